From an optimization exercise on the open Yosys and OpenROAD flow, aimed at a short achievable clock period and few clock cycles; shortcuts taken in it are not production practice.
The RTL was checked by simulation tests, not by an equivalence proof against the original design.
Order is by start time. A run may have started before the one above it ended, and the first run may already hold edits.
Not every run is shown, and edits may drop behaviour that the tests do not exercise.
Power figures rest on the tool's default switching activity, not on a simulated workload.

File: flow/config.mk
export PLATFORM = sky130hd
export DESIGN_NAME = cpu
export DESIGN_NICKNAME = cpu
export VERILOG_FILES = /design/flow/design.v
export SDC_FILE = /design/flow/constraint.sdc
export NUM_CORES = 4
export LEC_CHECK = 0
export CAP_MARGIN = 20
export CORE_MARGIN = 2
export CORE_UTILIZATION = 40
export SLEW_MARGIN = 20
File: flow/constraint.sdc
create_clock -name core_clock -period 7.0 [get_ports {clk}]
set_input_delay 1.4000 -clock core_clock [delete_from_list [all_inputs] [get_ports {clk}]]
set_output_delay 1.4000 -clock core_clock [all_outputs]
set_load 0.01 [all_outputs]
File: flow/design.v
module ALU(
    input [7:0] reg_data_A,      
    input [7:0] reg_data_B,
    input [3:0] ALU_Sel,
    output reg [3:0] NZVC,   
    output reg [7:0] Result
);
    reg [8:0] temp;   
	localparam ADD = 4'd0, SUB = 4'd1,
			LAND= 4'd2, LOR = 4'd3,
			BAND= 4'd4, BOR = 4'd5, XOR = 4'd6,
			INC = 4'd7, DEC = 4'd8;
	always @* begin
        {Result, temp, NZVC} = {8'b0, 9'b0, 4'b0};
        case(ALU_Sel)
            ADD: temp = {1'b0, reg_data_A} + {1'b0, reg_data_B};                         
            SUB: temp = {1'b0, reg_data_A} - {1'b0, reg_data_B};            				  
            LAND: Result = reg_data_A != 0 && reg_data_B != 0 ? 8'h01 : 8'h00;           
            LOR: Result = reg_data_A != 0 || reg_data_B != 0 ? 8'h01 : 8'h00;             
            BAND: Result = reg_data_A & reg_data_B;            									 
            BOR: Result = reg_data_A | reg_data_B;                                        
            XOR: Result = reg_data_A ^ reg_data_B;                                        
            INC: temp = {1'b0, reg_data_A} + 9'b1;                                        
            DEC: temp = {1'b0, reg_data_A} - 9'b1;                                       
        endcase
		if (ALU_Sel==ADD || ALU_Sel==SUB || ALU_Sel==INC || ALU_Sel==DEC)
				Result = temp[7:0];
		NZVC[3] = Result[7];                  
        NZVC[2] = ~|Result;                   
        if (ALU_Sel==ADD || ALU_Sel==INC) begin
            NZVC[1] = (reg_data_A[7]^Result[7]) & ~(reg_data_A[7]^reg_data_B[7]);  
            NZVC[0] = temp[8];                                                     
        end
        else if (ALU_Sel==SUB || ALU_Sel==DEC) begin
            NZVC[1] = (reg_data_A[7]^Result[7]) &  (reg_data_A[7]^reg_data_B[7]);  
            NZVC[0] = temp[8];                                                     
        end
    end
endmodule
module register_file(
    input clk,
    input reset,
    input [3:0] read_addr_A,
    input [3:0] read_addr_B,
    input [3:0] write_addr,
    input [7:0] write_data,
    input write_enable,
    output [7:0] read_data_A,
    output [7:0] read_data_B
);
    reg [7:0] registers [0:15];
    integer i;
    always @(posedge clk) begin
        if (!reset) begin
            for (i = 0; i < 16; i = i + 1) begin
                registers[i] <= 8'h00;
            end
        end else if (write_enable) begin
            registers[write_addr] <= write_data;
        end
    end
    assign read_data_A = registers[read_addr_A];
    assign read_data_B = registers[read_addr_B];   
endmodule
module data_path (
    input  logic        clk,
    input  logic        reset,
    input  logic        IR_Load,
    input  logic        MAR_Load,
    input  logic        PC_Load,
    input  logic        PC_Inc,
    input  logic        CCR_Load,
    input  logic [1:0]  Bus1_Sel,
    input  logic [2:0]  Bus2_Sel,
    input  logic        addr_sel,         
	 input  logic [3:0]  ALU_Sel,
    input  logic [7:0]  from_memory,
    input  logic [7:0]  alu_result,
    input  logic [7:0]  reg_data_A,
    input  logic [7:0]  reg_data_B,
    input  logic [3:0]  NZVC,
    input  logic [7:0]  immediate_value, 
    input  logic [7:0]  address_value, 
    output logic [7:0]  address,
    output logic [7:0]  to_memory,
    output logic [7:0]  bus2_data,        
    output logic [3:0]  CCR_Result,
    output logic [7:0]  IR                
);
    logic [7:0] PC, MAR, IR_reg;
    logic [3:0] CCR;
	 logic [7:0] BUS1;
	 logic [7:0] BUS2;
    assign BUS1 = (Bus1_Sel == 2'd0) ? PC         :
                       (Bus1_Sel == 2'd1) ? reg_data_A :
                                           reg_data_B;
    assign BUS2 = (Bus2_Sel == 3'd0) ? alu_result     :
                       (Bus2_Sel == 3'd1) ? BUS1           :
                       (Bus2_Sel == 3'd2) ? from_memory    :
                       (Bus2_Sel == 3'd3) ? immediate_value:  
                       (Bus2_Sel == 3'd4) ? address_value  : 8'h00;
    assign bus2_data = BUS2;  
    always_ff @(posedge clk or negedge reset) begin
        if (!reset) begin
            PC      <= 8'h00;
            MAR     <= 8'h00;
            IR_reg  <= 8'h00;
            CCR     <= 4'h0;
        end
        else begin
            if (IR_Load) IR_reg <= BUS2;
            if (MAR_Load) MAR   <= BUS2;
            if (PC_Load)        PC <= BUS2;
            else if (PC_Inc)    PC <= PC + 1;
            if (CCR_Load)       CCR <= NZVC;
        end
    end
    assign IR       = IR_reg;
    assign address  = (addr_sel) ? MAR : PC;   
    assign to_memory= BUS1;
    assign CCR_Result = CCR;
endmodule
module control_unit (
    input logic clk,
    input logic reset,
    input logic [7:0] IR,
    input logic [7:0] from_memory,
    input logic [3:0] CCR_Result,
    output logic IR_Load,
    output logic MAR_Load,
    output logic PC_Load,
    output logic PC_Inc,
    output logic [3:0] reg_read_addr_A,
    output logic [3:0] reg_read_addr_B,
    output logic [3:0] reg_write_addr,
    output logic reg_write_enable,
    output logic [3:0] ALU_Sel,
    output logic CCR_Load,
    output logic [2:0] Bus2_Sel,
    output logic [1:0] Bus1_Sel,
    output logic ALU_B_Sel,
    output logic write,
    output logic [7:0] immediate_out,
    output logic [7:0] address_out,
    output logic addr_sel
);
    typedef enum logic [2:0] {
        FETCH, DECODE, EXECUTE, LOADSTORE, DATA, BRANCH
    } state_t;
    state_t state, next;
    logic [3:0] cycle_count;
    logic [7:0] reg_operand_1, reg_operand_2;
    logic LoadStoreOP, DataOP, BranchOP;
    always_ff @(posedge clk) begin
        if (state==FETCH && cycle_count==3) reg_operand_1 <= from_memory;  
        if (state==FETCH && cycle_count==5) reg_operand_2 <= from_memory;  
    end
    assign immediate_out = (IR[7:4]==4'h2) ? reg_operand_1 : reg_operand_2;
    assign address_out   = reg_operand_2;
    always_ff @(posedge clk or negedge reset) begin
        if (!reset) begin
            state <= FETCH;
            cycle_count <= 4'd0;
        end else if (state != next) begin
				 state <= next;
				 cycle_count <= 4'd0;
			end else
				 cycle_count <= cycle_count + 4'd1;
	 end
    always_comb begin
        next = state;
        unique case (state)
            FETCH: if (cycle_count==4'd5)
                        next = DECODE;
            DECODE: next = EXECUTE;
            EXECUTE: case(IR[7:4])
                          4'h8 : next = LOADSTORE;
                          4'h9 : next = DATA;
                          4'hA : next = LOADSTORE;
                          4'h2 : next = BRANCH;
                          default : next = FETCH;
                       endcase
            LOADSTORE: if ( (IR==8'h80) || cycle_count==3'd2)
							next = FETCH;
            DATA:      if (cycle_count==3'd0)
                            next = FETCH;
            BRANCH:    if (cycle_count==3'd1)
                            next = FETCH;
            default:   next = FETCH;
        endcase
    end
    typedef logic [24:0] ctrl_t;   
	 ctrl_t ctrl;
    function automatic ctrl_t CTL (
        input logic         a_sel, b_sel, wr, ccr_load, reg_we,
        input logic [3:0]   alu, reg_wa,
        input logic [1:0]   b1,
        input logic [2:0]   b2,
        input logic         pc_inc, pc_load, mar_load, ir_load
    );
        CTL = {a_sel, b_sel, wr, ccr_load, reg_we,
                alu, reg_wa, b1, b2, pc_inc, pc_load,
                mar_load, ir_load};
    endfunction
    localparam ctrl_t
        C_NOP  = CTL(1'b0,1'b0,1'b0,1'b0,1'b0, 4'd0,4'd0, 2'd0,3'd0, 1'b0,1'b0,1'b0,1'b0),
        CF0    = CTL(1'b0,1'b0,1'b0,1'b0,1'b0, 4'd0,4'd0, 2'd0,3'b001, 1'b0,1'b0,1'b1,1'b0),
        CF1    = CTL(1'b0,1'b0,1'b0,1'b0,1'b0, 4'd0,4'd0, 2'd0,3'b010, 1'b1,1'b0,1'b0,1'b1),
        CF2    = CF0,
        CF3    = CTL(1'b0,1'b0,1'b0,1'b0,1'b0, 4'd0,4'd0, 2'd0,3'b010, 1'b1,1'b0,1'b0,1'b0),
        CF4    = CF0,
        CF5    = CF3;
    function automatic ctrl_t INC_and_DEC (input logic inc, input logic [3:0] r);
        INC_and_DEC = CTL(1'b1, 1'b0,           
                   1'b1, 1'b1, 1'b1,         
                   inc ? 4'd7 : 4'd8,   
                   r,
                   2'd1, 3'd0,      
                   1'b0,1'b0,1'b0,1'b0);
    endfunction
    function automatic ctrl_t decode(
        input state_t       state,
        input logic [2:0]   cycle_count,
        input logic [7:0]   ir
    );
        ctrl_t c;
        logic [3:0] alu;
        logic pc_load;
        c = C_NOP;
         unique case (state)
            FETCH: case (cycle_count)
                    4'd0: c = CF0;
                    4'd1: c = CF1;
                    4'd2: c = CF2;
                    4'd3: c = CF3;
                    4'd4: c = CF4;
                    4'd5: c = CF5;
                endcase
            LOADSTORE: begin
                if ((ir==8'h80) && (cycle_count==3'b0)) begin               
                    c = CTL(1'b0,1'b0,1'b0,1'b0,1'b1, 4'd0, reg_operand_1[3:0], 2'd0,3'b011,1'b0,1'b0,1'b0,1'b0);
                end
                else if ((ir[7:4]==4'hA) && (cycle_count==3'b0)) begin      
                    c = CTL(1'b0,1'b0,1'b0,1'b0,1'b0, 4'd0,4'd0, 2'd0,3'b001, 1'b0,1'b0,1'b1,1'b0);
                end
                else if ((ir[7:4]==4'hA) && (cycle_count==3'd2)) begin                  
                    c = INC_and_DEC(ir==8'hA0, reg_operand_1[3:0]);
                end
            end
            DATA: if (cycle_count==4'd0) begin
                case (ir[2:0])
                    3'b000: alu = 4'd0;    
                    3'b001: alu = 4'd1;    
                    3'b010: alu = 4'd4;    
                    3'b011: alu = 4'd5;    
                    3'b100: alu = 4'd6;    
                    default: alu = 4'd0;
                endcase
                c = CTL(1'b0,1'b0,1'b0,1'b1,1'b1, alu, reg_operand_1[3:0], 2'd1, 3'd0, 1'b0,1'b0,1'b0,1'b0);
            end
            BRANCH: begin
                if (cycle_count==4'd0)
                    c = CTL(1'b1,1'b1,1'b0,1'b0,1'b0, 4'd0,4'd0, 2'd0,3'd0, 1'b0,1'b0,1'b0,1'b0);
                if (cycle_count==4'd1) begin
                    case (ir[2:0])
                        3'b000: pc_load = 1'b1;               
                        3'b011: pc_load = ~CCR_Result[2];     
                        3'b100: pc_load =  CCR_Result[2];     
                        default: pc_load = 1'b0;
                    endcase
                    c = CTL(1'b0,1'b0,1'b0,1'b0,1'b0, 4'd0,4'd0, 2'd0,3'd0, 1'b0, pc_load, 1'b0,1'b0);
                end
            end
            DECODE: ;
            EXECUTE: ;
            default: ;
        endcase
        decode = c;
    endfunction
    always_comb ctrl = decode(state, cycle_count, IR);
    assign { addr_sel, ALU_B_Sel, write, CCR_Load, reg_write_enable,
             ALU_Sel,
             reg_write_addr,
             Bus1_Sel, Bus2_Sel,
             PC_Inc, PC_Load, MAR_Load, IR_Load } = ctrl;
    assign reg_read_addr_A = (state==DATA || (state==LOADSTORE && IR[7:4]==4'hA)) ? reg_operand_1[3:0] : 4'd0;
    assign reg_read_addr_B = (state==DATA) ? reg_operand_2[3:0] : 4'd0;
endmodule
module cpu(
    input clk,
    input reset,
    output [7:0] address,
    input [7:0] from_memory,
    output write,
    output [7:0] to_memory
);
    wire        IR_Load;
    wire [7:0]  IR;
    wire        MAR_Load;
    wire        PC_Load;
    wire        PC_Inc;
    wire [3:0]  ALU_Sel;
    wire [3:0]  CCR_Result;
    wire        CCR_Load;
    wire [2:0]  Bus2_Sel;
    wire [1:0]  Bus1_Sel;
    wire [7:0]  immediate_value;
    wire [7:0]  address_value;
    wire        ALU_B_Sel;
    wire        addr_sel;        
    wire [3:0] reg_read_addr_A, reg_read_addr_B, reg_write_addr;
    wire [7:0] reg_read_data_A, reg_read_data_B, reg_write_data;
    wire reg_write_enable;
    wire [7:0] alu_result;
    wire [3:0] NZVC;
    control_unit control_unit1 (
        .clk(clk),
        .reset(reset),
        .IR_Load(IR_Load),
        .IR(IR),
        .MAR_Load(MAR_Load),
        .PC_Load(PC_Load),
        .PC_Inc(PC_Inc),
        .reg_read_addr_A(reg_read_addr_A),
        .reg_read_addr_B(reg_read_addr_B),
        .reg_write_addr(reg_write_addr),
        .reg_write_enable(reg_write_enable),
        .ALU_Sel(ALU_Sel),
        .CCR_Result(CCR_Result),
        .CCR_Load(CCR_Load),
        .Bus2_Sel(Bus2_Sel),
        .Bus1_Sel(Bus1_Sel),
        .ALU_B_Sel(ALU_B_Sel),
        .write(write),
        .from_memory(from_memory),
        .immediate_out(immediate_value),
        .address_out(address_value),
        .addr_sel(addr_sel)
    );
    data_path data_path1 (
        .clk(clk),
        .reset(reset),
        .IR_Load(IR_Load),
        .IR(IR),
        .MAR_Load(MAR_Load),
        .address(address),
        .PC_Load(PC_Load),
        .PC_Inc(PC_Inc),
        .ALU_Sel(ALU_Sel),
        .CCR_Result(CCR_Result),
        .CCR_Load(CCR_Load),
        .Bus2_Sel(Bus2_Sel),
        .Bus1_Sel(Bus1_Sel),
        .from_memory(from_memory),
        .to_memory(to_memory),
        .bus2_data(reg_write_data),
        .alu_result(alu_result),
        .reg_data_A(reg_read_data_A),
        .reg_data_B(reg_read_data_B),
        .NZVC(NZVC),
        .immediate_value(immediate_value),
        .address_value(address_value),
        .addr_sel(addr_sel)
    );
    register_file reg_file (
        .clk(clk),
        .reset(reset),
        .read_addr_A(reg_read_addr_A),
        .read_addr_B(reg_read_addr_B),
        .write_addr(reg_write_addr),
        .write_data(reg_write_data),
        .write_enable(reg_write_enable),
        .read_data_A(reg_read_data_A),
        .read_data_B(reg_read_data_B)
    );
    ALU alu1 (
        .reg_data_A(reg_read_data_A),
        .reg_data_B(reg_read_data_B),
        .ALU_Sel(ALU_Sel),
        .NZVC(NZVC),
        .Result(alu_result)
    );
endmodule
File: flow/run.sh
#!/bin/bash
# synth_recipe.tcl (not shown) runs the flow's synth.tcl, then flattens the netlist and writes it again
# the make line also repeats each setting of config.mk as NAME=value (left out here)
make -C /OpenROAD-flow-scripts/flow DESIGN_CONFIG=/design/flow/config.mk WORK_HOME=/design/flow/orfs CLKGATE_MAP_FILE= SYNTH_SCRIPT=/design/flow/synth_recipe.tcl finish
==> results of run 1 <==
[through the flow]
step                      setup WS, ns  power, uW  std cells  hold WS [ns]
after floorplan                  2.087       3384       1031        0.4507
after global placement           1.184       4352       1347        0.4705
after detailed placement        0.9837       4368       1347        0.4791
after CTS                       0.9509       5389       1379        0.4972
after global routing            0.3975       5685       1379        0.5342
final                           0.9004       5399       1379        0.4996
[worst register-to-register path, cell delays in order (launching register included)]
cell      delay (ns)
dfrtp_1         0.58
nor3b_2         0.43
a21o_1          0.38
nand2_1         0.33
buf_4           0.37
mux2_2          0.33
o22ai_1         0.16
o211ai_1        0.13
o21ai_0         0.31
ha_1            0.25
inv_1           0.05
fa_1            0.41
a21o_1          0.18
a21o_1          0.20
a21o_1          0.18
a21oi_1         0.18
xnor2_1         0.09
a221o_1         0.32
o211ai_1        0.19
a21boi_4        0.68
nor2_1          0.11
[power groups by stage]
stage | Combinational, uW | Clock, uW | Sequential (uW)
2_1_floorplan | 2030 | 0 | 1360
3_3_place_gp | 2910 | 0 | 1440
3_5_place_dp | 2920 | 0 | 1450
4_1_cts | 2930 | 1030 | 1430
5_1_grt | 3180 | 1060 | 1450
6_report | 2950 | 1020 | 1430
[cells in the final DEF, fill, tap and decap left out, drive strengths merged, types with 9 or more instances in the layout]
master and count:
a211oi 20, a21o 9, a21oi 64, a221oi 9
a31oi 9, buf 26, clkbuf 17, clkdlybuf4s50 25
dfrtp 32, edfxtp 144, ha 30, inv 33
mux2 26, mux2i 36, mux4 26, nand2 83
nand2b 9, nand3 22, nor2 175, nor3 13
o211ai 17, o21ai 60, o221ai 15, o22ai 13
xnor2 9
[synth_stat cells (all sizes together), types with 4 or more instances]
cell,instances,share of area [%]
inv,28,0.97
mux2,26,2.7
o22ai,13,0.75
o2111ai,4,0.32
and3,6,0.34
nand2,83,2.9
a21o,9,0.62
a211oi,20,1.4
nor3,13,0.70
nand2b,9,0.52
a31oi,9,0.83
nand3,22,1.0
a22oi,7,0.53
mux2i,36,3.3
nor4b,4,0.38
buf,47,2.9
edfxtp,144,40
nor2,175,6.0
dfrtp,32,7.4
o21ai,60,2.9
xor2,6,0.48
xnor2,9,0.72
o221ai,15,1.2
nor3b,6,0.51
ha,30,3.4
o21a,5,0.34
a21oi,64,3.3
and2,5,0.29
nor2b,7,0.40
mux4,26,5.4
a221oi,9,0.72
o211ai,17,1.2
nand3b,7,0.48
clkbuf,29,1.0
[cells by family (layout without fill, tap and decap cells)]
logic type,Yosys count,after routing,share of synthesized area (%)
AOI/OAI and AO/OA,257,257,16.42
xor gates and xnor gates,15,15,1.207
adders and majority gates,31,31,3.631
buffers and inverters,104,111,4.872
DFF,176,176,47.07
muxes,88,88,11.38
and+or+nand+nor,360,360,15.42
[routing by layer]
metal / part of all wire (%) / global-route usage [%] / up-vias
li1: - / - / 3833
met1: 45 / 36.52 / 4210
met2: 43 / 35.33 / 492
met3: 8.4 / 4.372 / 82
met4: 3.8 / 10.29 / 0
met5: 0 / 0 / -
[path summary, 6_finish.rpt]
check / from / endpoint / slack [ns] / depth (start not counted)
worst max-delay path: control_unit1.state[2]$_DFFE_PN0N_ / reg_file.registers[3][6]$_SDFFCE_PN0P_ / 0.90 / 20
worst min-delay path: data_path1.IR_reg[3]$_DFFE_PN0P_ / data_path1.IR_reg[3]$_DFFE_PN0P_ / 0.50 / 2
worst max register to register: control_unit1.state[2]$_DFFE_PN0N_ / reg_file.registers[3][6]$_SDFFCE_PN0P_ / 0.90 / 20
worst min register to register: data_path1.IR_reg[3]$_DFFE_PN0P_ / data_path1.IR_reg[3]$_DFFE_PN0P_ / 0.50 / 2
max in group asynchronous: reset / control_unit1.cycle_count[0]$_DFF_PN0_ / 5.45 / 2
min in group asynchronous: reset / data_path1.MAR[3]$_DFFE_PN0P_ / 1.08 / 2
[cell type report]
type | instances | area share (%)
multi-input cells | 751 | 43.91
flip-flops and latches | 176 | 42.75
repair buffers | 51 | 3.695
well taps | 341 | 3.559
clock buffers | 17 | 3.549
clock inverters | 15 | 1.660
inverters | 28 | 0.8767
==> notes.md, run 1 <==
====================================================================================
Overall Global Routing Usage                                                  24.58%
Clock tree sinks                                                                 176
Post-layout instance area                                                 11990 um^2
Proportion of synthesized flip-flops having asynchronous set or reset         18.18%
Unique cell type count in the Yosys netlist                                       82
Critical Path Fanout Max                                                          31
Sort of element at the start of the critical path                           register
CTS HTree Levels                                                                   4
Register clock-pin slew on the reported worst setup and hold paths           0.07 ns
Filler Cells Inserted                                                           2508
Vias in the first global route                                                  8264
Maximum number of pins on one net before global-route repair                      51
Sw frac                                                                       49.35%
Count of warnings emitted by yosys                                                 4
Flip-flop and latch area                                                   5125 um^2
Count of flip-flops with a built-in enable after synthesis                       144
Detailed-route via count                                                        8617
Initial Util                                                                  40.51%
Combinational share of power                                                   54.6%
Setup Buffers After CTS                                                            0
Cell at the slowest stage of the critical path                              a21boi_4
P_sw                                                                         2665 uW
Start-to-end type of the worst setup path                                    reg2reg
Fraction of layout cells with a size suffix above 1                           14.45%
Via-to-Cell Ratio                                                              6.249
# nets final                                                                    1066
Most used cell, CP                                                            a21o_1
Total global routing overflow                                                      0
Register containing the most flip-flops in the final layout             reg_file.registers
Clock latency at the later pin of the worst-skew pair                        0.44 ns
HP Class                                                                     reg2reg
Count of state elements after synthesis                                          176
Reported max-cap violation count                                                   0
Hold buffer count at cts                                                           0
Peak per-stage delay on the critical path                                    0.67 ns
Max FFs per register                                                             128
Portion of total power attributed to the clock network                         18.9%
Setup repair after global routing missed its margin                            false
Maximum ir drop on the vdd rail                                            0.3832 mV
Height of the chip                                                          169.0 um
Total clock buffers created by CTS                                                17
Power Dens Cells                                                        450.4 nW/um^2
First-pass iteration count of the detailed router                                  5
Slew at the pin closest to its max-slew limit                               1.085 ns
Horizontal die dimension                                                    169.0 um
# diodes                                                                           0
Final design utilization                                                      44.60%
Result of the run                                                       finished clean
Final number of setup-violating endpoints                                          0
Sequential-to-total area share from yosys stat                                47.07%
Leakage power figure                                                     0.004520 uW
Placed standard-cell area                                                 11360 um^2
TNS Setup                                                                       0 ns
TritonCTS clock tree                                                           built
Multi-input gate area                                                      5264 um^2
Cell area after synthesis                                                 10890 um^2
Number of pins with negative max-slew slack in the final report                    0
Core area                                                                 26880 um^2
Ys flop type                                                                edfxtp_1
Total number of placement rows                                                    60
Syn Nets                                                                        1072
WP data arrival                                                              6.26 ns
Quantity of I/O buffers inserted on ports                                         26
Final HPWL DP                                                               24.48 mm
WL per Instance                                                             24.93 um
Setup crit end kind                                                         register
Fmax                                                                      0.1639 GHz
Placer congestion estimate                                                    0.9716
Area added between synthesis and finish                                       10.10%
Shortest clock period the worst path allows after layout                    6.100 ns
Cell internal power dissipation                                              2734 uW
Antenna violations before repair                                                   0
Fraction of the cycle the final worst path needs                              87.14%
Relative contribution of sequential cells to total power                       26.5%
Global-route wire length before repair                                      51.94 mm
Remaining antenna violation count after routing                                    0
Ordered list of cells on the worst path                                 nor3b_2 -> a21o_1 -> nand2_1 -> buf_4 -> mux2_2 -> o22ai_1 -> o211ai_1 -> o21ai_0 -> ha_1 -> inv_1 -> fa_1 -> a21o_1 -> a21o_1 -> a21o_1 -> a21oi_1 -> xnor2_1 -> a221o_1 -> o211ai_1 -> a21boi_4 -> nor2_1
Worst-case clock buffer depth                                                      2
Boundary pin count                                                                27
Drt first-iter violations                                                       1142
Full die area                                                             28560 um^2
Top Family by Delay on Critical Path                                    compound AO/OA/AOI/OAI gates
Data required time of the worst path                                         7.16 ns
Skew final                                                                0.01295 ns
Number of endpoints with negative hold slack in the final report                   0
Root Buffer                                                                clkbuf_16
WP buf/inv                                                                         2
PostCTS Resize Cnt                                                                 0
Total wirelength of the detailed-routed design                              34.38 mm
Residual DRC                                                                       0
Worst rel slew slack                                                          27.67%
Average cell area after synthesis                                         10.56 um^2
Post-Synthesis Cells                                                            1031
====================================================================================
Testbench counts, summed over its fixed seeds: cycles 314,689.
==> run 2: changes to the inputs <==
==> flow/design.v (replaced) <==
module cpu(
    input clk,
    input reset,
    output [7:0] address,
    input [7:0] from_memory,
    output write,
    output [7:0] to_memory
);
    localparam S_OP = 2'd0, S_B1 = 2'd1, S_B2 = 2'd2, S_WR = 2'd3;
    reg [7:0] A;           
    reg [1:0] st;
    reg       wr;
    reg [7:0] R [0:15];
    reg       Z;
    reg       i_ld, i_alu, i_id, i_inc;
    reg [2:0] i_aop;
    reg [3:0] x;
    reg       ex_v;        
    reg       ex_z;        
    reg [2:0] ex_op;       
    reg [3:0] ex_x;
    reg [7:0] ex_a, ex_b;
    assign address  = A;
    assign write    = wr;
    assign to_memory = ex_a;
    reg [7:0] res;
    always @* begin
        case (ex_op)
            3'd1: res = ex_a - ex_b;
            3'd2: res = ex_a & ex_b;
            3'd3: res = ex_a | ex_b;
            3'd4: res = ex_a ^ ex_b;
            3'd5: res = ex_b;
            default: res = ex_a + ex_b;
        endcase
    end
    wire       zf  = (ex_v && ex_z) ? (res == 8'd0) : Z;
    wire [7:0] r0f = (ex_v && ex_x == 4'd0) ? res : R[0];
    function [7:0] zadj(input [7:0] a);
        if (a[7:4] == 4'hE)
            case (a[3:0])
                4'd0, 4'd3, 4'd6, 4'd9, 4'd12, 4'd15: zadj = 8'hF2;
                4'd1, 4'd4, 4'd7, 4'd10, 4'd13:       zadj = 8'hF0;
                default:                              zadj = 8'hF1;
            endcase
        else
            zadj = a;
    endfunction
    wire in_ram = (A >= 8'h80) && (A < 8'hE0);
    wire [7:0] op = (st == S_WR && in_ram) ? ex_a : from_memory;
    wire op_ld  = (op == 8'h80);
    wire op_alu = (op[7:4] == 4'h9);
    wire op_id  = (op[7:4] == 4'hA);
    wire op_br  = (op[7:4] == 4'h2) &&
                  ((op[2:0] == 3'd0) || (op[2:0] == 3'd3 && !zf) || (op[2:0] == 3'd4 && zf));
    wire op_multi = op_ld | op_alu | op_id;
    wire [7:0] a_next3 = zadj(A + 8'd3);
    wire [7:0] a_next1 = zadj(A + 8'd1);
    wire [7:0] a_tgt   = zadj({r0f[6:0], 1'b0});
    wire is_op = (st == S_OP) || (st == S_WR);
    wire [3:0] rsel = (st == S_B1) ? from_memory[3:0] : x;
    wire [7:0] rd   = R[rsel];
    wire [7:0] ry   = R[from_memory[3:0]];
    integer k;
    always @(posedge clk or negedge reset) begin
        if (!reset) begin
            A <= 8'd0; st <= S_OP; wr <= 1'b0; Z <= 1'b0;
            i_ld <= 1'b0; i_alu <= 1'b0; i_id <= 1'b0; i_inc <= 1'b0;
            i_aop <= 3'd0; x <= 4'd0;
            ex_v <= 1'b0; ex_z <= 1'b0; ex_op <= 3'd0; ex_x <= 4'd0;
            ex_a <= 8'd0; ex_b <= 8'd0;
            for (k = 0; k < 16; k = k + 1) R[k] <= 8'd0;
        end else begin
            if (ex_v) begin
                R[ex_x] <= res;
                if (ex_z) Z <= (res == 8'd0);
            end
            ex_v <= 1'b0;
            wr <= 1'b0;
            case (st)
                S_B1: begin
                    x <= from_memory[3:0];
                    ex_a <= rd;
                    if (i_id) begin
                        A <= A + 8'd2;
                        st <= S_WR;
                        wr <= 1'b1;
                        ex_v <= 1'b1; ex_z <= 1'b1; ex_x <= from_memory[3:0];
                        ex_op <= 3'd0;
                        ex_b <= i_inc ? 8'h01 : 8'hFF;
                    end else begin
                        A <= A + 8'd1;
                        st <= S_B2;
                    end
                end
                S_B2: begin
                    A <= a_next1;
                    st <= S_OP;
                    ex_v <= 1'b1; ex_x <= x; ex_a <= rd;
                    ex_z <= i_alu;
                    if (i_ld) begin
                        ex_op <= 3'd5; ex_b <= from_memory;
                    end else begin
                        ex_b <= ry;
                        case (i_aop)
                            3'd1: ex_op <= 3'd1;
                            3'd2: ex_op <= 3'd2;
                            3'd3: ex_op <= 3'd3;
                            3'd4: ex_op <= 3'd4;
                            default: ex_op <= 3'd0;
                        endcase
                    end
                end
                default: begin  
                    i_ld <= op_ld; i_alu <= op_alu; i_id <= op_id;
                    i_inc <= (op == 8'hA0); i_aop <= op[2:0];
                    if (op_multi) begin
                        A <= A + 8'd1;
                        st <= S_B1;
                    end else begin
                        A <= op_br ? a_tgt : a_next3;
                        st <= S_OP;
                    end
                end
            endcase
        end
    end
endmodule
--- a/flow/config.mk
+++ b/flow/config.mk
@@ -7,2 +7,3 @@
 export LEC_CHECK = 0
+export ABC_CLOCK_PERIOD_IN_PS = 2200
 export CAP_MARGIN = 20
@@ -10,2 +11,3 @@
 export CORE_UTILIZATION = 40
+export SETUP_SLACK_MARGIN = 4.8
 export SLEW_MARGIN = 20
==> notes.md, run 2 <==
====================================================================================
# nets final                                                                    1448
Count of flip-flops with a built-in enable after synthesis                         0
Synthesized-area fraction occupied by adder cells                             4.050%
Data required time of the worst path                                         7.33 ns
Sequential-to-total area share from yosys stat                                40.05%
Register-to-register path setup slack                                        3.39 ns
Drt first-iter violations                                                       1429
Total wirelength of the detailed-routed design                              45.18 mm
Hold buffer count at cts                                                           0
Maximum ir drop on the vdd rail                                            0.3291 mV
Initial Util                                                                  40.81%
Start point of the critical path                                        ex_op[2]$_DFFE_PN0P_
Max FFs per register                                                             128
Fraction of layout cells with a size suffix above 1                           37.22%
Combinational family with the most area after synthesis                 compound AO/OA/AOI/OAI gates
Xor and xnor fraction of the mapped netlist area                              2.139%
Syn Nets                                                                        1273
Origin of the critical flop-to-flop path                                ex_op[2]$_DFFE_PN0P_
Register clock-pin slew on the reported worst setup and hold paths           0.08 ns
Horizontal die dimension                                                    169.8 um
Shortest clock period the worst path allows after layout                    3.609 ns
Setup crit end kind                                                         register
Leakage power figure                                                     0.006677 uW
Reported max-cap violation count                                                   0
Total clock buffers created by CTS                                                17
Number of pins with negative max-slew slack in the final report                    0
Ys flop type                                                                 dfrtp_1
Full die area                                                             28840 um^2
Worst-case clock buffer depth                                                      2
Average cell area after synthesis                                         8.956 um^2
Worst rel slew slack                                                          33.19%
Core area                                                                 26950 um^2
Remaining antenna violation count after routing                                    0
Via-to-Cell Ratio                                                              6.368
Antenna violations before repair                                                   1
HP Class                                                                     reg2reg
Final Hold Slack                                                           0.5135 ns
Final design utilization                                                      57.15%
Count of warnings emitted by yosys                                                 2
Critical Path Fanout Max                                                           5
Final HPWL DP                                                               25.98 mm
Clock latency at the later pin of the worst-skew pair                        0.46 ns
Vias in the first global route                                                 10900
Boundary pin count                                                                27
Cell area after synthesis                                                 11000 um^2
Residual DRC                                                                       0
Quantity of I/O buffers inserted on ports                                         26
Power Dens Cells                                                        431.1 nW/um^2
Sum of internal, switching and leakage power                                 6640 uW
Placer congestion estimate                                                    0.9294
WL per Instance                                                             25.70 um
Proportion of synthesized area in mux cells                                   9.772%
TritonCTS clock tree                                                           built
CTS HTree Levels                                                                   4
Detailed-route via count                                                       11200
WP data arrival                                                              3.94 ns
Top library cells by usage in the layout, fill and taps aside           155 x dfrtp_1, 126 x nor2_1, 118 x buf_4
Most common cell after layout, fill and taps aside                           dfrtp_1
Fraction of the cycle the final worst path needs                              51.55%
Total global routing overflow                                                      0
First-pass iteration count of the detailed router                                  6
Fmax                                                                      0.2771 GHz
Root Buffer                                                                clkbuf_16
Result of the run                                                       finished clean
Start-to-end type of the worst setup path                                    reg2reg
Post-Synthesis Cells                                                            1228
Total number of placement rows                                                    60
Area added between synthesis and finish                                       40.05%
Simple-gate portion of the synthesized area                                   16.79%
Register containing the most flip-flops in the final layout                        R
Height of the chip                                                          169.8 um
Share of the synthesized area in compound gates (AO/OA/AOI/OAI)               22.64%
Top area cells in the synthesized netlist                               dfrtp_1 40%, mux2_2 5.4%, nor2_1 5.2%
Sort of element at the start of the critical path                           register
Setup repair after global routing missed its margin                             true
Launch instance of the worst min-delay path                             Z$_DFFE_PN0P_
Maximum number of pins on one net before global-route repair                      69
Clock tree sinks                                                                 176
Unique cell type count in the Yosys netlist                                       89
Skew final                                                                0.01814 ns
Count leader, synth                                                          dfrtp_1
Top post-synthesis cells by count                                       176 x dfrtp_1, 152 x nor2_1, 117 x nand2_1
Area share of the largest cell type after synthesis                           40.05%
Count of state elements after synthesis                                          176
Slew at the pin closest to its max-slew limit                              0.9994 ns
Number of endpoints with negative hold slack in the final report                   0
Cell taking the most area after synthesis                                    dfrtp_1
Final number of setup-violating endpoints                                          0
Proportion of synthesized flip-flops having asynchronous set or reset         100.0%
Post-layout instance area                                                 15400 um^2
Global-route wire length before repair                                      66.99 mm
Overall Global Routing Usage                                                  31.16%
Placed standard-cell area                                                 11860 um^2
TNS Setup                                                                       0 ns
====================================================================================
run 2: worst paths after layout:
check                                        to  depth (start not counted)
max                              A[1]$_DFF_PN0_                         14
min                               Z$_DFFE_PN0P_                          2
max reg2reg                      A[1]$_DFF_PN0_                         14
min reg2reg                       Z$_DFFE_PN0P_                          2
max in group asynchronous  ex_op[0]$_DFFE_PN0P_                          2
min in group asynchronous   R[3][7]$_DFFE_PN0P_                          1
run 2: stage by stage:
stage | instances | setup slack, ns
final | 1758 | 3.391
after global placement | 1532 | 2.299
after detailed placement | 1532 | 2.217
after CTS | 1736 | 3.541
after global routing | 1758 | 3.282
after floorplan | 1228 | 3.459
run 2: cell families after synthesis:
kind of cell | count (synthesis)
XOR/XNOR | 26
multiplexers | 98
flip-flops | 176
AND/OR/NAND/NOR | 398
buffers and inverters | 122
AO/OA/AOI/OAI | 373
adder cells (fa/ha/maj) | 35
run 2: metal layers:
layer / GRT usage, % / up-vias / part of all wire [%]
li1: - / 4829 / -
met4: 18.02 / 0 / 6.6
met1: 40.61 / 5436 / 40
met2: 47.40 / 716 / 44
met3: 7.442 / 214 / 9.5
met5: 0 / - / 0
run 2: layout make-up:
type / instances / area (um^2)
Antenna cell: 1 / 2.502
Clock buffer: 17 / 425.4
Clock inverter: 15 / 182.7
Fill cell: 2234 / 11550
Inverter: 43 / 173.9
Multi-Input combinational cell: 932 / 7236
Sequential cell: 176 / 4433
Tap cell: 341 / 426.7
Timing Repair Buffer: 233 / 2522
run 2: what timing repair did:
action	4_1_cts	5_1_grt
setup buffers	162	20
cloned	10	1
setup endpoints to repair	231	200
resized for setup	292	91
pin swaps	104	32
run 2: worst max-delay path, cell delays in order (launching register included):
cell       delay [ns]
dfrtp_2          0.44
nor3b_4          0.26
mux2_4           0.35
inv_4            0.07
ha_4             0.18
nor2b_4          0.13
o311a_4          0.34
o2111ai_4        0.21
o311a_4          0.27
o21ba_4          0.16
a311o_1          0.41
buf_6            0.15
nand3_4          0.11
nor4bb_4         0.30
o31ai_1          0.11
run 2: where the power goes:
group / switching [uW] / internal (uW)
clock network: 513 / 486
logic: 2190 / 1870
registers: 311 / 1260
total: 3020 / 3620
Testbench counts for the RTL of run 2, summed over its fixed seeds: cycles 52,247.
==> run 3: changes to the inputs <==
==> flow/design.v (replaced) <==
module cpu(
    input clk,
    input reset,
    output [7:0] address,
    input [7:0] from_memory,
    output write,
    output [7:0] to_memory
);
    localparam K = 4;
    reg [7:0]   A;           
    reg [255:0] oh;          
    reg         s_b1, s_b2, s_wr;    
    reg [7:0]   R [0:15];
    reg         Z;
    reg         i_ld, i_alu, i_id, i_inc;
    reg [2:0]   i_aop;
    reg [15:0]  i_xoh;
    reg         ex_v, ex_z, ex_imm_sel;
    reg [5:0]   ex_op;       
    reg [15:0]  ex_xoh, ex_yoh;
    reg [7:0]   ex_imm;
    reg [7:0] ra, rb;
    integer q;
    always @* begin
        ra = 8'd0; rb = 8'd0;
        for (q = 0; q < 16; q = q + 1) begin
            ra = ra | ({8{ex_xoh[q]}} & R[q]);
            rb = rb | ({8{ex_yoh[q]}} & R[q]);
        end
    end
    wire [7:0] ea = ra;
    wire [7:0] eb = ex_imm_sel ? ex_imm : rb;
    wire       cin = ex_op[1];
    wire [7:0] bb = eb ^ {8{cin}};
    wire [7:0] g0 = ea & bb, p0 = ea ^ bb;
    wire [7:0] gc, pc_;
    reg  [7:0] G1, P1, G2, P2, G3, P3;
    integer t;
    always @* begin
        for (t = 0; t < 8; t = t + 1) begin
            if (t % 2 == 1) begin G1[t] = g0[t] | (p0[t] & g0[t-1]); P1[t] = p0[t] & p0[t-1]; end
            else            begin G1[t] = g0[t]; P1[t] = p0[t]; end
        end
        for (t = 0; t < 8; t = t + 1) begin
            if (t % 4 >= 2) begin G2[t] = G1[t] | (P1[t] & G1[(t/4)*4+1]); P2[t] = P1[t] & P1[(t/4)*4+1]; end
            else            begin G2[t] = G1[t]; P2[t] = P1[t]; end
        end
        for (t = 0; t < 8; t = t + 1) begin
            if (t >= 4) begin G3[t] = G2[t] | (P2[t] & G2[3]); P3[t] = P2[t] & P2[3]; end
            else        begin G3[t] = G2[t]; P3[t] = P2[t]; end
        end
    end
    wire [7:0] carry = {G3[6:0] | (P3[6:0] & {7{cin}}), cin};
    wire [7:0] sum = p0 ^ carry;
    wire [7:0] res = ({8{ex_op[0] | ex_op[1]}} & sum) |
                     ({8{ex_op[2]}} & (ea & eb)) |
                     ({8{ex_op[3]}} & (ea | eb)) |
                     ({8{ex_op[4]}} & (ea ^ eb)) |
                     ({8{ex_op[5]}} & eb);
    wire [7:0] zt = {ea[6:0] | bb[6:0], cin};
    wire z_sum = &(p0 ~^ zt);
    wire z_new = ((ex_op[0] | ex_op[1]) & z_sum) |
                 (ex_op[2] & ~|(ea & eb)) |
                 (ex_op[3] & ~|(ea | eb)) |
                 (ex_op[4] & (ea == eb));
    assign address   = A;
    assign write     = s_wr;
    assign to_memory = ea;
    wire       in_ram = (A >= 8'h80) && (A < 8'hE0);
    wire [7:0] byte_now = (s_wr && in_ram) ? ea : from_memory;
    function isnop(input [7:0] o);
        isnop = !((o == 8'h80) || (o[7:4] == 4'h9) || (o[7:4] == 4'hA) ||
                  (o[7:4] == 4'h2 && (o[2:0] == 3'd0 || o[2:0] == 3'd3 || o[2:0] == 3'd4)));
    endfunction
    wire nop_now = isnop(byte_now);
    wire [7:0]   cd [0:255];
    wire [255:0] cv, cn;        
    genvar g, j;
    generate
        for (g = 0; g < 256; g = g + 1) begin : shadow
            if (g >= 224 && g < 240) begin : zero
                assign cd[g] = 8'h00;
                assign cv[g] = 1'b1;
                assign cn[g] = 1'b1;
            end else begin : ent
                reg [7:0] d;
                reg v, n;
                always @(posedge clk) if (oh[g]) d <= byte_now;
                always @(posedge clk or negedge reset)
                    if (!reset) begin
                        v <= 1'b0; n <= 1'b0;
                    end else if (oh[g]) begin
                        v <= 1'b1; n <= nop_now;
                    end
                assign cd[g] = d;
                assign cv[g] = v;
                assign cn[g] = n;
            end
        end
    endgenerate
    reg [7:0] b1c, b2c;
    reg       b1v, b2v;
    reg [K:1] sk;
    integer e, mm;
    always @* begin
        b1c = 8'd0; b2c = 8'd0; b1v = 1'b0; b2v = 1'b0; sk = {K{1'b0}};
        for (e = 0; e < 256; e = e + 1) begin
            b1c = b1c | ({8{oh[e]}} & cd[(e + 1) & 255]);
            b2c = b2c | ({8{oh[e]}} & cd[(e + 2) & 255]);
            b1v = b1v | (oh[e] & cv[(e + 1) & 255]);
            b2v = b2v | (oh[e] & cv[(e + 2) & 255]);
            for (mm = 1; mm <= K; mm = mm + 1)
                sk[mm] = sk[mm] | (oh[e] & cn[(e + 3 * mm) & 255]);
        end
    end
    function [7:0] zadj(input [7:0] a);
        if (a[7:4] == 4'hE)
            case (a[3:0])
                4'd0, 4'd3, 4'd6, 4'd9, 4'd12, 4'd15: zadj = 8'hF2;
                4'd1, 4'd4, 4'd7, 4'd10, 4'd13:       zadj = 8'hF0;
                default:                              zadj = 8'hF1;
            endcase
        else
            zadj = a;
    endfunction
    function [255:0] rot(input [255:0] v, input integer n);
        rot = (v << n) | (v >> (256 - n));
    endfunction
    function [255:0] zoh(input [255:0] v);
        begin
            zoh = v;
            zoh[239:224] = 16'd0;
            zoh[240] = v[240] | v[225] | v[228] | v[231] | v[234] | v[237];
            zoh[241] = v[241] | v[226] | v[229] | v[232] | v[235] | v[238];
            zoh[242] = v[242] | v[224] | v[227] | v[230] | v[233] | v[236] | v[239];
        end
    endfunction
    reg [K:0] nsel;
    integer u;
    reg run;
    always @* begin
        run = 1'b1;
        for (u = 0; u <= K; u = u + 1) begin
            if (u == K) nsel[u] = run;
            else begin
                nsel[u] = run & ~sk[u+1];
                run = run & sk[u+1];
            end
        end
    end
    reg [7:0]   nxt_a;
    reg [255:0] nxt_oh;
    always @* begin
        nxt_a = 8'd0; nxt_oh = 256'd0;
        for (u = 0; u <= K; u = u + 1) begin
            nxt_a  = nxt_a  | ({8{nsel[u]}} & zadj(A + 8'd3 * u + 8'd3));
            nxt_oh = nxt_oh | ({256{nsel[u]}} & zoh(rot(oh, 3 * u + 3)));
        end
    end
    wire [7:0]   tgt_a  = zadj({R[0][6:0], 1'b0});
    wire [255:0] tgt_oh = 256'd1 << tgt_a;
    wire s_op   = ~(s_b1 | s_b2);            
    wire [7:0] op = byte_now;
    wire op_ld  = (op == 8'h80);
    wire op_alu = (op[7:4] == 4'h9);
    wire op_id  = (op[7:4] == 4'hA);
    wire op_bx  = (op[7:4] == 4'h2) && (op[2:0] == 3'd0 || op[2:0] == 3'd3 || op[2:0] == 3'd4);
    wire br_stall = op_bx && ex_v && (ex_z || ex_xoh[0]);
    wire op_br  = op_bx && ((op[2:0] == 3'd0) || (op[2:0] == 3'd3 && !Z) || (op[2:0] == 3'd4 && Z));
    wire op_la  = op_ld | op_alu;
    function [5:0] aluop(input [2:0] f);
        case (f)
            3'd1: aluop = 6'b000010;
            3'd2: aluop = 6'b000100;
            3'd3: aluop = 6'b001000;
            3'd4: aluop = 6'b010000;
            default: aluop = 6'b000001;
        endcase
    endfunction
    function [15:0] dec4(input [3:0] r);
        dec4 = 16'd1 << r;
    endfunction
    wire o_stall = s_op & br_stall;
    wire o_go    = s_op & ~br_stall;
    wire sel_tgt = o_go & op_br;
    wire sel_a1  = o_go & ((op_la & ~b1v) | (op_id & ~b1v));
    wire sel_a2  = (o_go & op_la & b1v & ~b2v) | (s_b1 & i_id);
    wire sel_a3  = o_go & op_id & b1v;
    wire sel_nxt = o_go & ~op_br & ~(op_la & ~(b1v & b2v)) & ~op_id;
    wire sel_za1 = s_b2;
    wire sel_b1n = s_b1 & ~i_id;             
    wire sel_za2 = sel_b1n & b1v;
    wire sel_a1b = sel_b1n & ~b1v;
    wire [7:0] a_next =
        ({8{o_stall}} & A) |
        ({8{sel_tgt}} & tgt_a) |
        ({8{sel_a1 | sel_a1b}} & (A + 8'd1)) |
        ({8{sel_a2}}  & (A + 8'd2)) |
        ({8{sel_a3}}  & (A + 8'd3)) |
        ({8{sel_za1}} & zadj(A + 8'd1)) |
        ({8{sel_za2}} & zadj(A + 8'd2)) |
        ({8{sel_nxt}} & nxt_a);
    wire [255:0] oh_next =
        ({256{o_stall}} & oh) |
        ({256{sel_tgt}} & tgt_oh) |
        ({256{sel_a1 | sel_a1b}} & rot(oh, 1)) |
        ({256{sel_a2}}  & rot(oh, 2)) |
        ({256{sel_a3}}  & rot(oh, 3)) |
        ({256{sel_za1}} & zoh(rot(oh, 1))) |
        ({256{sel_za2}} & zoh(rot(oh, 2))) |
        ({256{sel_nxt}} & nxt_oh);
    integer k;
    always @(posedge clk or negedge reset) begin
        if (!reset) begin
            A <= 8'd0; oh <= 256'd1;
            s_b1 <= 1'b0; s_b2 <= 1'b0; s_wr <= 1'b0; Z <= 1'b0;
            i_ld <= 1'b0; i_alu <= 1'b0; i_id <= 1'b0; i_inc <= 1'b0;
            i_aop <= 3'd0; i_xoh <= 16'd0;
            ex_v <= 1'b0; ex_z <= 1'b0; ex_imm_sel <= 1'b0; ex_op <= 6'd0;
            ex_xoh <= 16'd0; ex_yoh <= 16'd0; ex_imm <= 8'd0;
            for (k = 0; k < 16; k = k + 1) R[k] <= 8'd0;
        end else begin
            if (ex_v) begin
                for (k = 0; k < 16; k = k + 1)
                    if (ex_xoh[k]) R[k] <= res;
                if (ex_z) Z <= z_new;
            end
            A  <= a_next;
            oh <= oh_next;
            s_b1 <= sel_a1;
            s_b2 <= (o_go & op_la & b1v & ~b2v) | sel_a1b;
            s_wr <= sel_a3 | (s_b1 & i_id);
            ex_v <= 1'b0;
            if (s_op) begin
                i_ld <= op_ld; i_alu <= op_alu; i_id <= op_id;
                i_inc <= (op == 8'hA0); i_aop <= op[2:0];
                i_xoh <= dec4(b1c[3:0]);
            end
            if (s_b1 && !i_id) i_xoh <= dec4(from_memory[3:0]);
            if (o_go & op_la & b1v & b2v) begin
                ex_v <= 1'b1; ex_z <= op_alu; ex_xoh <= dec4(b1c[3:0]);
                ex_yoh <= dec4(b2c[3:0]); ex_imm <= b2c; ex_imm_sel <= op_ld;
                ex_op <= op_ld ? 6'b100000 : aluop(op[2:0]);
            end else if (sel_a3) begin
                ex_v <= 1'b1; ex_z <= 1'b1; ex_xoh <= dec4(b1c[3:0]);
                ex_imm_sel <= 1'b1; ex_imm <= (op == 8'hA0) ? 8'h01 : 8'hFF;
                ex_op <= 6'b000001;
            end else if (s_b1 && i_id) begin
                ex_v <= 1'b1; ex_z <= 1'b1; ex_xoh <= dec4(from_memory[3:0]);
                ex_imm_sel <= 1'b1; ex_imm <= i_inc ? 8'h01 : 8'hFF;
                ex_op <= 6'b000001;
            end else if (sel_za2) begin
                ex_v <= 1'b1; ex_z <= i_alu; ex_xoh <= dec4(from_memory[3:0]);
                ex_yoh <= dec4(b1c[3:0]); ex_imm <= b1c; ex_imm_sel <= i_ld;
                ex_op <= i_ld ? 6'b100000 : aluop(i_aop);
            end else if (s_b2) begin
                ex_v <= 1'b1; ex_z <= i_alu; ex_xoh <= i_xoh;
                ex_yoh <= dec4(from_memory[3:0]); ex_imm <= from_memory; ex_imm_sel <= i_ld;
                ex_op <= i_ld ? 6'b100000 : aluop(i_aop);
            end
        end
    end
endmodule
--- a/flow/config.mk
+++ b/flow/config.mk
@@ -7,3 +7,3 @@
 export LEC_CHECK = 0
-export ABC_CLOCK_PERIOD_IN_PS = 2200
+export ABC_CLOCK_PERIOD_IN_PS = 2500
 export CAP_MARGIN = 20
@@ -11,3 +11,4 @@
 export CORE_UTILIZATION = 40
-export SETUP_SLACK_MARGIN = 4.8
+export SETUP_SLACK_MARGIN = 4.3
 export SLEW_MARGIN = 20
+export TNS_END_PERCENT = 5
==> notes.md, run 3 <==
====================================================================================
Total clock buffers created by CTS                                               336
Post-Synthesis Cells                                                           11360
Maximum number of pins on one net before global-route repair                     241
Clock tree sinks                                                                2868
Total global routing overflow                                                      6
Root Buffer                                                                clkbuf_16
Cell area after synthesis                                                138500 um^2
Placer congestion estimate                                                     1.174
Unique cell type count in the Yosys netlist                                       79
Worst-case clock buffer depth                                                      4
Tool error                                                              [ERROR GRT-0116] Global routing finished with congestion. Check the congestion regions in the DRC Viewer.
Boundary pin count                                                                27
CTS HTree Levels                                                                   5
Top post-synthesis cells by count                                       1920 x edfxtp_1, 1116 x a22oi_1, 1104 x a221oi_1
Total number of placement rows                                                   216
Proportion of synthesized flip-flops having asynchronous set or reset         33.05%
Last stage reached                                                      global routing (5_1_grt)
Horizontal die dimension                                                    592.5 um
Vias in the first global route                                                154200
Count of flip-flops with a built-in enable after synthesis                      1920
Count of warnings emitted by yosys                                                 2
Initial Util                                                                  40.11%
Overall Global Routing Usage                                                  79.22%
Count leader, synth                                                         edfxtp_1
Height of the chip                                                          592.5 um
Average cell area after synthesis                                         12.19 um^2
Count of state elements after synthesis                                         2868
Syn Nets                                                                       11420
Top area cells in the synthesized netlist                               edfxtp_1 42%, dfrtp_1 17%, a221oi_1 7.0%
Area share of the largest cell type after synthesis                           41.62%
Cell taking the most area after synthesis                                   edfxtp_1
Final HPWL DP                                                               820.6 mm
Ys flop type                                                                edfxtp_1
Result of the run                                                       aborted with a tool error
Quantity of I/O buffers inserted on ports                                         26
Sequential-to-total area share from yosys stat                                58.75%
Global-route wire length before repair                                       1792 mm
====================================================================================
==> run 3: what timing repair did <==
action / CTS
endpoints found under the hold margin: 0
buffers inserted: 599
cloned: 68
endpoints found under the setup margin: 2550
hold buffers: 0
resized for setup: 520
pin swaps: 213
==> run 3: metrics by stage <==
step	utilization, %	power, uW	cells	setup slack (ns)	instance area (um^2)
2_1_floorplan	-	31690	11360	1.247	138700
3_3_place_gp	43.17	47160	15610	0.9802	149100
3_5_place_dp	43.21	47040	15620	1.202	149200
4_1_cts	49.32	66960	16910	2.524	170300
==> run 3: worst max-delay path by stage <==
| stage | startpoint | endpoint | slack (ns) | cells after the start |
|---|---|---|---|---|
| after floorplan | from_memory[3] | oh[170]$_DFF_PN0_ | 1.25 | 11 |
| after global placement | oh[204]$_DFF_PN0_ | oh[223]$_DFF_PN0_ | 0.98 | 12 |
| after detailed placement | oh[216]$_DFF_PN0_ | oh[223]$_DFF_PN0_ | 1.20 | 12 |
| after CTS | oh[72]$_DFF_PN0_ | oh[140]$_DFF_PN0_ | 2.52 | 16 |
==> run 3: power groups by stage <==
stage	Clock [uW]	Combinational (uW)	Sequential, uW
after CTS	18300	22300	26300
after global placement	0	19300	27800
after detailed placement	0	19300	27800
after floorplan	0	8810	22900
==> run 3: layer usage <==
layer | overflow | GRT usage, %
met1 | 0 | 81.22
met2 | 0 | 87.64
met3 | 3 | 72.72
met4 | 3 | 72.47
met5 | 0 | 52.96
==> run 3: cell families after synthesis <==
kind of cell             count (synthesis)  synth area share [%]
AO/OA/AOI/OAI                         4563                 26.14
XOR/XNOR                                53                0.3351
adder cells (fa/ha/maj)                 44                0.3974
buffers and inverters                 1339                 3.710
flip-flops                            2868                 58.75
multiplexers                           277                 2.226
AND/OR/NAND/NOR                       2217                 8.449
Testbench counts for the RTL of run 3, summed over its fixed seeds: cycles 23,110.
==> run 4: changes to the inputs <==
==> flow/design.v (replaced) <==
module cpu(
    input clk,
    input reset,
    output [7:0] address,
    input [7:0] from_memory,
    output write,
    output [7:0] to_memory
);
    localparam K = 4;
    reg [7:0]   A;           
    reg [255:0] oh;          
    reg         s_b1, s_b2, s_wr;    
    reg [7:0]   R [0:15];
    reg         Z;
    reg         i_ld, i_alu, i_id, i_inc;
    reg [2:0]   i_aop;
    reg [15:0]  i_xoh;
    reg         rd_v, rd_z, rd_imm_sel;
    reg [5:0]   rd_op;       
    reg [15:0]  rd_xoh, rd_yoh;
    reg [7:0]   rd_imm;
    reg         ex_v, ex_z;
    reg [5:0]   ex_op;
    reg [15:0]  ex_xoh;
    reg [7:0]   ea, eb;      
    wire       cin = ex_op[1];
    wire [7:0] g0 = ea & eb, p0 = ea ^ eb;
    reg  [7:0] G1, P1, G2, P2, G3, P3;
    integer t;
    always @* begin
        for (t = 0; t < 8; t = t + 1) begin
            if (t % 2 == 1) begin G1[t] = g0[t] | (p0[t] & g0[t-1]); P1[t] = p0[t] & p0[t-1]; end
            else            begin G1[t] = g0[t]; P1[t] = p0[t]; end
        end
        for (t = 0; t < 8; t = t + 1) begin
            if (t % 4 >= 2) begin G2[t] = G1[t] | (P1[t] & G1[(t/4)*4+1]); P2[t] = P1[t] & P1[(t/4)*4+1]; end
            else            begin G2[t] = G1[t]; P2[t] = P1[t]; end
        end
        for (t = 0; t < 8; t = t + 1) begin
            if (t >= 4) begin G3[t] = G2[t] | (P2[t] & G2[3]); P3[t] = P2[t] & P2[3]; end
            else        begin G3[t] = G2[t]; P3[t] = P2[t]; end
        end
    end
    wire [7:0] carry = {G3[6:0] | (P3[6:0] & {7{cin}}), cin};
    wire [7:0] sum = p0 ^ carry;
    wire [7:0] res = ({8{ex_op[0] | ex_op[1]}} & sum) |
                     ({8{ex_op[2]}} & g0) |
                     ({8{ex_op[3]}} & (ea | eb)) |
                     ({8{ex_op[4]}} & p0) |
                     ({8{ex_op[5]}} & eb);
    wire [7:0] zt = {ea[6:0] | eb[6:0], cin};
    wire z_new = ((ex_op[0] | ex_op[1]) & (&(p0 ~^ zt))) |
                 (ex_op[2] & ~|g0) |
                 (ex_op[3] & ~|(ea | eb)) |
                 (ex_op[4] & ~|p0);
    wire z_eff = (ex_v && ex_z) ? z_new : Z;
    reg [7:0] ra, rb;
    integer q;
    always @* begin
        ra = 8'd0; rb = 8'd0;
        for (q = 0; q < 16; q = q + 1) begin
            ra = ra | ({8{rd_xoh[q]}} & R[q]);
            rb = rb | ({8{rd_yoh[q]}} & R[q]);
        end
    end
    wire       fwd_a = ex_v & |(ex_xoh & rd_xoh);
    wire       fwd_b = ex_v & |(ex_xoh & rd_yoh);
    wire [7:0] a_val = fwd_a ? res : ra;
    wire [7:0] b_val = rd_imm_sel ? rd_imm : (fwd_b ? res : rb);
    assign address   = A;
    assign write     = s_wr;
    assign to_memory = ra;       
    wire       in_ram = (A >= 8'h80) && (A < 8'hE0);
    wire [7:0] byte_now = (s_wr && in_ram) ? ra : from_memory;
    function isnop(input [7:0] o);
        isnop = !((o == 8'h80) || (o[7:4] == 4'h9) || (o[7:4] == 4'hA) ||
                  (o[7:4] == 4'h2 && (o[2:0] == 3'd0 || o[2:0] == 3'd3 || o[2:0] == 3'd4)));
    endfunction
    wire nop_now = isnop(byte_now);
    wire [7:0]   cd [0:255];
    wire [255:0] cv, cn;        
    genvar g;
    generate
        for (g = 0; g < 256; g = g + 1) begin : shadow
            if (g >= 224 && g < 240) begin : zero
                assign cd[g] = 8'h00;
                assign cv[g] = 1'b1;
                assign cn[g] = 1'b1;
            end else begin : ent
                reg [7:0] d;
                reg v, n;
                always @(posedge clk) if (oh[g]) d <= byte_now;
                always @(posedge clk or negedge reset)
                    if (!reset) begin
                        v <= 1'b0; n <= 1'b0;
                    end else if (oh[g]) begin
                        v <= 1'b1; n <= nop_now;
                    end
                assign cd[g] = d;
                assign cv[g] = v;
                assign cn[g] = n;
            end
        end
    endgenerate
    reg [7:0] b1c, b2c;
    reg       b1v, b2v;
    reg [K:1] sk;
    integer e, mm;
    always @* begin
        b1c = 8'd0; b2c = 8'd0; b1v = 1'b0; b2v = 1'b0; sk = {K{1'b0}};
        for (e = 0; e < 256; e = e + 1) begin
            b1c = b1c | ({8{oh[e]}} & cd[(e + 1) & 255]);
            b2c = b2c | ({8{oh[e]}} & cd[(e + 2) & 255]);
            b1v = b1v | (oh[e] & cv[(e + 1) & 255]);
            b2v = b2v | (oh[e] & cv[(e + 2) & 255]);
            for (mm = 1; mm <= K; mm = mm + 1)
                sk[mm] = sk[mm] | (oh[e] & cn[(e + 3 * mm) & 255]);
        end
    end
    function [7:0] zadj(input [7:0] a);
        if (a[7:4] == 4'hE)
            case (a[3:0])
                4'd0, 4'd3, 4'd6, 4'd9, 4'd12, 4'd15: zadj = 8'hF2;
                4'd1, 4'd4, 4'd7, 4'd10, 4'd13:       zadj = 8'hF0;
                default:                              zadj = 8'hF1;
            endcase
        else
            zadj = a;
    endfunction
    function [255:0] rot(input [255:0] v, input integer n);
        rot = (v << n) | (v >> (256 - n));
    endfunction
    reg [K:0] nsel;
    integer u;
    reg run;
    always @* begin
        run = 1'b1;
        for (u = 0; u <= K; u = u + 1) begin
            if (u == K) nsel[u] = run;
            else begin
                nsel[u] = run & ~sk[u+1];
                run = run & sk[u+1];
            end
        end
    end
    reg [7:0]   nxt_a;
    reg [255:0] nxt_oh;
    always @* begin
        nxt_a = 8'd0; nxt_oh = 256'd0;
        for (u = 0; u <= K; u = u + 1) begin
            nxt_a  = nxt_a  | ({8{nsel[u]}} & (A + 8'd3 * u + 8'd3));
            nxt_oh = nxt_oh | ({256{nsel[u]}} & rot(oh, 3 * u + 3));
        end
    end
    wire [7:0]   tgt_a  = zadj({R[0][6:0], 1'b0});
    wire [255:0] tgt_oh = 256'd1 << tgt_a;
    wire s_op   = ~(s_b1 | s_b2);            
    wire [7:0] op = byte_now;
    wire k_ld   = (op == 8'h80);
    wire k_alu  = (op[7:4] == 4'h9);
    wire k_la   = k_ld | k_alu;
    wire k_id   = (op[7:4] == 4'hA);
    wire k_bx   = (op[7:4] == 4'h2);
    wire k_bra  = k_bx & (op[2:0] == 3'd0);
    wire k_bne  = k_bx & (op[2:0] == 3'd3);
    wire k_beq  = k_bx & (op[2:0] == 3'd4);
    wire k_nop  = ~(k_la | k_id | k_bra | k_bne | k_beq);
    wire stall_r0  = (rd_v & rd_xoh[0]) | (ex_v & ex_xoh[0]);
    wire stall_any = stall_r0 | (rd_v & rd_z);
    wire la_nxt = b1v & b2v;
    wire la_a2  = b1v & ~b2v;
    wire la_a1  = ~b1v;
    wire id_a3  = b1v & ~rd_v;
    wire bne_tgt = ~stall_any & ~z_eff;
    wire beq_tgt = ~stall_any &  z_eff;
    wire sel_stay = s_op & ((k_bra & stall_r0) | ((k_bne | k_beq) & stall_any));
    wire sel_tgt  = s_op & ((k_bra & ~stall_r0) | (k_bne & bne_tgt) | (k_beq & beq_tgt));
    wire sel_nxt  = s_op & (k_nop | (k_la & la_nxt) | (k_bne & ~stall_any & z_eff) |
                            (k_beq & ~stall_any & ~z_eff));
    wire b1_b2    = s_b1 & ~i_id & ~b1v;             
    wire sel_a1   = (s_op & ((k_la & la_a1) | (k_id & ~id_a3))) | s_b2 | b1_b2;
    wire sel_a2   = (s_op & k_la & la_a2) | (s_b1 & ~b1_b2);
    wire sel_a3   = s_op & k_id & id_a3;
    wire [7:0] a_next =
        ({8{sel_stay}} & A) |
        ({8{sel_tgt}}  & tgt_a) |
        ({8{sel_nxt}}  & nxt_a) |
        ({8{sel_a1}}   & (A + 8'd1)) |
        ({8{sel_a2}}   & (A + 8'd2)) |
        ({8{sel_a3}}   & (A + 8'd3));
    wire [255:0] oh_next =
        ({256{sel_stay}} & oh) |
        ({256{sel_tgt}}  & tgt_oh) |
        ({256{sel_nxt}}  & nxt_oh) |
        ({256{sel_a1}}   & rot(oh, 1)) |
        ({256{sel_a2}}   & rot(oh, 2)) |
        ({256{sel_a3}}   & rot(oh, 3));
    function [5:0] aluop(input [2:0] f);
        case (f)
            3'd1: aluop = 6'b000010;
            3'd2: aluop = 6'b000100;
            3'd3: aluop = 6'b001000;
            3'd4: aluop = 6'b010000;
            default: aluop = 6'b000001;
        endcase
    endfunction
    function [15:0] dec4(input [3:0] r);
        dec4 = 16'd1 << r;
    endfunction
    wire is_la_c = s_op & k_la & la_nxt;         
    wire is_id_c = sel_a3;                       
    wire is_id_b = s_b1 & i_id;                  
    wire is_la_b = s_b1 & ~i_id & b1v;           
    wire is_la_2 = s_b2;                         
    wire issue   = is_la_c | is_id_c | is_id_b | is_la_b | is_la_2;
    integer k;
    always @(posedge clk or negedge reset) begin
        if (!reset) begin
            A <= 8'd0; oh <= 256'd1;
            s_b1 <= 1'b0; s_b2 <= 1'b0; s_wr <= 1'b0; Z <= 1'b0;
            i_ld <= 1'b0; i_alu <= 1'b0; i_id <= 1'b0; i_inc <= 1'b0;
            i_aop <= 3'd0; i_xoh <= 16'd0;
            rd_v <= 1'b0; rd_z <= 1'b0; rd_imm_sel <= 1'b0; rd_op <= 6'd0;
            rd_xoh <= 16'd0; rd_yoh <= 16'd0; rd_imm <= 8'd0;
            ex_v <= 1'b0; ex_z <= 1'b0; ex_op <= 6'd0; ex_xoh <= 16'd0;
            ea <= 8'd0; eb <= 8'd0;
            for (k = 0; k < 16; k = k + 1) R[k] <= 8'd0;
        end else begin
            if (ex_v) begin
                for (k = 0; k < 16; k = k + 1)
                    if (ex_xoh[k]) R[k] <= res;
                if (ex_z) Z <= z_new;
            end
            ex_v <= rd_v; ex_z <= rd_z; ex_op <= rd_op; ex_xoh <= rd_xoh;
            ea <= a_val;
            eb <= rd_op[1] ? ~b_val : b_val;
            A  <= a_next;
            oh <= oh_next;
            s_b1 <= s_op & ((k_la & la_a1) | (k_id & ~id_a3));
            s_b2 <= (s_op & k_la & la_a2) | b1_b2;
            s_wr <= is_id_c | is_id_b;
            if (s_op) begin
                i_ld <= k_ld; i_alu <= k_alu; i_id <= k_id;
                i_inc <= (op == 8'hA0); i_aop <= op[2:0];
                i_xoh <= dec4(b1c[3:0]);
            end
            if (b1_b2) i_xoh <= dec4(from_memory[3:0]);
            rd_v <= issue;
            if (is_la_c) begin
                rd_z <= k_alu; rd_xoh <= dec4(b1c[3:0]);
                rd_yoh <= dec4(b2c[3:0]); rd_imm <= b2c; rd_imm_sel <= k_ld;
                rd_op <= k_ld ? 6'b100000 : aluop(op[2:0]);
            end else if (is_id_c) begin
                rd_z <= 1'b1; rd_xoh <= dec4(b1c[3:0]);
                rd_imm_sel <= 1'b1; rd_imm <= (op == 8'hA0) ? 8'h01 : 8'hFF;
                rd_op <= 6'b000001;
            end else if (is_id_b) begin
                rd_z <= 1'b1; rd_xoh <= dec4(from_memory[3:0]);
                rd_imm_sel <= 1'b1; rd_imm <= i_inc ? 8'h01 : 8'hFF;
                rd_op <= 6'b000001;
            end else if (is_la_b) begin
                rd_z <= i_alu; rd_xoh <= dec4(from_memory[3:0]);
                rd_yoh <= dec4(b1c[3:0]); rd_imm <= b1c; rd_imm_sel <= i_ld;
                rd_op <= i_ld ? 6'b100000 : aluop(i_aop);
            end else if (is_la_2) begin
                rd_z <= i_alu; rd_xoh <= i_xoh;
                rd_yoh <= dec4(from_memory[3:0]); rd_imm <= from_memory; rd_imm_sel <= i_ld;
                rd_op <= i_ld ? 6'b100000 : aluop(i_aop);
            end
        end
    end
endmodule
--- a/flow/config.mk
+++ b/flow/config.mk
@@ -10,4 +10,4 @@
 export CORE_MARGIN = 2
-export CORE_UTILIZATION = 40
-export SETUP_SLACK_MARGIN = 4.3
+export CORE_UTILIZATION = 28
+export SETUP_SLACK_MARGIN = 4.0
 export SLEW_MARGIN = 20
==> notes.md, run 4 <==
====================================================================================
Ys flop type                                                                edfxtp_1
Cell area after synthesis                                                140700 um^2
Total clock buffers created by CTS                                               345
Worst-case clock buffer depth                                                      4
Overall Global Routing Usage                                                  54.92%
Unique cell type count in the Yosys netlist                                       94
Hold buffer count at cts                                                           0
Sequential-to-total area share from yosys stat                                58.57%
Post-Synthesis Cells                                                           12100
Last stage reached                                                      global routing (5_1_grt)
Height of the chip                                                          712.8 um
Cell taking the most area after synthesis                                   edfxtp_1
Result of the run                                                       aborted with a tool error
Tool error                                                              [ERROR GRT-0232] Routing congestion too high. Check the congestion heatmap in the GUI.
Placer congestion estimate                                                     1.115
Pre-CTS setup slack                                                         1.202 ns
Simple-gate portion of the synthesized area                                   9.617%
Xor and xnor fraction of the mapped netlist area                             0.1743%
Boundary pin count                                                                27
Top area cells in the synthesized netlist                               edfxtp_1 41%, dfrtp_1 18%, a22oi_1 6.4%
Quantity of I/O buffers inserted on ports                                         26
Total number of placement rows                                                   260
Proportion of synthesized area in mux cells                                  0.7632%
Area share of the largest cell type after synthesis                           40.99%
Final HPWL DP                                                               857.9 mm
Clock tree sinks                                                                2908
Average cell area after synthesis                                         11.62 um^2
Count of warnings emitted by yosys                                                 2
Share of the synthesized area in compound gates (AO/OA/AOI/OAI)               26.33%
Initial Util                                                                  28.08%
Root Buffer                                                                clkbuf_16
Maximum number of pins on one net before global-route repair                     241
CTS HTree Levels                                                                   5
Count leader, synth                                                         edfxtp_1
Syn Nets                                                                       12140
Count of flip-flops with a built-in enable after synthesis                      1920
Horizontal die dimension                                                    712.8 um
Proportion of synthesized flip-flops having asynchronous set or reset         33.98%
Count of state elements after synthesis                                         2908
Combinational family with the most area after synthesis                 compound AO/OA/AOI/OAI gates
Synthesized-area fraction occupied by adder cells                            0.2544%
Top post-synthesis cells by count                                       1920 x edfxtp_1, 1256 x clkbuf_1, 1192 x a22oi_1
Total global routing overflow                                                      2
====================================================================================
run 4: cell count changes after synthesis, sizes merged, moves of 109 or more:
cell	before	now
nor2	252	681
clkbuf	979	1256
a21oi	208	467
mux2	249	18
a31oi	252	23
o21a	4	229
a221oi	1104	940
a211oi	25	137
and3	259	150
run 4: through the flow:
stage,instance area (um^2),util [%],std cells
after floorplan,140800,-,12100
after global placement,152100,30.35,18170
after detailed placement,152100,30.37,18170
after CTS,175500,35.03,19590
run 4: power groups by stage:
stage / combinational [uW] / sequential (uW) / clock (uW)
CTS: 57700 / 32800 / 19000
floorplan: 20400 / 26100 / 0
detailed placement: 47100 / 36000 / 0
global placement: 47500 / 36100 / 0
run 4: kinds of logic after synthesis:
| kind of cell | after synthesis |
|---|---|
| AOI/OAI and AO/OA | 4756 |
| xor gates and xnor gates | 28 |
| adders and majority gates | 28 |
| buffers and inverters | 1548 |
| DFF | 2908 |
| muxes | 105 |
| and+or+nand+nor | 2728 |
run 4: repair_timing:
item | 4_1_cts
buffers inserted | 713
endpoints found under the setup margin | 2331
pin swaps | 169
resized for setup | 566
cloned | 77
run 4: how the worst min path moves through the flow:
stage	from	depth (start not counted)	endpoint
after floorplan	rd_xoh[10]$_DFFE_PN0P_	0	ex_xoh[10]$_DFF_PN0_
after CTS	rd_op[0]$_DFFE_PN0P_	0	ex_op[0]$_DFF_PN0_
after detailed placement	rd_op[0]$_DFFE_PN0P_	0	ex_op[0]$_DFF_PN0_
after global placement	rd_op[0]$_DFFE_PN0P_	0	ex_op[0]$_DFF_PN0_
run 4: layer usage:
| layer | GRT usage, % | GRT overflow |
|---|---|---|
| met5 | 23.48 | 0 |
| met4 | 52.65 | 0 |
| met3 | 45.76 | 0 |
| met2 | 64.81 | 2 |
| met1 | 56.06 | 0 |
Testbench counts for the RTL of run 4, summed over its fixed seeds: cycles 25,044.
==> run 5: changes to the inputs <==
==> flow/design.v (replaced) <==
module cpu(
    input clk,
    input reset,
    output [7:0] address,
    input [7:0] from_memory,
    output write,
    output [7:0] to_memory
);
    localparam S_OP = 2'd0, S_B1 = 2'd1, S_B2 = 2'd2, S_WR = 2'd3;
    reg [7:0] A;           
    reg [1:0] st;
    reg       wr;
    reg [7:0] R [0:15];
    reg       Z;
    reg       i_ld, i_alu, i_id, i_inc;
    reg [2:0] i_aop;
    reg [3:0] x;
    reg       ex_v;        
    reg       ex_z;        
    reg [2:0] ex_op;       
    reg [3:0] ex_x;
    reg [7:0] ex_a, ex_b;
    assign address  = A;
    assign write    = wr;
    assign to_memory = ex_a;
    reg [7:0] res;
    always @* begin
        case (ex_op)
            3'd1: res = ex_a - ex_b;
            3'd2: res = ex_a & ex_b;
            3'd3: res = ex_a | ex_b;
            3'd4: res = ex_a ^ ex_b;
            3'd5: res = ex_b;
            default: res = ex_a + ex_b;
        endcase
    end
    wire       zf  = Z;
    wire [7:0] r0f = R[0];
    function [7:0] zadj(input [7:0] a);
        if (a[7:4] == 4'hE)
            case (a[3:0])
                4'd0, 4'd3, 4'd6, 4'd9, 4'd12, 4'd15: zadj = 8'hF2;
                4'd1, 4'd4, 4'd7, 4'd10, 4'd13:       zadj = 8'hF0;
                default:                              zadj = 8'hF1;
            endcase
        else
            zadj = a;
    endfunction
    wire in_ram = (A >= 8'h80) && (A < 8'hE0);
    wire [7:0] op = (st == S_WR && in_ram) ? ex_a : from_memory;
    wire op_ld  = (op == 8'h80);
    wire op_alu = (op[7:4] == 4'h9);
    wire op_id  = (op[7:4] == 4'hA);
    wire op_bx  = (op[7:4] == 4'h2) && (op[2:0] == 3'd0 || op[2:0] == 3'd3 || op[2:0] == 3'd4);
    wire br_stall = op_bx && ex_v && (ex_z || ex_x == 4'd0);
    wire op_br  = op_bx && ((op[2:0] == 3'd0) || (op[2:0] == 3'd3 && !zf) || (op[2:0] == 3'd4 && zf));
    wire op_multi = op_ld | op_alu | op_id;
    wire [7:0] a_next3 = zadj(A + 8'd3);
    wire [7:0] a_next1 = zadj(A + 8'd1);
    wire [7:0] a_tgt   = zadj({r0f[6:0], 1'b0});
    wire is_op = (st == S_OP) || (st == S_WR);
    wire [3:0] rsel = (st == S_B1) ? from_memory[3:0] : x;
    wire [7:0] rd   = R[rsel];
    wire [7:0] ry   = R[from_memory[3:0]];
    integer k;
    always @(posedge clk or negedge reset) begin
        if (!reset) begin
            A <= 8'd0; st <= S_OP; wr <= 1'b0; Z <= 1'b0;
            i_ld <= 1'b0; i_alu <= 1'b0; i_id <= 1'b0; i_inc <= 1'b0;
            i_aop <= 3'd0; x <= 4'd0;
            ex_v <= 1'b0; ex_z <= 1'b0; ex_op <= 3'd0; ex_x <= 4'd0;
            ex_a <= 8'd0; ex_b <= 8'd0;
            for (k = 0; k < 16; k = k + 1) R[k] <= 8'd0;
        end else begin
            if (ex_v) begin
                R[ex_x] <= res;
                if (ex_z) Z <= (res == 8'd0);
            end
            ex_v <= 1'b0;
            wr <= 1'b0;
            case (st)
                S_B1: begin
                    x <= from_memory[3:0];
                    ex_a <= rd;
                    if (i_id) begin
                        A <= A + 8'd2;
                        st <= S_WR;
                        wr <= 1'b1;
                        ex_v <= 1'b1; ex_z <= 1'b1; ex_x <= from_memory[3:0];
                        ex_op <= 3'd0;
                        ex_b <= i_inc ? 8'h01 : 8'hFF;
                    end else begin
                        A <= A + 8'd1;
                        st <= S_B2;
                    end
                end
                S_B2: begin
                    A <= a_next1;
                    st <= S_OP;
                    ex_v <= 1'b1; ex_x <= x; ex_a <= rd;
                    ex_z <= i_alu;
                    if (i_ld) begin
                        ex_op <= 3'd5; ex_b <= from_memory;
                    end else begin
                        ex_b <= ry;
                        case (i_aop)
                            3'd1: ex_op <= 3'd1;
                            3'd2: ex_op <= 3'd2;
                            3'd3: ex_op <= 3'd3;
                            3'd4: ex_op <= 3'd4;
                            default: ex_op <= 3'd0;
                        endcase
                    end
                end
                default: begin  
                    i_ld <= op_ld; i_alu <= op_alu; i_id <= op_id;
                    i_inc <= (op == 8'hA0); i_aop <= op[2:0];
                    if (br_stall) begin
                        st <= S_OP;
                    end else if (op_multi) begin
                        A <= A + 8'd1;
                        st <= S_B1;
                    end else begin
                        A <= op_br ? a_tgt : a_next3;
                        st <= S_OP;
                    end
                end
            endcase
        end
    end
endmodule
==> flow/config.mk (replaced) <==
export PLATFORM = sky130hd
export DESIGN_NAME = cpu
export DESIGN_NICKNAME = cpu
export VERILOG_FILES = /design/flow/design.v
export SDC_FILE = /design/flow/constraint.sdc
export NUM_CORES = 4
export LEC_CHECK = 0
export ABC_CLOCK_PERIOD_IN_PS = 2200
export CAP_MARGIN = 20
export CORE_MARGIN = 2
export CORE_UTILIZATION = 40
export SETUP_SLACK_MARGIN = 4.6
export SLEW_MARGIN = 20
export TNS_END_PERCENT = 10
==> notes.md, run 5 <==
====================================================================================
Worst rel slew slack                                                          35.62%
Height of the chip                                                          172.2 um
Most common cell after layout, fill and taps aside                           dfrtp_1
Overall Global Routing Usage                                                  30.46%
WP data arrival                                                              3.33 ns
Total number of placement rows                                                    61
Cell taking the most area after synthesis                                    dfrtp_1
Data required time of the worst path                                         7.31 ns
Peak per-stage delay on the critical path                                    0.47 ns
Number of endpoints with negative hold slack in the final report                   0
Final number of setup-violating endpoints                                          0
Shortest clock period the worst path allows after layout                    3.021 ns
Drt first-iter violations                                                       1319
Full die area                                                             29650 um^2
Pre-CTS setup slack                                                         2.518 ns
HP Class                                                                     reg2reg
Register clock-pin slew on the reported worst setup and hold paths           0.07 ns
Xor and xnor fraction of the mapped netlist area                              2.245%
Register containing the most flip-flops in the final layout                        R
Horizontal die dimension                                                    172.2 um
Critical Path Fanout Max                                                          13
Final Hold Slack                                                           0.5162 ns
Combinational family with the most area after synthesis                 compound AO/OA/AOI/OAI gates
Area added between synthesis and finish                                       27.08%
TNS Setup                                                                       0 ns
Filler Cells Inserted                                                           2542
Sequential-to-total area share from yosys stat                                38.93%
Max FFs per register                                                             128
Antenna violations before repair                                                   3
# nets final                                                                    1364
Total wirelength of the detailed-routed design                              44.59 mm
Power Dens Cells                                                        348.7 nW/um^2
Top post-synthesis cells by count                                       176 x dfrtp_1, 112 x a21oi_1, 105 x nor2_1
Via-to-Cell Ratio                                                              6.355
Simple-gate portion of the synthesized area                                   14.30%
TritonCTS clock tree                                                           built
CTS HTree Levels                                                                   4
Top library cells by usage in the layout, fill and taps aside           156 x dfrtp_1, 99 x nor2_1, 98 x nand2_1
Area share of the largest cell type after synthesis                           38.93%
Maximum number of pins on one net before global-route repair                      65
Skew final                                                                0.01452 ns
Proportion of synthesized area in mux cells                                   11.63%
Average cell area after synthesis                                         9.229 um^2
Placed standard-cell area                                                 11990 um^2
Top area cells in the synthesized netlist                               dfrtp_1 39%, mux2_2 7.0%, a21oi_1 5.0%
Setup crit end kind                                                         register
Final WS setup                                                              3.979 ns
Maximum ir drop on the vdd rail                                            0.3056 mV
Fraction of the cycle the final worst path needs                              43.16%
Root Buffer                                                                clkbuf_16
Cell at the slowest stage of the critical path                                 inv_1
Initial Util                                                                  40.73%
Final HPWL DP                                                               28.66 mm
Clock latency at the later pin of the worst-skew pair                        0.46 ns
Vias in the first global route                                                 10250
Start-to-end type of the worst setup path                                     in2reg
Sw frac                                                                       44.11%
Total clock buffers created by CTS                                                17
Combinational share of power                                                   49.5%
WL per Instance                                                             26.06 um
Worst-case clock buffer depth                                                      2
Ordered list of cells on the worst path                                 buf_12 -> buf_12 -> inv_1 -> nor3_1 -> a32o_1 -> a22oi_1 -> o221ai_1 -> o221ai_1 -> a31oi_1
Ys flop type                                                                 dfrtp_1
P_sw                                                                         2212 uW
Global-route wire length before repair                                      65.94 mm
Synthesized-area fraction occupied by adder cells                             3.937%
Proportion of synthesized flip-flops having asynchronous set or reset         100.0%
Core area                                                                 27780 um^2
Quantity of I/O buffers inserted on ports                                         26
Total global routing overflow                                                      0
Detailed-route via count                                                       10870
Cell internal power dissipation                                              2803 uW
Count leader, synth                                                          dfrtp_1
Cell area after synthesis                                                 11310 um^2
Placer congestion estimate                                                    0.9730
Clock tree sinks                                                                 176
Post-layout instance area                                                 14380 um^2
Count of state elements after synthesis                                          176
Portion of total power attributed to the clock network                         19.2%
First-pass iteration count of the detailed router                                  7
Share of the synthesized area in compound gates (AO/OA/AOI/OAI)               24.02%
Syn Nets                                                                        1271
Sort of element at the start of the critical path                          input pin
Top Family by Delay on Critical Path                                    compound AO/OA/AOI/OAI gates
Fmax                                                                      0.3310 GHz
Setup repair after global routing missed its margin                             true
Relative contribution of sequential cells to total power                       31.3%
Result of the run                                                       finished clean
Fraction of layout cells with a size suffix above 1                           28.75%
WP buf/inv                                                                         3
Slew at the pin closest to its max-slew limit                              0.9657 ns
Count of warnings emitted by yosys                                                 2
Number of pins with negative max-slew slack in the final report                    0
Residual DRC                                                                       0
Post-Synthesis Cells                                                            1226
Remaining antenna violation count after routing                                    0
Count of flip-flops with a built-in enable after synthesis                         0
Reported max-cap violation count                                                   0
Hold buffer count at cts                                                           0
Leakage power figure                                                     0.006106 uW
Unique cell type count in the Yosys netlist                                       86
Boundary pin count                                                                27
====================================================================================
run 5: cell count changes after synthesis, sizes merged, moves of 811 or more:
cell / before / now
a221oi: 940 / 6
a22o: 979 / 11
a22oi: 1193 / 63
clkbuf: 1256 / 54
dfrtp: 987 / 176
edfxtp: 1920 / 0
run 5: area by class of cell:
type	instances	area, um^2	share of cell area (%)
clock inverters	12	123.9	0.8615
well taps	378	473.0	3.289
flip-flops and latches	176	4432	30.82
inverters	42	176.4	1.227
multi-input cells	926	7012	48.76
repair buffers	156	1723	11.98
diodes	1	2.502	0.01740
clock buffers	20	436.7	3.037
run 5: power by group through the flow:
stage          clock network, uW  logic (uW)  registers, uW
6_report                     962        2480           1570
5_1_grt                     1010        2630           1590
3_3_place_gp                   0        1800           1610
4_1_cts                      966        2150           1560
3_5_place_dp                   0        1820           1610
2_1_floorplan                  0        1310           1420
run 5: repair_timing:
item | 4_1_cts | 5_1_grt
endpoints found under the setup margin | 158 | 224
gates cloned | 7 | 1
resized for setup | 166 | 65
buffers inserted | 71 | 22
endpoints found under the hold margin | 0 | 0
pin swaps | 53 | 26
run 5: worst register-to-register path, cell delays in order, from the launching register on:
cell	delay (ns)
dfrtp_2	0.44
buf_6	0.13
nor3_4	0.26
a31oi_4	0.13
xnor2_2	0.16
ha_1	0.30
or3_1	0.37
o21ai_2	0.07
a31oi_2	0.07
xnor2_1	0.21
a221oi_2	0.08
buf_4	0.17
buf_6	0.12
buf_6	0.12
mux2_4	0.26
run 5: final timing paths:
path                                startpoint  cells past startpoint  slack, ns                   to
setup / recovery                from_memory[3]                      9       3.98  ex_b[3]$_DFFE_PN0P_
hold / removal               i_alu$_DFFE_PN0P_                      1       0.52     ex_z$_DFFE_PN0P_
setup reg to reg           ex_b[1]$_DFFE_PN0P_                     14       3.99  R[7][7]$_DFFE_PN0P_
hold reg to reg              i_alu$_DFFE_PN0P_                      1       0.52     ex_z$_DFFE_PN0P_
max in group asynchronous                reset                      2       4.68  ex_a[2]$_DFFE_PN0N_
min in group asynchronous                reset                      1       0.95  ex_a[7]$_DFFE_PN0N_
run 5: per-stage QoR:
step                util [%]  power, uW  instances
finish                 51.76       5014       1711
global route           51.75       5239       1710
CTS                    50.23       4675       1687
detailed placement     43.15       3431       1577
global placement       43.04       3415       1573
floorplan                  -       2733       1226
run 5: cell families after synthesis:
family | after synthesis
buf+inv | 124
flops | 176
simple gates | 334
compound gates | 412
xor+xnor | 29
fa+ha+maj | 35
mux | 116
run 5: per-layer routing:
metal  GRT usage (%)  vias up  routed length [um]
met5               0        -                  20
met4           13.30        4                2237
met2           47.39      618               19900
met1           40.45     5331               18290
li1                -     4745                   -
met3           7.370      176                4146
Testbench counts for the RTL of run 5, summed over its fixed seeds: cycles 53,510.
==> run 6: changes to the inputs <==
==> flow/design.v (replaced) <==
module cpu(
    input clk,
    input reset,
    output [7:0] address,
    input [7:0] from_memory,
    output write,
    output [7:0] to_memory
);
    localparam K = 4;
    reg [7:0]   A;           
    reg [255:0] oh;          
    reg         s_b1, s_b2, s_wr;    
    reg [7:0]   R [0:15];
    reg         Z;
    reg         i_ld, i_alu, i_id, i_inc;
    reg [2:0]   i_aop;
    reg [15:0]  i_xoh;
    reg         rd_v, rd_z, rd_imm_sel;
    reg [5:0]   rd_op;       
    reg [15:0]  rd_xoh, rd_yoh;
    reg [7:0]   rd_imm;
    reg         ex_v, ex_z;
    reg [5:0]   ex_op;
    reg [15:0]  ex_xoh;
    reg [7:0]   ea, eb;      
    wire       cin = ex_op[1];
    wire [7:0] g0 = ea & eb, p0 = ea ^ eb;
    reg  [7:0] G1, P1, G2, P2, G3, P3;
    integer t;
    always @* begin
        for (t = 0; t < 8; t = t + 1) begin
            if (t % 2 == 1) begin G1[t] = g0[t] | (p0[t] & g0[t-1]); P1[t] = p0[t] & p0[t-1]; end
            else            begin G1[t] = g0[t]; P1[t] = p0[t]; end
        end
        for (t = 0; t < 8; t = t + 1) begin
            if (t % 4 >= 2) begin G2[t] = G1[t] | (P1[t] & G1[(t/4)*4+1]); P2[t] = P1[t] & P1[(t/4)*4+1]; end
            else            begin G2[t] = G1[t]; P2[t] = P1[t]; end
        end
        for (t = 0; t < 8; t = t + 1) begin
            if (t >= 4) begin G3[t] = G2[t] | (P2[t] & G2[3]); P3[t] = P2[t] & P2[3]; end
            else        begin G3[t] = G2[t]; P3[t] = P2[t]; end
        end
    end
    wire [7:0] carry = {G3[6:0] | (P3[6:0] & {7{cin}}), cin};
    wire [7:0] sum = p0 ^ carry;
    wire [7:0] res = ({8{ex_op[0] | ex_op[1]}} & sum) |
                     ({8{ex_op[2]}} & g0) |
                     ({8{ex_op[3]}} & (ea | eb)) |
                     ({8{ex_op[4]}} & p0) |
                     ({8{ex_op[5]}} & eb);
    wire [7:0] zt = {ea[6:0] | eb[6:0], cin};
    wire z_new = ((ex_op[0] | ex_op[1]) & (&(p0 ~^ zt))) |
                 (ex_op[2] & ~|g0) |
                 (ex_op[3] & ~|(ea | eb)) |
                 (ex_op[4] & ~|p0);
    wire z_eff = (ex_v && ex_z) ? z_new : Z;
    reg [7:0] ra, rb;
    integer q;
    always @* begin
        ra = 8'd0; rb = 8'd0;
        for (q = 0; q < 16; q = q + 1) begin
            ra = ra | ({8{rd_xoh[q]}} & R[q]);
            rb = rb | ({8{rd_yoh[q]}} & R[q]);
        end
    end
    wire       fwd_a = ex_v & |(ex_xoh & rd_xoh);
    wire       fwd_b = ex_v & |(ex_xoh & rd_yoh);
    wire [7:0] a_val = fwd_a ? res : ra;
    wire [7:0] b_val = rd_imm_sel ? rd_imm : (fwd_b ? res : rb);
    assign address   = A;
    wire wr_haz = s_wr & ex_v & |(ex_xoh & rd_xoh);
    assign write     = s_wr & ~wr_haz;
    assign to_memory = ra;       
    wire       in_ram = (A >= 8'h80) && (A < 8'hE0);
    wire [7:0] byte_now = (s_wr && in_ram) ? ra : from_memory;
    function isnop(input [7:0] o);
        isnop = !((o == 8'h80) || (o[7:4] == 4'h9) || (o[7:4] == 4'hA) ||
                  (o[7:4] == 4'h2 && (o[2:0] == 3'd0 || o[2:0] == 3'd3 || o[2:0] == 3'd4)));
    endfunction
    wire nop_now = isnop(byte_now);
    wire [7:0]   cd [0:255];
    wire [255:0] cv, cn;        
    genvar g;
    generate
        for (g = 0; g < 256; g = g + 1) begin : shadow
            if (g >= 224 && g < 240) begin : zero
                assign cd[g] = 8'h00;
                assign cv[g] = 1'b1;
                assign cn[g] = 1'b1;
            end else begin : ent
                reg [7:0] d;
                reg v, n;
                always @(posedge clk) if (oh[g]) d <= byte_now;
                always @(posedge clk or negedge reset)
                    if (!reset) begin
                        v <= 1'b0; n <= 1'b0;
                    end else if (oh[g] & ~wr_haz) begin
                        v <= 1'b1; n <= nop_now;
                    end
                assign cd[g] = d;
                assign cv[g] = v;
                assign cn[g] = n;
            end
        end
    endgenerate
    reg [7:0] b1c, b2c;
    reg       b1v, b2v;
    reg [K:1] sk;
    integer e, mm;
    always @* begin
        b1c = 8'd0; b2c = 8'd0; b1v = 1'b0; b2v = 1'b0; sk = {K{1'b0}};
        for (e = 0; e < 256; e = e + 1) begin
            b1c = b1c | ({8{oh[e]}} & cd[(e + 1) & 255]);
            b2c = b2c | ({8{oh[e]}} & cd[(e + 2) & 255]);
            b1v = b1v | (oh[e] & cv[(e + 1) & 255]);
            b2v = b2v | (oh[e] & cv[(e + 2) & 255]);
            for (mm = 1; mm <= K; mm = mm + 1)
                sk[mm] = sk[mm] | (oh[e] & cn[(e + 3 * mm) & 255]);
        end
    end
    function [7:0] zadj(input [7:0] a);
        if (a[7:4] == 4'hE)
            case (a[3:0])
                4'd0, 4'd3, 4'd6, 4'd9, 4'd12, 4'd15: zadj = 8'hF2;
                4'd1, 4'd4, 4'd7, 4'd10, 4'd13:       zadj = 8'hF0;
                default:                              zadj = 8'hF1;
            endcase
        else
            zadj = a;
    endfunction
    function [255:0] rot(input [255:0] v, input integer n);
        rot = (v << n) | (v >> (256 - n));
    endfunction
    reg [K:0] nsel;
    integer u;
    reg run;
    always @* begin
        run = 1'b1;
        for (u = 0; u <= K; u = u + 1) begin
            if (u == K) nsel[u] = run;
            else begin
                nsel[u] = run & ~sk[u+1];
                run = run & sk[u+1];
            end
        end
    end
    reg [7:0]   nxt_a;
    reg [255:0] nxt_oh;
    always @* begin
        nxt_a = 8'd0; nxt_oh = 256'd0;
        for (u = 0; u <= K; u = u + 1) begin
            nxt_a  = nxt_a  | ({8{nsel[u]}} & (A + 8'd3 * u + 8'd3));
            nxt_oh = nxt_oh | ({256{nsel[u]}} & rot(oh, 3 * u + 3));
        end
    end
    wire [7:0]   tgt_a  = zadj({R[0][6:0], 1'b0});
    wire [255:0] tgt_oh = 256'd1 << tgt_a;
    wire s_op   = ~(s_b1 | s_b2 | wr_haz);   
    wire [7:0] op = byte_now;
    wire k_ld   = (op == 8'h80);
    wire k_alu  = (op[7:4] == 4'h9);
    wire k_la   = k_ld | k_alu;
    wire k_id   = (op[7:4] == 4'hA);
    wire k_bx   = (op[7:4] == 4'h2);
    wire k_bra  = k_bx & (op[2:0] == 3'd0);
    wire k_bne  = k_bx & (op[2:0] == 3'd3);
    wire k_beq  = k_bx & (op[2:0] == 3'd4);
    wire k_nop  = ~(k_la | k_id | k_bra | k_bne | k_beq);
    wire stall_r0  = (rd_v & rd_xoh[0]) | (ex_v & ex_xoh[0]);
    wire stall_any = stall_r0 | (rd_v & rd_z);
    wire la_nxt = b1v & b2v;
    wire la_a2  = b1v & ~b2v;
    wire la_a1  = ~b1v;
    wire id_a3  = b1v;
    wire bne_tgt = ~stall_any & ~z_eff;
    wire beq_tgt = ~stall_any &  z_eff;
    wire sel_stay = wr_haz | s_op & ((k_bra & stall_r0) | ((k_bne | k_beq) & stall_any));
    wire sel_tgt  = s_op & ((k_bra & ~stall_r0) | (k_bne & bne_tgt) | (k_beq & beq_tgt));
    wire sel_nxt  = s_op & (k_nop | (k_la & la_nxt) | (k_bne & ~stall_any & z_eff) |
                            (k_beq & ~stall_any & ~z_eff));
    wire b1_b2    = s_b1 & ~i_id & ~b1v;             
    wire sel_a1   = (s_op & ((k_la & la_a1) | (k_id & ~id_a3))) | s_b2 | b1_b2;
    wire sel_a2   = (s_op & k_la & la_a2) | (s_b1 & ~b1_b2);
    wire sel_a3   = s_op & k_id & id_a3;
    wire [7:0] a_next =
        ({8{sel_stay}} & A) |
        ({8{sel_tgt}}  & tgt_a) |
        ({8{sel_nxt}}  & nxt_a) |
        ({8{sel_a1}}   & (A + 8'd1)) |
        ({8{sel_a2}}   & (A + 8'd2)) |
        ({8{sel_a3}}   & (A + 8'd3));
    wire [255:0] oh_next =
        ({256{sel_stay}} & oh) |
        ({256{sel_tgt}}  & tgt_oh) |
        ({256{sel_nxt}}  & nxt_oh) |
        ({256{sel_a1}}   & rot(oh, 1)) |
        ({256{sel_a2}}   & rot(oh, 2)) |
        ({256{sel_a3}}   & rot(oh, 3));
    function [5:0] aluop(input [2:0] f);
        case (f)
            3'd1: aluop = 6'b000010;
            3'd2: aluop = 6'b000100;
            3'd3: aluop = 6'b001000;
            3'd4: aluop = 6'b010000;
            default: aluop = 6'b000001;
        endcase
    endfunction
    function [15:0] dec4(input [3:0] r);
        dec4 = 16'd1 << r;
    endfunction
    wire is_la_c = s_op & k_la & la_nxt;         
    wire is_id_c = sel_a3;                       
    wire is_id_b = s_b1 & i_id;                  
    wire is_la_b = s_b1 & ~i_id & b1v;           
    wire is_la_2 = s_b2;                         
    wire issue   = is_la_c | is_id_c | is_id_b | is_la_b | is_la_2;
    wire [7:0]  incdec_op = (op == 8'hA0) ? 8'h01 : 8'hFF;
    wire [7:0]  incdec_i  = i_inc ? 8'h01 : 8'hFF;
    wire [15:0] rd_xoh_n = s_b2 ? i_xoh : s_b1 ? dec4(from_memory[3:0]) : dec4(b1c[3:0]);
    wire [15:0] rd_yoh_n = s_b2 ? dec4(from_memory[3:0]) : s_b1 ? dec4(b1c[3:0]) : dec4(b2c[3:0]);
    wire [7:0]  rd_imm_n = s_b2 ? from_memory : s_b1 ? (i_id ? incdec_i : b1c) : (k_id ? incdec_op : b2c);
    wire        rd_imm_sel_n = s_op ? (k_ld | k_id) : (i_ld | i_id);
    wire        rd_z_n = s_op ? (k_alu | k_id) : (i_alu | i_id);
    wire [5:0]  rd_op_n = s_op ? (k_ld ? 6'b100000 : k_id ? 6'b000001 : aluop(op[2:0]))
                               : (i_ld ? 6'b100000 : i_id ? 6'b000001 : aluop(i_aop));
    integer k;
    always @(posedge clk or negedge reset) begin
        if (!reset) begin
            A <= 8'd0; oh <= 256'd1;
            s_b1 <= 1'b0; s_b2 <= 1'b0; s_wr <= 1'b0; Z <= 1'b0;
            i_ld <= 1'b0; i_alu <= 1'b0; i_id <= 1'b0; i_inc <= 1'b0;
            i_aop <= 3'd0; i_xoh <= 16'd0;
            rd_v <= 1'b0; rd_z <= 1'b0; rd_imm_sel <= 1'b0; rd_op <= 6'd0;
            rd_xoh <= 16'd0; rd_yoh <= 16'd0; rd_imm <= 8'd0;
            ex_v <= 1'b0; ex_z <= 1'b0; ex_op <= 6'd0; ex_xoh <= 16'd0;
            ea <= 8'd0; eb <= 8'd0;
            for (k = 0; k < 16; k = k + 1) R[k] <= 8'd0;
        end else begin
            if (ex_v) begin
                for (k = 0; k < 16; k = k + 1)
                    if (ex_xoh[k]) R[k] <= res;
                if (ex_z) Z <= z_new;
            end
            ex_v <= rd_v & ~wr_haz; ex_z <= rd_z; ex_op <= rd_op; ex_xoh <= rd_xoh;
            ea <= a_val;
            eb <= rd_op[1] ? ~b_val : b_val;
            A  <= a_next;
            oh <= oh_next;
            s_b1 <= s_op & ((k_la & la_a1) | (k_id & ~id_a3));
            s_b2 <= (s_op & k_la & la_a2) | b1_b2;
            s_wr <= is_id_c | is_id_b | wr_haz;
            if (s_op) begin
                i_ld <= k_ld; i_alu <= k_alu; i_id <= k_id;
                i_inc <= (op == 8'hA0); i_aop <= op[2:0];
                i_xoh <= dec4(b1c[3:0]);
            end
            if (b1_b2) i_xoh <= dec4(from_memory[3:0]);
            if (!wr_haz) rd_v <= issue;
            if (issue & ~wr_haz) begin
                rd_z <= rd_z_n; rd_xoh <= rd_xoh_n; rd_yoh <= rd_yoh_n;
                rd_imm <= rd_imm_n; rd_imm_sel <= rd_imm_sel_n; rd_op <= rd_op_n;
            end
        end
    end
endmodule
==> flow/config.mk (replaced) <==
export PLATFORM = sky130hd
export DESIGN_NAME = cpu
export DESIGN_NICKNAME = cpu
export VERILOG_FILES = /design/flow/design.v
export SDC_FILE = /design/flow/constraint.sdc
export NUM_CORES = 4
export LEC_CHECK = 0
export ABC_CLOCK_PERIOD_IN_PS = 2500
export CAP_MARGIN = 20
export CORE_MARGIN = 2
export CORE_UTILIZATION = 30
export GPL_ROUTABILITY_DRIVEN = 1
export PLACE_DENSITY = 0.4
export SETUP_SLACK_MARGIN = 4.0
export SLEW_MARGIN = 20
export TNS_END_PERCENT = 5
==> notes.md, run 6 <==
====================================================================================
Result of the run                                                       aborted with a tool error
Last stage reached                                                      global routing (5_1_grt)
Tool error                                                              [ERROR GRT-0232] Routing congestion too high. Check the congestion heatmap in the GUI.
Boundary pin count                                                                27
Overall Global Routing Usage                                                  63.97%
Total global routing overflow                                                      1
Count of warnings emitted by yosys                                                 2
Count of state elements after synthesis                                         2908
Quantity of I/O buffers inserted on ports                                         26
Top area cells in the synthesized netlist                               edfxtp_1 41%, dfrtp_1 18%, a221oi_1 6.8%
Top post-synthesis cells by count                                       1920 x edfxtp_1, 1207 x a22oi_1, 1080 x a221oi_1
Count leader, synth                                                         edfxtp_1
Cell taking the most area after synthesis                                   edfxtp_1
Sequential-to-total area share from yosys stat                                59.20%
Count of flip-flops with a built-in enable after synthesis                      1920
Placer congestion estimate                                                     1.101
Proportion of synthesized flip-flops having asynchronous set or reset         33.98%
Height of the chip                                                          685.0 um
Ys flop type                                                                edfxtp_1
CTS HTree Levels                                                                   5
Total number of placement rows                                                   250
Worst-case clock buffer depth                                                      4
Final HPWL DP                                                               991.3 mm
Unique cell type count in the Yosys netlist                                       87
Root Buffer                                                                clkbuf_16
Cell area after synthesis                                                139100 um^2
Initial Util                                                                  30.08%
Clock tree sinks                                                                2908
Maximum number of pins on one net before global-route repair                     241
Average cell area after synthesis                                         11.90 um^2
Syn Nets                                                                       11740
Total clock buffers created by CTS                                               356
Post-Synthesis Cells                                                           11700
Area share of the largest cell type after synthesis                           41.44%
Horizontal die dimension                                                    685.0 um
====================================================================================
run 6: metrics by stage:
step / instance area (um^2) / setup slack [ns] / hold WS (ns) / utilization, % / instances
2_1_floorplan: 139300 / 1.114 / 0.3487 / - / 11700
3_3_place_gp: 152600 / 1.350 / 0.3725 / 32.99 / 17680
3_5_place_dp: 152700 / 1.289 / 0.3739 / 33.01 / 17690
4_1_cts: 172200 / 2.425 / 0.3755 / 37.22 / 18900
run 6: cells by family after synthesis:
kind of cell / Yosys count / share of synthesized area (%)
fa+ha+maj: 29 / 0.2716
simple gates: 2687 / 9.384
mux: 42 / 0.3363
flops: 2908 / 59.20
xor+xnor: 30 / 0.1888
buf+inv: 1332 / 3.885
compound gates: 4669 / 26.73
run 6: repair_timing:
item	4_1_cts
setup endpoints to repair	2266
cloned	43
hold buffers	0
setup buffers	522
gates resized for setup	345
pin swaps	46
run 6: power groups by stage:
stage	clock [uW]	sequential, uW	combinational (uW)
detailed placement	0	36000	39700
global placement	0	36300	40200
CTS	19700	33200	46900
floorplan	0	25800	15800
run 6: layer usage:
metal	track usage, %	overflow
met5	25.03	0
met4	59.25	0
met3	50.03	1
met2	76.85	0
met1	67.26	0
run 6: how the worst max path moves through the flow:
| stage | to | slack (ns) | cells past startpoint |
|---|---|---|---|
| 3_3_place_gp | oh[253]$_DFF_PN0_ | 1.35 | 11 |
| 4_1_cts | rd_yoh[3]$_DFFE_PN0P_ | 2.42 | 12 |
| 3_5_place_dp | oh[253]$_DFF_PN0_ | 1.29 | 11 |
| 2_1_floorplan | rd_imm[0]$_DFFE_PN0P_ | 1.11 | 11 |
Testbench counts for the RTL of run 6, summed over its fixed seeds: cycles 23,098.
==> run 7: changes to the inputs <==
--- a/flow/design.v
+++ b/flow/design.v
@@ -55,3 +55,2 @@
                  (ex_op[4] & ~|p0);
-    wire z_eff = (ex_v && ex_z) ? z_new : Z;
     reg [7:0] ra, rb;
@@ -69,2 +68,11 @@
     wire [7:0] b_val = rd_imm_sel ? rd_imm : (fwd_b ? res : rb);
+    wire       rd_fwd = fwd_a | (fwd_b & ~rd_imm_sel);
+    wire [7:0] nb  = rd_imm_sel ? rd_imm : rb;
+    wire [7:0] np  = ra ^ nb;
+    wire [7:0] nt  = {ra[6:0] | nb[6:0], 1'b0};
+    wire z_rd = (rd_op[0] & (&(np ~^ nt))) |
+                ((rd_op[1] | rd_op[4]) & ~|np) |
+                (rd_op[2] & ~|(ra & nb)) |
+                (rd_op[3] & ~|(ra | nb));
+    wire z_eff = (rd_v && rd_z) ? z_rd : (ex_v && ex_z) ? z_new : Z;
     assign address   = A;
@@ -169,3 +177,3 @@
     wire stall_r0  = (rd_v & rd_xoh[0]) | (ex_v & ex_xoh[0]);
-    wire stall_any = stall_r0 | (rd_v & rd_z);
+    wire stall_any = stall_r0 | (rd_v & rd_z & rd_fwd);
     wire la_nxt = b1v & b2v;
--- a/flow/config.mk
+++ b/flow/config.mk
@@ -9,7 +9,9 @@
 export CAP_MARGIN = 20
+export CELL_PAD_IN_SITES_DETAIL_PLACEMENT = 1
+export CELL_PAD_IN_SITES_GLOBAL_PLACEMENT = 2
 export CORE_MARGIN = 2
-export CORE_UTILIZATION = 30
+export CORE_UTILIZATION = 35
 export GPL_ROUTABILITY_DRIVEN = 1
-export PLACE_DENSITY = 0.4
-export SETUP_SLACK_MARGIN = 4.0
+export PLACE_DENSITY = 0.5
+export SETUP_SLACK_MARGIN = 3.5
 export SLEW_MARGIN = 20
==> notes.md, run 7 <==
====================================================================================
Maximum number of pins on one net before global-route repair                     220
Worst-case clock buffer depth                                                      4
Proportion of synthesized area in mux cells                                   2.070%
Count of state elements after synthesis                                         2908
Total placed cells including tap cells                                         16980
Top area cells in the synthesized netlist                               edfxtp_1 41%, dfrtp_1 18%, a221oi_1 6.9%
Placer congestion estimate                                                     1.119
Xor and xnor fraction of the mapped netlist area                             0.2173%
Height of the chip                                                          638.9 um
Cell taking the most area after synthesis                                   edfxtp_1
Boundary pin count                                                                27
Average cell area after synthesis                                         11.70 um^2
CTS HTree Levels                                                                   5
Ys flop type                                                                edfxtp_1
Result of the run                                                       aborted with a tool error
Final HPWL DP                                                               911.3 mm
Sequential-to-total area share from yosys stat                                58.39%
Placed standard-cell area                                                152600 um^2
Share of the synthesized area in compound gates (AO/OA/AOI/OAI)               26.00%
Count of flip-flops with a built-in enable after synthesis                      1920
Count leader, synth                                                         edfxtp_1
Last stage reached                                                      global routing (5_1_grt)
Top post-synthesis cells by count                                       1920 x edfxtp_1, 1238 x nand2_1, 1104 x a221oi_1
Clock tree sinks                                                                2908
Count of warnings emitted by yosys                                                 2
Horizontal die dimension                                                    638.9 um
Initial Util                                                                  35.09%
Total number of placement rows                                                   233
Simple-gate portion of the synthesized area                                   9.043%
Proportion of synthesized flip-flops having asynchronous set or reset         33.98%
Unique cell type count in the Yosys netlist                                       86
Tool error                                                              [ERROR GRT-0229] Vertical edge usage exceeds the maximum allowed. (84, 55) usage=65535 limit=2200
Synthesized-area fraction occupied by adder cells                            0.4097%
Cell area after synthesis                                                141100 um^2
Root Buffer                                                                clkbuf_16
Combinational family with the most area after synthesis                 compound AO/OA/AOI/OAI gates
Syn Nets                                                                       12120
Total clock buffers created by CTS                                               351
Area share of the largest cell type after synthesis                           40.87%
Quantity of I/O buffers inserted on ports                                         26
Post-Synthesis Cells                                                           12060
====================================================================================
## run 7: cell count changes after synthesis, sizes merged, moves of 56 or more
cell | previous run | this run
a22oi | 1207 | 848
nand2 | 885 | 1239
o21ai | 355 | 654
nor2 | 475 | 256
a21oi | 204 | 419
mux2 | 38 | 206
nand3 | 350 | 191
o21a | 131 | 3
a211o | 9 | 123
a21o | 89 | 11
a31o | 80 | 7
inv | 60 | 117
mux2i | 4 | 60
## run 7: cell families after synthesis
group / after synthesis
xor+xnor: 35
mux: 266
flops: 2908
buf+inv: 1400
simple gates: 2650
fa+ha+maj: 45
compound gates: 4759
## run 7: power by group through the flow
| stage | combinational, uW | sequential (uW) | clock [uW] |
|---|---|---|---|
| after detailed placement | 52000 | 35500 | 0 |
| after global placement | 57000 | 36500 | 0 |
| after floorplan | 25800 | 26300 | 0 |
| after CTS | 71800 | 33700 | 19600 |
## run 7: timing repair
action / CTS
hold buffers: 0
gates resized for setup: 485
endpoints found under the setup margin: 1749
gates cloned: 65
setup buffers: 645
pin swaps: 101
## run 7: how the worst min path moves through the flow
stage	endpoint	slack (ns)	cells after the start
floorplan	ex_op[5]$_DFF_PN0_	0.35	0
global placement	ex_op[5]$_DFF_PN0_	0.37	0
detailed placement	ex_op[5]$_DFF_PN0_	0.38	0
CTS	ex_op[5]$_DFF_PN0_	0.38	0
## run 7: through the flow
step           worst slack (ns)  hold WS (ns)
2_1_floorplan             1.275        0.3486
3_3_place_gp             0.7518        0.3652
3_5_place_dp              1.390        0.3774
4_1_cts                   2.423        0.3816
Testbench counts for the RTL of run 7, summed over its fixed seeds: cycles 22,341.
==> run 8: changes to the inputs <==
--- a/flow/design.v
+++ b/flow/design.v
@@ -25,2 +25,5 @@
     reg [7:0]   ea, eb;      
+    function [15:0] dec4(input [3:0] r);
+        dec4 = 16'd1 << r;
+    endfunction
     wire       cin = ex_op[1];
@@ -69,2 +72,9 @@
     wire       rd_fwd = fwd_a | (fwd_b & ~rd_imm_sel);
+    wire [15:0] t_oh = dec4(s_b1 ? from_memory[3:0] : b1c[3:0]);
+    reg  [7:0]  rt;
+    always @* begin
+        rt = 8'd0;
+        for (q = 0; q < 16; q = q + 1) rt = rt | ({8{t_oh[q]}} & R[q]);
+    end
+    wire        fwd_t = ex_v & |(ex_xoh & t_oh);
     wire [7:0] nb  = rd_imm_sel ? rd_imm : rb;
@@ -78,7 +88,7 @@
     assign address   = A;
-    wire wr_haz = s_wr & ex_v & |(ex_xoh & rd_xoh);
-    assign write     = s_wr & ~wr_haz;
-    assign to_memory = ra;       
+    reg  [7:0] tom;              
+    assign write     = s_wr;
+    assign to_memory = tom;
     wire       in_ram = (A >= 8'h80) && (A < 8'hE0);
-    wire [7:0] byte_now = (s_wr && in_ram) ? ra : from_memory;
+    wire [7:0] byte_now = (s_wr && in_ram) ? tom : from_memory;
     function isnop(input [7:0] o);
@@ -104,3 +114,3 @@
                         v <= 1'b0; n <= 1'b0;
-                    end else if (oh[g] & ~wr_haz) begin
+                    end else if (oh[g]) begin
                         v <= 1'b1; n <= nop_now;
@@ -165,3 +175,3 @@
     wire [255:0] tgt_oh = 256'd1 << tgt_a;
-    wire s_op   = ~(s_b1 | s_b2 | wr_haz);   
+    wire s_op   = ~(s_b1 | s_b2);            
     wire [7:0] op = byte_now;
@@ -181,6 +191,5 @@
     wire la_a1  = ~b1v;
-    wire id_a3  = b1v;
     wire bne_tgt = ~stall_any & ~z_eff;
     wire beq_tgt = ~stall_any &  z_eff;
-    wire sel_stay = wr_haz | s_op & ((k_bra & stall_r0) | ((k_bne | k_beq) & stall_any));
+    wire sel_stay = s_op & ((k_bra & stall_r0) | ((k_bne | k_beq) & stall_any));
     wire sel_tgt  = s_op & ((k_bra & ~stall_r0) | (k_bne & bne_tgt) | (k_beq & beq_tgt));
@@ -189,5 +198,6 @@
     wire b1_b2    = s_b1 & ~i_id & ~b1v;             
+    wire id_a3    = b1v & ~rd_v;
     wire sel_a1   = (s_op & ((k_la & la_a1) | (k_id & ~id_a3))) | s_b2 | b1_b2;
+    wire sel_a3   = s_op & k_id & id_a3;
     wire sel_a2   = (s_op & k_la & la_a2) | (s_b1 & ~b1_b2);
-    wire sel_a3   = s_op & k_id & id_a3;
     wire [7:0] a_next =
@@ -215,7 +225,3 @@
     endfunction
-    function [15:0] dec4(input [3:0] r);
-        dec4 = 16'd1 << r;
-    endfunction
     wire is_la_c = s_op & k_la & la_nxt;         
-    wire is_id_c = sel_a3;                       
     wire is_id_b = s_b1 & i_id;                  
@@ -223,2 +229,3 @@
     wire is_la_2 = s_b2;                         
+    wire is_id_c = sel_a3;                       
     wire issue   = is_la_c | is_id_c | is_id_b | is_la_b | is_la_2;
@@ -243,3 +250,3 @@
             ex_v <= 1'b0; ex_z <= 1'b0; ex_op <= 6'd0; ex_xoh <= 16'd0;
-            ea <= 8'd0; eb <= 8'd0;
+            ea <= 8'd0; eb <= 8'd0; tom <= 8'd0;
             for (k = 0; k < 16; k = k + 1) R[k] <= 8'd0;
@@ -251,3 +258,3 @@
             end
-            ex_v <= rd_v & ~wr_haz; ex_z <= rd_z; ex_op <= rd_op; ex_xoh <= rd_xoh;
+            ex_v <= rd_v; ex_z <= rd_z; ex_op <= rd_op; ex_xoh <= rd_xoh;
             ea <= a_val;
@@ -258,3 +265,4 @@
             s_b2 <= (s_op & k_la & la_a2) | b1_b2;
-            s_wr <= is_id_c | is_id_b | wr_haz;
+            s_wr <= is_id_b | is_id_c;
+            if (is_id_b | is_id_c) tom <= fwd_t ? res : rt;
             if (s_op) begin
@@ -265,4 +273,4 @@
             if (b1_b2) i_xoh <= dec4(from_memory[3:0]);
-            if (!wr_haz) rd_v <= issue;
-            if (issue & ~wr_haz) begin
+            rd_v <= issue;
+            if (issue) begin
                 rd_z <= rd_z_n; rd_xoh <= rd_xoh_n; rd_yoh <= rd_yoh_n;
--- a/flow/config.mk
+++ b/flow/config.mk
@@ -9,8 +9,8 @@
 export CAP_MARGIN = 20
-export CELL_PAD_IN_SITES_DETAIL_PLACEMENT = 1
-export CELL_PAD_IN_SITES_GLOBAL_PLACEMENT = 2
+export CELL_PAD_IN_SITES_DETAIL_PLACEMENT = 2
+export CELL_PAD_IN_SITES_GLOBAL_PLACEMENT = 4
 export CORE_MARGIN = 2
-export CORE_UTILIZATION = 35
+export CORE_UTILIZATION = 25
 export GPL_ROUTABILITY_DRIVEN = 1
-export PLACE_DENSITY = 0.5
+export PLACE_DENSITY = 0.35
 export SETUP_SLACK_MARGIN = 3.5
==> notes.md, run 8 <==
====================================================================================
Result of the run                                                       complete, but fails checks
Layout Check Fail Reasons                                               antenna violations, max-slew violations
Top Family by Delay on Critical Path                                    simple AND/OR/NAND/NOR gates
CTS HTree Levels                                                                   5
Flip-flop and latch area                                                  83520 um^2
Leakage power figure                                                      0.06434 uW
Unique cell type count in the Yosys netlist                                       74
Drt first-iter violations                                                      39790
Wire length on met3                                                         252.7 mm
Final number of setup-violating endpoints                                          0
Multi-input gate area                                                     55600 um^2
Registers with the most flip-flops                                      shadow.ent.d (1920), oh (256)
Met1 layer wirelength in the final routing                                  595.9 mm
Fmax                                                                      0.1703 GHz
Most common cell after layout, fill and taps aside                          edfxtp_1
Overall Global Routing Usage                                                  54.88%
Count leader, synth                                                         edfxtp_1
HP Class                                                                    in2async
Total global routing overflow                                                      0
Cell taking the most area after synthesis                                   edfxtp_1
Setup repair after global routing missed its margin                             true
Cell at the slowest stage of the critical path                                nor4_4
Global-route wire length before repair                                       1971 mm
Hold buffer count at cts                                                           0
Final HPWL DP                                                                1101 mm
Count of flip-flops with a built-in enable after synthesis                      1920
Clock tree sinks                                                                2916
Sw frac                                                                       43.64%
Antenna violations before repair                                                 419
Slew at the pin closest to its max-slew limit                               1.582 ns
Post-Synthesis Cells                                                           11460
Initial Util                                                                  25.10%
Root Buffer                                                                clkbuf_16
Number of pins with negative max-slew slack in the final report                   76
Via-to-Cell Ratio                                                              8.353
Proportion of synthesized flip-flops having asynchronous set or reset         34.16%
Wire length on met2                                                         616.4 mm
Fraction of the cycle the final worst path needs                              83.90%
Total wirelength of the detailed-routed design                               1644 mm
Setup crit end kind                                                         register
Core area                                                                561200 um^2
Most used cell, CP                                                            nor4_4
Detailed-route via count                                                      173700
Horizontal die dimension                                                    754.7 um
Count of warnings emitted by yosys                                                 2
Worst-case clock buffer depth                                                      4
WL per Instance                                                             79.06 um
Total number of placement rows                                                   275
Register clock-pin slew on the reported worst setup and hold paths           0.06 ns
Sum of internal, switching and leakage power                                68220 uW
Shortest clock period the worst path allows after layout                    5.873 ns
Boundary pin count                                                                27
Worst rel slew slack                                                         -5.445%
Clock latency at the later pin of the worst-skew pair                        1.14 ns
Portion of total power attributed to the clock network                         30.4%
TNS Setup                                                                       0 ns
P_sw                                                                        29770 uW
Power Dens Cells                                                        378.0 nW/um^2
Max FFs per register                                                            1920
Cell area after synthesis                                                140900 um^2
Maximum ir drop on the vdd rail                                            0.3350 mV
WP data arrival                                                              6.80 ns
Register containing the most flip-flops in the final layout             shadow.ent.d
Maximum number of pins on one net before global-route repair                     240
Height of the chip                                                          754.7 um
WP buf/inv                                                                         2
First-pass iteration count of the detailed router                                  9
R2R depth                                                                         14
Placer congestion estimate                                                     1.082
Uppermost layer routed                                                          met5
TritonCTS clock tree                                                           built
Reported max-cap violation count                                                   0
Skew final                                                                0.09824 ns
Remaining antenna violation count after routing                                    1
Average cell area after synthesis                                         12.30 um^2
Full die area                                                            569500 um^2
Top post-synthesis cells by count                                       1920 x edfxtp_1, 1124 x a221oi_1, 1117 x a22o_1
Combinational share of power                                                   32.0%
Fraction of layout cells with a size suffix above 1                           27.41%
Area share of the largest cell type after synthesis                           40.93%
Residual DRC                                                                       0
Ordered list of cells on the worst path                                 a22o_1 -> a221oi_1 -> nand4_1 -> or4_1 -> nor4_4 -> buf_6 -> a21oi_4 -> and2_4 -> and3_2 -> buf_4 -> a222oi_1 -> nand3_1 -> nor4_4 -> a211oi_2
Count of state elements after synthesis                                         2916
Top library cells by usage in the layout, fill and taps aside           1920 x edfxtp_1, 1505 x buf_4, 1115 x a22o_1
Syn Nets                                                                       11510
Total clock buffers created by CTS                                               376
Relative contribution of sequential cells to total power                       37.6%
Instance count on the critical path                                               14
Critical Path Fanout Max                                                          20
Area added between synthesis and finish                                       28.13%
Filler Cells Inserted                                                          58210
Vias in the first global route                                                145400
Top area cells in the synthesized netlist                               edfxtp_1 41%, dfrtp_1 18%, a221oi_1 7.0%
Sort of element at the start of the critical path                           register
# nets final                                                                   12480
Data required time of the worst path                                         7.92 ns
Sequential-to-total area share from yosys stat                                58.62%
Number of endpoints with negative hold slack in the final report                   0
Final Hold Slack                                                           0.1992 ns
Cell internal power dissipation                                             38450 uW
Quantity of I/O buffers inserted on ports                                         26
Peak per-stage delay on the critical path                                    1.06 ns
Start-to-end type of the worst setup path                                    reg2reg
Ys flop type                                                                edfxtp_1
====================================================================================
==> run 8: changes by cell type after synthesis, sizes merged, moves of 199 or more <==
cell    previous run  this run
nand2b           245        20
a222oi           271        20
o21ai            654       213
a31oi             17       274
or2                4       243
a22oi            848      1089
mux2i             60       259
nand2           1239       214
o22ai             31       248
and3              20       253
==> run 8: kinds of logic (layout without fill, tap and decap cells) <==
group	after synthesis	in the layout	share of synthesized area [%]
adders and majority gates	44	44	0.3961
xor gates and xnor gates	29	29	0.1803
muxes	509	509	3.839
buffers and inverters	1346	2636	3.617
other	0	564	0
DFF	2916	2916	58.62
and+or+nand+nor	1832	1832	7.305
AOI/OAI and AO/OA	4780	4780	26.04
==> run 8: timing repair <==
| action | in CTS | in global routing |
|---|---|---|
| gates cloned | 13 | 32 |
| gates resized for setup | 337 | 220 |
| endpoints found under the setup margin | 1530 | 1254 |
| setup buffers | 289 | 171 |
| pin swaps | 76 | 61 |
==> run 8: through the flow <==
step                setup slack, ns  instance area, um^2  cells  util [%]
finish                        1.127               180500  20790     32.16
global route                  1.534               179300  20320     31.96
CTS                           1.655               175500  20020     31.27
detailed placement           0.5454               158500  19020     28.24
global placement             0.3377               158500  19020     28.24
floorplan                     1.461               141200  11460         -
==> run 8: cell type report <==
type,instances,area share [%]
inverter,67,0.1518
antenna,564,0.7819
timing repair buffer,1873,10.04
clock inverter,192,1.038
tap,7479,5.184
multi-input combinational,7194,30.80
clock buffer,504,5.731
sequential,2916,46.27
==> run 8: worst paths after layout <==
kind | from | end | slack [ns]
setup / recovery | oh[219]$_DFF_PN0_ | tom[4]$_DFFE_PN0P_ | 1.13
hold / removal | reset | shadow[48].ent.v$_DFFE_PN0P_ | 0.20
setup reg to reg | oh[219]$_DFF_PN0_ | tom[4]$_DFFE_PN0P_ | 1.13
hold reg to reg | rd_op[5]$_DFFE_PN0P_ | ex_op[5]$_DFF_PN0_ | 0.37
max in group asynchronous | reset | oh[17]$_DFF_PN0_ | 4.76
min in group core_clock | rd_op[5]$_DFFE_PN0P_ | ex_op[5]$_DFF_PN0_ | 0.37
==> run 8: power groups by stage <==
stage | Clock [uW] | Sequential, uW | Combinational, uW
floorplan | 0 | 22000 | 9040
global placement | 0 | 25600 | 18000
detailed placement | 0 | 25600 | 18100
CTS | 20500 | 25100 | 19900
global route | 21000 | 25300 | 21800
finish | 20700 | 25700 | 21800
==> run 8: worst register-to-register path, stage by stage (launching register included) <==
cell and delay (ns):
dfrtp_4 0.75, a22o_1 0.75, a221oi_1 0.22, nand4_1 0.21, or4_1 0.74, nor4_4 1.06, buf_6 0.26, a21oi_4 0.11
and2_4 0.21, and3_2 0.33, buf_4 0.21, a222oi_1 0.22, nand3_1 0.23, nor4_4 0.34, a211oi_2 0.08
==> run 8: metal layers <==
metal,global-route usage (%),vias up
li1,-,50790
met1,64.83,91410
met2,70.70,23740
met3,30.32,7637
met4,47.13,84
met5,1.557,-
Testbench counts for the RTL of run 8, summed over its fixed seeds: cycles 24,262.
==> run 9: changes to the inputs <==
--- a/flow/design.v
+++ b/flow/design.v
@@ -10,3 +10,5 @@
     reg [7:0]   A;           
-    reg [255:0] oh;          
+    reg [255:0] pcoh;        
+    reg         cb1v, cb2v;  
+    reg [K:1]   csk;         
     reg         s_b1, s_b2, s_wr;    
@@ -72,3 +74,3 @@
     wire       rd_fwd = fwd_a | (fwd_b & ~rd_imm_sel);
-    wire [15:0] t_oh = dec4(s_b1 ? from_memory[3:0] : b1c[3:0]);
+    wire [15:0] t_oh = dec4(from_memory[3:0]);
     reg  [7:0]  rt;
@@ -79,10 +81,3 @@
     wire        fwd_t = ex_v & |(ex_xoh & t_oh);
-    wire [7:0] nb  = rd_imm_sel ? rd_imm : rb;
-    wire [7:0] np  = ra ^ nb;
-    wire [7:0] nt  = {ra[6:0] | nb[6:0], 1'b0};
-    wire z_rd = (rd_op[0] & (&(np ~^ nt))) |
-                ((rd_op[1] | rd_op[4]) & ~|np) |
-                (rd_op[2] & ~|(ra & nb)) |
-                (rd_op[3] & ~|(ra | nb));
-    wire z_eff = (rd_v && rd_z) ? z_rd : (ex_v && ex_z) ? z_new : Z;
+    wire z_eff = (ex_v && ex_z) ? z_new : Z;
     assign address   = A;
@@ -98,2 +93,6 @@
     wire nop_now = isnop(byte_now);
+    function [255:0] rot(input [255:0] v, input integer n);
+        rot = (v << n) | (v >> (256 - n));
+    endfunction
+    wire [255:0] wen = s_b1 ? rot(pcoh, 1) : s_b2 ? rot(pcoh, 2) : pcoh;
     wire [7:0]   cd [0:255];
@@ -110,3 +109,3 @@
                 reg v, n;
-                always @(posedge clk) if (oh[g]) d <= byte_now;
+                always @(posedge clk) if (wen[g]) d <= byte_now;
                 always @(posedge clk or negedge reset)
@@ -114,3 +113,3 @@
                         v <= 1'b0; n <= 1'b0;
-                    end else if (oh[g]) begin
+                    end else if (wen[g]) begin
                         v <= 1'b1; n <= nop_now;
@@ -123,15 +122,18 @@
     endgenerate
-    reg [7:0] b1c, b2c;
-    reg       b1v, b2v;
-    reg [K:1] sk;
+    reg [3:0] b1x;
+    reg [7:0] b2c;
+    reg [K:0] lv1, lv2;
+    reg [2*K:1] lnb;          
     integer e, mm;
     always @* begin
-        b1c = 8'd0; b2c = 8'd0; b1v = 1'b0; b2v = 1'b0; sk = {K{1'b0}};
+        b1x = 4'd0; b2c = 8'd0; lv1 = {(K+1){1'b0}}; lv2 = {(K+1){1'b0}}; lnb = {(2*K){1'b0}};
         for (e = 0; e < 256; e = e + 1) begin
-            b1c = b1c | ({8{oh[e]}} & cd[(e + 1) & 255]);
-            b2c = b2c | ({8{oh[e]}} & cd[(e + 2) & 255]);
-            b1v = b1v | (oh[e] & cv[(e + 1) & 255]);
-            b2v = b2v | (oh[e] & cv[(e + 2) & 255]);
-            for (mm = 1; mm <= K; mm = mm + 1)
-                sk[mm] = sk[mm] | (oh[e] & cn[(e + 3 * mm) & 255]);
+            b1x = b1x | ({4{pcoh[e]}} & cd[(e + 1) & 255][3:0]);
+            b2c = b2c | ({8{pcoh[e]}} & cd[(e + 2) & 255]);
+            for (mm = 0; mm <= K; mm = mm + 1) begin
+                lv1[mm] = lv1[mm] | (pcoh[e] & cv[(e + 3 * mm + 4) & 255]);
+                lv2[mm] = lv2[mm] | (pcoh[e] & cv[(e + 3 * mm + 5) & 255]);
+            end
+            for (mm = 1; mm <= 2 * K; mm = mm + 1)
+                lnb[mm] = lnb[mm] | (pcoh[e] & cn[(e + 3 * mm + 3) & 255]);
         end
@@ -148,5 +150,2 @@
     endfunction
-    function [255:0] rot(input [255:0] v, input integer n);
-        rot = (v << n) | (v >> (256 - n));
-    endfunction
     reg [K:0] nsel;
@@ -159,4 +158,4 @@
             else begin
-                nsel[u] = run & ~sk[u+1];
-                run = run & sk[u+1];
+                nsel[u] = run & ~csk[u+1];
+                run = run & csk[u+1];
             end
@@ -166,11 +165,27 @@
     reg [255:0] nxt_oh;
-    always @* begin
-        nxt_a = 8'd0; nxt_oh = 256'd0;
+    reg         nxt_v1, nxt_v2;
+    reg [K:1]   nxt_sk;
+    integer w;
+    always @* begin
+        nxt_a = 8'd0; nxt_oh = 256'd0; nxt_v1 = 1'b0; nxt_v2 = 1'b0; nxt_sk = {K{1'b0}};
         for (u = 0; u <= K; u = u + 1) begin
             nxt_a  = nxt_a  | ({8{nsel[u]}} & (A + 8'd3 * u + 8'd3));
-            nxt_oh = nxt_oh | ({256{nsel[u]}} & rot(oh, 3 * u + 3));
-        end
-    end
-    wire [7:0]   tgt_a  = zadj({R[0][6:0], 1'b0});
-    wire [255:0] tgt_oh = 256'd1 << tgt_a;
+            nxt_oh = nxt_oh | ({256{nsel[u]}} & rot(pcoh, 3 * u + 3));
+            nxt_v1 = nxt_v1 | (nsel[u] & lv1[u]);
+            nxt_v2 = nxt_v2 | (nsel[u] & lv2[u]);
+            for (w = 1; w <= K; w = w + 1)
+                nxt_sk[w] = nxt_sk[w] | (nsel[u] & lnb[u + w]);
+        end
+    end
+    reg  [7:0]   tgt_a;
+    reg  [255:0] tgt_oh;
+    wire [7:0]   tgt_new = zadj({res[6:0], 1'b0});
+    reg tgt_v1, tgt_v2;
+    always @* begin
+        tgt_v1 = 1'b0; tgt_v2 = 1'b0;
+        for (e = 0; e < 256; e = e + 1) begin
+            tgt_v1 = tgt_v1 | (tgt_oh[e] & cv[(e + 1) & 255]);
+            tgt_v2 = tgt_v2 | (tgt_oh[e] & cv[(e + 2) & 255]);
+        end
+    end
     wire s_op   = ~(s_b1 | s_b2);            
@@ -187,6 +202,4 @@
     wire stall_r0  = (rd_v & rd_xoh[0]) | (ex_v & ex_xoh[0]);
-    wire stall_any = stall_r0 | (rd_v & rd_z & rd_fwd);
-    wire la_nxt = b1v & b2v;
-    wire la_a2  = b1v & ~b2v;
-    wire la_a1  = ~b1v;
+    wire stall_any = stall_r0 | (rd_v & rd_z);
+    wire la_c    = cb1v & cb2v;
     wire bne_tgt = ~stall_any & ~z_eff;
@@ -194,24 +207,36 @@
     wire sel_stay = s_op & ((k_bra & stall_r0) | ((k_bne | k_beq) & stall_any));
-    wire sel_tgt  = s_op & ((k_bra & ~stall_r0) | (k_bne & bne_tgt) | (k_beq & beq_tgt));
-    wire sel_nxt  = s_op & (k_nop | (k_la & la_nxt) | (k_bne & ~stall_any & z_eff) |
-                            (k_beq & ~stall_any & ~z_eff));
-    wire b1_b2    = s_b1 & ~i_id & ~b1v;             
-    wire id_a3    = b1v & ~rd_v;
-    wire sel_a1   = (s_op & ((k_la & la_a1) | (k_id & ~id_a3))) | s_b2 | b1_b2;
-    wire sel_a3   = s_op & k_id & id_a3;
-    wire sel_a2   = (s_op & k_la & la_a2) | (s_b1 & ~b1_b2);
-    wire [7:0] a_next =
+    wire tgt_c    = s_op & k_bra & ~stall_r0;
+    wire nxt_c    = s_op & (k_nop | (k_la & la_c));
+    wire tgt_z0   = tgt_c | (s_op & k_bne & ~stall_any);
+    wire tgt_z1   = tgt_c | (s_op & k_beq & ~stall_any);
+    wire nxt_z0   = nxt_c | (s_op & k_beq & ~stall_any);
+    wire nxt_z1   = nxt_c | (s_op & k_bne & ~stall_any);
+    wire sel_tgt  = z_eff ? tgt_z1 : tgt_z0;
+    wire sel_nxt  = z_eff ? nxt_z1 : nxt_z0;
+    wire sel_b1   = s_op & ((k_la & ~la_c) | k_id);    
+    wire sel_b2   = s_b1 & ~i_id;                       
+    wire sel_p3a1 = s_b2;                               
+    wire sel_p3a2 = s_b1 & i_id;                        
+    wire sel_keep = sel_stay | sel_b1 | sel_b2;         
+    wire sel_p3   = sel_p3a1 | sel_p3a2;
+    wire [7:0] a_base =
         ({8{sel_stay}} & A) |
-        ({8{sel_tgt}}  & tgt_a) |
-        ({8{sel_nxt}}  & nxt_a) |
-        ({8{sel_a1}}   & (A + 8'd1)) |
-        ({8{sel_a2}}   & (A + 8'd2)) |
-        ({8{sel_a3}}   & (A + 8'd3));
-    wire [255:0] oh_next =
-        ({256{sel_stay}} & oh) |
-        ({256{sel_tgt}}  & tgt_oh) |
-        ({256{sel_nxt}}  & nxt_oh) |
-        ({256{sel_a1}}   & rot(oh, 1)) |
-        ({256{sel_a2}}   & rot(oh, 2)) |
-        ({256{sel_a3}}   & rot(oh, 3));
+        ({8{sel_b1 | sel_b2 | sel_p3a1}} & (A + 8'd1)) |
+        ({8{sel_p3a2}} & (A + 8'd2));
+    wire [7:0] a_next0 = a_base | ({8{tgt_z0}} & tgt_a) | ({8{nxt_z0}} & nxt_a);
+    wire [7:0] a_next1 = a_base | ({8{tgt_z1}} & tgt_a) | ({8{nxt_z1}} & nxt_a);
+    wire [7:0] a_next  = z_eff ? a_next1 : a_next0;
+    wire [255:0] p_base = ({256{sel_keep}} & pcoh) | ({256{sel_p3}} & rot(pcoh, 3));
+    wire [255:0] p_next0 = p_base | ({256{tgt_z0}} & tgt_oh) | ({256{nxt_z0}} & nxt_oh);
+    wire [255:0] p_next1 = p_base | ({256{tgt_z1}} & tgt_oh) | ({256{nxt_z1}} & nxt_oh);
+    wire [255:0] pcoh_next = z_eff ? p_next1 : p_next0;
+    wire c1_base = (sel_keep & cb1v) | (sel_p3 & lv1[0]);
+    wire c2_base = (sel_keep & cb2v) | (sel_p3 & lv2[0]);
+    wire cb1v_next = z_eff ? (c1_base | (tgt_z1 & tgt_v1) | (nxt_z1 & nxt_v1))
+                           : (c1_base | (tgt_z0 & tgt_v1) | (nxt_z0 & nxt_v1));
+    wire cb2v_next = z_eff ? (c2_base | (tgt_z1 & tgt_v2) | (nxt_z1 & nxt_v2))
+                           : (c2_base | (tgt_z0 & tgt_v2) | (nxt_z0 & nxt_v2));
+    wire [K:1] csk_base = ({K{sel_keep}} & csk) | ({K{sel_p3}} & lnb[K:1]);
+    wire [K:1] csk_next = z_eff ? (csk_base | ({K{nxt_z1}} & nxt_sk))
+                                : (csk_base | ({K{nxt_z0}} & nxt_sk));
     function [5:0] aluop(input [2:0] f);
@@ -225,16 +250,13 @@
     endfunction
-    wire is_la_c = s_op & k_la & la_nxt;         
+    wire is_la_c = s_op & k_la & la_c;           
     wire is_id_b = s_b1 & i_id;                  
-    wire is_la_b = s_b1 & ~i_id & b1v;           
     wire is_la_2 = s_b2;                         
-    wire is_id_c = sel_a3;                       
-    wire issue   = is_la_c | is_id_c | is_id_b | is_la_b | is_la_2;
-    wire [7:0]  incdec_op = (op == 8'hA0) ? 8'h01 : 8'hFF;
+    wire issue   = is_la_c | is_id_b | is_la_2;
     wire [7:0]  incdec_i  = i_inc ? 8'h01 : 8'hFF;
-    wire [15:0] rd_xoh_n = s_b2 ? i_xoh : s_b1 ? dec4(from_memory[3:0]) : dec4(b1c[3:0]);
-    wire [15:0] rd_yoh_n = s_b2 ? dec4(from_memory[3:0]) : s_b1 ? dec4(b1c[3:0]) : dec4(b2c[3:0]);
-    wire [7:0]  rd_imm_n = s_b2 ? from_memory : s_b1 ? (i_id ? incdec_i : b1c) : (k_id ? incdec_op : b2c);
-    wire        rd_imm_sel_n = s_op ? (k_ld | k_id) : (i_ld | i_id);
-    wire        rd_z_n = s_op ? (k_alu | k_id) : (i_alu | i_id);
-    wire [5:0]  rd_op_n = s_op ? (k_ld ? 6'b100000 : k_id ? 6'b000001 : aluop(op[2:0]))
+    wire [15:0] rd_xoh_n = s_b2 ? i_xoh : s_b1 ? dec4(from_memory[3:0]) : dec4(b1x);
+    wire [15:0] rd_yoh_n = s_b2 ? dec4(from_memory[3:0]) : dec4(b2c[3:0]);
+    wire [7:0]  rd_imm_n = s_b2 ? from_memory : s_b1 ? incdec_i : b2c;
+    wire        rd_imm_sel_n = s_op ? k_ld : (i_ld | i_id);
+    wire        rd_z_n = s_op ? k_alu : (i_alu | i_id);
+    wire [5:0]  rd_op_n = s_op ? (k_ld ? 6'b100000 : aluop(op[2:0]))
                                : (i_ld ? 6'b100000 : i_id ? 6'b000001 : aluop(i_aop));
@@ -243,3 +265,5 @@
         if (!reset) begin
-            A <= 8'd0; oh <= 256'd1;
+            A <= 8'd0; pcoh <= 256'd1;
+            tgt_a <= 8'd0; tgt_oh <= 256'd1;
+            cb1v <= 1'b0; cb2v <= 1'b0; csk <= {K{1'b0}};
             s_b1 <= 1'b0; s_b2 <= 1'b0; s_wr <= 1'b0; Z <= 1'b0;
@@ -256,2 +280,6 @@
                     if (ex_xoh[k]) R[k] <= res;
+                if (ex_xoh[0]) begin
+                    tgt_a  <= tgt_new;
+                    tgt_oh <= 256'd1 << tgt_new;
+                end
                 if (ex_z) Z <= z_new;
@@ -261,8 +289,9 @@
             eb <= rd_op[1] ? ~b_val : b_val;
-            A  <= a_next;
-            oh <= oh_next;
-            s_b1 <= s_op & ((k_la & la_a1) | (k_id & ~id_a3));
-            s_b2 <= (s_op & k_la & la_a2) | b1_b2;
-            s_wr <= is_id_b | is_id_c;
-            if (is_id_b | is_id_c) tom <= fwd_t ? res : rt;
+            A    <= a_next;
+            pcoh <= pcoh_next;
+            cb1v <= cb1v_next; cb2v <= cb2v_next; csk <= csk_next;
+            s_b1 <= sel_b1;
+            s_b2 <= sel_b2;
+            s_wr <= is_id_b;
+            if (is_id_b) tom <= fwd_t ? res : rt;
             if (s_op) begin
@@ -270,5 +299,4 @@
                 i_inc <= (op == 8'hA0); i_aop <= op[2:0];
-                i_xoh <= dec4(b1c[3:0]);
-            end
-            if (b1_b2) i_xoh <= dec4(from_memory[3:0]);
+            end
+            if (sel_b2) i_xoh <= dec4(from_memory[3:0]);
             rd_v <= issue;
==> notes.md, run 9 <==
====================================================================================
Count of warnings emitted by yosys                                                 2
Syn Nets                                                                       15330
Height of the chip                                                          824.2 um
Initial Util                                                                  25.06%
Result of the run                                                       aborted with a tool error
Final HPWL DP                                                                1788 mm
Count of flip-flops with a built-in enable after synthesis                      1920
Unique cell type count in the Yosys netlist                                       84
Count of state elements after synthesis                                         3186
Worst-case clock buffer depth                                                      4
Horizontal die dimension                                                    824.2 um
Quantity of I/O buffers inserted on ports                                         26
Root Buffer                                                                clkbuf_16
Maximum number of pins on one net before global-route repair                     240
Last stage reached                                                      global routing (5_1_grt)
Clock tree sinks                                                                3186
Placer congestion estimate                                                     1.207
Total clock buffers created by CTS                                               390
Average cell area after synthesis                                         11.00 um^2
Global-route wire length before repair                                       3526 mm
Ys flop type                                                                edfxtp_1
Proportion of synthesized flip-flops having asynchronous set or reset         39.74%
Total number of placement rows                                                   301
Top area cells in the synthesized netlist                               edfxtp_1 34%, dfrtp_1 19%, a221oi_1 8.2%
Overall Global Routing Usage                                                  81.13%
CTS HTree Levels                                                                   5
Tool error                                                              [ERROR GRT-0116] Global routing finished with congestion. Check the congestion regions in the DRC Viewer.
Total global routing overflow                                                    468
Top post-synthesis cells by count                                       1920 x edfxtp_1, 1710 x a22oi_1, 1580 x a221oi_1
Post-Synthesis Cells                                                           15290
Vias in the first global route                                                239100
Total placed cells including tap cells                                         24160
Sequential-to-total area share from yosys stat                                53.13%
Count leader, synth                                                         edfxtp_1
Cell area after synthesis                                                168200 um^2
Cell taking the most area after synthesis                                   edfxtp_1
Boundary pin count                                                                27
Area share of the largest cell type after synthesis                           34.29%
====================================================================================
## run 9: worst max path at each step
| stage | from | end | slack [ns] | cells after the start |
|---|---|---|---|---|
| 2_1_floorplan | from_memory[4] | rd_op[1]$_DFFE_PN0P_ | 2.35 | 7 |
| 3_3_place_gp | pcoh[57]$_DFF_PN0_ | csk[2]$_DFF_PN0_ | 0.83 | 9 |
| 3_5_place_dp | from_memory[2] | pcoh[90]$_DFF_PN0_ | 1.14 | 9 |
| 4_1_cts | pcoh[83]$_DFF_PN0_ | csk[2]$_DFF_PN0_ | 2.90 | 11 |
## run 9: through the flow
step | worst slack, ns | power, uW | util [%] | area (um^2)
after CTS | 2.904 | 167700 | 32.46 | 217900
after detailed placement | 1.137 | 134700 | 28.30 | 189900
after global placement | 0.8318 | 134300 | 28.23 | 189500
after floorplan | 2.346 | 59320 | - | 168200
## run 9: power groups by stage
stage	clock network (uW)	logic (uW)	registers [uW]
after floorplan	0	30000	29300
after global placement	0	89800	44500
after CTS	22400	107000	38300
after detailed placement	0	89800	44800
## run 9: timing repair
action / in CTS
gates cloned: 19
setup buffers: 755
resized for setup: 1252
pin swaps: 227
endpoints found under the setup margin: 2063
hold buffers: 0
hold endpoints to repair: 0
## run 9: cells by family after synthesis
| logic type | share of synthesized area [%] |
|---|---|
| AO/OA/AOI/OAI | 27.40 |
| AND/OR/NAND/NOR | 10.43 |
| flip-flops | 53.13 |
| buffers and inverters | 5.345 |
| multiplexers | 3.344 |
| adder cells (fa/ha/maj) | 0.2247 |
| XOR/XNOR | 0.1302 |
## run 9: metal layers
| metal | global-route usage, % | GRT overflow |
|---|---|---|
| met1 | 83.69 | 15 |
| met2 | 88.87 | 216 |
| met3 | 73.53 | 27 |
| met4 | 74.46 | 209 |
| met5 | 62.42 | 1 |
Testbench counts for the RTL of run 9, summed over its fixed seeds: cycles 26,620.
==> run 10: changes to the inputs <==
==> flow/design.v (replaced) <==
module cpu(
    input clk,
    input reset,
    output [7:0] address,
    input [7:0] from_memory,
    output write,
    output [7:0] to_memory
);
    localparam S_OP = 2'd0, S_B1 = 2'd1, S_B2 = 2'd2, S_WR = 2'd3;
    reg [7:0] A;           
    reg [1:0] st;
    reg       wr;
    reg [7:0] R [0:15];
    reg       Z;
    reg       i_ld, i_alu, i_id, i_inc;
    reg [2:0] i_aop;
    reg [3:0] x;
    reg       ex_v;        
    reg       ex_z;        
    reg [2:0] ex_op;       
    reg [3:0] ex_x;
    reg [7:0] ex_a, ex_b;
    assign address  = A;
    assign write    = wr;
    assign to_memory = ex_a;
    wire       cin = (ex_op == 3'd1);
    wire [7:0] bb  = ex_b ^ {8{cin}};
    wire [7:0] g0 = ex_a & bb, p0 = ex_a ^ bb;
    reg  [7:0] G1, P1, G2, P2, G3, P3;
    integer t;
    always @* begin
        for (t = 0; t < 8; t = t + 1) begin
            if (t % 2 == 1) begin G1[t] = g0[t] | (p0[t] & g0[t-1]); P1[t] = p0[t] & p0[t-1]; end
            else            begin G1[t] = g0[t]; P1[t] = p0[t]; end
        end
        for (t = 0; t < 8; t = t + 1) begin
            if (t % 4 >= 2) begin G2[t] = G1[t] | (P1[t] & G1[(t/4)*4+1]); P2[t] = P1[t] & P1[(t/4)*4+1]; end
            else            begin G2[t] = G1[t]; P2[t] = P1[t]; end
        end
        for (t = 0; t < 8; t = t + 1) begin
            if (t >= 4) begin G3[t] = G2[t] | (P2[t] & G2[3]); P3[t] = P2[t] & P2[3]; end
            else        begin G3[t] = G2[t]; P3[t] = P2[t]; end
        end
    end
    wire [7:0] carry = {G3[6:0] | (P3[6:0] & {7{cin}}), cin};
    wire [7:0] sum = p0 ^ carry;
    reg [7:0] res;
    always @* begin
        case (ex_op)
            3'd2: res = ex_a & ex_b;
            3'd3: res = ex_a | ex_b;
            3'd4: res = ex_a ^ ex_b;
            3'd5: res = ex_b;
            default: res = sum;
        endcase
    end
    wire       zf  = Z;
    wire [7:0] r0f = R[0];
    function [7:0] zadj(input [7:0] a);
        if (a[7:4] == 4'hE)
            case (a[3:0])
                4'd0, 4'd3, 4'd6, 4'd9, 4'd12, 4'd15: zadj = 8'hF2;
                4'd1, 4'd4, 4'd7, 4'd10, 4'd13:       zadj = 8'hF0;
                default:                              zadj = 8'hF1;
            endcase
        else
            zadj = a;
    endfunction
    wire in_ram = (A >= 8'h80) && (A < 8'hE0);
    wire [7:0] op = (st == S_WR && in_ram) ? ex_a : from_memory;
    wire op_ld  = (op == 8'h80);
    wire op_alu = (op[7:4] == 4'h9);
    wire op_id  = (op[7:4] == 4'hA);
    wire op_bx  = (op[7:4] == 4'h2) && (op[2:0] == 3'd0 || op[2:0] == 3'd3 || op[2:0] == 3'd4);
    wire br_stall = op_bx && ex_v && (ex_z || ex_x == 4'd0);
    wire op_br  = op_bx && ((op[2:0] == 3'd0) || (op[2:0] == 3'd3 && !zf) || (op[2:0] == 3'd4 && zf));
    wire op_multi = op_ld | op_alu | op_id;
    wire [7:0] a_next3 = zadj(A + 8'd3);
    wire [7:0] a_next1 = zadj(A + 8'd1);
    wire [7:0] a_tgt   = zadj({r0f[6:0], 1'b0});
    wire is_op = (st == S_OP) || (st == S_WR);
    wire [3:0] rsel = (st == S_B1) ? from_memory[3:0] : x;
    wire [7:0] rd   = R[rsel];
    wire [7:0] ry   = R[from_memory[3:0]];
    integer k;
    always @(posedge clk or negedge reset) begin
        if (!reset) begin
            A <= 8'd0; st <= S_OP; wr <= 1'b0; Z <= 1'b0;
            i_ld <= 1'b0; i_alu <= 1'b0; i_id <= 1'b0; i_inc <= 1'b0;
            i_aop <= 3'd0; x <= 4'd0;
            ex_v <= 1'b0; ex_z <= 1'b0; ex_op <= 3'd0; ex_x <= 4'd0;
            ex_a <= 8'd0; ex_b <= 8'd0;
            for (k = 0; k < 16; k = k + 1) R[k] <= 8'd0;
        end else begin
            if (ex_v) begin
                R[ex_x] <= res;
                if (ex_z) Z <= (res == 8'd0);
            end
            ex_v <= 1'b0;
            wr <= 1'b0;
            case (st)
                S_B1: begin
                    x <= from_memory[3:0];
                    ex_a <= rd;
                    if (i_id) begin
                        A <= A + 8'd2;
                        st <= S_WR;
                        wr <= 1'b1;
                        ex_v <= 1'b1; ex_z <= 1'b1; ex_x <= from_memory[3:0];
                        ex_op <= 3'd0;
                        ex_b <= i_inc ? 8'h01 : 8'hFF;
                    end else begin
                        A <= A + 8'd1;
                        st <= S_B2;
                    end
                end
                S_B2: begin
                    A <= a_next1;
                    st <= S_OP;
                    ex_v <= 1'b1; ex_x <= x; ex_a <= rd;
                    ex_z <= i_alu;
                    if (i_ld) begin
                        ex_op <= 3'd5; ex_b <= from_memory;
                    end else begin
                        ex_b <= ry;
                        case (i_aop)
                            3'd1: ex_op <= 3'd1;
                            3'd2: ex_op <= 3'd2;
                            3'd3: ex_op <= 3'd3;
                            3'd4: ex_op <= 3'd4;
                            default: ex_op <= 3'd0;
                        endcase
                    end
                end
                default: begin  
                    i_ld <= op_ld; i_alu <= op_alu; i_id <= op_id;
                    i_inc <= (op == 8'hA0); i_aop <= op[2:0];
                    if (br_stall) begin
                        st <= S_OP;
                    end else if (op_multi) begin
                        A <= A + 8'd1;
                        st <= S_B1;
                    end else begin
                        A <= op_br ? a_tgt : a_next3;
                        st <= S_OP;
                    end
                end
            endcase
        end
    end
endmodule
==> flow/config.mk (replaced) <==
export PLATFORM = sky130hd
export DESIGN_NAME = cpu
export DESIGN_NICKNAME = cpu
export VERILOG_FILES = /design/flow/design.v
export SDC_FILE = /design/flow/constraint.sdc
export NUM_CORES = 4
export LEC_CHECK = 0
export ABC_CLOCK_PERIOD_IN_PS = 2200
export CAP_MARGIN = 20
export CORE_MARGIN = 2
export CORE_UTILIZATION = 40
export SETUP_SLACK_MARGIN = 4.6
export SLEW_MARGIN = 20
export TNS_END_PERCENT = 10
==> notes.md, run 10 <==
====================================================================================
Boundary pin count                                                                27
Placer congestion estimate                                                    0.9909
Fraction of the cycle the final worst path needs                              43.77%
HP Class                                                                     reg2reg
Clock latency at the later pin of the worst-skew pair                        0.44 ns
Sequential-to-total area share from yosys stat                                39.45%
Top area cells in the synthesized netlist                               dfrtp_1 39%, mux2_2 6.0%, a22oi_1 5.3%
Number of endpoints with negative hold slack in the final report                   0
Data required time of the worst path                                         5.60 ns
# nets final                                                                    1359
Syn Nets                                                                        1259
Vias in the first global route                                                  9793
Cell area after synthesis                                                 11160 um^2
Setup repair after global routing missed its margin                             true
Slew at the pin closest to its max-slew limit                               1.024 ns
Area share of the largest cell type after synthesis                           39.45%
Via-to-Cell Ratio                                                              6.435
Average cell area after synthesis                                         9.181 um^2
Unique cell type count in the Yosys netlist                                       83
Reported max-cap violation count                                                   0
Max FFs per register                                                             128
Total clock buffers created by CTS                                                17
TritonCTS clock tree                                                           built
Residual DRC                                                                       0
Most common cell after layout, fill and taps aside                           dfrtp_1
Launch instance of the worst min-delay path                             i_alu$_DFFE_PN0P_
Met3 usage                                                                    5.760%
Maximum ir drop on the vdd rail                                            0.2091 mV
Shortest clock period the worst path allows after layout                    3.064 ns
Hold buffer count at cts                                                           0
Origin of the critical flop-to-flop path                                ex_op[2]$_DFFE_PN0P_
Post-layout instance area                                                 14190 um^2
Area added between synthesis and finish                                       27.10%
Result of the run                                                       finished clean
Critical Path Fanout Max                                                           7
Final number of setup-violating endpoints                                          0
Power Dens Cells                                                        381.8 nW/um^2
Quantity of I/O buffers inserted on ports                                         26
Initial Util                                                                  40.41%
Setup crit end kind                                                     primary output
Proportion of synthesized flip-flops having asynchronous set or reset         100.0%
Global-route wire length before repair                                      60.75 mm
WL per Instance                                                             25.12 um
Register clock-pin slew on the reported worst setup and hold paths           0.07 ns
First-pass iteration count of the detailed router                                  8
Sort of element at the start of the critical path                           register
Count of flip-flops with a built-in enable after synthesis                         0
Ys flop type                                                                 dfrtp_1
Total placed cells including tap cells                                          1576
Core area                                                                 27630 um^2
Leakage power figure                                                     0.005965 uW
Total wirelength of the detailed-routed design                              42.89 mm
Number of pins with negative max-slew slack in the final report                    0
Skew final                                                                0.01407 ns
GR met2 Demand/Resource                                                       42.51%
Full die area                                                             29260 um^2
Antenna violations before repair                                                   0
Top Family by Delay on Critical Path                                    buffers and inverters
CTS HTree Levels                                                                   4
Overall Global Routing Usage                                                  27.66%
Remaining antenna violation count after routing                                    0
Count leader, synth                                                          dfrtp_1
Post-route insts no fill                                                        1707
WP data arrival                                                              1.66 ns
Start point of the critical path                                        ex_a[7]$_DFFE_PN0N_
Cell at the slowest stage of the critical path                          clkdlybuf4s50_1
Fraction of layout cells with a size suffix above 1                           27.46%
Cell taking the most area after synthesis                                    dfrtp_1
Drt first-iter violations                                                       1783
Most Used Layer, Global Route                                                   met2
Horizontal die dimension                                                    171.1 um
WP buf/inv                                                                         1
TNS Setup                                                                       0 ns
Top library cells by usage in the layout, fill and taps aside           167 x dfrtp_1, 116 x nand2_1, 102 x nor2_1
Register containing the most flip-flops in the final layout                        R
Total number of placement rows                                                    61
Worst-case clock buffer depth                                                      2
Ordered list of cells on the worst path                                 clkdlybuf4s50_1
Peak per-stage delay on the critical path                                    0.62 ns
Placed standard-cell area                                                 11930 um^2
Worst rel slew slack                                                          31.50%
Global-route met1 utilization                                                 37.44%
Count of state elements after synthesis                                          176
# diodes                                                                           0
Fmax                                                                      0.3264 GHz
Detailed-route via count                                                       10990
Maximum number of pins on one net before global-route repair                      92
Final HPWL DP                                                               26.72 mm
Post-Synthesis Cells                                                            1216
Root Buffer                                                                clkbuf_16
Count of warnings emitted by yosys                                                 2
Clock tree sinks                                                                 176
Start-to-end type of the worst setup path                                    reg2out
Height of the chip                                                          171.1 um
Total global routing overflow                                                      0
Top post-synthesis cells by count                                       176 x dfrtp_1, 120 x nand2_1, 105 x nor2_1
====================================================================================
[run 10: cell families (layout without fill, tap and decap cells)]
logic type / count (synthesis) / count (layout) / share of synthesized area, %
compound gates: 416 / 416 / 25.43
simple gates: 355 / 355 / 15.37
flops: 176 / 176 / 39.45
buf+inv: 118 / 231 / 4.460
mux: 90 / 90 / 9.403
fa+ha+maj: 33 / 33 / 3.698
xor+xnor: 28 / 28 / 2.197
[run 10: path summary, 6_finish.rpt]
path	endpoint	slack (ns)	cells after the start
worst min register to register	i_alu$_DFFE_PN0P_	0.50	1
worst max register to register	Z$_DFFE_PN0P_	3.96	12
min in group asynchronous	R[9][2]$_DFFE_PN0P_	1.05	1
worst min-delay path	i_alu$_DFFE_PN0P_	0.50	1
worst max-delay path	to_memory[7]	3.94	1
max in group asynchronous	ex_op[0]$_DFFE_PN0P_	4.71	2
[run 10: what timing repair did]
action / in CTS / in global routing
gates cloned: 5 / 11
setup endpoints to repair: 159 / 235
buffers inserted: 21 / 62
resized for setup: 52 / 107
pin swaps: 12 / 51
[run 10: final cells by class]
type	instances	area (um^2)
clock buffer	18	439.2
clock inverter	14	136.4
fill	2525	13440
inverter	39	155.1
multi-input combinational	922	6790
sequential	176	4418
tap	378	473.0
timing repair buffer	159	1773
timing repair inverter	1	5.005
[run 10: per-layer routing]
layer  vias up  share of wire (%)
li1       4744                  -
met1      5322                 39
met4         0                6.4
met2       692                 44
met5         -                  0
met3       227                 11
[run 10: power by group]
part	switching [uW]	internal [uW]	total [uW]
sequential	392	1260	1650
combinational	1560	1250	2810
clock	471	485	956
total	2420	2990	5420
[run 10: per-stage QoR]
stage | setup slack [ns] | total power, uW | utilization (%) | hold slack [ns]
5_1_grt | 3.872 | 5673 | 51.36 | 0.5196
3_3_place_gp | 2.746 | 3660 | 43.16 | 0.4773
3_5_place_dp | 2.654 | 3694 | 43.19 | 0.4819
2_1_floorplan | 3.986 | 2977 | - | 0.4543
6_report | 3.936 | 5418 | 51.36 | 0.4972
4_1_cts | 3.962 | 5095 | 46.97 | 0.4999
Testbench counts for the RTL of run 10, summed over its fixed seeds: cycles 53,510.
==> run 11: changes to the inputs <==
--- a/flow/design.v
+++ b/flow/design.v
@@ -25,23 +25,2 @@
     assign to_memory = ex_a;
-    wire       cin = (ex_op == 3'd1);
-    wire [7:0] bb  = ex_b ^ {8{cin}};
-    wire [7:0] g0 = ex_a & bb, p0 = ex_a ^ bb;
-    reg  [7:0] G1, P1, G2, P2, G3, P3;
-    integer t;
-    always @* begin
-        for (t = 0; t < 8; t = t + 1) begin
-            if (t % 2 == 1) begin G1[t] = g0[t] | (p0[t] & g0[t-1]); P1[t] = p0[t] & p0[t-1]; end
-            else            begin G1[t] = g0[t]; P1[t] = p0[t]; end
-        end
-        for (t = 0; t < 8; t = t + 1) begin
-            if (t % 4 >= 2) begin G2[t] = G1[t] | (P1[t] & G1[(t/4)*4+1]); P2[t] = P1[t] & P1[(t/4)*4+1]; end
-            else            begin G2[t] = G1[t]; P2[t] = P1[t]; end
-        end
-        for (t = 0; t < 8; t = t + 1) begin
-            if (t >= 4) begin G3[t] = G2[t] | (P2[t] & G2[3]); P3[t] = P2[t] & P2[3]; end
-            else        begin G3[t] = G2[t]; P3[t] = P2[t]; end
-        end
-    end
-    wire [7:0] carry = {G3[6:0] | (P3[6:0] & {7{cin}}), cin};
-    wire [7:0] sum = p0 ^ carry;
     reg [7:0] res;
@@ -49,2 +28,3 @@
         case (ex_op)
+            3'd1: res = ex_a - ex_b;
             3'd2: res = ex_a & ex_b;
@@ -53,3 +33,3 @@
             3'd5: res = ex_b;
-            default: res = sum;
+            default: res = ex_a + ex_b;
         endcase
--- a/flow/config.mk
+++ b/flow/config.mk
@@ -10,5 +10,6 @@
 export CORE_MARGIN = 2
-export CORE_UTILIZATION = 40
-export SETUP_SLACK_MARGIN = 4.6
+export CORE_UTILIZATION = 55
+export PLACE_DENSITY = 0.75
+export SETUP_SLACK_MARGIN = 4.2
 export SLEW_MARGIN = 20
-export TNS_END_PERCENT = 10
+export TNS_END_PERCENT = 100
==> notes.md, run 11 <==
====================================================================================
Area added between synthesis and finish                                       26.51%
Critical Path Fanout Max                                                           7
WP data arrival                                                              3.33 ns
Total placed cells including tap cells                                          1462
Combinational share of power                                                   49.8%
Remaining antenna violation count after routing                                    0
Maximum number of pins on one net before global-route repair                      83
Result of the run                                                       finished clean
Hold buffer count at cts                                                           0
Root Buffer                                                                clkbuf_16
Cell taking the most area after synthesis                                    dfrtp_1
Total clock buffers created by CTS                                                17
Count of warnings emitted by yosys                                                 2
Height of the chip                                                          147.4 um
P_sw                                                                         2231 uW
Overall Global Routing Usage                                                  39.29%
Max FFs per register                                                             128
Pre-CTS setup slack                                                         2.619 ns
Number of pins with negative max-slew slack in the final report                    0
Fraction of the cycle the final worst path needs                              42.69%
Clock tree sinks                                                                 176
Final number of setup-violating endpoints                                          0
# nets final                                                                    1371
Unique cell type count in the Yosys netlist                                       86
R2R depth                                                                         13
Setup repair after global routing missed its margin                             true
Average cell area after synthesis                                         9.229 um^2
Post-route insts no fill                                                        1610
Reported max-cap violation count                                                   0
Horizontal die dimension                                                    147.4 um
Detailed-route via count                                                       11490
Number of endpoints with negative hold slack in the final report                   0
Count of flip-flops with a built-in enable after synthesis                         0
Terminating pin of the worst hold path                                  i_alu$_DFFE_PN0P_
Multi-input gate area                                                      7137 um^2
Slew at the pin closest to its max-slew limit                              0.9826 ns
Flip-flop and latch area                                                   4433 um^2
Filler Cells Inserted                                                           1465
Portion of total power attributed to the clock network                         19.4%
Area share of the largest cell type after synthesis                           38.93%
Register clock-pin slew on the reported worst setup and hold paths           0.07 ns
Worst-case clock buffer depth                                                      2
CTS HTree Levels                                                                   4
Proportion of synthesized flip-flops having asynchronous set or reset         100.0%
Boundary pin count                                                                27
HP Class                                                                     reg2reg
Sort of element at the start of the critical path                           register
Top post-synthesis cells by count                                       176 x dfrtp_1, 112 x a21oi_1, 105 x nor2_1
Power Dens Cells                                                        346.7 nW/um^2
Sequential-to-total area share from yosys stat                                38.93%
Cells on Worst Hold Path                                                           1
Post-layout instance area                                                 14310 um^2
Count of state elements after synthesis                                          176
Sw frac                                                                       44.96%
Start-to-end type of the worst setup path                                    reg2reg
Final HPWL DP                                                               26.94 mm
Shortest clock period the worst path allows after layout                    2.989 ns
Fraction of layout cells with a size suffix above 1                           30.47%
Maximum ir drop on the vdd rail                                            0.2060 mV
Total number of placement rows                                                    52
Antenna violations before repair                                                   2
WL per Instance                                                             27.78 um
Final design utilization                                                      70.74%
TritonCTS clock tree                                                           built
Most common cell after layout, fill and taps aside                           dfrtp_1
Global-route wire length before repair                                      64.14 mm
Cell area after synthesis                                                 11310 um^2
TNS Setup                                                                       0 ns
Fmax                                                                      0.3346 GHz
Worst rel slew slack                                                          34.49%
Quantity of I/O buffers inserted on ports                                         26
Top library cells by usage in the layout, fill and taps aside           155 x dfrtp_1, 106 x buf_4, 101 x nor2_1
Setup crit end kind                                                         register
Register containing the most flip-flops in the final layout                        R
Cell internal power dissipation                                              2732 uW
Launch instance of the worst min-delay path                             i_alu$_DFFE_PN0P_
Core area                                                                 20230 um^2
Via-to-Cell Ratio                                                              7.137
Register-to-register path setup slack                                        4.01 ns
Ys flop type                                                                 dfrtp_1
First-pass iteration count of the detailed router                                 15
Residual DRC                                                                       0
Top area cells in the synthesized netlist                               dfrtp_1 39%, mux2_2 7.0%, a21oi_1 5.0%
Full die area                                                             21740 um^2
Total wirelength of the detailed-routed design                              44.73 mm
Clock latency at the later pin of the worst-skew pair                        0.46 ns
Initial Util                                                                  55.92%
Post-Synthesis Cells                                                            1226
Skew final                                                                0.01269 ns
Data required time of the worst path                                         7.34 ns
Total global routing overflow                                                      0
Worst flop-to-flop path endpoint                                        Z$_DFFE_PN0P_
Leakage power figure                                                     0.006184 uW
Final WS setup                                                              4.011 ns
Count leader, synth                                                          dfrtp_1
Vias in the first global route                                                 10580
Drt first-iter violations                                                       1829
Syn Nets                                                                        1271
Placed standard-cell area                                                 11770 um^2
Origin of the critical flop-to-flop path                                ex_b[0]$_DFFE_PN0P_
Placer congestion estimate                                                     1.082
Relative contribution of sequential cells to total power                       30.8%
====================================================================================
==> run 11: per-stage QoR <==
| step | total power (uW) | hold slack (ns) |
|---|---|---|
| after global placement | 3315 | 0.4954 |
| after floorplan | 2728 | 0.4557 |
| after CTS | 4598 | 0.5067 |
| final | 4963 | 0.5199 |
| after detailed placement | 3357 | 0.4864 |
| after global routing | 5158 | 0.5410 |
==> run 11: power groups by stage <==
stage / combinational, uW / clock (uW) / sequential (uW)
global placement: 1710 / 0 / 1610
global route: 2610 / 1000 / 1540
floorplan: 1310 / 0 / 1420
detailed placement: 1750 / 0 / 1610
finish: 2470 / 964 / 1530
CTS: 2140 / 955 / 1500
==> run 11: layout make-up <==
type | instances | share of cell area, %
Tap cell | 270 | 2.360
Sequential cell | 176 | 30.97
Clock inverter | 14 | 0.9965
Clock buffer | 18 | 3.068
Inverter | 42 | 1.215
Timing Repair Buffer | 163 | 11.51
Multi-Input combinational cell | 926 | 49.86
Antenna cell | 1 | 0.01748
==> run 11: cell families (layout without fill, tap and decap cells) <==
logic type | after synthesis | count (layout) | synth area share (%)
flops | 176 | 176 | 38.93
other cells | 0 | 1 | 0
compound gates | 412 | 412 | 24.02
mux | 116 | 116 | 11.63
simple gates | 334 | 334 | 14.30
fa+ha+maj | 35 | 35 | 3.937
xor+xnor | 29 | 29 | 2.245
buf+inv | 124 | 237 | 4.943
==> run 11: timing repair <==
action,CTS,global route
pin swaps,22,66
setup endpoints to repair,157,96
resized for setup,126,125
buffers inserted,56,49
gates cloned,7,3
==> run 11: critical path, stage by stage, from the launching register on <==
cell      delay (ns)
dfrtp_1         0.41
buf_6           0.14
nor3_4          0.17
buf_6           0.14
a31oi_4         0.09
xnor2_2         0.15
ha_1            0.32
or3_4           0.37
o21ai_2         0.06
a31oi_1         0.07
xnor2_1         0.20
a221oi_4        0.37
inv_2           0.14
a32o_1          0.25
==> run 11: layer usage <==
metal  routed length, um  vias to the layer above  track usage [%]
li1                    -                     4760                -
met1               16030                     5472            50.43
met2               19510                      943            61.99
met3                5582                      314            9.877
met4                3564                        2            20.29
met5                  41                        -                0
==> run 11: how the worst max path moves through the flow <==
| stage | start | depth (start not counted) | slack (ns) | end |
|---|---|---|---|---|
| 2_1_floorplan | from_memory[1] | 8 | 3.86 | ex_a[0]$_DFFE_PN0N_ |
| 3_3_place_gp | ex_op[0]$_DFFE_PN0P_ | 11 | 2.81 | Z$_DFFE_PN0P_ |
| 5_1_grt | ex_b[0]$_DFFE_PN0P_ | 13 | 3.94 | Z$_DFFE_PN0P_ |
| 6_report | ex_b[0]$_DFFE_PN0P_ | 13 | 4.01 | Z$_DFFE_PN0P_ |
| 3_5_place_dp | ex_op[0]$_DFFE_PN0P_ | 10 | 2.62 | Z$_DFFE_PN0P_ |
| 4_1_cts | from_memory[1] | 9 | 4.04 | ex_a[0]$_DFFE_PN0N_ |
Testbench counts for the RTL of run 11, summed over its fixed seeds: cycles 53,510.

-- static timing again, ports no longer ideal --
In the flow no input, the clock included, has a driving cell. The finished layouts below were timed again as built, in two steps. Step 1: set_driving_cell puts a clkbuf_16 on clk and a buf_2 on each other input, an assumption about the parent block. Step 2, shift: input delay + t, output delay - t, t = (earliest + latest rising clock arrival at the registers) / 2. This alone moves slack from input paths to output paths. Three values: no drivers, after step 1, after step 2; two values: the first two.
| run | t, ns | setup slack, ns | worst setup path after step 2 |
|---|---|---|---|
| run 1 | 0.483 | 0.900 / 0.900 / 0.900 | register to register |
| run 2 | 0.503 | 3.391 / 3.391 / 3.386 | input to register |
| run 5 | 0.496 | 3.979 / 3.981 / 3.485 | input to register |
| run 8 | 1.238 | 1.127 / 1.127 / 1.127 | register to register |
| run 10 | 0.489 | 3.936 / 3.883 / 3.449 | input to register |
| run 11 | 0.503 | 4.011 / 3.931 / 3.428 | input to register |
For run 11, which loses most, drivers alone change the setup slack by -0.080 ns; drivers and shift together by -0.583 ns.
